Context: an optimization exercise on an open-source flow, tuned for small area. The choices shown serve that exercise and are no tape-out recipe.
Where RTL was checked, it was by simulation tests only, not by an equivalence proof against the original.
The runs stand in the order in which they began. Some may have run side by side, so a run need not build on the results above it, and the first need not be the original design.
Some runs may be left out. An edit can pass the tests and still lose a function that they never use.
For runs 1, 2 and 6, only the layout was checked, not whether the RTL still works.

==> design.v <==
module DW02_mult #(
    parameter A_width = 32,
    parameter B_width = 32
) (
    input  [A_width-1:0]         A,
    input  [B_width-1:0]         B,
    input                        TC,
    output [A_width+B_width-1:0] PRODUCT
);
    wire [A_width+B_width-1:0] prod_s = $signed(A) * $signed(B);
    wire [A_width+B_width-1:0] prod_u = A * B;
    assign PRODUCT = TC ? prod_s : prod_u;
endmodule
module DW_div #(
    parameter a_width  = 32,
    parameter b_width  = 32,
    parameter tc_mode  = 0,
    parameter rem_mode = 1
) (
    input  [a_width-1:0]     a,
    input  [b_width-1:0]     b,
    output [a_width-1:0]     quotient,
    output [b_width-1:0]     remainder,
    output                   divide_by_0
);
    wire a_neg = (tc_mode != 0) && a[a_width-1];
    wire b_neg = (tc_mode != 0) && b[b_width-1];
    wire [a_width-1:0] a_mag = a_neg ? (~a + 1'b1) : a;
    wire [b_width-1:0] b_mag = b_neg ? (~b + 1'b1) : b;
    reg [b_width:0]   rem;
    reg [a_width-1:0] q;
    integer i;
    always @(*) begin
        rem = '0;
        q   = '0;
        for (i = a_width-1; i >= 0; i = i - 1) begin
            rem = {rem[b_width-1:0], a_mag[i]};
            if (rem >= {1'b0, b_mag}) begin
                rem  = rem - {1'b0, b_mag};
                q[i] = 1'b1;
            end
        end
    end
    assign quotient    = (a_neg ^ b_neg) ? (~q + 1'b1) : q;
    assign remainder   = a_neg ? (~rem[b_width-1:0] + 1'b1) : rem[b_width-1:0];
    assign divide_by_0 = (b == '0);
endmodule
module divv #(
  	parameter a_width  = 32,
  	parameter b_width  = 32
) (
	input  			[a_width-1 : 0] a,
  	input  			[b_width-1 : 0] b,
  	output reg		[a_width-1 : 0] quotient,
  	output reg		[b_width-1 : 0] remainder
);
	wire [a_width-1 : 0] quotient_tmp;
	wire [b_width-1 : 0] remainder_tmp;
    DW_div #(
        .a_width        (a_width),
        .b_width        (b_width),
        .tc_mode        (1'b1),
        .rem_mode       (1'b1)
	) DW_div_signed (
        .a              (a), 
        .b              (b), 
        .quotient       (quotient_tmp), 
        .remainder      (remainder_tmp), 
        .divide_by_0    ()
    );
	always @(*) begin
		quotient = quotient_tmp;
		remainder = remainder_tmp;
		if ((a == 32'h80000000) && (b == {32{1'b1}})) begin		 
			quotient = a;
			remainder = 32'b0;
		end else if (b == 0) begin		 
			quotient = {a_width{1'b1}};
		end
	end
endmodule
module multiplier_unit #(
    parameter XLEN = 32
) (
    input           [XLEN-1:0]  i_mult_in1,
    input           [XLEN-1:0]  i_mult_in2,
    input           [6:0]       i_opcode,
    input           [6:0]       i_funct7,
    input           [2:0]       i_funct3,
    output  logic   [XLEN-1:0]  o_result,
    output  logic               o_muldiv     
);
    localparam OPCODE_R = 7'b0110011;
    localparam FUNCT7_MULDIV = 7'b0000001;
    localparam FUNCT3_MUL = 3'b000;
    localparam FUNCT3_MULH = 3'b001;
    localparam FUNCT3_MULHSU = 3'b010;
    localparam FUNCT3_MULHU = 3'b011;
    localparam FUNCT3_DIV = 3'b100;
    localparam FUNCT3_DIVU= 3'b101;
    localparam FUNCT3_REM = 3'b110;
    localparam FUNCT3_REMU = 3'b111;
    logic [XLEN+XLEN-1:0] mult_result_signed;
    logic [XLEN+XLEN-1:0] mult_result_unsigned;
    logic [XLEN+XLEN-1:0] mult_result_signed_unsigned;
    logic [XLEN+XLEN-1:0] tc_mult_result_signed_unsigned;
    logic [XLEN-1:0] tc_mult_in1;
    assign tc_mult_in1 = ~i_mult_in1 + 1'b1;
    assign tc_mult_result_signed_unsigned = ~mult_result_signed_unsigned + 1'b1;
    DW02_mult #(
        .A_width        (XLEN),
        .B_width        (XLEN)
    ) mult_signed (
        .A              (i_mult_in1),
        .B              (i_mult_in2),
        .TC             (1'b1),
        .PRODUCT        (mult_result_signed)
    );
    DW02_mult #(
        .A_width        (XLEN),
        .B_width        (XLEN)
    ) mult_unsigned (
        .A              (i_mult_in1),
        .B              (i_mult_in2),
        .TC             (1'b0),
        .PRODUCT        (mult_result_unsigned)
    );
    DW02_mult #(
        .A_width        (XLEN),
        .B_width        (XLEN)
    ) mult_signed_unsigned (
        .A              (tc_mult_in1),
        .B              (i_mult_in2),
        .TC             (1'b0),
        .PRODUCT        (mult_result_signed_unsigned)
    );
    logic [XLEN-1:0] div_result_signed;
    logic [XLEN-1:0] div_result_unsigned;
    logic [XLEN-1:0] rem_result_signed;
    logic [XLEN-1:0] rem_result_unsigned;
    divv #(
        .a_width        (XLEN),
        .b_width        (XLEN)
    ) div_signed (
        .a              (i_mult_in1), 
        .b              (i_mult_in2), 
        .quotient       (div_result_signed), 
        .remainder      (rem_result_signed)
    );
    DW_div #(
        .a_width        (XLEN),
        .b_width        (XLEN),
        .tc_mode        (1'b0),
        .rem_mode       (1'b1)
    ) div_unsigned (
        .a              (i_mult_in1), 
        .b              (i_mult_in2), 
        .quotient       (div_result_unsigned), 
        .remainder      (rem_result_unsigned), 
        .divide_by_0    ()
    );
    always @(*) begin
        if ((i_opcode == OPCODE_R) && (i_funct7 == FUNCT7_MULDIV)) begin         
            o_muldiv = 1'b1;
            case (i_funct3) 
                FUNCT3_MUL: begin
                    o_result = mult_result_signed[XLEN-1:0];
                end 
                FUNCT3_MULH: begin
                    o_result = mult_result_signed[XLEN+XLEN-1:XLEN];
                end    
                FUNCT3_MULHSU: begin
                    if (i_mult_in1[XLEN-1]) begin
                        o_result = tc_mult_result_signed_unsigned[XLEN+XLEN-1:XLEN];
                    end else begin 
                        o_result = mult_result_unsigned[XLEN+XLEN-1:XLEN];
                    end
                end        
                FUNCT3_MULHU: begin
                    o_result = mult_result_unsigned[XLEN+XLEN-1:XLEN];
                end
                FUNCT3_DIV: begin
                    o_result = div_result_signed;
                end
                FUNCT3_DIVU: begin
                    o_result = div_result_unsigned;
                end
                FUNCT3_REM: begin
                    o_result = rem_result_signed;
                end
                FUNCT3_REMU: begin
                    o_result = rem_result_unsigned;
                end            
            endcase           
        end else begin
            o_result = 32'b0;
            o_muldiv = 1'b0;
        end
    end
endmodule
module alu #(
    parameter XLEN = 32
) (
    input           [XLEN-1:0]  i_alu_in1,
    input           [XLEN-1:0]  i_alu_in2,
    input           [4:0]       i_alu_control,
    output  logic   [XLEN-1:0]  o_alu_result,
    output  logic               o_alu_zero
);
    localparam ALU_ADD = 5'b0_0000;
    localparam ALU_AND = 5'b0_0001;
    localparam ALU_OR = 5'b0_0010;
    localparam ALU_XOR = 5'b0_0011;
    localparam ALU_SLL = 5'b0_0100;
    localparam ALU_SRL = 5'b0_0101;
    localparam ALU_SRA = 5'b0_0110;
    localparam ALU_SUB = 5'b1_0000;
    localparam ALU_SLTU = 5'b1_1000;
    localparam ALU_SLT = 5'b1_0111;
    always_comb begin
        case (i_alu_control)
            ALU_ADD: begin
                o_alu_result = i_alu_in1 + i_alu_in2;
            end
            ALU_AND: begin
                o_alu_result = i_alu_in1 & i_alu_in2;
            end
            ALU_OR: begin
                o_alu_result = i_alu_in1 | i_alu_in2;
            end
            ALU_XOR: begin
                o_alu_result = i_alu_in1 ^ i_alu_in2;
            end
            ALU_SLL: begin
                o_alu_result = i_alu_in1 << i_alu_in2;
            end
            ALU_SRL: begin
                o_alu_result = i_alu_in1 >> i_alu_in2;
            end
            ALU_SRA: begin
                o_alu_result = $signed(i_alu_in1) >>> i_alu_in2;
            end
            ALU_SUB: begin
                o_alu_result = i_alu_in1 - i_alu_in2;
            end
            ALU_SLTU: begin
                o_alu_result = (i_alu_in1 < i_alu_in2) ? 1 : 0;
            end
            ALU_SLT: begin
                o_alu_result = ($signed(i_alu_in1) < $signed(i_alu_in2)) ? 1 : 0;
            end 
            default: begin
                o_alu_result = i_alu_in1 + i_alu_in2;        
            end
        endcase
    end
    assign o_alu_zero = (o_alu_result == '0) ? 1 : 0;
endmodule
module alu_control_unit (
    input           [6:0]   i_opcode,
    input           [6:0]   i_funct7,
    input           [2:0]   i_funct3,
    output  logic   [4:0]   o_alu_control
);
    localparam OPCODE_R = 7'b0110011;
    localparam OPCODE_I = 7'b0010011;
    localparam OPCODE_B = 7'b1100011;
    localparam BRANCH_BEQ = 3'b000;
    localparam BRANCH_BNE = 3'b001;
    localparam BRANCH_BLT = 3'b100;
    localparam BRANCH_BGE = 3'b101;
    localparam BRANCH_BLTU = 3'b110;
    localparam BRANCH_BGEU = 3'b111;
    localparam FUNCT3_ADD_SUB = 3'b000;
    localparam FUNCT3_SLL = 3'b001;
    localparam FUNCT3_SLT = 3'b010;
    localparam FUNCT3_SLTU = 3'b011;
    localparam FUNCT3_XOR = 3'b100;
    localparam FUNCT3_SRL_SRA = 3'b101;
    localparam FUNCT3_OR = 3'b110;
    localparam FUNCT3_AND = 3'b111;
    localparam ALU_ADD = 5'b0_0000;
    localparam ALU_AND = 5'b0_0001;
    localparam ALU_OR = 5'b0_0010;
    localparam ALU_XOR = 5'b0_0011;
    localparam ALU_SLL = 5'b0_0100;
    localparam ALU_SRL = 5'b0_0101;
    localparam ALU_SRA = 5'b0_0110;
    localparam ALU_SUB = 5'b1_0000;
    localparam ALU_SLTU = 5'b1_1000;
    localparam ALU_SLT = 5'b1_0111;
    always_comb begin
        if (i_opcode == OPCODE_B) begin
            case (i_funct3)
                BRANCH_BEQ: begin
                    o_alu_control = ALU_SUB;
                end
                BRANCH_BNE: begin
                    o_alu_control = ALU_SUB;
                end
                BRANCH_BLT: begin
                    o_alu_control = ALU_SLT;
                end
                BRANCH_BGE: begin
                    o_alu_control = ALU_SLT;
                end
                BRANCH_BLTU: begin
                    o_alu_control = ALU_SLTU;
                end
                BRANCH_BGEU: begin
                    o_alu_control = ALU_SLTU;
                end
                default: begin
                    o_alu_control = ALU_SUB;
                end
            endcase
        end else if ((i_opcode == OPCODE_R) || (i_opcode == OPCODE_I)) begin
            case (i_funct3)
                FUNCT3_ADD_SUB: begin
                    if (i_opcode == OPCODE_R) begin
                        if (i_funct7 == 7'h20) begin             
                            o_alu_control = ALU_SUB;
                        end else if (i_funct7 == 7'h00) begin    
                            o_alu_control = ALU_ADD;
                        end else begin
                            o_alu_control = ALU_ADD;
                        end
                    end else begin
                        o_alu_control = ALU_ADD;                 
                    end
                end
                FUNCT3_SLL: begin
                    o_alu_control = ALU_SLL;
                end
                FUNCT3_SLT: begin
                    o_alu_control = ALU_SLT;
                end
                FUNCT3_SLTU: begin
                    o_alu_control = ALU_SLTU;
                end
                FUNCT3_XOR: begin
                    o_alu_control = ALU_XOR;
                end
                FUNCT3_SRL_SRA: begin
                    if (i_funct7 == 7'h00) begin             
                        o_alu_control = ALU_SRL;
                    end else if (i_funct7 == 7'h20) begin    
                        o_alu_control = ALU_SRA;
                    end else begin
                        o_alu_control = ALU_ADD;
                    end
                end
                FUNCT3_OR: begin
                    o_alu_control = ALU_OR;
                end
                FUNCT3_AND: begin
                    o_alu_control = ALU_AND;
                end 
                default: begin
                    o_alu_control = ALU_ADD;
                end
            endcase
        end else begin
            o_alu_control = ALU_ADD;                     
        end
    end
endmodule
module branch_unit #(
    parameter XLEN = 32
) (
    input           [6:0]       i_opcode,
    input           [2:0]       i_funct3,
    input                       i_alu_zero,
    input           [XLEN-1:0]  i_pc,
    input           [31:0]      i_rs1_dout,
    input           [31:0]      i_imm,
    output  logic               o_branch_taken,
    output  logic   [XLEN-1:0]  o_pc_branch
);
    localparam OPCODE_JALR = 7'b1100111;
    localparam OPCODE_JAL = 7'b1101111;
    localparam OPCODE_BRANCH = 7'b1100011;
    localparam BRANCH_BEQ = 3'b000;
    localparam BRANCH_BNE = 3'b001;
    localparam BRANCH_BLT = 3'b100;
    localparam BRANCH_BGE = 3'b101;
    localparam BRANCH_BLTU = 3'b110;
    localparam BRANCH_BGEU = 3'b111;
    always_comb begin
        o_branch_taken = '0;
        o_pc_branch = '0;
        case (i_opcode)
            OPCODE_JAL: begin
                o_branch_taken = 1'b1;
                o_pc_branch = i_pc + i_imm;
            end
            OPCODE_JALR: begin
                if (i_funct3 == 3'h0) begin
                    o_branch_taken = 1'b1;
                    o_pc_branch = i_rs1_dout + i_imm;
                end else begin
                    o_branch_taken = 1'b0;
                end
            end
            OPCODE_BRANCH: begin
                o_pc_branch = i_pc + i_imm;
                case (i_funct3)
                    BRANCH_BEQ: begin
                        o_branch_taken = (i_alu_zero) ? 1'b1 : 1'b0;
                    end
                    BRANCH_BNE: begin
                        o_branch_taken = (!i_alu_zero) ? 1'b1 : 1'b0;
                    end
                    BRANCH_BLT: begin
                        o_branch_taken = (!i_alu_zero) ? 1'b1 : 1'b0;
                    end
                    BRANCH_BGE: begin
                        o_branch_taken = (i_alu_zero) ? 1'b1 : 1'b0;
                    end
                    BRANCH_BLTU: begin
                        o_branch_taken = (!i_alu_zero) ? 1'b1 : 1'b0;
                    end
                    BRANCH_BGEU: begin
                        o_branch_taken = (i_alu_zero) ? 1'b1 : 1'b0;
                    end 
                    default: begin
                        o_branch_taken = 1'b0;
                    end
                endcase
            end 
            default: begin
                o_branch_taken = 1'b0;
            end
        endcase
    end
endmodule
module forwarding_unit (
    input           [6:0]   i_opcode,
    input           [4:0]   i_rs1,
    input           [4:0]   i_rs2,
    input                   i_wb_reg_write,
    input           [4:0]   i_wb_rd,
    output  logic   [1:0]   o_forward_a,
    output  logic   [1:0]   o_forward_b
);
    localparam OPCODE_R = 7'b0110011;
    localparam OPCODE_STORE = 7'b0100011;
    localparam OPCODE_BRANCH = 7'b1100011;
    localparam OPCODE_JAL = 7'b1101111;
    localparam OPCODE_AUIPC = 7'b0010111;
    localparam OPCODE_LUI = 7'b0110111;
    localparam RF_DATA = 2'b01;
    localparam WB_DATA = 2'b10;
    always_comb begin
        o_forward_a = RF_DATA;
        if ((i_opcode != OPCODE_JAL) && (i_opcode != OPCODE_LUI) && (i_opcode != OPCODE_AUIPC)) begin
            if (i_wb_reg_write && (i_wb_rd != 5'd0) && (i_wb_rd == i_rs1)) begin
                o_forward_a = WB_DATA;
            end else begin
                o_forward_a = RF_DATA;
            end
        end else begin
            o_forward_a = RF_DATA;
        end
    end
    always_comb begin
        o_forward_b = RF_DATA;
        if ((i_opcode == OPCODE_R) || (i_opcode == OPCODE_STORE) || (i_opcode == OPCODE_BRANCH)) begin
            if (i_wb_reg_write && (i_wb_rd != 5'd0) && (i_wb_rd == i_rs2)) begin
                o_forward_b = WB_DATA;
            end else begin
                o_forward_b = RF_DATA;
            end
        end else begin
            o_forward_b = RF_DATA;
        end
    end
endmodule
module cs_registers #(
    parameter XLEN = 32
) (
    input                       i_clk,
    input                       i_rst_n,
    input           [11:0]      i_csr_addr,    
    input           [1:0]       i_csr_op,   
    input                       i_csr_write,
    input           [4:0]       i_fflags,
    input           [XLEN-1:0]  i_wr_data,   
    output  logic   [XLEN-1:0]  o_rd_data,
    output          [2:0]       o_frm
);
    localparam FFLAGS   = 12'h001;
    localparam FRM      = 12'h002;
    localparam FCSR     = 12'h003;
    localparam CSR_RW = 2'b00;
    localparam CSR_RS = 2'b01;
    localparam CSR_RC = 2'b10;
    logic [XLEN-1:0] wr_data;
    logic [7:0] fcsr;
    logic [2:0] frm;     
    struct packed {
        logic nv;    
        logic dz;    
        logic of;    
        logic uf;    
        logic nx;    
    } fflags;
    assign fcsr = {frm, fflags};
    always_comb begin
        case (i_csr_addr)
            FFLAGS: begin
                o_rd_data = {27'b0, fflags};
            end
            FRM: begin
                o_rd_data = {29'b0, frm};
            end 
            FCSR: begin
                o_rd_data = {24'b0, fcsr};
            end
            default: begin
                o_rd_data = '0;
            end
        endcase
    end
    always_comb begin
        case (i_csr_op)
            CSR_RW: begin
                wr_data = i_wr_data;
            end
            CSR_RS: begin    
                wr_data = o_rd_data | i_wr_data;
            end
            CSR_RC: begin    
                wr_data = o_rd_data & (~i_wr_data);
            end 
            default: begin
                wr_data = i_wr_data;
            end
        endcase
    end
    always_ff @(posedge i_clk or negedge i_rst_n) begin
        if (~i_rst_n) begin
            frm <= 3'b000;   
            fflags <= '0;    
        end else begin
            if (i_csr_write) begin
                if (|i_fflags) begin
                    frm <= frm;
                    fflags <= fflags | i_fflags;
                end else begin
                    case (i_csr_addr)
                        FFLAGS: begin
                            fflags <= wr_data[4:0];
                        end
                        FRM: begin
                            frm <= wr_data[2:0];
                        end 
                        FCSR: begin
                            frm <= wr_data[7:5];
                            fflags <= wr_data[4:0];
                        end
                        default: begin
                            frm <= frm;
                            fflags <= fflags;
                        end
                    endcase
                end
            end
        end
    end
    assign o_frm = frm;
    logic [31:0] debug_fcsr;
    logic [31:0] debug_frm;
    logic [31:0] debug_fflags;
    always_comb begin
        debug_fcsr = {24'b0, fcsr};
        debug_frm = {29'b0, frm};
        debug_fflags = {27'b0, fflags};
    end
endmodule
module core_ex_stage #(
    parameter XLEN = 32
) (
    input                       i_clk,
    input                       i_rst_n,
    input           [XLEN-1:0]  i_pc,
    input           [6:0]       i_opcode,
    input           [4:0]       i_rd,
    input           [2:0]       i_funct3,
    input           [4:0]       i_rs1,
    input           [4:0]       i_rs2,
    input           [6:0]       i_funct7,
    input           [XLEN-1:0]  i_rs1_dout,
    input           [XLEN-1:0]  i_rs2_dout,
    input           [XLEN-1:0]  i_imm,
    input           [XLEN-1:0]  i_rd_din,
    input           [1:0]       i_csr_op,
    input                       i_csr_imm,
    input                       i_csr_write,
    input           [4:0]       i_fflags,
    input           [4:0]       i_wb_rd,
    input                       i_wb_reg_write,
    output  logic   [XLEN-1:0]  o_alu_result,
    output  logic   [XLEN-1:0]  o_csr_data,
    output  logic   [XLEN-1:0]  o_mul_result,
    output  logic               o_branch_taken,
    output  logic   [XLEN-1:0]  o_pc_branch,
    output  logic   [XLEN-1:0]  o_forward_in1,
    output  logic   [XLEN-1:0]  o_forward_in2,
    output  logic   [2:0]       o_frm
);
    logic [1:0] forward_a;
    logic [1:0] forward_b;
    logic [4:0] alu_control;
    logic       alu_zero;
    logic [11:0] csr_addr;
    logic [XLEN-1:0] csr_source;
    alu_control_unit alu_ctrl_u (
        .i_opcode       (i_opcode),
        .i_funct7       (i_funct7),
        .i_funct3       (i_funct3),
        .o_alu_control  (alu_control)
    );
    localparam OPCODE_R = 7'b0110011;
    localparam OPCODE_STORE = 7'b0100011;
    localparam OPCODE_BRANCH = 7'b1100011;
    localparam OPCODE_AUIPC = 7'b0010111;
    forwarding_unit f_u (
        .i_opcode           (i_opcode),
        .i_rs1              (i_rs1),
        .i_rs2              (i_rs2),
        .i_wb_reg_write     (i_wb_reg_write),
        .i_wb_rd            (i_wb_rd),
        .o_forward_a        (forward_a),
        .o_forward_b        (forward_b)
    );
    always @(*) begin
        if (forward_a == 2'b10) begin    
            o_forward_in1 = i_rd_din;
        end else begin
            if (i_opcode == OPCODE_AUIPC) begin
                o_forward_in1 = i_pc;
            end else begin
                o_forward_in1 = i_rs1_dout;
            end
        end
    end
    always @(*) begin
        if (forward_b == 2'b10) begin    
            o_forward_in2 = i_rd_din;
        end else begin
            if ((i_opcode == OPCODE_R) || (i_opcode == OPCODE_STORE) || (i_opcode == OPCODE_BRANCH)) begin
                o_forward_in2 = i_rs2_dout;
            end else begin
                o_forward_in2 = i_imm;
            end
        end
    end
    logic [31:0] alu_in2;
    always @(*) begin
        if (i_opcode == OPCODE_STORE) begin
            alu_in2 = i_imm;
        end else if (i_opcode == OPCODE_R) begin
            if ((i_funct3 == 3'h1) || (i_funct3 == 3'h5)) begin
                alu_in2 = {27'b0, o_forward_in2[4:0]};
            end else begin
                alu_in2 = o_forward_in2;
            end
        end else begin
            alu_in2 = o_forward_in2;
        end
    end
    alu #(
        .XLEN           (XLEN)
    ) alu (
        .i_alu_in1      (o_forward_in1),
        .i_alu_in2      (alu_in2),
        .i_alu_control  (alu_control),
        .o_alu_result   (o_alu_result),
        .o_alu_zero     (alu_zero)
    );
    assign csr_addr = {i_funct7, i_rs2};
    assign csr_source = (i_csr_imm) ? {27'b0, i_rs1} : o_forward_in1;
    cs_registers csr (
        .i_clk          (i_clk),
        .i_rst_n        (i_rst_n),
        .i_csr_addr     (csr_addr), 
        .i_csr_op       (i_csr_op),
        .i_csr_write    (i_csr_write),
        .i_fflags       (i_fflags),
        .i_wr_data      (csr_source),  
        .o_rd_data      (o_csr_data),
        .o_frm          (o_frm)
    );
    multiplier_unit #(
        .XLEN(32)
    ) m_u (
        .i_mult_in1 (o_forward_in1),
        .i_mult_in2 (o_forward_in2),
        .i_opcode   (i_opcode),
        .i_funct3   (i_funct3),
        .i_funct7   (i_funct7),
        .o_result   (o_mul_result),
        .o_muldiv   ()
    );
    branch_unit #(
        .XLEN           (XLEN)
    ) b_u (
        .i_opcode       (i_opcode),
        .i_funct3       (i_funct3),
        .i_alu_zero     (alu_zero),
        .i_pc           (i_pc),
        .i_rs1_dout     (o_forward_in1),
        .i_imm          (i_imm),
        .o_branch_taken (o_branch_taken),
        .o_pc_branch    (o_pc_branch)
    );
endmodule
module immediate_generator (
    input           [6:0]   i_opcode,
    input           [4:0]   i_rd,
    input           [2:0]   i_funct3,
    input           [4:0]   i_rs1,
    input           [4:0]   i_rs2,
    input           [6:0]   i_funct7,
    output  logic   [31:0]  o_imm
);
    localparam OPCODE_I = 7'b0010011;
    localparam OPCODE_STORE = 7'b0100011;
    localparam OPCODE_LOAD = 7'b0000011;
    localparam OPCODE_BRANCH = 7'b1100011;
    localparam OPCODE_JALR = 7'b1100111;
    localparam OPCODE_JAL = 7'b1101111;
    localparam OPCODE_AUIPC = 7'b0010111;
    localparam OPCODE_LUI = 7'b0110111;
    localparam OPCODE_FLW = 7'b00_001_11;
    localparam OPCODE_FSW = 7'b01_001_11;
    localparam FUNCT3_SL = 3'b001;
    localparam FUNCT3_SR = 3'b101;
    logic [11:0] imm_i;      
    logic [11:0] imm_s;      
    logic [12:0] imm_b;      
    logic [20:0] imm_j;      
    logic [4:0]  sht_amt;    
    logic [19:0] imm_u;      
    logic [11:0] imm_flw;
    logic [11:0] imm_fsw;
    logic [31:0] imm_i_sext;
    logic [31:0] imm_s_sext;
    logic [31:0] imm_b_sext;
    logic [31:0] sht_amt_sext;
    logic [31:0] imm_j_sext;
    logic [31:0] imm_u_zfill;
    logic [31:0] imm_flw_sext;
    logic [31:0] imm_fsw_sext;
    assign imm_i = {i_funct7, i_rs2};
    assign imm_s = {i_funct7, i_rd};
    assign imm_b = {i_funct7[6], i_rd[0], i_funct7[5:0], i_rd[4:1], 1'b0};
    assign imm_j = {i_funct7[6], i_rs1, i_funct3, i_rs2[0], i_funct7[5:0], i_rs2[4:1], 1'b0};
    assign sht_amt = i_rs2;
    assign imm_u = {i_funct7, i_rs2, i_rs1, i_funct3};
    assign imm_flw = {i_funct7, i_rs2};
    assign imm_fsw = {i_funct7, i_rd};
    assign imm_i_sext = {{20{imm_i[11]}}, imm_i};
    assign imm_s_sext = {{20{imm_s[11]}}, imm_s};
    assign imm_b_sext = {{19{imm_b[12]}}, imm_b};
    assign sht_amt_sext = {{27{1'b0}}, sht_amt};
    assign imm_j_sext = {{11{imm_j[20]}}, imm_j};
    assign imm_u_zfill = {imm_u, 12'b0};
    assign imm_flw_sext = {{20{imm_flw[11]}}, imm_flw};
    assign imm_fsw_sext = {{20{imm_fsw[11]}}, imm_fsw};
    always_comb begin
        o_imm = '0;
        case (i_opcode)
            OPCODE_I: begin
                if ((i_funct3 == FUNCT3_SL) || (i_funct3 == FUNCT3_SR)) begin
                    o_imm = sht_amt_sext;
                end else begin
                    o_imm = imm_i_sext;
                end
            end
            OPCODE_STORE: begin
                o_imm = imm_s_sext;
            end
            OPCODE_LOAD: begin
                o_imm  = imm_i_sext;
            end 
            OPCODE_BRANCH: begin
                o_imm = imm_b_sext;
            end
            OPCODE_JALR: begin
                o_imm = imm_i_sext;          
            end 
            OPCODE_JAL: begin
                o_imm = imm_j_sext;          
            end
            OPCODE_AUIPC: begin
                o_imm = imm_u_zfill;         
            end
            OPCODE_LUI: begin
                o_imm = imm_u_zfill;
            end
            OPCODE_FLW: begin
                o_imm = imm_flw_sext;
            end
            OPCODE_FSW: begin
                o_imm = imm_fsw_sext;
            end
            default: 
                o_imm = '0;
        endcase
    end
endmodule
module main_control_unit (
    input           [6:0]   i_opcode,
    input           [4:0]   i_rd,
    input           [2:0]   i_funct3,
    input           [4:0]   i_rs1,
    input           [6:0]   i_funct7,
    output  logic           o_reg_write,
    output  logic   [1:0]   o_d_size,
    output  logic           o_d_unsigned,
    output  logic   [2:0]   o_mem_to_reg,
    output  logic           o_mem_write,
    output  logic   [1:0]   o_csr_op,
    output  logic           o_csr_imm,
    output  logic           o_csr_write
);
    localparam OPCODE_R = 7'b01_100_11;
    localparam OPCODE_I = 7'b00_100_11;
    localparam OPCODE_STORE = 7'b01_000_11;
    localparam OPCODE_LOAD = 7'b00_000_11;
    localparam OPCODE_JALR = 7'b11_001_11;
    localparam OPCODE_JAL = 7'b11_01111;
    localparam OPCODE_AUIPC = 7'b00_101_11;
    localparam OPCODE_LUI = 7'b01_101_11;
    localparam OPCODE_SYSTEM = 7'b11_100_11;     
    localparam OPCODE_CUSTOM_0 = 7'b00_010_11;
    localparam OPCODE_CUSTON_1 = 7'b01_010_11;
    localparam OPCODE_CUSTON_2 = 7'b10_110_11;   
    localparam OPCODE_CUSTON_3 = 7'b11_110_11;   
    localparam OPCODE_FLW = 7'b00_001_11;
    localparam OPCODE_FSW = 7'b01_001_11;
    localparam OPCODE_FP = 7'b10_100_11; 
    localparam OPCODE_FMADD = 7'b1000011;
    localparam OPCODE_FMSUB = 7'b1000111;
    localparam OPCODE_FNMSUB = 7'b1001011;
    localparam OPCODE_FNMADD = 7'b1001111;
    localparam FUNCT3_BYTE = 3'b000;
    localparam FUNCT3_HALF = 3'b001;
    localparam FUNCT3_WORD = 3'b010;
    localparam FUNCT3_BYTE_U = 3'b100;
    localparam FUNCT3_HALF_U = 3'b101;
    localparam FUNCT3_CSRRW = 3'b001;
    localparam FUNCT3_CSRRS = 3'b010;
    localparam FUNCT3_CSRRC = 3'b011;
    localparam FUNCT3_CSRRWI = 3'b101;
    localparam FUNCT3_CSRRSI = 3'b110;
    localparam FUNCT3_CSRRCI = 3'b111;
    localparam FUNCT7_MUL = 7'h01;
    localparam FUNCT7_FCVT_W_S = 7'b1100000;
    localparam FUNCT7_FMV_FCLASS = 7'b1110000;
    localparam FUNCT7_FCMP = 7'b1010000;
    localparam SIZE_HALF = 2'b01;
    localparam SIZE_WORD = 2'b10;
    localparam SRC_ALU = 3'b000;
    localparam SRC_DMEM = 3'b001;
    localparam SRC_PC_PLUS_4 = 3'b010;
    localparam SRC_IMM = 3'b011;
    localparam SRC_CSR = 3'b100;
    localparam SRC_MUL = 3'b101;      
    localparam SRC_FPU = 3'b110;      
    localparam CSR_RW = 2'b00;
    localparam CSR_RS = 2'b01;
    localparam CSR_RC = 2'b10;
    always_comb begin
        o_mem_write = '0;
        o_reg_write = '0;
        o_d_size = '0;
        o_d_unsigned = '0;
        o_mem_to_reg = '0;
        o_csr_op = '0;
        o_csr_imm = '0;
        o_csr_write = '0;
        case (i_opcode)
            OPCODE_R: begin
                o_reg_write = 1'b1;
                if (i_funct7 == FUNCT7_MUL) begin    
                    o_mem_to_reg = SRC_MUL;
                end else begin
                    o_mem_to_reg = SRC_ALU;          
                end
            end
            OPCODE_I: begin
                o_reg_write = 1'b1;
                o_mem_to_reg = SRC_ALU;
            end
            OPCODE_STORE: begin
                o_mem_write = 1'b1;
                case (i_funct3)
                    FUNCT3_BYTE: begin
                        o_d_size = 2'b00;
                    end
                    FUNCT3_HALF: begin
                        o_d_size = 2'b01;
                    end
                    FUNCT3_WORD: begin
                        o_d_size = 2'b10;
                    end
                    default: begin
                        o_d_size = '0;
                    end
                endcase
            end
            OPCODE_LOAD: begin
                o_reg_write = 1'b1;
                o_mem_to_reg = SRC_DMEM;
                case (i_funct3)
                    FUNCT3_BYTE: begin
                        o_d_size = 2'b00;
                    end
                    FUNCT3_HALF: begin
                        o_d_size = 2'b01;
                    end
                    FUNCT3_WORD: begin
                        o_d_size = 2'b10;
                    end
                    FUNCT3_BYTE_U: begin
                        o_d_size = 2'b00;
                        o_d_unsigned = 1'b1;
                    end
                    FUNCT3_HALF_U: begin
                        o_d_size = 2'b01;
                        o_d_unsigned = 1'b1;
                    end 
                    default: begin
                        o_d_size = '0;
                        o_d_unsigned = '0;
                    end
                endcase
            end
            OPCODE_JALR: begin
                o_reg_write = 1'b1;
                o_mem_to_reg = SRC_PC_PLUS_4;
            end
            OPCODE_JAL: begin
                o_reg_write = 1'b1;
                o_mem_to_reg = SRC_PC_PLUS_4;
            end
            OPCODE_AUIPC: begin
                o_reg_write = 1'b1;
                o_mem_to_reg = SRC_ALU;
            end
            OPCODE_LUI: begin
                o_reg_write = 1'b1;
                o_mem_to_reg = SRC_IMM;
            end
            OPCODE_SYSTEM: begin
                o_mem_to_reg = SRC_CSR;
                case (i_funct3)
                    FUNCT3_CSRRW: begin
                        o_csr_op = CSR_RW;
                        o_csr_write = 1'b1;
                        if (i_rd != '0) begin
                            o_reg_write = 1'b1;
                        end else begin
                            o_reg_write = 1'b0;
                        end
                    end
                    FUNCT3_CSRRS: begin
                        o_csr_op = CSR_RS;
                        o_reg_write = 1'b1;
                        if (i_rs1 != '0) begin
                            o_csr_write = 1'b1;
                        end else begin
                            o_csr_write = 1'b0;
                        end
                    end 
                    FUNCT3_CSRRC: begin
                        o_csr_op = CSR_RC;
                        o_reg_write = 1'b1;
                        if (i_rs1 != '0) begin
                            o_csr_write = 1'b1;
                        end else begin
                            o_csr_write = 1'b0;
                        end
                    end
                    FUNCT3_CSRRWI: begin
                        o_csr_op = CSR_RW;
                        o_csr_imm = 1'b1;
                        o_csr_write = 1'b1;
                        if (i_rd != '0) begin
                            o_reg_write = 1'b1;
                        end else begin
                            o_reg_write = 1'b0;
                        end
                    end
                    FUNCT3_CSRRSI: begin
                        o_csr_op = CSR_RS;
                        o_csr_imm = 1'b1;
                        o_reg_write = 1'b1;
                        if (i_rs1 != '0) begin
                            o_csr_write = 1'b1;
                        end else begin
                            o_csr_write = 1'b0;
                        end
                    end 
                    FUNCT3_CSRRCI: begin
                        o_csr_op = CSR_RC;
                        o_csr_imm = 1'b1;
                        o_reg_write = 1'b1;
                        if (i_rs1 != '0) begin
                            o_csr_write = 1'b1;
                        end else begin
                            o_csr_write = 1'b0;
                        end
                    end 
                    default: begin
                        o_csr_op = CSR_RW;
                        o_csr_imm = '0;
                        o_reg_write = '0;
                        o_csr_write = '0;
                    end
                endcase
            end
            OPCODE_FLW: begin
                o_mem_to_reg = SRC_DMEM;
                o_d_size = 2'b10;
            end
            OPCODE_FSW: begin
                o_mem_write = 1'b1;
                o_d_size = 2'b10;
            end
            OPCODE_FMADD: begin
                o_csr_write = 1'b1;
                o_mem_to_reg = SRC_FPU;
            end
            OPCODE_FMSUB: begin
                o_csr_write = 1'b1;
                o_mem_to_reg = SRC_FPU;
            end
            OPCODE_FNMSUB: begin
                o_csr_write = 1'b1;
                o_mem_to_reg = SRC_FPU;
            end
            OPCODE_FNMADD: begin
                o_csr_write = 1'b1;
                o_mem_to_reg = SRC_FPU;
            end
            OPCODE_FP: begin
                o_csr_write = 1'b1;
                o_reg_write = 1'b0;
                o_mem_to_reg = SRC_FPU;
                case (i_funct7)
                    FUNCT7_FCVT_W_S: begin
                        o_reg_write = 1'b1;
                    end
                    FUNCT7_FMV_FCLASS: begin     
                        o_reg_write = 1'b1;
                    end
                    FUNCT7_FCMP: begin
                        o_reg_write = 1'b1;
                    end
                    default: begin
                        o_reg_write = 1'b0;
                    end
                endcase
            end
            default: begin
                o_mem_write = '0;
                o_reg_write = '0;
                o_d_size = '0;
                o_d_unsigned = '0;
                o_mem_to_reg = '0;
                o_csr_write = '0;
            end
        endcase
    end
endmodule
module register_file #(
    parameter XLEN = 32
) (
    input                       i_clk,
    input                       i_rst_n,
    input           [4:0]       i_rs1,
    input           [4:0]       i_rs2,
    input           [4:0]       i_rd,
    input           [XLEN-1:0]  i_rd_din,
    input                       i_reg_write,
    output          [XLEN-1:0]  o_rs1_dout,
    output          [XLEN-1:0]  o_rs2_dout
);
    logic [XLEN-1:0] rf_data[0:31];
    int i;
    always_ff @(posedge i_clk or negedge i_rst_n) begin
        if (~i_rst_n) begin
            for (i = 0; i < 32; i = i + 1) begin
                rf_data[i] <= '0;
            end
        end else begin
            if (i_reg_write) begin
                if(i_rd == '0) begin
                    rf_data[i_rd] <= '0;             
                end else begin
                    rf_data[i_rd] <= i_rd_din;
                end
            end else begin
                rf_data[i_rd] <= rf_data[i_rd];
            end
        end
    end
    assign o_rs1_dout = (i_reg_write && (i_rd != 5'd0) && (i_rs1 == i_rd)) ? i_rd_din : rf_data[i_rs1];
    assign o_rs2_dout = (i_reg_write && (i_rd != 5'd0) && (i_rs2 == i_rd)) ? i_rd_din : rf_data[i_rs2];
    logic   [XLEN-1:0]  reg_x0;
    logic   [XLEN-1:0]  reg_x1;
    logic   [XLEN-1:0]  reg_x2;
    logic   [XLEN-1:0]  reg_x3;
    logic   [XLEN-1:0]  reg_x4;
    logic   [XLEN-1:0]  reg_x5;
    logic   [XLEN-1:0]  reg_x6;
    logic   [XLEN-1:0]  reg_x7;
    logic   [XLEN-1:0]  reg_x8;
    logic   [XLEN-1:0]  reg_x9;
    logic   [XLEN-1:0]  reg_x10;
    logic   [XLEN-1:0]  reg_x11;
    logic   [XLEN-1:0]  reg_x12;
    logic   [XLEN-1:0]  reg_x13;
    logic   [XLEN-1:0]  reg_x14;
    logic   [XLEN-1:0]  reg_x15;
    logic   [XLEN-1:0]  reg_x16;
    logic   [XLEN-1:0]  reg_x17;
    logic   [XLEN-1:0]  reg_x18;
    logic   [XLEN-1:0]  reg_x19;
    logic   [XLEN-1:0]  reg_x20;
    logic   [XLEN-1:0]  reg_x21;
    logic   [XLEN-1:0]  reg_x22;
    logic   [XLEN-1:0]  reg_x23;
    logic   [XLEN-1:0]  reg_x24;
    logic   [XLEN-1:0]  reg_x25;
    logic   [XLEN-1:0]  reg_x26;
    logic   [XLEN-1:0]  reg_x27;
    logic   [XLEN-1:0]  reg_x28;
    logic   [XLEN-1:0]  reg_x29;
    logic   [XLEN-1:0]  reg_x30;
    logic   [XLEN-1:0]  reg_x31;
    always_comb begin
        reg_x0  = rf_data[0];
        reg_x1  = rf_data[1];
        reg_x2  = rf_data[2];
        reg_x3  = rf_data[3];
        reg_x4  = rf_data[4];
        reg_x5  = rf_data[5];
        reg_x6  = rf_data[6];
        reg_x7  = rf_data[7];
        reg_x8  = rf_data[8];
        reg_x9  = rf_data[9];
        reg_x10 = rf_data[10];
        reg_x11 = rf_data[11];
        reg_x12 = rf_data[12];
        reg_x13 = rf_data[13];
        reg_x14 = rf_data[14];
        reg_x15 = rf_data[15];
        reg_x16 = rf_data[16];
        reg_x17 = rf_data[17];
        reg_x18 = rf_data[18];
        reg_x19 = rf_data[19];
        reg_x20 = rf_data[20];
        reg_x21 = rf_data[21];
        reg_x22 = rf_data[22];
        reg_x23 = rf_data[23];
        reg_x24 = rf_data[24];
        reg_x25 = rf_data[25];
        reg_x26 = rf_data[26];
        reg_x27 = rf_data[27];
        reg_x28 = rf_data[28];
        reg_x29 = rf_data[29];
        reg_x30 = rf_data[30];
        reg_x31 = rf_data[31];
    end
endmodule
module core_id_stage #(
    parameter XLEN = 32
) (
    input                       i_clk,
    input                       i_rst_n,
    input           [XLEN-1:0]  i_instr,
    input           [XLEN-1:0]  i_rd_din,
    input           [4:0]       i_wb_rd,
    input                       i_wb_reg_write,
    output  logic   [6:0]       o_opcode,
    output  logic   [4:0]       o_rd,
    output  logic   [2:0]       o_funct3,
    output  logic   [4:0]       o_rs1,
    output  logic   [4:0]       o_rs2,
    output  logic   [6:0]       o_funct7,
    output  logic               o_mem_write,
    output  logic               o_reg_write,
    output  logic   [2:0]       o_mem_to_reg,
    output  logic   [1:0]       o_d_size,
    output  logic               o_d_unsigned,
    output  logic   [1:0]       o_csr_op,
    output  logic               o_csr_imm,
    output  logic               o_csr_write,
    output  logic   [XLEN-1:0]  o_imm,
    output  logic   [XLEN-1:0]  o_rs1_dout,
    output  logic   [XLEN-1:0]  o_rs2_dout
);
    assign o_opcode = i_instr[6:0];
    assign o_rd = i_instr[11:7];
    assign o_funct3 = i_instr[14:12];
    assign o_rs1 = i_instr[19:15];
    assign o_rs2 = i_instr[24:20];
    assign o_funct7 = i_instr[31:25];
    main_control_unit ctrl_u (
        .i_opcode       (o_opcode),
        .i_rd           (o_rd),
        .i_funct3       (o_funct3),
        .i_rs1          (o_rs1),
        .i_funct7       (o_funct7),
        .o_mem_write    (o_mem_write),
        .o_reg_write    (o_reg_write),
        .o_mem_to_reg   (o_mem_to_reg),
        .o_d_size       (o_d_size),
        .o_d_unsigned   (o_d_unsigned),
        .o_csr_op       (o_csr_op),
        .o_csr_imm      (o_csr_imm),
        .o_csr_write    (o_csr_write)
    );
    immediate_generator imm_gen (
        .i_opcode   (o_opcode),
        .i_rd       (o_rd),
        .i_funct3   (o_funct3),
        .i_rs1      (o_rs1),
        .i_rs2      (o_rs2),
        .i_funct7   (o_funct7),
        .o_imm      (o_imm)
    );
    register_file #(
        .XLEN           (XLEN)
    ) rf (
        .i_clk          (i_clk),
        .i_rst_n        (i_rst_n),
        .i_rs1          (o_rs1),
        .i_rs2          (o_rs2),
        .i_rd           (i_wb_rd),
        .i_rd_din       (i_rd_din),
        .i_reg_write    (i_wb_reg_write),
        .o_rs1_dout     (o_rs1_dout),
        .o_rs2_dout     (o_rs2_dout)
    );
endmodule
module program_counter #(
    parameter XLEN = 32,
    parameter RESET_PC = 32'h4000_0000
) (
    input                       i_clk,
    input                       i_reset_n,
    input                       i_pc_write,
    input           [XLEN-1:0]  i_pc_next,
    output  logic   [XLEN-1:0]  o_pc_curr
);
    always_ff @(posedge i_clk or negedge i_reset_n) begin
        if (~i_reset_n) begin
            o_pc_curr <= RESET_PC;
        end else begin
            if (i_pc_write) begin
                o_pc_curr <= i_pc_next;
            end else begin
                o_pc_curr <= o_pc_curr;
            end
        end
    end
endmodule
module core_if_stage #(
    parameter XLEN = 32,
    parameter RESET_PC = 32'h4000_0000
) (
    input                       i_clk,
    input                       i_rst_n,
    input                       i_pc_write,
    input                       i_branch_taken,
    input   [XLEN-1:0]          i_pc_branch,
    output  logic   [XLEN-1:0]  o_pc_curr,
    output  logic   [XLEN-1:0]  o_pc_instr
);
    logic [XLEN-1:0] pc_next;
    logic [XLEN-1:0] pc_plus_4;
    logic [XLEN-1:0] pc_branch_plus_4;
    assign pc_plus_4 = o_pc_curr + 4;
    assign pc_branch_plus_4 = i_pc_branch + 4;
    assign pc_next = (i_branch_taken) ? pc_branch_plus_4 : pc_plus_4;
    program_counter #(
        .XLEN       (XLEN),
        .RESET_PC   (RESET_PC)
    ) pc (
        .i_clk      (i_clk),
        .i_reset_n  (i_rst_n),
        .i_pc_write (i_pc_write),
        .i_pc_next  (pc_next),
        .o_pc_curr  (o_pc_curr)
    );
    always_ff @(posedge i_clk or negedge i_rst_n) begin
        if (~i_rst_n) begin
            o_pc_instr <= '0;
        end else begin
            if (i_branch_taken) begin
                o_pc_instr <= i_pc_branch;
            end else begin
                o_pc_instr <= o_pc_curr;
            end
        end
    end
endmodule
module core_wb_stage #(
    parameter XLEN = 32,
    parameter FLEN = 32
) (
    input           [1:0]       i_d_size,
    input                       i_d_unsigned,
    input           [2:0]       i_mem_to_reg,
    input           [XLEN-1:0]  i_data_rd_data,
    input           [XLEN-1:0]  i_imm,
    input           [XLEN-1:0]  i_pc_plus_4,
    input           [XLEN-1:0]  i_alu_result,
    input           [XLEN-1:0]  i_csr_data,
    input           [XLEN-1:0]  i_mul_result,
    input           [FLEN-1:0]  i_fpu_result,
    output  logic   [XLEN-1:0]  o_rd_din
);
    localparam SRC_ALU = 3'b000;
    localparam SRC_DMEM = 3'b001;
    localparam SRC_PC_PLUS_4 = 3'b010;
    localparam SRC_IMM = 3'b011;
    localparam SRC_CSR = 3'b100;
    localparam SRC_MUL = 3'b101;     
    localparam SRC_FPU = 3'b110;     
    logic [31:0] dmem_dout;
    logic [31:0] dmem_dout_sized;
    assign dmem_dout = i_data_rd_data;
    always @(*) begin
        case (i_d_size)
            2'b00: begin     
                if (i_d_unsigned) begin
                    dmem_dout_sized = {24'b0, dmem_dout[7:0]};
                end else begin
                    dmem_dout_sized = $signed(dmem_dout << 24) >>> 24;
                end
            end
            2'b01: begin     
                if (i_d_unsigned) begin
                    dmem_dout_sized = {16'b0, dmem_dout[15:0]};
                end else begin
                    dmem_dout_sized = $signed(dmem_dout << 16) >>> 16;
                end
            end
            2'b11: begin     
                dmem_dout_sized = dmem_dout;
            end
            default: begin
                dmem_dout_sized = dmem_dout;
            end
        endcase
    end
    always @(*) begin
        case(i_mem_to_reg)
            SRC_ALU:
                o_rd_din = i_alu_result;     
            SRC_DMEM:
                o_rd_din = dmem_dout_sized;  
            SRC_PC_PLUS_4: 
                o_rd_din = i_pc_plus_4;      
            SRC_IMM:
                o_rd_din = i_imm;            
            SRC_CSR:
                o_rd_din = i_csr_data;
            SRC_MUL:
                o_rd_din = i_mul_result;
            SRC_FPU:
                o_rd_din = i_fpu_result;
            default: 
                o_rd_din = i_alu_result;
        endcase 
    end
endmodule
typedef struct packed {
    logic   [31:0]  pc;
    logic   [31:0]  instr;
} pipe_if_id;
typedef struct packed {
    logic   [31:0]  pc;
    logic   [6:0]   opcode;
    logic   [4:0]   rd;          
    logic   [2:0]   funct3;
    logic   [4:0]   rs1;
    logic   [4:0]   rs2;
    logic   [6:0]   funct7;
    logic   [31:0]  imm;
    logic           mem_write;
    logic           reg_write;
    logic   [2:0]   mem_to_reg;
    logic   [1:0]   d_size;
    logic           d_unsigned;
    logic   [1:0]   csr_op;
    logic           csr_imm;
    logic           csr_write;
    logic   [31:0]  rs1_dout;
    logic   [31:0]  rs2_dout;
} pipe_id_ex;
typedef struct packed {
    logic   [31:0]  pc_plus_4;
    logic   [4:0]   rd;
    logic   [31:0]  imm;
    logic   [31:0]  alu_result;
    logic   [31:0]  csr_data;
    logic   [31:0]  mul_result;
    logic   [31:0]  fpu_result;
    logic           reg_write;
    logic           fp_reg_write;
    logic   [2:0]   mem_to_reg;
    logic   [1:0]   d_size;
    logic           d_unsigned;
    logic   [31:0]  rd_din;
} pipe_ex_wb;
module core #(
    parameter XLEN = 32,
    parameter FLEN = 32,
    parameter RESET_PC = 32'h4000_0000
) (
    input                       i_clk,
    input                       i_rst_n,
    output  logic   [XLEN-1:0]  o_instr_addr,
    input           [XLEN-1:0]  i_instr_data,
    output  logic   [XLEN-1:0]  o_data_addr,
    input           [XLEN-1:0]  i_data_rd_data,
    output  logic   [XLEN-1:0]  o_data_wr_data,
    output  logic   [1:0]       o_data_mask,
    output  logic               o_data_wr_en,
    output  logic               o_data_out_ready,
    output  logic               o_data_in_valid,
    output  logic   [7:0]       o_data_in
);
    localparam OPCODE_FLW = 7'b0000111;
    localparam OPCODE_FSW = 7'b0100111;
    pipe_if_id      id;
    pipe_id_ex      ex;
    pipe_ex_wb      wb;
    logic pc_write;
    logic [XLEN-1:0] pc_curr;
    logic [XLEN-1:0] pc_instr;
    logic branch_taken;
    logic [XLEN-1:0] pc_branch;
    logic [6:0] opcode;
    logic [4:0] rd;
    logic [2:0] funct3;
    logic [4:0] rs1;
    logic [4:0] rs2;
    logic [6:0] funct7;
    logic mem_write;
    logic reg_write;
    logic [2:0] mem_to_reg;
    logic [1:0] d_size;
    logic d_unsigned;
    logic [1:0] csr_op;
    logic csr_imm;
    logic csr_write;
    logic [XLEN-1:0] wr_data;
    logic [XLEN-1:0] forward_in2;
    logic [XLEN-1:0] alu_result;
    logic [XLEN-1:0] csr_data;
    logic [XLEN-1:0] mul_result;
    logic [FLEN-1:0] fpu_result;
    logic ex_mem_write;
    logic [2:0] frm;
    logic [4:0] fflags;
    logic [XLEN-1:0] int_forward_rs1;
    logic [XLEN-1:0] imm;
    logic [XLEN-1:0] rs1_dout;
    logic [XLEN-1:0] rs2_dout;
    logic [XLEN-1:0] rd_din;
    logic [FLEN-1:0] fp_wr_data;
    logic fp_reg_write;
    logic if_flush;    
    logic id_flush;
    core_if_stage #(
        .XLEN           (32),
        .RESET_PC       (32'h4000_0000)
    ) core_IF (
        .i_clk          (i_clk),
        .i_rst_n        (i_rst_n),
        .i_pc_write     (pc_write),
        .i_branch_taken (branch_taken),
        .i_pc_branch    (pc_branch),
        .o_pc_curr      (pc_curr),
        .o_pc_instr     (pc_instr)
    );
    logic [XLEN-1:0] instr;
    assign o_instr_addr = (branch_taken) ? pc_branch : pc_curr;
    assign pc_write = 1'b1;
    assign instr = i_instr_data;
    assign if_flush = (branch_taken) ? 1 : 0;
    always_ff @(posedge i_clk or negedge i_rst_n) begin
        if (~i_rst_n) begin
            id <= '0;
        end else begin
            if (if_flush) begin
                id <= '0;
            end else begin
                id.pc <= pc_instr;
                id.instr <= instr;
            end
        end
    end
    core_id_stage #(
        .XLEN(32)
    ) core_ID (
        .i_clk          (i_clk),
        .i_rst_n        (i_rst_n),
        .i_instr        (id.instr),
        .i_rd_din       (rd_din),
        .i_wb_rd        (wb.rd),
        .i_wb_reg_write (wb.reg_write),
        .o_opcode       (opcode),
        .o_rd           (rd),
        .o_funct3       (funct3),
        .o_rs1          (rs1),
        .o_rs2          (rs2),
        .o_funct7       (funct7),
        .o_imm          (imm),
        .o_mem_write    (mem_write),
        .o_reg_write    (reg_write),
        .o_mem_to_reg   (mem_to_reg),
        .o_d_size       (d_size),
        .o_d_unsigned   (d_unsigned),
        .o_csr_op       (csr_op),
        .o_csr_imm      (csr_imm),
        .o_csr_write    (csr_write),
        .o_rs1_dout     (rs1_dout),
        .o_rs2_dout     (rs2_dout)
    );
    assign id_flush = (branch_taken) ? 1 : 0;
    assign fp_wr_data   = '0;
    assign fflags       = '0;
    assign fpu_result   = '0;
    assign fp_reg_write = 1'b0;
    always_ff @(posedge i_clk or negedge i_rst_n) begin
        if (~i_rst_n) begin
            ex <= '0;
        end else begin
            if (id_flush) begin
                ex <= '0;
            end else begin
                ex.pc <= id.pc;
                ex.opcode <= opcode;
                ex.rd <= rd;
                ex.funct3 <= funct3;
                ex.rs1 <= rs1;
                ex.rs2 <= rs2;
                ex.funct7 <= funct7;
                ex.imm <= imm;
                ex.mem_write <= mem_write;
                ex.reg_write <= reg_write;
                ex.mem_to_reg <= mem_to_reg;
                ex.d_size <= d_size;
                ex.d_unsigned <= d_unsigned;
                ex.csr_op <= csr_op;
                ex.csr_imm <= csr_imm;
                ex.csr_write <= csr_write;
                ex.rs1_dout <= rs1_dout;
                ex.rs2_dout <= rs2_dout;
            end
        end
    end
    core_ex_stage #(
        .XLEN(32)
    ) core_EX (
        .i_clk          (i_clk),
        .i_rst_n        (i_rst_n),
        .i_pc           (ex.pc),
        .i_opcode       (ex.opcode),
        .i_rd           (ex.rd),
        .i_funct3       (ex.funct3),
        .i_rs1          (ex.rs1),
        .i_rs2          (ex.rs2),
        .i_funct7       (ex.funct7),
        .i_rs1_dout     (ex.rs1_dout),
        .i_rs2_dout     (ex.rs2_dout),
        .i_imm          (ex.imm),
        .i_rd_din       (rd_din),
        .i_csr_op       (ex.csr_op),
        .i_csr_imm      (ex.csr_imm),
        .i_csr_write    (ex.csr_write),
        .i_fflags       (fflags),
        .i_wb_rd        (wb.rd),
        .i_wb_reg_write (wb.reg_write),
        .o_alu_result   (alu_result),
        .o_csr_data     (csr_data),
        .o_mul_result   (mul_result),
        .o_branch_taken (branch_taken),
        .o_pc_branch    (pc_branch),
        .o_forward_in1  (int_forward_rs1),
        .o_forward_in2  (forward_in2),
        .o_frm          (frm)
    );
    assign ex_mem_write = ((alu_result == 32'h80000008) && (ex.opcode[6:2] == 5'b01000) && (!branch_taken)) ? 1'b0 : ex.mem_write;
    assign wr_data = (ex.opcode == OPCODE_FSW) ? fp_wr_data : forward_in2;
    logic [7:0] data_in_q;
    logic data_in_valid_q;
    logic data_out_ready_q;
    always_ff @(posedge i_clk) begin
        data_in_q <= ((alu_result == 32'h80000008) && (ex.opcode[6:2] == 5'b01000) && (!branch_taken)) ? wr_data[7:0] : data_in_q;
        data_in_valid_q <= ((alu_result == 32'h80000008) && (ex.opcode[6:2] == 5'b01000) && (!branch_taken));
        data_out_ready_q <= ((alu_result == 32'h80000004) && (ex.opcode[6:2] == 5'b00000) && (!branch_taken));
    end
    assign o_data_in = data_in_q;
    assign o_data_in_valid = data_in_valid_q;
    assign o_data_out_ready = data_out_ready_q;
    assign o_data_addr = alu_result;
    assign o_data_wr_data = wr_data;
    assign o_data_mask = ex.d_size;
    assign o_data_wr_en = ex_mem_write;
    always_ff @(posedge i_clk or negedge i_rst_n) begin
        if (~i_rst_n) begin
            wb <= '0;
        end else begin
            wb.pc_plus_4 <= ex.pc + 4;
            wb.rd <= ex.rd;
            wb.imm <= ex.imm;
            wb.alu_result <= alu_result;
            wb.csr_data <= csr_data;
            wb.mul_result <= mul_result;
            wb.fpu_result <= fpu_result;
            wb.reg_write <= ex.reg_write;
            wb.fp_reg_write <= fp_reg_write;
            wb.mem_to_reg <= ex.mem_to_reg;
            wb.d_size <= ex.d_size;
            wb.d_unsigned <= ex.d_unsigned;
        end
    end
    core_wb_stage #(
        .XLEN(32)
    ) core_WB (
        .i_d_size       (wb.d_size),
        .i_d_unsigned   (wb.d_unsigned),
        .i_mem_to_reg   (wb.mem_to_reg),
        .i_data_rd_data (i_data_rd_data),
        .i_imm          (wb.imm),
        .i_pc_plus_4    (wb.pc_plus_4),
        .i_alu_result   (wb.alu_result),
        .i_csr_data     (wb.csr_data),
        .i_mul_result   (wb.mul_result),
        .i_fpu_result   (wb.fpu_result),
        .o_rd_din       (rd_din)
    );
endmodule
==> run.sh <==
#!/bin/bash
# synth_recipe.tcl (not shown) runs the flow's synth.tcl, then flattens the netlist and writes it again
# the make line also repeats each setting of config.mk as NAME=value (left out here)
make -C /OpenROAD-flow-scripts/flow DESIGN_CONFIG=/design/flow/config.mk WORK_HOME=/design/flow/orfs CLKGATE_MAP_FILE= SYNTH_SCRIPT=/design/flow/synth_recipe.tcl finish
==> config.mk <==
export PLATFORM = sky130hd
export DESIGN_NAME = core
export DESIGN_NICKNAME = core
export VERILOG_FILES = /design/flow/design.v
export SDC_FILE = /design/flow/constraint.sdc
export NUM_CORES = 8
export LEC_CHECK = 0
export CAP_MARGIN = 20
export CORE_MARGIN = 2
export CORE_UTILIZATION = 25
export PLACE_DENSITY = 0.4
export SLEW_MARGIN = 20
==> constraint.sdc <==
create_clock -name core_clock -period 300.0 [get_ports {i_clk}]
set_input_delay 60.0000 -clock core_clock [delete_from_list [all_inputs] [get_ports {i_clk}]]
set_output_delay 60.0000 -clock core_clock [all_outputs]
set_load 0.01 [all_outputs]
==> results of run 1 <==
[per-layer routing]
| layer | vias to the layer above | part of all wire | track usage |
|---|---|---|---|
| met2 | 15700 | 0.43 | 0.460 |
| met4 | 104 | 0.083 | 0.194 |
| met3 | 4709 | 0.090 | 0.0814 |
| met5 | - | 0.0013 | 0.0107 |
| met1 | 146000 | 0.39 | 0.360 |
| li1 | 125000 | - | - |
[final cells by class]
cell class              instances  area, µm²
inverters                    3815      14400
diodes                        184        460
clock inverters                51        591
multi-input cells           29000     231000
flip-flops and latches       1490      37300
fillers                    123000     821000
clock buffers                 239       4930
repair buffers               1275      10300
well taps                   15200      19000
[cells by family after synthesis]
family / after synthesis
and+or+nand+nor: 11000
AOI/OAI and AO/OA: 9627
buffers and inverters: 5509
adders and majority gates: 5269
xor gates and xnor gates: 1639
DFF: 1490
muxes: 1485
[metrics by stage]
| stage | hold WS [ns] | area, µm² | std cells |
|---|---|---|---|
| after CTS | 0.348 | 317000 | 51000 |
| after global placement | 0.333 | 311000 | 50700 |
| after global routing | 0.358 | 317000 | 51100 |
| after detailed placement | 0.335 | 312000 | 50700 |
| after floorplan | 0.331 | 286000 | 36000 |
| final | 0.348 | 318000 | 51200 |
[placed cells by master, fill, tap and decap left out, drive strengths merged, types with 148 or more instances in the layout]
cell type	count
fa	2433
a211oi	180
a22o	541
clkdlybuf4s50	173
o21bai	211
xor2	553
a22oi	405
mux2i	398
ha	2835
xnor2	1086
diode	184
nor2	2862
dfrtp	1479
a21boi	546
a21o	794
nand4	595
o21a	227
nor2b	335
o211ai	148
nor4	173
a31oi	191
a221oi	628
o21ai	2832
and3	182
and2	325
nor3	466
a21oi	1905
nand2	4664
o31ai	162
buf	1102
inv	3809
clkbuf	239
nand2b	343
nand3	508
mux2	1087
[registers in the layout, indices dropped and copies added (netlist names)]
register              cells
core_ID.rf.rf_data     1024
ex                      172
wb                      148
id                       64
core_IF.o_pc_instr       32
core_IF.pc.o_pc_curr     32
data_in_q                 8
core_EX.csr.fflags        5
core_EX.csr.frm           3
data_in_valid_q           1
data_out_ready_q          1
==> summary.md, run 1 <==
| Metric | Value |
|---|---|
| Req. time, crit path | `300.74 ns` |
| # Post-CTS Setup Buffers | `0` |
| Top cells by count, synth | `4662 x nand2_1, 3778 x inv_1, 2858 x nor2_1` |
| Simple-Gate Fraction of Synth Area | `0.172` |
| Total detailed-routing wirelength | `1770000 µm` |
| Final net count | `41100` |
| Critical Path AT | `261.77 ns` |
| Seq/Total Area, Yosys | `0.131` |
| Hold_buf cts | `0` |
| Final Setup Violations | `0` |
| Synthesized area per cell | `7.93 µm²` |
| Io pins | `175` |
| Post-synth EDFFs | `8` |
| Synthesized Nets | `41300` |
| Post-route antenna net violation count | `0` |
| Post-Place Worst Slack | `41.45 ns` |
| Core Box Area | `1140000 µm²` |
| Number of iterations in the first detailed-routing pass | `14` |
| Slowest stage delay, CP | `0.88 ns` |
| Final slew viol count | `0` |
| GRT overflow | `0` |
| Area share of the largest cell type after synthesis | `0.171` |
| Compound-Gate Fraction of Synth Area | `0.221` |
| Largest cells by area after synthesis | `fa_1 17%, dfrtp_1 13%, ha_1 12%` |
| Reg2reg end | `wb[100]$_DFF_PN0_` |
| Final Hold Viols | `0` |
| Critical Path Sink | `wb[100]$_DFF_PN0_` |
| HPWL after DPL | `1350000 µm` |
| Status | `complete, no violations` |
| Total GRT Usage | `0.297` |
| Die area | `1150000 µm²` |
| Mapped Cells | `36000` |
| Setup CP Type | `primary input to flop` |
| Critical Path Slowest Stage Cell | `a211oi_1` |
| CTS root buf | `clkbuf_16` |
| Yosys cell types | `147` |
| RSZ-0062 raised after global routing | `no` |
| Yosys Warn Count | `18` |
| Main synth FF type | `dfrtp_1` |
| Most common cell on crit path | `o21ai_0` |
| Worst-Skew Late Latency | `0.95 ns` |
| Hold Crit Start | `ex[132]$_DFF_PN0_` |
| Worst Skew | `0.106 ns` |
| First DRT Iteration DRCs | `34100` |
| First-pass GRT wire length | `2400000 µm` |
| Util after Layout | `0.279` |
| Final period utilization | `0.870` |
| Initial core utilization | `0.251` |
| Worst Max-Slew Pin Slew | `1.40 ns` |
| Mux cell area share after synthesis | `0.0569` |
| Post-CTS sizing | `0` |
| Setup WS post-layout | `38.97 ns` |
| Vias per inst | `5.70` |
| Fraction of registers with async set/reset | `0.993` |
| Min-Delay Path Class | `flop to flop` |
| Adder-Cell Fraction of Synth Area | `0.295` |
| Min Clock Period, post-route | `261.03 ns` |
| DIE WIDTH | `1070 µm` |
| Fraction of layout cells with a size suffix above 1 | `0.0895` |
| Relative slew margins | `0.0600` |
| Vias in the first global route | `284000` |
| RR Startpoint | `wb[204]$_DFF_PN0_` |
| Num CTS Buffers | `170` |
| Die height | `1070 µm` |
| Cell taking the most area after synthesis | `fa_1` |
| CTS H-tree depth | `4` |
| Cell Area, Synth | `286000 µm²` |
| Deepest clock path buffer count | `4` |
| CP bufs+invs | `47` |
| Hold Crit Endpoint | `wb[204]$_DFF_PN0_` |
| Most frequent cell after synthesis | `nand2_1` |
| Area grow syn2layout | `11.3%` |
| Crit path max fanout | `46` |
| Fmax achieved | `3.83 MHz` |
| Initial antenna violation count | `202` |
| R2R setup slack | `95.78 ns` |
| Crit path max-delay family | `compound AO/OA/AOI/OAI gates` |
| CTS Sinks | `1490` |
| Worst Setup End Kind | `flop` |
| Max cap viols | `0` |
| Largest net degree at the start of global routing | `157` |
| Port buffer count | `174` |
| Number of stages on the worst setup path | `869` |
| RD Place Congestion | `1.02` |
| Main combinational cell family by area after synthesis | `adder cells` |
| Via count | `292000` |
| Row cnt | `392` |
| Critical Path Source Type | `primary input` |
| Clock transition at path regs | `0.06 ns` |
| Setup_tns | `0 ns` |
| Critical path origin | `i_data_rd_data[1]` |
| Hold path depth | `0` |
| Yosys reg bits | `1490` |
| CTS tree | `yes` |
| Remaining DRCs | `0` |
| Xor/xnor share of the synthesized area | `0.0503` |
| Reg2reg path depth | `874` |
| Drt wl/cell | `34.6 µm` |
Power of run 1 is not shown: the default activity estimate is doubtful for this run.
==> run 2: changes to the inputs <==
==> design.v (replaced) <==
module mdu_array (
    input  logic [31:0] b,       
    input  logic [31:0] en,      
    input  logic [31:0] inj,     
    input  logic        divm,
    input  logic [31:0] z,       
    output logic [31:0] lo,      
    output logic [31:0] hi,      
    output logic [31:0] q        
);
    logic [31:0] xn [0:32];
    logic [31:0] h1, h2;
    assign xn[32] = '0;
    genvar i, k;
    generate
        for (i = 31; i >= 0; i = i - 1) begin : row
            logic [31:0] x, y, s;
            logic [32:0] c;
            assign x = {xn[i+1][30:0], inj[i]};
            assign y = b & {32{en[i]}};
            assign c[0] = divm;
            for (k = 0; k < 32; k = k + 1) begin : bitk
                assign s[k] = x[k] ^ y[k] ^ c[k];
                assign c[k+1] = (x[k] & y[k]) | (c[k] & (x[k] ^ y[k]));
            end
            assign q[i] = divm & z[i] & c[32-i];
            for (k = 0; k < 32; k = k + 1) begin : nxt
                if (k <= 31 - i) begin : d
                    assign xn[i][k] = (divm & ~q[i]) ? x[k] : s[k];
                end else begin : m
                    assign xn[i][k] = s[k];
                end
            end
            assign h1[i] = c[32];
            if (i >= 1) begin : hh
                assign h2[i-1] = xn[i][31];
            end
        end
    endgenerate
    assign h2[31] = 1'b0;
    assign lo = xn[0];
    assign hi = h1 + h2;
endmodule
module multiplier_unit (
    input  logic [31:0] i_a,         
    input  logic [31:0] i_b,         
    input  logic [2:0]  i_funct3,
    input  logic        i_shift,     
    input  logic        i_sra,
    input  logic [4:0]  i_shamt,
    output logic [31:0] o_result
);
    logic        divm, sa, sb, sra_s, inva, right;
    logic [31:0] am, bm, onehot, barr, lo, hi, q, z, sel;
    logic [4:0]  sh;
    logic        neg, cin;
    assign divm  = ~i_shift & i_funct3[2];
    assign sa    = ~i_shift & i_a[31] & (i_funct3[2] ? ~i_funct3[0] : (i_funct3[1] ^ i_funct3[0]));
    assign sb    = ~i_shift & i_b[31] & (i_funct3[2] ? ~i_funct3[0] : (~i_funct3[1] & i_funct3[0]));
    assign sra_s = i_shift & i_sra & i_a[31];
    assign right = i_shift & i_funct3[2];
    assign inva  = sa | sra_s;
    assign am = (i_a ^ {32{inva}}) + {31'b0, sa};
    assign bm = (i_b ^ {32{sb}}) + {31'b0, sb};
    assign sh = right ? ~i_shamt : i_shamt;
    assign onehot = 32'b1 << sh;
    assign barr = i_shift ? onehot : (bm ^ {32{divm}});
    assign z[0] = 1'b1;
    genvar i;
    generate
        for (i = 1; i < 32; i = i + 1) begin : zz
            assign z[i] = ~|bm[31:32-i];
        end
    endgenerate
    mdu_array u_arr (
        .b    (barr),
        .en   (am | {32{divm}}),
        .inj  (am & {32{divm}}),
        .divm (divm),
        .z    (z),
        .lo   (lo),
        .hi   (hi),
        .q    (q)
    );
    always_comb begin
        if (i_shift) begin
            sel = right ? {hi[30:0], lo[31]} : lo;
            neg = sra_s;
            cin = 1'b0;
        end else begin
            case (i_funct3)
                3'b000:                 begin sel = lo; neg = 1'b0;            cin = 1'b0; end
                3'b001, 3'b010, 3'b011: begin sel = hi; neg = sa ^ sb;         cin = (sa ^ sb) & ~|lo; end
                3'b100, 3'b101:         begin sel = q;  neg = (sa ^ sb) & |i_b; cin = (sa ^ sb) & |i_b; end
                default:                begin sel = lo; neg = sa;              cin = sa; end
            endcase
        end
    end
    assign o_result = (sel ^ {32{neg}}) + {31'b0, cin};
endmodule
module register_file (
    input  logic        i_clk,
    input  logic        i_rst_n,
    input  logic [4:0]  i_rs1,
    input  logic [4:0]  i_rs2,
    input  logic [4:0]  i_rd,
    input  logic [31:0] i_rd_din,
    input  logic        i_reg_write,
    output logic [31:0] o_rs1_dout,
    output logic [31:0] o_rs2_dout
);
    logic [31:0] rf [1:31];
    logic [31:1] valid;
    logic [31:1] we;
    logic [31:1] sel1, sel2;
    logic        fwd1, fwd2;
    genvar k;
    generate
        for (k = 1; k < 32; k = k + 1) begin : w
            assign we[k] = i_reg_write & (i_rd == k);
            always_ff @(posedge i_clk) begin
                if (we[k]) rf[k] <= i_rd_din;
            end
            always_ff @(posedge i_clk or negedge i_rst_n) begin
                if (~i_rst_n) valid[k] <= 1'b0;
                else if (we[k]) valid[k] <= 1'b1;
            end
        end
    endgenerate
    assign fwd1 = i_reg_write & (i_rd != 5'd0) & (i_rd == i_rs1);
    assign fwd2 = i_reg_write & (i_rd != 5'd0) & (i_rd == i_rs2);
    generate
        for (k = 1; k < 32; k = k + 1) begin : s
            assign sel1[k] = valid[k] & ~fwd1 & (i_rs1 == k);
            assign sel2[k] = valid[k] & ~fwd2 & (i_rs2 == k);
        end
    endgenerate
    always_comb begin
        o_rs1_dout = {32{fwd1}} & i_rd_din;
        o_rs2_dout = {32{fwd2}} & i_rd_din;
        for (int j = 1; j < 32; j = j + 1) begin
            o_rs1_dout = o_rs1_dout | ({32{sel1[j]}} & rf[j]);
            o_rs2_dout = o_rs2_dout | ({32{sel2[j]}} & rf[j]);
        end
    end
endmodule
module core #(
    parameter XLEN = 32,
    parameter FLEN = 32,
    parameter RESET_PC = 32'h4000_0000
) (
    input                       i_clk,
    input                       i_rst_n,
    output  logic   [XLEN-1:0]  o_instr_addr,
    input           [XLEN-1:0]  i_instr_data,
    output  logic   [XLEN-1:0]  o_data_addr,
    input           [XLEN-1:0]  i_data_rd_data,
    output  logic   [XLEN-1:0]  o_data_wr_data,
    output  logic   [1:0]       o_data_mask,
    output  logic               o_data_wr_en,
    output  logic               o_data_out_ready,
    output  logic               o_data_in_valid,
    output  logic   [7:0]       o_data_in
);
    logic [31:0] pc_curr;
    logic [1:0]  rst_cnt;            
    logic [31:2] id_instr, ex_instr;
    logic        id_v, ex_v;
    logic [31:0] wb_result;
    logic [4:0]  wb_rd;
    logic        wb_we, wb_load;
    logic [2:0]  wb_f3;
    logic [2:0]  frm;
    logic [4:0]  fflags;
    logic [7:0]  data_in_q;
    logic        data_in_valid_q, data_out_ready_q;
    logic [31:0] ins;
    assign ins = {ex_instr, 2'b11};
    logic [2:0] f3;
    logic [4:0] rd, rs1, rs2;
    assign f3  = ins[14:12];
    assign rd  = ins[11:7];
    assign rs1 = ins[19:15];
    assign rs2 = ins[24:20];
    logic op_load, op_opimm, op_auipc, op_store, op_op, op_lui, op_branch, op_jalr, op_jal, op_system;
    assign op_load   = ~ins[6] & ~ins[5] & ~ins[4];
    assign op_opimm  = ~ins[6] & ~ins[5] &  ins[4] & ~ins[2];
    assign op_auipc  = ~ins[6] & ~ins[5] &  ins[4] &  ins[2];
    assign op_store  = ~ins[6] &  ins[5] & ~ins[4];
    assign op_op     = ~ins[6] &  ins[5] &  ins[4] & ~ins[2];
    assign op_lui    = ~ins[6] &  ins[5] &  ins[4] &  ins[2];
    assign op_branch =  ins[6] & ~ins[4] & ~ins[2];
    assign op_jalr   =  ins[6] & ~ins[4] &  ins[2] & ~ins[3];
    assign op_jal    =  ins[3];
    assign op_system =  ins[6] &  ins[4];
    logic muldiv, is_shift;
    assign muldiv   = op_op & ins[25];
    assign is_shift = (op_op | op_opimm) & (f3[1:0] == 2'b01);
    logic [31:0] imm;
    always_comb begin
        if (op_store)
            imm = {{20{ins[31]}}, ins[31:25], ins[11:7]};
        else if (op_branch)
            imm = {{20{ins[31]}}, ins[7], ins[30:25], ins[11:8], 1'b0};
        else if (op_lui | op_auipc)
            imm = {ins[31:12], 12'b0};
        else if (op_jal)
            imm = {{12{ins[31]}}, ins[19:12], ins[20], ins[30:21], 1'b0};
        else
            imm = {{20{ins[31]}}, ins[31:20]};
    end
    logic [31:0] rd_din, rs1v, rs2v;
    register_file rf (
        .i_clk       (i_clk),
        .i_rst_n     (i_rst_n),
        .i_rs1       (rs1),
        .i_rs2       (rs2),
        .i_rd        (wb_rd),
        .i_rd_din    (rd_din),
        .i_reg_write (wb_we),
        .o_rs1_dout  (rs1v),
        .o_rs2_dout  (rs2v)
    );
    logic ex_pcz;
    logic [31:0] pc_m8, ex_pc, link;
    assign ex_pcz = (rst_cnt == 2'd2);
    assign pc_m8  = pc_curr - 32'd8;
    assign ex_pc  = ex_pcz ? 32'd0 : pc_m8 - 32'd4;
    assign link   = ex_pcz ? 32'd4 : pc_m8;
    logic [31:0] op2, alu_b, alu_res;
    logic [32:0] sum;
    logic        sub, ltu, lt, eq;
    assign op2   = (op_op | op_branch) ? rs2v : imm;
    assign sub   = op_branch | ((op_op | op_opimm) & f3[1] & ~f3[2]) | (op_op & (f3 == 3'b000) & ins[30]);
    assign alu_b = op2 ^ {32{sub}};
    assign sum   = {1'b0, rs1v} + {1'b0, alu_b} + {32'b0, sub};
    assign ltu   = ~sum[32];
    assign lt    = (rs1v[31] ^ op2[31]) ? rs1v[31] : ltu;
    assign eq    = ~|sum[31:0];
    always_comb begin
        case (f3)
            3'b010:  alu_res = {31'b0, lt};
            3'b011:  alu_res = {31'b0, ltu};
            3'b100:  alu_res = rs1v ^ op2;
            3'b110:  alu_res = rs1v | op2;
            3'b111:  alu_res = rs1v & op2;
            default: alu_res = sum[31:0];
        endcase
    end
    logic [31:0] mdu_res;
    multiplier_unit mdu (
        .i_a      (rs1v),
        .i_b      (rs2v),
        .i_funct3 (f3),
        .i_shift  (~muldiv),
        .i_sra    (ins[30]),
        .i_shamt  (op_op ? rs2v[4:0] : rs2),
        .o_result (mdu_res)
    );
    logic [31:0] tgt;
    logic        cond, taken;
    assign tgt   = ((op_jalr | op_load | op_store) ? rs1v : ex_pc) + imm;
    assign cond  = (f3[2] ? (f3[1] ? ltu : lt) : eq) ^ f3[0];
    assign taken = ex_v & (op_jal | op_jalr | (op_branch & cond));
    assign o_instr_addr = taken ? tgt : pc_curr;
    logic mem_write, uart_w, uart_r;
    assign mem_write = ex_v & op_store;
    assign uart_w    = mem_write & (tgt == 32'h8000_0008);
    assign uart_r    = ex_v & op_load & (tgt == 32'h8000_0004);
    assign o_data_addr    = tgt;
    assign o_data_wr_data = rs2v;
    assign o_data_mask    = f3[1:0];
    assign o_data_wr_en   = mem_write & ~uart_w;
    always_ff @(posedge i_clk) begin
        data_in_q        <= rs2v[7:0];
        data_in_valid_q  <= uart_w;
        data_out_ready_q <= uart_r;
    end
    assign o_data_in        = data_in_q;
    assign o_data_in_valid  = data_in_valid_q;
    assign o_data_out_ready = data_out_ready_q;
    logic [31:0] csr_rdata, csr_src, csr_wdata;
    logic        csr_write;
    logic        a_ff, a_frm, a_fcsr;
    assign a_ff   = (ins[31:20] == 12'h001);
    assign a_frm  = (ins[31:20] == 12'h002);
    assign a_fcsr = (ins[31:20] == 12'h003);
    assign csr_rdata = a_fcsr ? {24'b0, frm, fflags} : a_ff ? {27'b0, fflags} : a_frm ? {29'b0, frm} : 32'b0;
    assign csr_src   = f3[2] ? {27'b0, rs1} : rs1v;
    always_comb begin
        case (f3[1:0])
            2'b10:   csr_wdata = csr_rdata | csr_src;
            2'b11:   csr_wdata = csr_rdata & ~csr_src;
            default: csr_wdata = csr_src;
        endcase
    end
    assign csr_write = ex_v & op_system & (f3[1:0] != 2'b00) & ((f3[1:0] == 2'b01) | (rs1 != 5'd0));
    always_ff @(posedge i_clk or negedge i_rst_n) begin
        if (~i_rst_n) begin
            frm    <= 3'b0;
            fflags <= 5'b0;
        end else if (csr_write) begin
            if (a_ff | a_fcsr) fflags <= csr_wdata[4:0];
            if (a_frm)         frm    <= csr_wdata[2:0];
            else if (a_fcsr)   frm    <= csr_wdata[7:5];
        end
    end
    logic [31:0] ex_result;
    logic        reg_write;
    always_comb begin
        if (op_jal | op_jalr)          ex_result = link;
        else if (op_lui)               ex_result = imm;
        else if (op_auipc)             ex_result = tgt;
        else if (op_system)            ex_result = csr_rdata;
        else if (muldiv | is_shift)    ex_result = mdu_res;
        else                           ex_result = alu_res;
    end
    assign reg_write = ex_v & (rd != 5'd0) &
                       (op_op | op_opimm | op_load | op_jal | op_jalr | op_auipc | op_lui |
                        (op_system & (f3[1:0] != 2'b00)));
    logic [31:0] ld;
    always_comb begin
        case (wb_f3[1:0])
            2'b00:   ld = {{24{~wb_f3[2] & i_data_rd_data[7]}},  i_data_rd_data[7:0]};
            2'b01:   ld = {{16{~wb_f3[2] & i_data_rd_data[15]}}, i_data_rd_data[15:0]};
            default: ld = i_data_rd_data;
        endcase
    end
    assign rd_din = wb_load ? ld : wb_result;
    always_ff @(posedge i_clk or negedge i_rst_n) begin
        if (~i_rst_n) begin
            pc_curr <= RESET_PC;
            rst_cnt <= 2'd0;
            id_v    <= 1'b0;
            ex_v    <= 1'b0;
            wb_we   <= 1'b0;
        end else begin
            pc_curr <= o_instr_addr + 32'd4;
            if (rst_cnt != 2'd3) rst_cnt <= rst_cnt + 2'd1;
            id_v    <= ~taken;
            ex_v    <= id_v & ~taken;
            wb_we   <= reg_write;
        end
    end
    always_ff @(posedge i_clk) begin
        id_instr  <= i_instr_data[31:2];
        ex_instr  <= id_instr;
        wb_result <= ex_result;
        wb_rd     <= rd;
        wb_load   <= op_load;
        wb_f3     <= f3;
    end
endmodule
==> run 2 against run 1 <==
Against the previous run:
- maximum frequency down 11%
- sequential share of layout area up 15 points
- first-iteration DRC count down 49%
- largest cell class unchanged
- setup slack worse by 33 ns
==> summary.md, run 2 <==
| Metric | Value |
|---|---|
| Status | `complete, no violations (unchanged)` |
| Total GRT Usage | `0.328 (was 0.297)` |
| CTS Sinks | `1179 (was 1490)` |
| Reg2reg path depth | `708 (was 874)` |
| Post-synth EDFFs | `992 (was 8)` |
| Row cnt | `239 (was 392)` |
| Synthesized area per cell | `9.54 µm² (was 7.93 µm²)` |
| Area grow syn2layout | `17.8% (was 11.3%)` |
| First DRT Iteration DRCs | `17400 (was 34100)` |
| Worst Max-Slew Pin Slew | `1.39 ns (was 1.40 ns)` |
| CTS H-tree depth | `4 (unchanged)` |
| Deepest clock path buffer count | `4 (unchanged)` |
| Hold Crit Start | `id_instr[6]$_DFF_P_ (was ex[132]$_DFF_PN0_)` |
| Vias in the first global route | `103000 (was 284000)` |
| Max reg flops | `992 (was 1024)` |
| Clock transition at path regs | `0.07 ns (was 0.06 ns)` |
| Critical path origin | `i_data_rd_data[7] (was i_data_rd_data[1])` |
| Setup CP Type | `primary input to flop (unchanged)` |
| Num CTS Buffers | `139 (was 170)` |
| Number of iterations in the first detailed-routing pass | `10 (was 14)` |
| Final Hold Viols | `0 (unchanged)` |
| Yosys Warn Count | `6 (was 18)` |
| Yosys reg bits | `1179 (was 1490)` |
| RSZ-0062 raised after global routing | `no (unchanged)` |
| Drt wl/cell | `41.6 µm (was 34.6 µm)` |
| Worst-Skew Late Latency | `0.90 ns (was 0.95 ns)` |
| Post-route antenna net violation count | `0 (unchanged)` |
| Relative slew margins | `0.0603 (was 0.0600)` |
| Min Clock Period, post-route | `293.70 ns (was 261.03 ns)` |
| Setup_tns | `0 ns (unchanged)` |
| Initial antenna violation count | `126 (was 202)` |
| Largest net degree at the start of global routing | `63 (was 157)` |
| Min-Delay Path Class | `flop to flop (unchanged)` |
| Hold_buf cts | `0 (unchanged)` |
| Total detailed-routing wirelength | `719000 µm (was 1770000 µm)` |
| Critical Path Sink | `wb_result[30]$_DFF_P_ (was wb[100]$_DFF_PN0_)` |
| Seq/Total Area, Yosys | `0.320 (was 0.131)` |
| Placed inst area | `120000 µm² (was 312000 µm²)` |
| Slowest stage delay, CP | `0.75 ns (was 0.88 ns)` |
| Worst Setup End Kind | `flop (unchanged)` |
| Crit path max-delay family | `adder cells (was compound AO/OA/AOI/OAI gates)` |
| Mapped Cells | `11100 (was 36000)` |
| Main synth FF type | `edfxtp_1 (was dfrtp_1)` |
| Synthesized Nets | `12400 (was 41300)` |
| DIE WIDTH | `655 µm (was 1070 µm)` |
| Final net count | `12700 (was 41100)` |
| Final period utilization | `0.979 (was 0.870)` |
| Fmax achieved | `3.40 MHz (was 3.83 MHz)` |
| Hold Crit Endpoint | `ex_instr[6]$_DFF_P_ (was wb[204]$_DFF_PN0_)` |
| Hold path depth | `0 (unchanged)` |
| First-pass GRT wire length | `955000 µm (was 2400000 µm)` |
| Remaining DRCs | `0 (unchanged)` |
| Yosys cell types | `131 (was 147)` |
| Final slew viol count | `0 (unchanged)` |
| Top cells by count, synth | `1508 x nor2_1, 1088 x nand2_1, 996 x fa_1 (was 4662 x nand2_1, 3778 x inv_1, 2858 x nor2_1)` |
| Max cap viols | `0 (unchanged)` |
| Initial core utilization | `0.251 (about the same)` |
| Reg2reg end | `wb_result[30]$_DFF_P_ (was wb[100]$_DFF_PN0_)` |
| CTS root buf | `clkbuf_16 (unchanged)` |
| Final Setup Violations | `0 (unchanged)` |
| Fraction of layout cells with a size suffix above 1 | `0.151 (was 0.0895)` |
| Fraction of registers with async set/reset | `0.0645 (was 0.993)` |
| Io pins | `175 (unchanged)` |
| CP bufs+invs | `76 (was 47)` |
| Core Box Area | `423000 µm² (was 1140000 µm²)` |
| Critical Path Slowest Stage Cell | `or4_1 (was a211oi_1)` |
| R2R setup slack | `63.24 ns (was 95.78 ns)` |
| Most frequent cells in the layout | `1452 x nor2_1, 1085 x nand2_1, 992 x edfxtp_1 (was 4623 x nand2_1, 3746 x inv_1, 2831 x ha_1)` |
| Die height | `655 µm (was 1070 µm)` |
| Port buffer count | `172 (was 174)` |
| CTS tree | `yes (unchanged)` |
| Vias per inst | `6.23 (was 5.70)` |
| HPWL after DPL | `502000 µm (was 1350000 µm)` |
| GRT overflow | `0 (unchanged)` |
| RD Place Congestion | `1.02 (about the same)` |
| RR Startpoint | `ex_instr[24]$_DFF_P_ (was wb[204]$_DFF_PN0_)` |
| Post-route cell area | `125000 µm² (was 318000 µm²)` |
| Largest Register | `rf.rf (was core_ID.rf.rf_data)` |
| Crit path max fanout | `33 (was 46)` |
| Cell taking the most area after synthesis | `edfxtp_1 (was fa_1)` |
| Most common cell after layout, fill and taps aside | `nor2_1 (was nand2_1)` |
| Critical Path Source Type | `primary input (unchanged)` |
| Critical Path AT | `294.38 ns (was 261.77 ns)` |
| Most common cell on crit path | `fa_1 (was o21ai_0)` |
| Cell Area, Synth | `106000 µm² (was 286000 µm²)` |
| Number of stages on the worst setup path | `925 (was 869)` |
| Largest cells by area after synthesis | `edfxtp_1 28%, fa_1 19%, nor2_1 5.3% (was fa_1 17%, dfrtp_1 13%, ha_1 12%)` |
| Via count | `108000 (was 292000)` |
| Req. time, crit path | `300.68 ns (was 300.74 ns)` |
| Most frequent cell after synthesis | `nor2_1 (was nand2_1)` |
| Regs by FF count | `rf.rf: 992 flops, pc_curr: 32 flops, wb_result: 32 flops (was core_ID.rf.rf_data: 1024 flops, ex: 172 flops, wb: 148 flops)` |
| Area share of the largest cell type after synthesis | `0.281 (was 0.171)` |
| Die area | `429000 µm² (was 1150000 µm²)` |
| Worst Skew | `0.104 ns (was 0.106 ns)` |
-- run 2: changes by cell type in the layout (fill, tap and decap cells not counted), moves of 984 or more --
cell	delta
a21oi_1	-1422
dfrtp_1	-1397
edfxtp_1	+984
fa_1	-1440
ha_1	-2627
inv_1	-3271
mux2_2	-1009
nand2_1	-3538
nor2_1	-1290
o21ai_0	-2418
-- run 2: kinds of logic after synthesis --
group / Yosys count / share of synthesized area
AO/OA/AOI/OAI: 2852 / 0.195
AND/OR/NAND/NOR: 4037 / 0.178
multiplexers: 133 / 0.0136
XOR/XNOR: 370 / 0.0306
buffers and inverters: 1345 / 0.0509
adder cells (fa/ha/maj): 1200 / 0.212
flip-flops: 1179 / 0.320
-- run 2: timing repair --
| item | CTS | global route |
|---|---|---|
| buffers inserted | 0 | 17 |
| gates resized for setup | 0 | 40 |
| setup endpoints to repair | 0 | 32 |
-- run 2: final cells by class --
class,instances,area (µm²)
fillers,44200,298000
multi-input cells,8592,68900
flip-flops and latches,1179,33900
repair buffers,1032,8330
well taps,5663,7090
clock buffers,185,3900
inverters,486,1830
clock inverters,55,536
diodes,118,295
-- run 2: metrics by stage --
stage | setup WS, ns | instances | hold slack [ns] | utilization
2_1_floorplan | 26.70 | 11100 | 0.310 | -
3_3_place_gp | 3.56 | 16900 | 0.313 | 0.283
3_5_place_dp | 3.87 | 16900 | 0.315 | 0.283
4_1_cts | 2.95 | 17200 | 0.311 | 0.294
5_1_grt | 0.0191 | 17200 | 0.315 | 0.295
6_report | 6.30 | 17300 | 0.310 | 0.295
-- run 2: layer usage --
| metal | part of all wire | track usage |
|---|---|---|
| met4 | 0.089 | 0.238 |
| met3 | 0.12 | 0.117 |
| met2 | 0.41 | 0.474 |
| met5 | 0.00074 | 0.00362 |
| met1 | 0.38 | 0.400 |
Power of run 2 is not shown: the default activity estimate is doubtful for this run.
==> run 3: changes to the inputs <==
--- a/design.v
+++ b/design.v
@@ -100,2 +100,49 @@
 endmodule
+module rca #(parameter int W = 32) (
+    input  logic [W-1:0] a,
+    input  logic [W-1:0] b,
+    input  logic         ci,
+    output logic [W-1:0] s,
+    output logic         co
+);
+    logic [W:0] c;
+    assign c[0] = ci;
+    genvar k;
+    generate
+        for (k = 0; k < W; k = k + 1) begin : bitk
+            assign s[k]   = a[k] ^ b[k] ^ c[k];
+            assign c[k+1] = (a[k] & b[k]) | (c[k] & (a[k] ^ b[k]));
+        end
+    endgenerate
+    assign co = c[W];
+endmodule
+module inc_rc #(parameter int W = 32) (
+    input  logic [W-1:0] a,
+    input  logic         ci,
+    output logic [W-1:0] s
+);
+    logic [W:0] c;
+    assign c[0] = ci;
+    genvar k;
+    generate
+        for (k = 0; k < W; k = k + 1) begin : bitk
+            assign s[k]   = a[k] ^ c[k];
+            assign c[k+1] = a[k] & c[k];
+        end
+    endgenerate
+endmodule
+module dec_rc #(parameter int W = 32) (
+    input  logic [W-1:0] a,
+    output logic [W-1:0] s
+);
+    logic [W:0] bo;
+    assign bo[0] = 1'b1;
+    genvar k;
+    generate
+        for (k = 0; k < W; k = k + 1) begin : bitk
+            assign s[k]    = a[k] ^ bo[k];
+            assign bo[k+1] = ~a[k] & bo[k];
+        end
+    endgenerate
+endmodule
 module register_file (
@@ -103,8 +150,10 @@
     input  logic        i_rst_n,
-    input  logic [4:0]  i_rs1,
-    input  logic [4:0]  i_rs2,
-    input  logic [4:0]  i_rd,
+    input  logic [4:0]  i_id_rs1,        
+    input  logic [4:0]  i_id_rs2,
+    input  logic [4:0]  i_ex_rd,         
+    input  logic        i_ex_reg_write,  
+    input  logic [4:0]  i_rd,            
     input  logic [31:0] i_rd_din,
     input  logic        i_reg_write,
-    output logic [31:0] o_rs1_dout,
+    output logic [31:0] o_rs1_dout,      
     output logic [31:0] o_rs2_dout
@@ -112,6 +161,6 @@
     logic [31:0] rf [1:31];
-    logic [31:1] valid;
-    logic [31:1] we;
-    logic [31:1] sel1, sel2;
-    logic        fwd1, fwd2;
+    logic [31:1] valid, we, valid_nx;
+    logic [31:1] sel1, sel2;             
+    logic        fwd1, fwd2;             
+    logic        fwd1_nx, fwd2_nx;
     genvar k;
@@ -120,2 +169,3 @@
             assign we[k] = i_reg_write & (i_rd == k);
+            assign valid_nx[k] = valid[k] | we[k];
             always_ff @(posedge i_clk) begin
@@ -125,3 +175,3 @@
                 if (~i_rst_n) valid[k] <= 1'b0;
-                else if (we[k]) valid[k] <= 1'b1;
+                else          valid[k] <= valid_nx[k];
             end
@@ -129,10 +179,12 @@
     endgenerate
-    assign fwd1 = i_reg_write & (i_rd != 5'd0) & (i_rd == i_rs1);
-    assign fwd2 = i_reg_write & (i_rd != 5'd0) & (i_rd == i_rs2);
-    generate
-        for (k = 1; k < 32; k = k + 1) begin : s
-            assign sel1[k] = valid[k] & ~fwd1 & (i_rs1 == k);
-            assign sel2[k] = valid[k] & ~fwd2 & (i_rs2 == k);
+    assign fwd1_nx = i_ex_reg_write & (i_ex_rd == i_id_rs1);
+    assign fwd2_nx = i_ex_reg_write & (i_ex_rd == i_id_rs2);
+    always_ff @(posedge i_clk) begin
+        fwd1 <= fwd1_nx;
+        fwd2 <= fwd2_nx;
+        for (int j = 1; j < 32; j = j + 1) begin
+            sel1[j] <= valid_nx[j] & ~fwd1_nx & (i_id_rs1 == j);
+            sel2[j] <= valid_nx[j] & ~fwd2_nx & (i_id_rs2 == j);
         end
-    endgenerate
+    end
     always_comb begin
@@ -176,2 +228,3 @@
     logic        data_in_valid_q, data_out_ready_q;
+    logic        reg_write;
     logic [31:0] ins;
@@ -215,4 +268,6 @@
         .i_rst_n     (i_rst_n),
-        .i_rs1       (rs1),
-        .i_rs2       (rs2),
+        .i_id_rs1    (id_instr[19:15]),
+        .i_id_rs2    (id_instr[24:20]),
+        .i_ex_rd     (rd),
+        .i_ex_reg_write (reg_write),
         .i_rd        (wb_rd),
@@ -226,4 +281,7 @@
     assign ex_pcz = (rst_cnt == 2'd2);
-    assign pc_m8  = pc_curr - 32'd8;
-    assign ex_pc  = ex_pcz ? 32'd0 : pc_m8 - 32'd4;
+    logic [31:2] pc_m12;
+    assign pc_m8[2:0] = pc_curr[2:0];
+    dec_rc #(29) u_m8  (.a(pc_curr[31:3]), .s(pc_m8[31:3]));
+    dec_rc #(30) u_m12 (.a(pc_m8[31:2]),   .s(pc_m12));
+    assign ex_pc  = ex_pcz ? 32'd0 : {pc_m12, pc_curr[1:0]};
     assign link   = ex_pcz ? 32'd4 : pc_m8;
@@ -235,3 +293,3 @@
     assign alu_b = op2 ^ {32{sub}};
-    assign sum   = {1'b0, rs1v} + {1'b0, alu_b} + {32'b0, sub};
+    rca #(32) u_alu (.a(rs1v), .b(alu_b), .ci(sub), .s(sum[31:0]), .co(sum[32]));
     assign ltu   = ~sum[32];
@@ -261,3 +319,4 @@
     logic        cond, taken;
-    assign tgt   = ((op_jalr | op_load | op_store) ? rs1v : ex_pc) + imm;
+    logic tgt_co;
+    rca #(32) u_tgt (.a((op_jalr | op_load | op_store) ? rs1v : ex_pc), .b(imm), .ci(1'b0), .s(tgt), .co(tgt_co));
     assign cond  = (f3[2] ? (f3[1] ? ltu : lt) : eq) ^ f3[0];
@@ -265,2 +324,5 @@
     assign o_instr_addr = taken ? tgt : pc_curr;
+    logic [31:0] pc_next;
+    assign pc_next[1:0] = o_instr_addr[1:0];
+    inc_rc #(30) u_pc4 (.a(o_instr_addr[31:2]), .ci(1'b1), .s(pc_next[31:2]));
     logic mem_write, uart_w, uart_r;
@@ -308,3 +370,2 @@
     logic [31:0] ex_result;
-    logic        reg_write;
     always_comb begin
@@ -337,3 +398,3 @@
         end else begin
-            pc_curr <= o_instr_addr + 32'd4;
+            pc_curr <= pc_next;
             if (rst_cnt != 2'd3) rst_cnt <= rst_cnt + 2'd1;
==> run 3 against run 2 <==
Against the previous run:
- critical path depth is 5 lower
- sequential share of layout area up 2.1 points
- wire length decreased by 17%
- first-iteration DRC count shrank 14%
- die area shrank 4.1%
- non-clock buffer count up 84
- synthesized cell count shrank 9.0%
- setup slack lost 0.033 ns
- global-route usage fell by 4.5 points
- register-to-register slack better by 1.3 ns
- flip-flop and latch count increased by 64
- via count down 11%
==> summary.md, run 3 <==
| Metric | Value |
|---|---|
| Status | `complete, no violations (unchanged)` |
| Largest net degree at the start of global routing | `82 (was 63)` |
| Post-route antenna net violation count | `0 (unchanged)` |
| Final period utilization | `0.979 (about the same)` |
| Setup_tns | `0 ns (unchanged)` |
| Row cnt | `234 (was 239)` |
| Port buffer count | `172 (unchanged)` |
| Critical Path Slowest Stage Cell | `or4b_2 (was or4_1)` |
| Hold Crit Endpoint | `ex_instr[27]$_DFF_P_ (was ex_instr[6]$_DFF_P_)` |
| Largest cells by area after synthesis | `edfxtp_1 29%, fa_1 21%, nor2_1 5.3% (was edfxtp_1 28%, fa_1 19%, nor2_1 5.3%)` |
| RR Startpoint | `ex_instr[5]$_DFF_P_ (was ex_instr[24]$_DFF_P_)` |
| DR top layer | `met5 (unchanged)` |
| Fraction of layout cells with a size suffix above 1 | `0.161 (was 0.151)` |
| CTS H-tree depth | `4 (unchanged)` |
| GRT overflow | `0 (unchanged)` |
| Top cells by count, synth | `1440 x nor2_1, 1055 x fa_1, 992 x edfxtp_1 (was 1508 x nor2_1, 1088 x nand2_1, 996 x fa_1)` |
| Slowest stage delay, CP | `0.82 ns (was 0.75 ns)` |
| Final net count | `12000 (was 12700)` |
| Post-synth EDFFs | `992 (unchanged)` |
| Critical path origin | `i_data_rd_data[7] (unchanged)` |
| Critical Path AT | `294.43 ns (was 294.38 ns)` |
| Relative slew margins | `0.166 (was 0.0603)` |
| Worst Setup End Kind | `flop (unchanged)` |
| Reg2reg end | `wb_result[30]$_DFF_P_ (unchanged)` |
| Deepest clock path buffer count | `4 (unchanged)` |
| Fmax achieved | `3.40 MHz (about the same)` |
| Mapped Cells | `10100 (was 11100)` |
| Core Box Area | `406000 µm² (was 423000 µm²)` |
| Main synth FF type | `edfxtp_1 (unchanged)` |
| Vias in the first global route | `93000 (was 103000)` |
| Min Clock Period, post-route | `293.74 ns (was 293.70 ns)` |
| Critical Path Sink | `wb_result[30]$_DFF_P_ (unchanged)` |
| HPWL after DPL | `419000 µm (was 502000 µm)` |
| RSZ-0062 raised after global routing | `no (unchanged)` |
| Via count | `96200 (was 108000)` |
| First-pass GRT wire length | `805000 µm (was 955000 µm)` |
| Vias per inst | `5.95 (was 6.23)` |
| R2R setup slack | `64.57 ns (was 63.24 ns)` |
| Final Setup Violations | `0 (unchanged)` |
| Met3 routed WL | `72500 µm (was 86600 µm)` |
| Die height | `641 µm (was 655 µm)` |
| First DRT Iteration DRCs | `14900 (was 17400)` |
| Clock transition at path regs | `0.06 ns (was 0.07 ns)` |
| Area share of the largest cell type after synthesis | `0.293 (was 0.281)` |
| Hold Crit Start | `id_instr[27]$_DFF_P_ (was id_instr[6]$_DFF_P_)` |
| Setup CP Type | `primary input to flop (unchanged)` |
| Crit path max fanout | `33 (unchanged)` |
| Largest Register | `rf.rf (unchanged)` |
| Number of stages on the worst setup path | `920 (was 925)` |
| CTS root buf | `clkbuf_16 (unchanged)` |
| Initial antenna violation count | `42 (was 126)` |
| DIE WIDTH | `641 µm (was 655 µm)` |
| Total detailed-routing wirelength | `598000 µm (was 719000 µm)` |
| Regs by FF count | `rf.rf: 992 flops, pc_curr: 32 flops, wb_result: 32 flops (unchanged)` |
| Reg2reg path depth | `727 (was 708)` |
| Total GRT Usage | `0.283 (was 0.328)` |
| Synthesized area per cell | `10.0 µm² (was 9.54 µm²)` |
| Max cap viols | `0 (unchanged)` |
| Cell Area, Synth | `102000 µm² (was 106000 µm²)` |
| Max reg flops | `992 (unchanged)` |
| CP bufs+invs | `79 (was 76)` |
| Crit path max-delay family | `adder cells (unchanged)` |
| Critical Path Source Type | `primary input (unchanged)` |
| Most common cell on crit path | `fa_1 (unchanged)` |
| Area grow syn2layout | `18.6% (was 17.8%)` |
| Hold_buf cts | `0 (unchanged)` |
| CTS Sinks | `1243 (was 1179)` |
| Final Hold Viols | `0 (unchanged)` |
| Yosys Warn Count | `6 (unchanged)` |
| Yosys reg bits | `1243 (was 1179)` |
| RD Place Congestion | `0.980 (was 1.02)` |
| CTS tree | `yes (unchanged)` |
| Yosys cell types | `123 (was 131)` |
| Final slew viol count | `0 (unchanged)` |
| Req. time, crit path | `300.70 ns (was 300.68 ns)` |
| Die area | `411000 µm² (was 429000 µm²)` |
| Wl on met1 | `247000 µm (was 270000 µm)` |
| Initial core utilization | `0.251 (about the same)` |
| Fraction of registers with async set/reset | `0.0611 (was 0.0645)` |
| Num CTS Buffers | `140 (was 139)` |
| Most frequent cell after synthesis | `nor2_1 (unchanged)` |
| Worst Skew | `0.121 ns (was 0.104 ns)` |
| Seq/Total Area, Yosys | `0.346 (was 0.320)` |
| Number of iterations in the first detailed-routing pass | `10 (unchanged)` |
| Io pins | `175 (unchanged)` |
| Drt wl/cell | `37.0 µm (was 41.6 µm)` |
| Remaining DRCs | `0 (unchanged)` |
| Worst Max-Slew Pin Slew | `1.24 ns (was 1.39 ns)` |
| Min-Delay Path Class | `flop to flop (unchanged)` |
| Worst-Skew Late Latency | `0.90 ns (about the same)` |
| Most frequent cells in the layout | `1384 x nor2_1, 1052 x fa_1, 992 x edfxtp_1 (was 1452 x nor2_1, 1085 x nand2_1, 992 x edfxtp_1)` |
| Met2 routed WL | `243000 µm (was 298000 µm)` |
| Hold path depth | `0 (unchanged)` |
| Most common cell after layout, fill and taps aside | `nor2_1 (unchanged)` |
| Cell taking the most area after synthesis | `edfxtp_1 (unchanged)` |
| Synthesized Nets | `11500 (was 12400)` |
## run 3: kinds of logic (layout without fill, tap and decap cells)
| logic type | Yosys count | count (layout) | synth area share |
|---|---|---|---|
| buf+inv | 1225 | 1841 | 0.0467 |
| mux | 137 | 137 | 0.0143 |
| flops | 1243 | 1243 | 0.346 |
| other cells | 0 | 21 | 0 |
| xor+xnor | 241 | 241 | 0.0209 |
| compound gates | 2544 | 2544 | 0.181 |
| simple gates | 3455 | 3455 | 0.155 |
| fa+ha+maj | 1276 | 1276 | 0.235 |
## run 3: per-stage QoR
step           instances  area, µm²  utilization  hold slack, ns  setup WS (ns)
2_1_floorplan      10100     102000            -           0.310          23.17
3_3_place_gp       15900     116000        0.285           0.311           2.37
3_5_place_dp       15900     116000        0.286           0.312           3.69
4_1_cts            16200     120000        0.296           0.325           2.99
5_1_grt            16200     120000        0.297           0.330          0.130
6_report           16200     121000        0.297           0.324           6.26
## run 3: repair_timing
item / 4_1_cts / 5_1_grt
resized for setup: 0 / 47
setup buffers: 0 / 5
setup endpoints to repair: 0 / 32
## run 3: layout make-up
cell class	instances	area (µm²)
diodes	21	52.6
clock buffers	179	3830
clock inverters	59	562
fillers	42200	285000
inverters	487	1830
multi-input cells	7653	63100
flip-flops and latches	1243	35300
well taps	5428	6790
repair buffers	1116	9060
## run 3: routing by layer
metal	GRT usage	vias to the layer above
met1	0.390	49800
met5	0.00189	-
met3	0.0823	1430
met2	0.403	7214
li1	-	37800
met4	0.132	30
Power of run 3 is not shown: the default activity estimate is doubtful for this run.
==> run 4: changes to the inputs <==
--- a/design.v
+++ b/design.v
@@ -5,3 +5,3 @@
     input  logic        divm,
-    input  logic [31:0] z,       
+    input  logic [31:0] cin,     
     output logic [31:0] lo,      
@@ -20,3 +20,3 @@
             assign y = b & {32{en[i]}};
-            assign c[0] = divm;
+            assign c[0] = cin[i];
             for (k = 0; k < 32; k = k + 1) begin : bitk
@@ -25,3 +25,3 @@
             end
-            assign q[i] = divm & z[i] & c[32-i];
+            assign q[i] = divm & c[32-i];
             for (k = 0; k < 32; k = k + 1) begin : nxt
@@ -43,2 +43,14 @@
 endmodule
+module prefix_or (
+    input  logic [31:0] x,
+    output logic [31:0] po
+);
+    assign po[0] = 1'b0;
+    genvar k;
+    generate
+        for (k = 1; k < 32; k = k + 1) begin : p
+            assign po[k] = po[k-1] | x[k-1];
+        end
+    endgenerate
+endmodule
 module multiplier_unit (
@@ -62,5 +74,8 @@
     assign inva  = sa | sra_s;
-    assign am = (i_a ^ {32{inva}}) + {31'b0, sa};
-    assign bm = (i_b ^ {32{sb}}) + {31'b0, sb};
-    assign sh = right ? ~i_shamt : i_shamt;
+    logic [31:0] poa, pob, pos;
+    prefix_or u_poa (.x(i_a), .po(poa));
+    prefix_or u_pob (.x(i_b), .po(pob));
+    assign am = i_a ^ ({32{inva}} & (poa | {32{~sa}}));
+    assign bm = i_b ^ ({32{sb}} & pob);
+    assign sh = right ? (~i_shamt + 5'd1) : i_shamt;
     assign onehot = 32'b1 << sh;
@@ -76,6 +91,6 @@
         .b    (barr),
-        .en   (am | {32{divm}}),
+        .en   (divm ? z : am),
         .inj  (am & {32{divm}}),
         .divm (divm),
-        .z    (z),
+        .cin  (z & {32{divm}}),
         .lo   (lo),
@@ -86,3 +101,3 @@
         if (i_shift) begin
-            sel = right ? {hi[30:0], lo[31]} : lo;
+            sel = (right & |i_shamt) ? hi : lo;
             neg = sra_s;
@@ -98,3 +113,4 @@
     end
-    assign o_result = (sel ^ {32{neg}}) + {31'b0, cin};
+    prefix_or u_pos (.x(sel), .po(pos));
+    assign o_result = sel ^ ({32{neg}} & (pos | {32{~cin}}));
 endmodule
@@ -370,10 +386,13 @@
     logic [31:0] ex_result;
+    logic [31:0] other_result;
+    logic        use_mdu;
     always_comb begin
-        if (op_jal | op_jalr)          ex_result = link;
-        else if (op_lui)               ex_result = imm;
-        else if (op_auipc)             ex_result = tgt;
-        else if (op_system)            ex_result = csr_rdata;
-        else if (muldiv | is_shift)    ex_result = mdu_res;
-        else                           ex_result = alu_res;
+        if (op_jal | op_jalr)          other_result = link;
+        else if (op_lui)               other_result = imm;
+        else if (op_auipc)             other_result = tgt;
+        else if (op_system)            other_result = csr_rdata;
+        else                           other_result = alu_res;
     end
+    assign use_mdu   = muldiv | is_shift;
+    assign ex_result = use_mdu ? mdu_res : other_result;
     assign reg_write = ex_v & (rd != 5'd0) &
--- a/config.mk
+++ b/config.mk
@@ -9,4 +9,5 @@
 export CORE_MARGIN = 2
-export CORE_UTILIZATION = 25
-export PLACE_DENSITY = 0.4
+export CORE_UTILIZATION = 50
+export CTS_BUF_LIST = sky130_fd_sc_hd__clkbuf_4
+export PLACE_DENSITY = 0.6
 export SLEW_MARGIN = 20
==> run 4 against run 3 <==
Against the previous run:
- register-to-register slack lost 1.7 ns
- non-clock buffer count shrank 533
- setup slack lost 1.5 ns
- die area shrank 50%
- cell count shrank 19%
- worst hold slack lost 0.0024 ns
- synthesized cell count shrank 1.1%
==> summary.md, run 4 <==
| Metric | Value |
|---|---|
| Num CTS Buffers | `305 (was 140)` |
| Reg2reg end | `wb_result[30]$_DFF_P_ (unchanged)` |
| Max cap viols | `0 (unchanged)` |
| Yosys reg bits | `1243 (unchanged)` |
| Final slew viol count | `0 (unchanged)` |
| Most common cell after layout, fill and taps aside | `nand2_1 (was nor2_1)` |
| Worst hold slack | `0.322 ns (was 0.324 ns)` |
| Final Hold Viols | `0 (unchanged)` |
| Total GRT Usage | `0.496 (was 0.283)` |
| Largest cells by area after synthesis | `edfxtp_1 30%, fa_1 21%, nand2_1 4.6% (was edfxtp_1 29%, fa_1 21%, nor2_1 5.3%)` |
| Mapped Cells | `10000 (was 10100)` |
| Fraction of layout cells with a size suffix above 1 | `0.123 (was 0.161)` |
| Sequential Area | `35300 µm² (about the same)` |
| RD Place Congestion | `1.11 (was 0.980)` |
| Fraction of registers with async set/reset | `0.0611 (unchanged)` |
| Post-route antenna net violation count | `0 (unchanged)` |
| Die area | `204000 µm² (was 411000 µm²)` |
| Total detailed-routing wirelength | `515000 µm (was 598000 µm)` |
| Core Box Area | `199000 µm² (was 406000 µm²)` |
| CTS tree | `yes (unchanged)` |
| Final period utilization | `0.984 (was 0.979)` |
| Largest net degree at the start of global routing | `65 (was 82)` |
| Reg2reg path depth | `712 (was 727)` |
| Post-synth EDFFs | `992 (unchanged)` |
| Drt wl/cell | `39.3 µm (was 37.0 µm)` |
| Req. time, crit path | `301.15 ns (was 300.70 ns)` |
| Main synth FF type | `edfxtp_1 (unchanged)` |
| Relative slew margins | `0.0687 (was 0.166)` |
| Critical Path Slowest Stage Cell | `a211o_1 (was or4b_2)` |
| Worst Max-Slew Pin Slew | `1.39 ns (was 1.24 ns)` |
| Synthesized Nets | `11400 (was 11500)` |
| Initial core utilization | `0.502 (was 0.251)` |
| Deepest clock path buffer count | `4 (unchanged)` |
| Critical Path AT | `296.41 ns (was 294.43 ns)` |
| Fmax achieved | `3.39 MHz (was 3.40 MHz)` |
| First DRT Iteration DRCs | `17700 (was 14900)` |
| Cell taking the most area after synthesis | `edfxtp_1 (unchanged)` |
| Yosys cell types | `122 (was 123)` |
| Final Setup Violations | `0 (unchanged)` |
| Number of iterations in the first detailed-routing pass | `13 (was 10)` |
| Largest Register | `rf.rf (unchanged)` |
| Most frequent cells in the layout | `1213 x nand2_1, 1138 x nor2_1, 1052 x fa_1 (was 1384 x nor2_1, 1052 x fa_1, 992 x edfxtp_1)` |
| RSZ-0062 raised after global routing | `no (unchanged)` |
| Crit path max fanout | `34 (was 33)` |
| Critical Path Sink | `wb_result[30]$_DFF_P_ (unchanged)` |
| Status | `complete, no violations (unchanged)` |
| First-pass GRT wire length | `709000 µm (was 805000 µm)` |
| Number of stages on the worst setup path | `926 (was 920)` |
| Vias in the first global route | `92700 (was 93000)` |
| Slowest stage delay, CP | `1.08 ns (was 0.82 ns)` |
| DIE WIDTH | `452 µm (was 641 µm)` |
| Max reg flops | `992 (unchanged)` |
| Setup CP Type | `primary input to flop (unchanged)` |
| Hold Crit Start | `id_instr[29]$_DFF_P_ (was id_instr[27]$_DFF_P_)` |
| Clock transition at path regs | `0.07 ns (was 0.06 ns)` |
| Worst Skew | `0.131 ns (was 0.121 ns)` |
| Most common cell on crit path | `fa_1 (unchanged)` |
| Worst Setup End Kind | `flop (unchanged)` |
| Cell Area, Synth | `100000 µm² (was 102000 µm²)` |
| GRT overflow | `0 (unchanged)` |
| CTS root buf | `clkbuf_4 (was clkbuf_16)` |
| Synthesized area per cell | `10.0 µm² (about the same)` |
| CTS H-tree depth | `5 (was 4)` |
| Crit path max-delay family | `adder cells (unchanged)` |
| Min Clock Period, post-route | `295.26 ns (was 293.74 ns)` |
| Setup_tns | `0 ns (unchanged)` |
| Multi-input gate area | `60700 µm² (was 63100 µm²)` |
| Min-Delay Path Class | `flop to flop (unchanged)` |
| Remaining DRCs | `0 (unchanged)` |
| R2R setup slack | `62.89 ns (was 64.57 ns)` |
| Final net count | `11500 (was 12000)` |
| Area share of the largest cell type after synthesis | `0.297 (was 0.293)` |
| Regs by FF count | `rf.rf: 992 flops, pc_curr: 32 flops, wb_result: 32 flops (unchanged)` |
| Via count | `95800 (was 96200)` |
| Critical Path Source Type | `primary input (unchanged)` |
| HPWL after DPL | `340000 µm (was 419000 µm)` |
| RR Startpoint | `wb_load$_DFF_P_ (was ex_instr[5]$_DFF_P_)` |
| Port buffer count | `172 (unchanged)` |
| Most frequent cell after synthesis | `nand2_1 (was nor2_1)` |
| Seq/Total Area, Yosys | `0.351 (was 0.346)` |
| Vias per inst | `7.32 (was 5.95)` |
| Yosys Warn Count | `6 (unchanged)` |
| Row cnt | `164 (was 234)` |
| Io pins | `175 (unchanged)` |
| Initial antenna violation count | `34 (was 42)` |
| Hold Crit Endpoint | `ex_instr[29]$_DFF_P_ (was ex_instr[27]$_DFF_P_)` |
| CP bufs+invs | `106 (was 79)` |
| Hold path depth | `0 (unchanged)` |
| Area grow syn2layout | `9.90% (was 18.6%)` |
| Top cells by count, synth | `1220 x nand2_1, 1188 x nor2_1, 1055 x fa_1 (was 1440 x nor2_1, 1055 x fa_1, 992 x edfxtp_1)` |
| Worst-Skew Late Latency | `1.32 ns (was 0.90 ns)` |
| Fill cell count | `18000 (was 42200)` |
| Critical path origin | `i_data_rd_data[7] (unchanged)` |
| Die height | `452 µm (was 641 µm)` |
| CTS Sinks | `1243 (unchanged)` |
==> run 4: stage by stage <==
stage	util	cells	area, µm²	setup WS (ns)
3_3_place_gp	0.533	12500	106000	6.57
3_5_place_dp	0.533	12500	106000	5.61
4_1_cts	0.551	13000	110000	5.79
2_1_floorplan	-	10000	100000	24.13
5_1_grt	0.552	13100	110000	0.0695
6_report	0.552	13100	110000	4.74
==> run 4: cells by family after synthesis <==
| kind of cell | synth area share |
|---|---|
| xor+xnor | 0.0173 |
| mux | 0.0135 |
| buf+inv | 0.0515 |
| flops | 0.351 |
| simple gates | 0.147 |
| fa+ha+maj | 0.238 |
| compound gates | 0.180 |
==> run 4: layer usage <==
metal,global-route usage,part of all wire,up-vias
met5,0.0205,0.0014,-
met1,0.583,0.32,46800
met3,0.195,0.15,2955
met4,0.440,0.12,20
met2,0.701,0.41,9417
li1,-,-,36600
==> run 4: repair_timing <==
item,4_1_cts,5_1_grt
hold buffers,0,0
buffers inserted,0,1
hold endpoints to repair,0,0
setup endpoints to repair,0,32
gates resized for setup,0,16
==> run 4: final cells by class <==
class                      count  area share
multi-input combinational   7450       0.551
antenna                       36    0.000818
inverter                     604      0.0206
timing repair buffer         583      0.0437
sequential                  1243       0.320
tap                         2656      0.0302
clock buffer                 423      0.0288
clock inverter                93     0.00407
Power of run 4 is not shown: the default activity estimate is doubtful for this run.
==> run 5: changes to the inputs <==
==> flow/run.sh (new file) <==
#!/bin/bash
export BUFFER_PORTS_ARGS="-buffer_cell sky130_fd_sc_hd__buf_1"
export CTS_ARGS="-sink_clustering_enable -repair_clock_nets -buf_list sky130_fd_sc_hd__clkbuf_4 -sink_clustering_size 8 -sink_clustering_max_diameter 40 -dont_use_dummy_load"
bash standard.sh > standard_flow.log 2>&1
==> standard.sh (new file) <==
#!/bin/bash
# synth_recipe.tcl (not shown) runs the flow's synth.tcl, then flattens the netlist and writes it again
# the make line also repeats each setting of config.mk as NAME=value (left out here)
make -C /OpenROAD-flow-scripts/flow DESIGN_CONFIG=/design/flow/config.mk WORK_HOME=/design/flow/orfs CLKGATE_MAP_FILE= SYNTH_SCRIPT=/design/flow/synth_recipe.tcl "${@:-finish}"
removed: run.sh
==> run 5 against run 4 <==
Against the previous run:
- cell count down 2.3%
- final area down 2.7%
- critical path type unchanged
- clock skew up 0.057 ns
- still clean
- setup slack worse by 0.0063 ns
==> summary.md, run 5 <==
| Metric | Value |
|---|---|
| Initial core utilization | `0.502 (unchanged)` |
| Cell Area, Synth | `100000 µm² (unchanged)` |
| CP bufs+invs | `91 (was 106)` |
| HPWL after DPL | `347000 µm (was 340000 µm)` |
| Global routing usage on met2 | `0.711 (was 0.701)` |
| First DRT Iteration DRCs | `16900 (was 17700)` |
| DIE WIDTH | `452 µm (unchanged)` |
| Die height | `452 µm (unchanged)` |
| Most frequent cell after synthesis | `nand2_1 (unchanged)` |
| Top cells by count, synth | `1220 x nand2_1, 1188 x nor2_1, 1055 x fa_1 (unchanged)` |
| Port buffer count | `172 (unchanged)` |
| Max reg flops | `992 (unchanged)` |
| Relative slew margins | `0.0733 (was 0.0687)` |
| Most common cell after layout, fill and taps aside | `nand2_1 (unchanged)` |
| Status | `complete, no violations (unchanged)` |
| Setup CP Type | `primary input to flop (unchanged)` |
| RR Startpoint | `wb_load$_DFF_P_ (unchanged)` |
| Most frequent cells in the layout | `1213 x nand2_1, 1137 x nor2_1, 1051 x fa_1 (was 1213 x nand2_1, 1138 x nor2_1, 1052 x fa_1)` |
| Post-route antenna net violation count | `0 (unchanged)` |
| Hold Crit Endpoint | `ex_instr[9]$_DFF_P_ (was ex_instr[29]$_DFF_P_)` |
| Die area | `204000 µm² (unchanged)` |
| Min-Delay Path Class | `flop to flop (unchanged)` |
| Mapped Cells | `10000 (unchanged)` |
| Critical Path AT | `296.34 ns (was 296.41 ns)` |
| Hold Crit Start | `id_instr[9]$_DFF_P_ (was id_instr[29]$_DFF_P_)` |
| Regs by FF count | `rf.rf: 992 flops, pc_curr: 32 flops, wb_result: 32 flops (unchanged)` |
| Number of iterations in the first detailed-routing pass | `13 (unchanged)` |
| CTS tree | `yes (unchanged)` |
| RD Place Congestion | `1.07 (was 1.11)` |
| Worst Max-Slew Pin Slew | `1.39 ns (about the same)` |
| RSZ-0062 raised after global routing | `no (unchanged)` |
| Slowest stage delay, CP | `0.97 ns (was 1.08 ns)` |
| GRT overflow | `0 (unchanged)` |
| Remaining DRCs | `0 (unchanged)` |
| First-pass GRT wire length | `710000 µm (was 709000 µm)` |
| Critical Path Sink | `wb_result[30]$_DFF_P_ (unchanged)` |
| Via count | `94000 (was 95800)` |
| Num CTS Buffers | `183 (was 305)` |
| Crit path max fanout | `33 (was 34)` |
| Vias in the first global route | `91000 (was 92700)` |
| Critical path origin | `i_data_rd_data[7] (unchanged)` |
| Core Box Area | `199000 µm² (unchanged)` |
| Largest Register | `rf.rf (unchanged)` |
| Drt wl/cell | `40.4 µm (was 39.3 µm)` |
| Largest cells by area after synthesis | `edfxtp_1 30%, fa_1 21%, nand2_1 4.6% (unchanged)` |
| Worst Setup End Kind | `flop (unchanged)` |
| Main synth FF type | `edfxtp_1 (unchanged)` |
| Min Clock Period, post-route | `295.26 ns (about the same)` |
| Number of stages on the worst setup path | `710 (was 926)` |
| Fraction of layout cells with a size suffix above 1 | `0.104 (was 0.123)` |
| Reg2reg path depth | `715 (was 712)` |
| Worst-Skew Late Latency | `1.25 ns (was 1.32 ns)` |
| Total GRT Usage | `0.500 (was 0.496)` |
| Seq/Total Area, Yosys | `0.351 (unchanged)` |
| Final Hold Viols | `0 (unchanged)` |
| Hold path depth | `0 (unchanged)` |
| Fmax achieved | `3.39 MHz (about the same)` |
| Reg2reg end | `wb_result[30]$_DFF_P_ (unchanged)` |
| Final period utilization | `0.984 (about the same)` |
| Area grow syn2layout | `6.88% (was 9.90%)` |
| Placed inst area | `105000 µm² (was 106000 µm²)` |
| Met3 Resource Use GR | `0.191 (was 0.195)` |
| CTS Sinks | `1243 (unchanged)` |
| CTS root buf | `clkbuf_4 (unchanged)` |
| Clock transition at path regs | `0.08 ns (was 0.07 ns)` |
| Post-route cell area | `107000 µm² (was 110000 µm²)` |
| Synthesized Nets | `11400 (unchanged)` |
| M1 GR Usage | `0.588 (was 0.583)` |
| Vias per inst | `7.35 (was 7.32)` |
| CTS H-tree depth | `4 (was 5)` |
| Post-synth EDFFs | `992 (unchanged)` |
| Top Usage Layer GRT | `met2 (unchanged)` |
| Critical Path Source Type | `primary input (unchanged)` |
| Critical Path Slowest Stage Cell | `a211o_1 (unchanged)` |
| Total detailed-routing wirelength | `517000 µm (was 515000 µm)` |
| Io pins | `175 (unchanged)` |
| Area share of the largest cell type after synthesis | `0.297 (unchanged)` |
| Fraction of registers with async set/reset | `0.0611 (unchanged)` |
| Most common cell on crit path | `fa_1 (unchanged)` |
| Final net count | `11400 (was 11500)` |
| Yosys Warn Count | `6 (unchanged)` |
| Final Setup Violations | `0 (unchanged)` |
| Yosys reg bits | `1243 (unchanged)` |
| Largest net degree at the start of global routing | `65 (unchanged)` |
| Hold_buf cts | `0 (unchanged)` |
| R2R setup slack | `62.74 ns (was 62.89 ns)` |
| Cell taking the most area after synthesis | `edfxtp_1 (unchanged)` |
| Max cap viols | `0 (unchanged)` |
| Deepest clock path buffer count | `3 (was 4)` |
| Worst Skew | `0.188 ns (was 0.131 ns)` |
| Crit path max-delay family | `adder cells (unchanged)` |
| Initial antenna violation count | `37 (was 34)` |
| Final slew viol count | `0 (unchanged)` |
| Req. time, crit path | `301.08 ns (was 301.15 ns)` |
| Row cnt | `164 (unchanged)` |
| Yosys cell types | `122 (unchanged)` |
| Synthesized area per cell | `10.0 µm² (unchanged)` |
| Setup_tns | `0 ns (unchanged)` |
run 5: stage by stage:
step	util	cells	setup WS [ns]	hold WS, ns
after floorplan	-	10000	24.13	0.310
after global placement	0.529	12600	6.58	0.311
after detailed placement	0.529	12600	5.96	0.314
after CTS	0.536	12800	6.03	0.241
after global routing	0.536	12800	0.178	0.268
final	0.537	12800	4.74	0.269
run 5: kinds of logic after synthesis:
logic type | after synthesis | share of synthesized area
XOR/XNOR | 198 | 0.0173
adder cells (fa/ha/maj) | 1276 | 0.238
multiplexers | 127 | 0.0135
AND/OR/NAND/NOR | 3331 | 0.147
buffers and inverters | 1315 | 0.0515
AO/OA/AOI/OAI | 2518 | 0.180
flip-flops | 1243 | 0.351
run 5: what timing repair did:
item                                    CTS  global route
resized for setup                         0            13
buffers inserted                          0             1
endpoints found under the setup margin    0            32
run 5: layout make-up:
| class | instances | area (µm²) |
|---|---|---|
| diodes | 34 | 85.1 |
| fillers | 18300 | 92400 |
| flip-flops and latches | 1243 | 35300 |
| clock buffers | 183 | 1370 |
| inverters | 604 | 2270 |
| well taps | 2656 | 3320 |
| multi-input cells | 7450 | 60700 |
| repair buffers | 622 | 4050 |
run 5: metal layers:
metal  vias up  part of all wire
li1      36100                 -
met1     46400              0.33
met2      8669              0.41
met3      2783              0.15
met4        34              0.12
met5         -            0.0011
Power of run 5 is not shown: the default activity estimate is doubtful for this run.
==> run 6: changes to the inputs <==
--- a/design.v
+++ b/design.v
@@ -2,6 +2,6 @@
     input  logic [31:0] b,       
-    input  logic [31:0] en,      
+    input  logic [31:0] a,       
     input  logic [31:0] inj,     
     input  logic        divm,
-    input  logic [31:0] cin,     
+    input  logic [31:0] z,       
     output logic [31:0] lo,      
@@ -16,15 +16,30 @@
         for (i = 31; i >= 0; i = i - 1) begin : row
+            localparam int L = 32 - i;
             logic [31:0] x, y, s;
             logic [32:0] c;
+            logic keep, cm;
             assign x = {xn[i+1][30:0], inj[i]};
-            assign y = b & {32{en[i]}};
-            assign c[0] = cin[i];
-            for (k = 0; k < 32; k = k + 1) begin : bitk
-                assign s[k] = x[k] ^ y[k] ^ c[k];
-                assign c[k+1] = (x[k] & y[k]) | (c[k] & (x[k] ^ y[k]));
+            assign c[0] = divm;
+            for (k = 0; k < L; k = k + 1) begin : dbit
+                assign s[k] = x[k] ^ b[k] ^ c[k];
+                assign c[k+1] = (x[k] & b[k]) | (c[k] & (x[k] ^ b[k]));
+            end
+            assign q[i] = divm & z[i] & c[L];
+            assign keep = divm ? ~(z[i] & c[L]) : ~a[i];
+            if (L < 32) begin : mreg
+                assign cm = c[L] & a[i];
+                for (k = L; k < 32; k = k + 1) begin : mbit
+                    logic ck;
+                    assign ck = (k == L) ? cm : c[k];
+                    assign y[k] = b[k] & a[i];
+                    assign s[k] = x[k] ^ y[k] ^ ck;
+                    assign c[k+1] = (x[k] & y[k]) | (ck & (x[k] ^ y[k]));
+                end
+                assign h1[i] = c[32];
+            end else begin : nomreg
+                assign h1[i] = c[32] & a[i] & ~divm;
             end
-            assign q[i] = divm & c[32-i];
             for (k = 0; k < 32; k = k + 1) begin : nxt
-                if (k <= 31 - i) begin : d
-                    assign xn[i][k] = (divm & ~q[i]) ? x[k] : s[k];
+                if (k < L) begin : d
+                    assign xn[i][k] = keep ? x[k] : s[k];
                 end else begin : m
@@ -33,3 +48,2 @@
             end
-            assign h1[i] = c[32];
             if (i >= 1) begin : hh
@@ -91,6 +105,6 @@
         .b    (barr),
-        .en   (divm ? z : am),
+        .a    (am),
         .inj  (am & {32{divm}}),
         .divm (divm),
-        .cin  (z & {32{divm}}),
+        .z    (z),
         .lo   (lo),
==> run 6 against run 5 <==
Against the previous run:
- synthesized cell count fell by 7.4%
- critical endpoint is now wb_result[31]$_DFF_P_
- cell count fell by 5.8%
- sequential share of layout area rose by 0.77 points
- critical path type unchanged
- final area fell by 2.3%
- flip-flop and latch count did not move
- clock skew fell by 0.015 ns
- wire length fell by 7.6%
- worst hold slack improved by 0.029 ns
- non-clock buffer count fell by 80
- die area fell by 2.1%
==> summary.md, run 6 <==
| Metric | Value |
|---|---|
| Area grow syn2layout | `6.67% (was 6.88%)` |
| Most common cell on crit path | `fa_1 (unchanged)` |
| Yosys reg bits | `1243 (unchanged)` |
| Status | `complete, no violations (unchanged)` |
| Number of iterations in the first detailed-routing pass | `14 (was 13)` |
| Die area | `200000 µm² (was 204000 µm²)` |
| Main synth FF type | `edfxtp_1 (unchanged)` |
| Core Box Area | `195000 µm² (was 199000 µm²)` |
| Die height | `447 µm (was 452 µm)` |
| CTS Sinks | `1243 (unchanged)` |
| Post-route cell area | `105000 µm² (was 107000 µm²)` |
| Req. time, crit path | `301.07 ns (was 301.08 ns)` |
| Placed inst area | `103000 µm² (was 105000 µm²)` |
| Critical Path Slowest Stage Cell | `a31oi_4 (was a211o_1)` |
| Setup CP Type | `primary input to flop (unchanged)` |
| Total GRT Usage | `0.474 (was 0.500)` |
| Cell taking the most area after synthesis | `edfxtp_1 (unchanged)` |
| Max reg flops | `992 (unchanged)` |
| Total detailed-routing wirelength | `478000 µm (was 517000 µm)` |
| Worst Skew | `0.173 ns (was 0.188 ns)` |
| Worst hold slack | `0.298 ns (was 0.269 ns)` |
| Port buffer count | `172 (unchanged)` |
| Vias per inst | `7.41 (was 7.35)` |
| Final Hold Viols | `0 (unchanged)` |
| Critical path origin | `i_data_rd_data[7] (unchanged)` |
| Worst Setup End Kind | `flop (unchanged)` |
| Hold Crit Endpoint | `ex_instr[4]$_DFF_P_ (was ex_instr[9]$_DFF_P_)` |
| Max cap viols | `0 (unchanged)` |
| Most common cell after layout, fill and taps aside | `nor2_1 (was nand2_1)` |
| Remaining DRCs | `0 (unchanged)` |
| Cell Area, Synth | `98100 µm² (was 100000 µm²)` |
| Min-Delay Path Class | `flop to flop (unchanged)` |
| Reg2reg end | `wb_result[31]$_DFF_P_ (was wb_result[30]$_DFF_P_)` |
| CP bufs+invs | `47 (was 91)` |
| CTS root buf | `clkbuf_4 (unchanged)` |
| Post-synth EDFFs | `992 (unchanged)` |
| Worst Max-Slew Pin Slew | `1.33 ns (was 1.39 ns)` |
| Final net count | `10700 (was 11400)` |
| Largest net degree at the start of global routing | `55 (was 65)` |
| Setup WS post-layout | `5.89 ns (was 4.74 ns)` |
| Post-route antenna net violation count | `0 (unchanged)` |
| Largest Register | `rf.rf (unchanged)` |
| Synthesized Nets | `10600 (was 11400)` |
| Post-Place Worst Slack | `7.01 ns (was 5.96 ns)` |
| RD Place Congestion | `1.04 (was 1.07)` |
| Io pins | `175 (unchanged)` |
| Yosys Warn Count | `6 (unchanged)` |
| RR Startpoint | `rf.sel1[23]$_DFF_P_ (was wb_load$_DFF_P_)` |
| Initial core utilization | `0.503 (was 0.502)` |
| Worst-Skew Late Latency | `1.41 ns (was 1.25 ns)` |
| Crit path max fanout | `41 (was 33)` |
| R2R setup slack | `63.63 ns (was 62.74 ns)` |
| Final Setup Violations | `0 (unchanged)` |
| Crit path max-delay family | `adder cells (unchanged)` |
| Largest cells by area after synthesis | `edfxtp_1 30%, fa_1 22%, a22oi_1 4.9% (was edfxtp_1 30%, fa_1 21%, nand2_1 4.6%)` |
| Slowest stage delay, CP | `0.94 ns (was 0.97 ns)` |
| Most frequent cells in the layout | `1099 x nor2_1, 1054 x fa_1, 992 x edfxtp_1 (was 1213 x nand2_1, 1137 x nor2_1, 1051 x fa_1)` |
| RSZ-0062 raised after global routing | `no (unchanged)` |
| Fraction of registers with async set/reset | `0.0611 (unchanged)` |
| Hold Crit Start | `id_instr[4]$_DFF_P_ (was id_instr[9]$_DFF_P_)` |
| Deepest clock path buffer count | `3 (unchanged)` |
| Fmax achieved | `3.40 MHz (was 3.39 MHz)` |
| Synthesized area per cell | `10.6 µm² (was 10.0 µm²)` |
| Area share of the largest cell type after synthesis | `0.304 (was 0.297)` |
| Reg2reg path depth | `703 (was 715)` |
| Final period utilization | `0.980 (was 0.984)` |
| Number of stages on the worst setup path | `703 (was 710)` |
| Critical Path AT | `295.19 ns (was 296.34 ns)` |
| Row cnt | `162 (was 164)` |
| Initial antenna violation count | `29 (was 37)` |
| GRT overflow | `0 (unchanged)` |
| Fraction of layout cells with a size suffix above 1 | `0.111 (was 0.104)` |
| Most frequent cell after synthesis | `nor2_1 (was nand2_1)` |
| Vias in the first global route | `84700 (was 91000)` |
| CTS H-tree depth | `4 (unchanged)` |
| Critical Path Source Type | `primary input (unchanged)` |
| Critical Path Sink | `wb_result[31]$_DFF_P_ (was wb_result[30]$_DFF_P_)` |
| DIE WIDTH | `447 µm (was 452 µm)` |
| Min Clock Period, post-route | `294.11 ns (was 295.26 ns)` |
| HPWL after DPL | `322000 µm (was 347000 µm)` |
| CTS tree | `yes (unchanged)` |
| Final slew viol count | `0 (unchanged)` |
| Via count | `89300 (was 94000)` |
| Hold path depth | `0 (unchanged)` |
| First-pass GRT wire length | `659000 µm (was 710000 µm)` |
| Yosys cell types | `147 (was 122)` |
| First DRT Iteration DRCs | `18200 (was 16900)` |
| Setup_tns | `0 ns (unchanged)` |
| Regs by FF count | `rf.rf: 992 flops, pc_curr: 32 flops, wb_result: 32 flops (unchanged)` |
| Clock transition at path regs | `0.08 ns (about the same)` |
| Relative slew margins | `0.103 (was 0.0733)` |
| Seq/Total Area, Yosys | `0.359 (was 0.351)` |
| Top cells by count, synth | `1132 x nor2_1, 1055 x fa_1, 992 x edfxtp_1 (was 1220 x nand2_1, 1188 x nor2_1, 1055 x fa_1)` |
| Drt wl/cell | `39.7 µm (was 40.4 µm)` |
| Mapped Cells | `9264 (was 10000)` |
| Num CTS Buffers | `195 (was 183)` |
-- run 6: cell families (layout without fill, tap and decap cells) --
kind of cell,after synthesis,in the layout,share of synthesized area
AO/OA/AOI/OAI,2501,2501,0.189
flip-flops,1243,1243,0.359
other,0,29,0
adder cells (fa/ha/maj),1274,1274,0.243
buffers and inverters,1110,1240,0.0470
AND/OR/NAND/NOR,2851,2851,0.134
XOR/XNOR,165,165,0.0148
multiplexers,120,120,0.0131
-- run 6: metal layers --
layer  GRT usage  part of all wire  up-vias
met5     0.00806           0.00072        -
met4       0.278             0.078       26
met3       0.215              0.18     2087
met2       0.625              0.39     8616
met1       0.636              0.36    44300
li1            -                 -    34300
-- run 6: per-stage QoR --
step,cells,utilization
after floorplan,9264,-
after global placement,11800,0.528
after detailed placement,11800,0.528
after CTS,12000,0.536
after global routing,12000,0.536
final,12000,0.537
-- run 6: what timing repair did --
action / CTS / global route
setup buffers: 0 / 5
resized for setup: 0 / 18
endpoints found under the hold margin: 0 / 0
endpoints found under the setup margin: 0 / 29
hold buffers: 0 / 0
-- run 6: cell type report --
class	count	area, µm²
Fill cell	17700	90400
Antenna cell	29	72.6
Timing Repair Buffer	542	3420
Clock buffer	195	1460
Tap cell	2624	3280
Sequential cell	1243	35300
Multi-Input combinational cell	6911	59200
Timing Repair inverter	1	5.00
Inverter	502	1900
Power of run 6 is not shown: the default activity estimate is doubtful for this run.
==> run 7: changes to the inputs <==
--- a/design.v
+++ b/design.v
@@ -55,3 +55,10 @@
     assign lo = xn[0];
-    assign hi = h1 + h2;
+    logic [31:0] hs, hc;
+    logic        hs_co;
+    rca #(32) u_hs (.a({h1[31:1], 1'b0}), .b(h2), .ci(1'b0), .s(hs), .co(hs_co));
+    assign hc[0] = h1[0];
+    for (k = 1; k < 32; k = k + 1) begin : inc
+        assign hc[k] = hc[k-1] & hs[k-1];
+    end
+    assign hi = hs ^ hc;
 endmodule
==> run 7 against run 6 <==
Against the previous run:
- via count is 0.13% higher
- register-to-register slack worse by 0.98 ns
- worst hold slack better by 0.021 ns
- core utilization is 0.37 points higher
- critical path depth is 6 higher
- critical endpoint unchanged
==> summary.md, run 7 <==
| Metric | Value |
|---|---|
| Die height | `446 µm (was 447 µm)` |
| Cell taking the most area after synthesis | `edfxtp_1 (unchanged)` |
| Crit path max-delay family | `adder cells (unchanged)` |
| First-pass GRT wire length | `680000 µm (was 659000 µm)` |
| Min Clock Period, post-route | `295.06 ns (was 294.11 ns)` |
| CTS tree | `yes (unchanged)` |
| Setup_tns | `0 ns (unchanged)` |
| Max reg flops | `992 (unchanged)` |
| Reg2reg end | `wb_result[31]$_DFF_P_ (unchanged)` |
| Slowest stage delay, CP | `0.90 ns (was 0.94 ns)` |
| Placed inst area | `103000 µm² (about the same)` |
| Number of iterations in the first detailed-routing pass | `13 (was 14)` |
| Fraction of registers with async set/reset | `0.0611 (unchanged)` |
| Critical Path Slowest Stage Cell | `or4_1 (was a31oi_4)` |
| Yosys reg bits | `1243 (unchanged)` |
| Critical path origin | `i_data_rd_data[7] (unchanged)` |
| Total GRT Usage | `0.493 (was 0.474)` |
| Clock transition at path regs | `0.09 ns (was 0.08 ns)` |
| Initial antenna violation count | `40 (was 29)` |
| Total detailed-routing wirelength | `496000 µm (was 478000 µm)` |
| Largest Register | `rf.rf (unchanged)` |
| Most common cell after layout, fill and taps aside | `fa_1 (was nor2_1)` |
| Critical Path Source Type | `primary input (unchanged)` |
| RR Startpoint | `rf.sel1[3]$_DFF_P_ (was rf.sel1[23]$_DFF_P_)` |
| Yosys Warn Count | `6 (unchanged)` |
| Most frequent cells in the layout | `1073 x fa_1, 1065 x nor2_1, 992 x edfxtp_1 (was 1099 x nor2_1, 1054 x fa_1, 992 x edfxtp_1)` |
| Final Setup Violations | `0 (unchanged)` |
| CP bufs+invs | `53 (was 47)` |
| Cell Area, Synth | `97600 µm² (was 98100 µm²)` |
| Reg2reg path depth | `714 (was 703)` |
| Fmax achieved | `3.39 MHz (was 3.40 MHz)` |
| Synthesized area per cell | `10.6 µm² (about the same)` |
| Final Hold Viols | `0 (unchanged)` |
| Final slew viol count | `0 (unchanged)` |
| Req. time, crit path | `301.18 ns (was 301.07 ns)` |
| Mapped Cells | `9180 (was 9264)` |
| Final period utilization | `0.984 (was 0.980)` |
| Worst Max-Slew Pin Slew | `1.34 ns (was 1.33 ns)` |
| Largest cells by area after synthesis | `edfxtp_1 31%, fa_1 22%, a22oi_1 4.7% (was edfxtp_1 30%, fa_1 22%, a22oi_1 4.9%)` |
| Hold_buf cts | `0 (unchanged)` |
| Post-route cell area | `105000 µm² (about the same)` |
| Row cnt | `162 (unchanged)` |
| HPWL after DPL | `337000 µm (was 322000 µm)` |
| Vias in the first global route | `86700 (was 84700)` |
| RD Place Congestion | `1.04 (about the same)` |
| Hold Crit Endpoint | `ex_instr[13]$_DFF_P_ (was ex_instr[4]$_DFF_P_)` |
| Regs by FF count | `rf.rf: 992 flops, pc_curr: 32 flops, wb_result: 32 flops (unchanged)` |
| Top cells by count, synth | `1105 x nor2_1, 1083 x fa_1, 992 x edfxtp_1 (was 1132 x nor2_1, 1055 x fa_1, 992 x edfxtp_1)` |
| R2R setup slack | `62.65 ns (was 63.63 ns)` |
| Crit path max fanout | `38 (was 41)` |
| Min-Delay Path Class | `flop to flop (unchanged)` |
| Drt wl/cell | `41.5 µm (was 39.7 µm)` |
| CTS Sinks | `1243 (unchanged)` |
| Initial core utilization | `0.502 (was 0.503)` |
| Max cap viols | `0 (unchanged)` |
| Core Box Area | `194000 µm² (was 195000 µm²)` |
| RSZ-0062 raised after global routing | `no (unchanged)` |
| Final net count | `10700 (about the same)` |
| Main synth FF type | `edfxtp_1 (unchanged)` |
| Worst-Skew Late Latency | `1.29 ns (was 1.41 ns)` |
| Fraction of layout cells with a size suffix above 1 | `0.115 (was 0.111)` |
| Deepest clock path buffer count | `3 (unchanged)` |
| Number of stages on the worst setup path | `709 (was 703)` |
| Most common cell on crit path | `fa_1 (unchanged)` |
| Setup CP Type | `primary input to flop (unchanged)` |
| DIE WIDTH | `446 µm (was 447 µm)` |
| Worst Setup End Kind | `flop (unchanged)` |
| Io pins | `175 (unchanged)` |
| Area grow syn2layout | `7.63% (was 6.67%)` |
| Port buffer count | `172 (unchanged)` |
| Area share of the largest cell type after synthesis | `0.305 (was 0.304)` |
| GRT overflow | `0 (unchanged)` |
| Most frequent cell after synthesis | `nor2_1 (unchanged)` |
| Post-route antenna net violation count | `0 (unchanged)` |
| Hold path depth | `0 (unchanged)` |
| Status | `complete, no violations (unchanged)` |
| Num CTS Buffers | `180 (was 195)` |
| CTS root buf | `clkbuf_4 (unchanged)` |
| First DRT Iteration DRCs | `16900 (was 18200)` |
| Largest net degree at the start of global routing | `65 (was 55)` |
| Critical Path Sink | `wb_result[31]$_DFF_P_ (unchanged)` |
| Synthesized Nets | `10500 (was 10600)` |
| Critical Path AT | `296.24 ns (was 295.19 ns)` |
| Seq/Total Area, Yosys | `0.361 (was 0.359)` |
| Vias per inst | `7.48 (was 7.41)` |
| Relative slew margins | `0.104 (was 0.103)` |
| Via count | `89400 (was 89300)` |
| Post-synth EDFFs | `992 (unchanged)` |
| Worst Skew | `0.138 ns (was 0.173 ns)` |
| Remaining DRCs | `0 (unchanged)` |
| CTS H-tree depth | `4 (unchanged)` |
| Die area | `199000 µm² (was 200000 µm²)` |
| Hold Crit Start | `id_instr[13]$_DFF_P_ (was id_instr[4]$_DFF_P_)` |
| Yosys cell types | `121 (was 147)` |
==> run 7: metrics by stage <==
stage / hold WS, ns / util / worst slack, ns / cells
2_1_floorplan: 0.310 / - / 31.30 / 9180
3_3_place_gp: 0.311 / 0.532 / 4.10 / 11700
6_report: 0.319 / 0.540 / 4.94 / 12000
3_5_place_dp: 0.312 / 0.532 / 3.92 / 11700
4_1_cts: 0.324 / 0.539 / 3.89 / 11900
5_1_grt: 0.327 / 0.540 / 0.0899 / 11900
==> run 7: timing repair <==
action / CTS / global route
setup buffers: 0 / 4
endpoints found under the setup margin: 0 / 32
resized for setup: 0 / 38
endpoints found under the hold margin: 0 / 0
==> run 7: cell type report <==
class / instances / area [µm²]
diodes: 34 / 85.1
clock buffers: 180 / 1350
inverters: 380 / 1430
fillers: 17200 / 89400
repair buffers: 647 / 4240
well taps: 2542 / 3180
multi-input cells: 6925 / 59400
flip-flops and latches: 1243 / 35300
==> run 7: logic make-up (layout without fill, tap and decap cells) <==
| logic type | Yosys count | after routing | share of synthesized area |
|---|---|---|---|
| and+or+nand+nor | 2821 | 2821 | 0.131 |
| AOI/OAI and AO/OA | 2537 | 2537 | 0.190 |
| adders and majority gates | 1303 | 1303 | 0.250 |
| DFF | 1243 | 1243 | 0.361 |
| buffers and inverters | 1012 | 1207 | 0.0415 |
| xor gates and xnor gates | 152 | 152 | 0.0136 |
| muxes | 112 | 112 | 0.0122 |
| other | 0 | 34 | 0 |
==> run 7: layer usage <==
metal / track usage / wire (µm) / vias up
met2: 0.716 / 206000 / 8156
met5: 0.0147 / 800 / -
li1: - / - / 34400
met3: 0.173 / 69800 / 2628
met4: 0.407 / 55200 / 40
met1: 0.589 / 164000 / 44200
Power of run 7 is not shown: the default activity estimate is doubtful for this run.
==> run 8: changes to the inputs <==
==> run.sh (new file) <==
#!/bin/bash
# synth_recipe.tcl (not shown) runs the flow's synth.tcl, then flattens the netlist and writes it again
# the make line also repeats each setting of config.mk as NAME=value (left out here)
make -C /OpenROAD-flow-scripts/flow DESIGN_CONFIG=/design/flow/config.mk WORK_HOME=/design/flow/orfs CLKGATE_MAP_FILE= SYNTH_SCRIPT=/design/flow/synth_recipe.tcl finish
--- a/config.mk
+++ b/config.mk
@@ -11,2 +11,4 @@
 export CTS_BUF_LIST = sky130_fd_sc_hd__clkbuf_4
+export CTS_CLUSTER_DIAMETER = 40
+export CTS_CLUSTER_SIZE = 8
 export PLACE_DENSITY = 0.6
removed: flow/run.sh
removed: standard.sh
==> run 8 against run 7 <==
Against the previous run:
- wire length down 1.1%
- first-iteration DRC count down 3.3%
- synthesized cell count unchanged
- die area unchanged
- critical endpoint unchanged
- flip-flop and latch count unchanged
- cell count up 0.69%
- still clean
- setup slack worse by 0.094 ns
==> summary.md, run 8 <==
| Metric | Value |
|---|---|
| Crit path max fanout | `38 (unchanged)` |
| Critical Path AT | `296.30 ns (was 296.24 ns)` |
| Worst-Skew Late Latency | `1.34 ns (was 1.29 ns)` |
| CTS tree | `yes (unchanged)` |
| Largest Register | `rf.rf (unchanged)` |
| Seq/Total Area, Yosys | `0.361 (unchanged)` |
| Post-synth EDFFs | `992 (unchanged)` |
| Crit path max-delay family | `adder cells (unchanged)` |
| Most frequent cell after synthesis | `nor2_1 (unchanged)` |
| Critical Path Source Type | `primary input (unchanged)` |
| Row cnt | `162 (unchanged)` |
| Most common cell on crit path | `fa_1 (unchanged)` |
| Setup CP Type | `primary input to flop (unchanged)` |
| Die area | `199000 µm² (unchanged)` |
| Area share of the largest cell type after synthesis | `0.305 (unchanged)` |
| Main synth FF type | `edfxtp_1 (unchanged)` |
| Initial core utilization | `0.502 (unchanged)` |
| Reg2reg path depth | `705 (was 714)` |
| Critical path origin | `i_data_rd_data[7] (unchanged)` |
| Deepest clock path buffer count | `3 (unchanged)` |
| Worst Max-Slew Pin Slew | `1.28 ns (was 1.34 ns)` |
| DIE WIDTH | `446 µm (unchanged)` |
| CTS root buf | `clkbuf_4 (unchanged)` |
| Post-route antenna net violation count | `0 (unchanged)` |
| HPWL after DPL | `329000 µm (was 337000 µm)` |
| Vias in the first global route | `86700 (about the same)` |
| Hold_buf cts | `0 (unchanged)` |
| Via count | `89500 (was 89400)` |
| CP bufs+invs | `51 (was 53)` |
| Yosys reg bits | `1243 (unchanged)` |
| Min-Delay Path Class | `flop to flop (unchanged)` |
| Req. time, crit path | `301.15 ns (was 301.18 ns)` |
| Area grow syn2layout | `9.48% (was 7.63%)` |
| Setup_tns | `0 ns (unchanged)` |
| Critical Path Sink | `wb_result[31]$_DFF_P_ (unchanged)` |
| Slowest stage delay, CP | `0.94 ns (was 0.90 ns)` |
| Initial antenna violation count | `32 (was 40)` |
| Vias per inst | `7.43 (was 7.48)` |
| Core Box Area | `194000 µm² (unchanged)` |
| Die height | `446 µm (unchanged)` |
| Worst Setup End Kind | `flop (unchanged)` |
| Most frequent cells in the layout | `1073 x fa_1, 1065 x nor2_1, 992 x edfxtp_1 (unchanged)` |
| Cell Area, Synth | `97600 µm² (unchanged)` |
| Largest net degree at the start of global routing | `77 (was 65)` |
| Yosys Warn Count | `6 (unchanged)` |
| Drt wl/cell | `40.8 µm (was 41.5 µm)` |
| RD Place Congestion | `1.05 (was 1.04)` |
| Fill cell count | `17200 (about the same)` |
| Max reg flops | `992 (unchanged)` |
| Remaining DRCs | `0 (unchanged)` |
| CTS H-tree depth | `4 (unchanged)` |
| Hold Crit Endpoint | `ex_instr[9]$_DFF_P_ (was ex_instr[13]$_DFF_P_)` |
| Status | `complete, no violations (unchanged)` |
| Critical Path Slowest Stage Cell | `or4_1 (unchanged)` |
| Top cells by count, synth | `1105 x nor2_1, 1083 x fa_1, 992 x edfxtp_1 (unchanged)` |
| Num CTS Buffers | `183 (was 180)` |
| Min Clock Period, post-route | `295.15 ns (was 295.06 ns)` |
| First DRT Iteration DRCs | `16300 (was 16900)` |
| Hold Crit Start | `id_instr[9]$_DFF_P_ (was id_instr[13]$_DFF_P_)` |
| Cell taking the most area after synthesis | `edfxtp_1 (unchanged)` |
| CTS Sinks | `1243 (unchanged)` |
| Relative slew margins | `0.142 (was 0.104)` |
| First-pass GRT wire length | `674000 µm (was 680000 µm)` |
| Port buffer count | `172 (unchanged)` |
| Synthesized area per cell | `10.6 µm² (unchanged)` |
| Final net count | `10800 (was 10700)` |
| Most common cell after layout, fill and taps aside | `fa_1 (unchanged)` |
| R2R setup slack | `62.73 ns (was 62.65 ns)` |
| Yosys cell types | `121 (unchanged)` |
| Regs by FF count | `rf.rf: 992 flops, pc_curr: 32 flops, wb_result: 32 flops (unchanged)` |
| Worst Skew | `0.129 ns (was 0.138 ns)` |
| Number of iterations in the first detailed-routing pass | `13 (unchanged)` |
| Hold path depth | `0 (unchanged)` |
| Fraction of registers with async set/reset | `0.0611 (unchanged)` |
| Clock transition at path regs | `0.09 ns (about the same)` |
| Number of stages on the worst setup path | `706 (was 709)` |
| Final Hold Viols | `0 (unchanged)` |
| Max cap viols | `0 (unchanged)` |
| Total detailed-routing wirelength | `491000 µm (was 496000 µm)` |
| Largest cells by area after synthesis | `edfxtp_1 31%, fa_1 22%, a22oi_1 4.7% (unchanged)` |
| Total GRT Usage | `0.487 (was 0.493)` |
| GRT overflow | `0 (unchanged)` |
| RR Startpoint | `wb_load$_DFF_P_ (was rf.sel1[3]$_DFF_P_)` |
| Fraction of layout cells with a size suffix above 1 | `0.122 (was 0.115)` |
| Fmax achieved | `3.39 MHz (about the same)` |
| Final Setup Violations | `0 (unchanged)` |
| Reg2reg end | `wb_result[31]$_DFF_P_ (unchanged)` |
| RSZ-0062 raised after global routing | `no (unchanged)` |
| Synthesized Nets | `10500 (unchanged)` |
| Final period utilization | `0.984 (about the same)` |
| Final slew viol count | `0 (unchanged)` |
| Mapped Cells | `9180 (unchanged)` |
| Io pins | `175 (unchanged)` |
## run 8: cell count changes in the layout (fill, tap and decap cells not counted), sizes merged
| cell | change |
|---|---|
| clkbuf | +32 |
| a31oi | +1 |
| clkinv | +16 |
| clkdlybuf4s50 | +171 |
| clkinvlp | +9 |
| diode | +11 |
| buf | -168 |
| inv | +3 |
| bufinv | +8 |
## run 8: cell type report
cell class | instances | area (µm²) | area share
antenna | 45 | 113 | 0.00105
clock buffer | 213 | 1600 | 0.0150
clock inverter | 36 | 442 | 0.00414
inverter | 380 | 1430 | 0.0134
multi-input combinational | 6926 | 59400 | 0.557
sequential | 1243 | 35300 | 0.330
tap | 2542 | 3180 | 0.0298
timing repair buffer | 649 | 5320 | 0.0498
## run 8: cell families after synthesis
logic type               synth area share
AO/OA/AOI/OAI                       0.190
XOR/XNOR                           0.0136
adder cells (fa/ha/maj)             0.250
buffers and inverters              0.0415
flip-flops                          0.361
multiplexers                       0.0122
AND/OR/NAND/NOR                     0.131
## run 8: per-stage QoR
stage	util	area, µm²	hold slack [ns]	instances	setup WS [ns]
floorplan	-	97600	0.310	9180	31.30
global placement	0.537	104000	0.310	11700	4.61
detailed placement	0.537	104000	0.312	11700	4.19
CTS	0.548	106000	0.318	12000	4.26
global route	0.549	107000	0.332	12000	0.00426
finish	0.549	107000	0.315	12000	4.85
## run 8: what timing repair did
action | CTS | global route
endpoints found under the setup margin | 0 | 32
setup buffers | 0 | 11
gates resized for setup | 0 | 32
hold endpoints to repair | 0 | 0
## run 8: layer usage
layer / vias up / global-route usage / wire length [µm]
li1: 34500 / - / -
met1: 44400 / 0.582 / 164000
met2: 8032 / 0.711 / 206000
met3: 2569 / 0.174 / 69100
met4: 22 / 0.390 / 51500
met5: - / 0.00440 / 144
Power of run 8 is not shown: the default activity estimate is doubtful for this run.
==> run 9: changes to the inputs <==
--- a/design.v
+++ b/design.v
@@ -83,3 +83,5 @@
     input  logic [4:0]  i_shamt,
-    output logic [31:0] o_result
+    output logic [31:0] o_result,    
+    output logic        o_neg,       
+    output logic        o_cin
 );
@@ -95,3 +97,3 @@
     assign inva  = sa | sra_s;
-    logic [31:0] poa, pob, pos;
+    logic [31:0] poa, pob;
     prefix_or u_poa (.x(i_a), .po(poa));
@@ -134,4 +136,5 @@
     end
-    prefix_or u_pos (.x(sel), .po(pos));
-    assign o_result = sel ^ ({32{neg}} & (pos | {32{~cin}}));
+    assign o_result = sel;
+    assign o_neg    = neg;
+    assign o_cin    = neg & cin;
 endmodule
@@ -259,3 +262,3 @@
     logic [4:0]  wb_rd;
-    logic        wb_we, wb_load;
+    logic        wb_we, wb_load, wb_neg, wb_cin;
     logic [2:0]  wb_f3;
@@ -345,2 +348,3 @@
     logic [31:0] mdu_res;
+    logic        mdu_neg, mdu_cin;
     multiplier_unit mdu (
@@ -352,3 +356,5 @@
         .i_shamt  (op_op ? rs2v[4:0] : rs2),
-        .o_result (mdu_res)
+        .o_result (mdu_res),
+        .o_neg    (mdu_neg),
+        .o_cin    (mdu_cin)
     );
@@ -429,3 +435,5 @@
     end
-    assign rd_din = wb_load ? ld : wb_result;
+    logic [31:0] wb_val;
+    inc_rc #(32) u_wbneg (.a(wb_result ^ {32{wb_neg}}), .ci(wb_cin), .s(wb_val));
+    assign rd_din = wb_load ? ld : wb_val;
     always_ff @(posedge i_clk or negedge i_rst_n) begin
@@ -451,2 +459,4 @@
         wb_load   <= op_load;
+        wb_neg    <= use_mdu & mdu_neg;
+        wb_cin    <= use_mdu & mdu_cin;
         wb_f3     <= f3;
==> flow/run.sh (new file) <==
#!/bin/bash
export BUFFER_PORTS_ARGS="-buffer_cell sky130_fd_sc_hd__buf_1"
export CTS_ARGS="-sink_clustering_enable -repair_clock_nets -buf_list sky130_fd_sc_hd__clkbuf_4 -sink_clustering_size 8 -sink_clustering_max_diameter 40 -dont_use_dummy_load"
bash standard.sh > standard_flow.log 2>&1
==> standard.sh (new file) <==
#!/bin/bash
# synth_recipe.tcl (not shown) runs the flow's synth.tcl, then flattens the netlist and writes it again
# the make line also repeats each setting of config.mk as NAME=value (left out here)
make -C /OpenROAD-flow-scripts/flow DESIGN_CONFIG=/design/flow/config.mk WORK_HOME=/design/flow/orfs CLKGATE_MAP_FILE= SYNTH_SCRIPT=/design/flow/synth_recipe.tcl "${@:-finish}"
--- a/config.mk
+++ b/config.mk
@@ -11,4 +11,2 @@
 export CTS_BUF_LIST = sky130_fd_sc_hd__clkbuf_4
-export CTS_CLUSTER_DIAMETER = 40
-export CTS_CLUSTER_SIZE = 8
 export PLACE_DENSITY = 0.6
removed: run.sh
==> run 9 against run 8 <==
Against the previous run:
- area after synthesis shrank 1.7%
- synthesized cell count shrank 3.8%
- worst hold slack lost 0.012 ns
- register-to-register slack lost 1.9 ns
- sequential share of layout area grew 1.3 points
- still clean
- global-route usage shrank 2.2 points
- flip-flop and latch count grew 2
- highest routed layer unchanged
- clock skew grew 0.023 ns
- first-iteration DRC count shrank 11%
- cell count shrank 4.1%
- wire length shrank 5.8%
==> summary.md, run 9 <==
| Metric | Value |
|---|---|
| Status | `complete, no violations (unchanged)` |
| CTS Sinks | `1245 (was 1243)` |
| Hold Crit Start | `id_instr[13]$_DFF_P_ (was id_instr[9]$_DFF_P_)` |
| GRT overflow | `0 (unchanged)` |
| Top cells by count, synth | `1100 x nor2_1, 1083 x fa_1, 992 x edfxtp_1 (was 1105 x nor2_1, 1083 x fa_1, 992 x edfxtp_1)` |
| Total GRT Usage | `0.465 (was 0.487)` |
| Row cnt | `160 (was 162)` |
| Initial antenna violation count | `26 (was 32)` |
| Most frequent cell after synthesis | `nor2_1 (unchanged)` |
| Crit path max fanout | `34 (was 38)` |
| Largest net degree at the start of global routing | `68 (was 77)` |
| Number of stages on the worst setup path | `693 (was 706)` |
| Critical Path Slowest Stage Cell | `nor4b_2 (was or4_1)` |
| CTS H-tree depth | `4 (unchanged)` |
| Number of iterations in the first detailed-routing pass | `11 (was 13)` |
| CTS tree | `yes (unchanged)` |
| Core Box Area | `190000 µm² (was 194000 µm²)` |
| Critical Path Source Type | `primary input (unchanged)` |
| Cell taking the most area after synthesis | `edfxtp_1 (unchanged)` |
| Area grow syn2layout | `7.19% (was 9.48%)` |
| Yosys reg bits | `1245 (was 1243)` |
| Final net count | `10400 (was 10800)` |
| Drt wl/cell | `40.0 µm (was 40.8 µm)` |
| R2R setup slack | `60.87 ns (was 62.73 ns)` |
| Total detailed-routing wirelength | `462000 µm (was 491000 µm)` |
| Post-CTS sizing | `0 (unchanged)` |
| HPWL after DPL | `319000 µm (was 329000 µm)` |
| Synthesized area per cell | `10.9 µm² (was 10.6 µm²)` |
| Post-route antenna net violation count | `0 (unchanged)` |
| Die height | `442 µm (was 446 µm)` |
| Reg2reg end | `wb_result[31]$_DFF_P_ (unchanged)` |
| Regs by FF count | `rf.rf: 992 flops, pc_curr: 32 flops, wb_result: 32 flops (unchanged)` |
| Critical Path AT | `294.72 ns (was 296.30 ns)` |
| Most common cell on crit path | `fa_1 (unchanged)` |
| Fmax achieved | `3.40 MHz (was 3.39 MHz)` |
| Hold path depth | `0 (unchanged)` |
| Post-synth EDFFs | `992 (unchanged)` |
| First-pass GRT wire length | `638000 µm (was 674000 µm)` |
| Clock transition at path regs | `0.09 ns (about the same)` |
| Fraction of registers with async set/reset | `0.0610 (was 0.0611)` |
| Setup CP Type | `primary input to flop (unchanged)` |
| Mapped Cells | `8833 (was 9180)` |
| Slowest stage delay, CP | `0.93 ns (was 0.94 ns)` |
| RD Place Congestion | `1.06 (was 1.05)` |
| Cell Area, Synth | `95900 µm² (was 97600 µm²)` |
| Io pins | `175 (unchanged)` |
| Req. time, crit path | `301.01 ns (was 301.15 ns)` |
| Max reg flops | `992 (unchanged)` |
| Setup_tns | `0 ns (unchanged)` |
| Via count | `85000 (was 89500)` |
| Critical path origin | `i_data_rd_data[2] (was i_data_rd_data[7])` |
| Yosys Warn Count | `6 (unchanged)` |
| Vias per inst | `7.36 (was 7.43)` |
| Reg2reg path depth | `720 (was 705)` |
| Deepest clock path buffer count | `3 (unchanged)` |
| Initial core utilization | `0.504 (was 0.502)` |
| Yosys cell types | `135 (was 121)` |
| Fill cell count | `16900 (was 17200)` |
| Hold_buf cts | `0 (unchanged)` |
| Most frequent cells in the layout | `1083 x fa_1, 1067 x nor2_1, 992 x edfxtp_1 (was 1073 x fa_1, 1065 x nor2_1, 992 x edfxtp_1)` |
| Min Clock Period, post-route | `293.70 ns (was 295.15 ns)` |
| Fraction of layout cells with a size suffix above 1 | `0.116 (was 0.122)` |
| Min-Delay Path Class | `flop to flop (unchanged)` |
| Area share of the largest cell type after synthesis | `0.310 (was 0.305)` |
| Largest Register | `rf.rf (unchanged)` |
| Worst Max-Slew Pin Slew | `1.38 ns (was 1.28 ns)` |
| Most common cell after layout, fill and taps aside | `fa_1 (unchanged)` |
| Main synth FF type | `edfxtp_1 (unchanged)` |
| Critical Path Sink | `wb_result[31]$_DFF_P_ (unchanged)` |
| Final period utilization | `0.979 (was 0.984)` |
| RR Startpoint | `wb_neg$_DFF_P_ (was wb_load$_DFF_P_)` |
| Crit path max-delay family | `adder cells (unchanged)` |
| Synthesized Nets | `10200 (was 10500)` |
| Seq/Total Area, Yosys | `0.367 (was 0.361)` |
| Largest cells by area after synthesis | `edfxtp_1 31%, fa_1 23%, a22oi_1 5.4% (was edfxtp_1 31%, fa_1 22%, a22oi_1 4.7%)` |
| # Post-CTS Setup Buffers | `0 (unchanged)` |
| Relative slew margins | `0.0746 (was 0.142)` |
| CP bufs+invs | `46 (was 51)` |
| Vias in the first global route | `82700 (was 86700)` |
| Final Hold Viols | `0 (unchanged)` |
| Max cap viols | `0 (unchanged)` |
| Worst Setup End Kind | `flop (unchanged)` |
| Worst Skew | `0.152 ns (was 0.129 ns)` |
| Remaining DRCs | `0 (unchanged)` |
| First DRT Iteration DRCs | `14600 (was 16300)` |
| RSZ-0062 raised after global routing | `no (unchanged)` |
| Final slew viol count | `0 (unchanged)` |
| Final Setup Violations | `0 (unchanged)` |
| Worst-Skew Late Latency | `1.34 ns (about the same)` |
| Die area | `195000 µm² (was 199000 µm²)` |
| CTS root buf | `clkbuf_4 (unchanged)` |
| Port buffer count | `172 (unchanged)` |
| DIE WIDTH | `442 µm (was 446 µm)` |
| Num CTS Buffers | `204 (was 183)` |
| Hold Crit Endpoint | `ex_instr[13]$_DFF_P_ (was ex_instr[9]$_DFF_P_)` |
[run 9: cell types whose count changed after synthesis, sizes merged, moves of 17 or more]
cell    previous run  this run
a21oi            334       285
clkbuf           409       359
ha               220       251
o22ai             58        19
a211o             40        20
a31oi            131       114
nor3             169       139
inv              378       351
a22oi            616       694
a221oi           210       174
xor2              26        66
buf              223       246
xnor2            126       100
a22o             179       135
[run 9: area by class of cell]
class	instances	area, µm²	area share
diodes	21	52.6	0.000511
clock buffers	204	1530	0.0149
inverters	354	1330	0.0129
multi-input cells	6629	57700	0.561
flip-flops and latches	1245	35300	0.343
well taps	2511	3140	0.0305
repair buffers	581	3800	0.0370
[run 9: cell families (layout without fill, tap and decap cells)]
family / count (synthesis) / count (layout) / share of synthesized area
simple gates: 2701 / 2701 / 0.127
buf+inv: 959 / 1139 / 0.0412
mux: 128 / 128 / 0.0143
fa+ha+maj: 1334 / 1334 / 0.259
xor+xnor: 167 / 167 / 0.0155
other cells: 0 / 21 / 0
compound gates: 2299 / 2299 / 0.175
flops: 1245 / 1245 / 0.367
[run 9: routing by layer]
| layer | GRT usage | wire (µm) | up-vias |
|---|---|---|---|
| met2 | 0.683 | 195000 | 7390 |
| met4 | 0.380 | 49200 | 20 |
| met5 | 0.00635 | 318 | - |
| met3 | 0.176 | 66600 | 2363 |
| li1 | - | - | 32800 |
| met1 | 0.542 | 151000 | 42400 |
[run 9: stage by stage]
stage	hold slack, ns	setup slack [ns]	cell area (µm²)	instances	util
floorplan	0.310	33.46	95900	8833	-
global placement	0.313	8.08	101000	11300	0.531
detailed placement	0.312	7.15	101000	11300	0.531
CTS	0.308	7.94	103000	11500	0.540
global route	0.314	0.671	103000	11500	0.540
finish	0.303	6.30	103000	11500	0.540
Power of run 9 is not shown: the default activity estimate is doubtful for this run.
==> run 10: changes to the inputs <==
==> run.sh (new file) <==
#!/bin/bash
# synth_recipe.tcl (not shown) runs the flow's synth.tcl, then flattens the netlist and writes it again
# the make line also repeats each setting of config.mk as NAME=value (left out here)
make -C /OpenROAD-flow-scripts/flow DESIGN_CONFIG=/design/flow/config.mk WORK_HOME=/design/flow/orfs CLKGATE_MAP_FILE= SYNTH_SCRIPT=/design/flow/synth_recipe.tcl finish
--- a/config.mk
+++ b/config.mk
@@ -11,2 +11,4 @@
 export CTS_BUF_LIST = sky130_fd_sc_hd__clkbuf_4
+export CTS_CLUSTER_DIAMETER = 40
+export CTS_CLUSTER_SIZE = 8
 export PLACE_DENSITY = 0.6
removed: flow/run.sh
removed: standard.sh
==> run 10 against run 9 <==
Against the previous run:
- via count is essentially flat
- wire length is 1.1% lower
- setup slack worse by 0.58 ns
- die area stayed put
- worst hold slack worse by 0.016 ns
- sequential share of layout area decreased by 0.76 points
- register-to-register slack lost 1.0 ns
- critical endpoint unchanged
==> summary.md, run 10 <==
| Metric | Value |
|---|---|
| Critical Path Slowest Stage Cell | `nor4b_2 (unchanged)` |
| Vias per inst | `7.28 (was 7.36)` |
| Worst Skew | `0.113 ns (was 0.152 ns)` |
| Core Box Area | `190000 µm² (unchanged)` |
| Remaining DRCs | `0 (unchanged)` |
| Area share of the largest cell type after synthesis | `0.310 (unchanged)` |
| RD Place Congestion | `1.04 (was 1.06)` |
| Most common cell after layout, fill and taps aside | `fa_1 (unchanged)` |
| # Post-CTS Setup Buffers | `0 (unchanged)` |
| Cell taking the most area after synthesis | `edfxtp_1 (unchanged)` |
| Min Clock Period, post-route | `294.29 ns (was 293.70 ns)` |
| Row cnt | `160 (unchanged)` |
| Placed inst area | `102000 µm² (was 101000 µm²)` |
| Number of stages on the worst setup path | `687 (was 693)` |
| Final Setup Violations | `0 (unchanged)` |
| Post-route antenna net violation count | `0 (unchanged)` |
| Fraction of layout cells with a size suffix above 1 | `0.125 (was 0.116)` |
| Max cap viols | `0 (unchanged)` |
| Hold_buf cts | `0 (unchanged)` |
| Synthesized Nets | `10200 (unchanged)` |
| Final net count | `10400 (about the same)` |
| Clock transition at path regs | `0.09 ns (about the same)` |
| Critical Path Source Type | `primary input (unchanged)` |
| DIE WIDTH | `442 µm (unchanged)` |
| Initial antenna violation count | `30 (was 26)` |
| Die height | `442 µm (unchanged)` |
| Hold Crit Start | `id_instr[27]$_DFF_P_ (was id_instr[13]$_DFF_P_)` |
| Max reg flops | `992 (unchanged)` |
| Mapped Cells | `8833 (unchanged)` |
| Post-synth EDFFs | `992 (unchanged)` |
| RSZ-0062 raised after global routing | `no (unchanged)` |
| RR Startpoint | `wb_neg$_DFF_P_ (unchanged)` |
| Worst Setup End Kind | `flop (unchanged)` |
| Final Hold Viols | `0 (unchanged)` |
| Setup_tns | `0 ns (unchanged)` |
| Total detailed-routing wirelength | `457000 µm (was 462000 µm)` |
| Cell Area, Synth | `95900 µm² (unchanged)` |
| First-pass GRT wire length | `634000 µm (was 638000 µm)` |
| Critical path origin | `i_data_rd_data[15] (was i_data_rd_data[2])` |
| Critical Path AT | `295.37 ns (was 294.72 ns)` |
| Hold path depth | `0 (unchanged)` |
| Min-Delay Path Class | `flop to flop (unchanged)` |
| Critical Path Sink | `wb_result[31]$_DFF_P_ (unchanged)` |
| Largest cells by area after synthesis | `edfxtp_1 31%, fa_1 23%, a22oi_1 5.4% (unchanged)` |
| Main synth FF type | `edfxtp_1 (unchanged)` |
| Synthesized area per cell | `10.9 µm² (unchanged)` |
| CTS root buf | `clkbuf_4 (unchanged)` |
| Initial core utilization | `0.504 (unchanged)` |
| R2R setup slack | `59.86 ns (was 60.87 ns)` |
| Most common cell on crit path | `fa_1 (unchanged)` |
| Largest Register | `rf.rf (unchanged)` |
| Drt wl/cell | `39.2 µm (was 40.0 µm)` |
| CTS tree | `yes (unchanged)` |
| Total GRT Usage | `0.460 (was 0.465)` |
| Area grow syn2layout | `9.63% (was 7.19%)` |
| Seq/Total Area, Yosys | `0.367 (unchanged)` |
| Regs by FF count | `rf.rf: 992 flops, pc_curr: 32 flops, wb_result: 32 flops (unchanged)` |
| Setup CP Type | `primary input to flop (unchanged)` |
| Post-route cell area | `105000 µm² (was 103000 µm²)` |
| Slowest stage delay, CP | `0.92 ns (was 0.93 ns)` |
| Num CTS Buffers | `207 (was 204)` |
| Final slew viol count | `0 (unchanged)` |
| Final period utilization | `0.981 (was 0.979)` |
| First DRT Iteration DRCs | `14300 (was 14600)` |
| Fmax achieved | `3.40 MHz (about the same)` |
| Crit path max fanout | `40 (was 34)` |
| Via count | `85000 (about the same)` |
| Most frequent cells in the layout | `1083 x fa_1, 1067 x nor2_1, 992 x edfxtp_1 (unchanged)` |
| Fraction of registers with async set/reset | `0.0610 (unchanged)` |
| Number of iterations in the first detailed-routing pass | `11 (unchanged)` |
| HPWL after DPL | `314000 µm (was 319000 µm)` |
| Relative slew margins | `0.105 (was 0.0746)` |
| Worst Max-Slew Pin Slew | `1.34 ns (was 1.38 ns)` |
| Crit path max-delay family | `adder cells (unchanged)` |
| Post-CTS sizing | `0 (unchanged)` |
| GRT overflow | `0 (unchanged)` |
| Top cells by count, synth | `1100 x nor2_1, 1083 x fa_1, 992 x edfxtp_1 (unchanged)` |
| Most frequent cell after synthesis | `nor2_1 (unchanged)` |
| Hold Crit Endpoint | `ex_instr[27]$_DFF_P_ (was ex_instr[13]$_DFF_P_)` |
| CP bufs+invs | `44 (was 46)` |
| CTS Sinks | `1245 (unchanged)` |
| Req. time, crit path | `301.08 ns (was 301.01 ns)` |
| CTS H-tree depth | `4 (unchanged)` |
| Reg2reg end | `wb_result[31]$_DFF_P_ (unchanged)` |
| Yosys reg bits | `1245 (unchanged)` |
| Die area | `195000 µm² (unchanged)` |
| Port buffer count | `172 (unchanged)` |
| Io pins | `175 (unchanged)` |
| Largest net degree at the start of global routing | `62 (was 68)` |
| Yosys Warn Count | `6 (unchanged)` |
| Status | `complete, no violations (unchanged)` |
| Reg2reg path depth | `709 (was 720)` |
| Vias in the first global route | `83200 (was 82700)` |
| Worst-Skew Late Latency | `1.38 ns (was 1.34 ns)` |
| Yosys cell types | `135 (unchanged)` |
| Deepest clock path buffer count | `3 (unchanged)` |
[run 10: cell counts after synthesis]
Identical to the previous run, type by type.
[run 10: cell type report]
cell class	instances	area (µm²)
multi-input cells	6629	57700
repair buffers	559	4680
well taps	2511	3140
clock inverters	87	1060
diodes	30	75.1
flip-flops and latches	1245	35300
inverters	354	1330
clock buffers	254	1910
fillers	16600	85200
[run 10: cell families after synthesis]
| group | after synthesis | share of synthesized area |
|---|---|---|
| adder cells (fa/ha/maj) | 1334 | 0.259 |
| XOR/XNOR | 167 | 0.0155 |
| flip-flops | 1245 | 0.367 |
| AND/OR/NAND/NOR | 2701 | 0.127 |
| buffers and inverters | 959 | 0.0412 |
| AO/OA/AOI/OAI | 2299 | 0.175 |
| multiplexers | 128 | 0.0143 |
[run 10: metrics by stage]
step	hold slack (ns)	worst slack, ns	utilization	std cells
2_1_floorplan	0.310	33.46	-	8833
3_3_place_gp	0.314	7.39	0.536	11300
3_5_place_dp	0.313	6.89	0.536	11300
4_1_cts	0.278	7.49	0.552	11600
5_1_grt	0.263	0.492	0.552	11700
6_report	0.287	5.71	0.552	11700
[run 10: routing by layer]
metal | wire, µm | global-route usage | up-vias
li1 | - | - | 33000
met1 | 151000 | 0.542 | 42500
met2 | 196000 | 0.688 | 7298
met3 | 66400 | 0.174 | 2218
met4 | 44100 | 0.338 | 18
met5 | 148 | 0.00366 | -
Power of run 10 is not shown: the default activity estimate is doubtful for this run.
==> run 11: changes to the inputs <==
==> flow/run.sh (new file) <==
#!/bin/bash
export BUFFER_PORTS_ARGS="-buffer_cell sky130_fd_sc_hd__buf_1"
export CTS_ARGS="-sink_clustering_enable -repair_clock_nets -buf_list sky130_fd_sc_hd__clkbuf_4 -sink_clustering_size 8 -sink_clustering_max_diameter 40 -dont_use_dummy_load"
bash standard.sh > standard_flow.log 2>&1
==> standard.sh (new file) <==
#!/bin/bash
# synth_recipe.tcl (not shown) runs the flow's synth.tcl, then flattens the netlist and writes it again
# the make line also repeats each setting of config.mk as NAME=value (left out here)
make -C /OpenROAD-flow-scripts/flow DESIGN_CONFIG=/design/flow/config.mk WORK_HOME=/design/flow/orfs CLKGATE_MAP_FILE= SYNTH_SCRIPT=/design/flow/synth_recipe.tcl "${@:-finish}"
--- a/config.mk
+++ b/config.mk
@@ -11,5 +11,3 @@
 export CTS_BUF_LIST = sky130_fd_sc_hd__clkbuf_4
-export CTS_CLUSTER_DIAMETER = 40
-export CTS_CLUSTER_SIZE = 8
-export PLACE_DENSITY = 0.6
+export PLACE_DENSITY = 0.8
 export SLEW_MARGIN = 20
removed: run.sh
==> run 11 against run 10 <==
Against the previous run:
- critical endpoint unchanged
- critical path depth up 5
- largest cell class unchanged
- setup slack worse by 0.048 ns
- non-clock buffer count down 57
- first-iteration DRC count up 23%
==> summary.md, run 11 <==
| Metric | Value |
|---|---|
| Util after Layout | `0.536 (was 0.552)` |
| Fill cell count | `16300 (was 16600)` |
| Seq/Total Area, Yosys | `0.367 (unchanged)` |
| Vias per inst | `7.57 (was 7.28)` |
| Total GRT Usage | `0.446 (was 0.460)` |
| Vias in the first global route | `84000 (was 83200)` |
| Synthesized Nets | `10200 (unchanged)` |
| GRT overflow | `0 (unchanged)` |
| Critical path origin | `i_data_rd_data[7] (was i_data_rd_data[15])` |
| Number of stages on the worst setup path | `692 (was 687)` |
| Most frequent cells in the layout | `1083 x fa_1, 1067 x nor2_1, 992 x edfxtp_1 (unchanged)` |
| Relative slew margins | `0.0960 (was 0.105)` |
| Worst Max-Slew Pin Slew | `1.36 ns (was 1.34 ns)` |
| Num CTS Buffers | `183 (was 207)` |
| Status | `complete, no violations (unchanged)` |
| Min Clock Period, post-route | `294.33 ns (was 294.29 ns)` |
| Critical Path Sink | `wb_result[31]$_DFF_P_ (unchanged)` |
| R2R setup slack | `59.34 ns (was 59.86 ns)` |
| Crit path max-delay family | `adder cells (unchanged)` |
| CTS H-tree depth | `4 (unchanged)` |
| # Post-CTS Setup Buffers | `0 (unchanged)` |
| Non-Filler Instances | `11400 (was 11700)` |
| Final Hold Viols | `0 (unchanged)` |
| Yosys cell types | `135 (unchanged)` |
| Total detailed-routing wirelength | `445000 µm (was 457000 µm)` |
| Top cells by count, synth | `1100 x nor2_1, 1083 x fa_1, 992 x edfxtp_1 (unchanged)` |
| Fraction of registers with async set/reset | `0.0610 (unchanged)` |
| Min-Delay Path Class | `flop to flop (unchanged)` |
| Largest net degree at the start of global routing | `63 (was 62)` |
| Die area | `195000 µm² (unchanged)` |
| Io pins | `175 (unchanged)` |
| Hold path depth | `0 (unchanged)` |
| CP bufs+invs | `48 (was 44)` |
| Fraction of layout cells with a size suffix above 1 | `0.106 (was 0.125)` |
| Post-route antenna net violation count | `0 (unchanged)` |
| Final net count | `10300 (was 10400)` |
| Initial antenna violation count | `20 (was 30)` |
| Worst Skew | `0.211 ns (was 0.113 ns)` |
| Reg2reg path depth | `718 (was 709)` |
| Final Setup Violations | `0 (unchanged)` |
| First-pass GRT wire length | `620000 µm (was 634000 µm)` |
| Yosys reg bits | `1245 (unchanged)` |
| Cell Area, Synth | `95900 µm² (unchanged)` |
| Post-CTS sizing | `0 (unchanged)` |
| Placed inst area | `101000 µm² (was 102000 µm²)` |
| Area share of the largest cell type after synthesis | `0.310 (unchanged)` |
| RD Place Congestion | `1.08 (was 1.04)` |
| Number of iterations in the first detailed-routing pass | `13 (was 11)` |
| Deepest clock path buffer count | `3 (unchanged)` |
| Main synth FF type | `edfxtp_1 (unchanged)` |
| Yosys Warn Count | `6 (unchanged)` |
| Hold Crit Endpoint | `ex_instr[14]$_DFF_P_ (was ex_instr[27]$_DFF_P_)` |
| Final period utilization | `0.981 (about the same)` |
| Largest cells by area after synthesis | `edfxtp_1 31%, fa_1 23%, a22oi_1 5.4% (unchanged)` |
| Most frequent cell after synthesis | `nor2_1 (unchanged)` |
| Via count | `86700 (was 85000)` |
| Sequential Area | `35300 µm² (about the same)` |
| Multi-input gate area | `57700 µm² (about the same)` |
| Crit path max fanout | `34 (was 40)` |
| RSZ-0062 raised after global routing | `no (unchanged)` |
| Critical Path AT | `295.39 ns (was 295.37 ns)` |
| Critical Path Slowest Stage Cell | `o32ai_2 (was nor4b_2)` |
| Clock transition at path regs | `0.09 ns (about the same)` |
| Max reg flops | `992 (unchanged)` |
| Hold_buf cts | `0 (unchanged)` |
| Fmax achieved | `3.40 MHz (about the same)` |
| Port buffer count | `172 (unchanged)` |
| Cell taking the most area after synthesis | `edfxtp_1 (unchanged)` |
| Row cnt | `160 (unchanged)` |
| Critical Path Source Type | `primary input (unchanged)` |
| Regs by FF count | `rf.rf: 992 flops, pc_curr: 32 flops, wb_result: 32 flops (unchanged)` |
| Final slew viol count | `0 (unchanged)` |
| Core Box Area | `190000 µm² (unchanged)` |
| DP Cell Count | `11200 (was 11300)` |
| Hold Crit Start | `id_instr[14]$_DFF_P_ (was id_instr[27]$_DFF_P_)` |
| Post-route cell area | `102000 µm² (was 105000 µm²)` |
| Worst-Skew Late Latency | `1.26 ns (was 1.38 ns)` |
| CTS tree | `yes (unchanged)` |
| First DRT Iteration DRCs | `17600 (was 14300)` |
| Setup_tns | `0 ns (unchanged)` |
| Initial core utilization | `0.504 (unchanged)` |
| Mapped Cells | `8833 (unchanged)` |
| Drt wl/cell | `38.8 µm (was 39.2 µm)` |
| Largest Register | `rf.rf (unchanged)` |
| Remaining DRCs | `0 (unchanged)` |
| Worst Setup End Kind | `flop (unchanged)` |
| Reg2reg end | `wb_result[31]$_DFF_P_ (unchanged)` |
| CTS root buf | `clkbuf_4 (unchanged)` |
| RR Startpoint | `wb_neg$_DFF_P_ (unchanged)` |
| Max cap viols | `0 (unchanged)` |
| Synthesized area per cell | `10.9 µm² (unchanged)` |
| CTS Sinks | `1245 (unchanged)` |
| Setup CP Type | `primary input to flop (unchanged)` |
| Most common cell on crit path | `fa_1 (unchanged)` |
| DIE WIDTH | `442 µm (unchanged)` |
| Post-synth EDFFs | `992 (unchanged)` |
| Req. time, crit path | `301.05 ns (was 301.08 ns)` |
| Slowest stage delay, CP | `0.91 ns (was 0.92 ns)` |
| Most common cell after layout, fill and taps aside | `fa_1 (unchanged)` |
| Area grow syn2layout | `6.35% (was 9.63%)` |
| Die height | `442 µm (unchanged)` |
| HPWL after DPL | `302000 µm (was 314000 µm)` |
==> run 11: per-layer routing <==
layer | wire [µm] | track usage | vias to the layer above
met5 | 385 | 0.00928 | -
met4 | 49800 | 0.355 | 28
met3 | 76400 | 0.205 | 3003
met2 | 180000 | 0.633 | 8951
met1 | 138000 | 0.518 | 42000
li1 | - | - | 32600
==> run 11: cells by family after synthesis <==
logic type | Yosys count | share of synthesized area
adders and majority gates | 1334 | 0.259
muxes | 128 | 0.0143
buffers and inverters | 959 | 0.0412
DFF | 1245 | 0.367
xor gates and xnor gates | 167 | 0.0155
AOI/OAI and AO/OA | 2299 | 0.175
and+or+nand+nor | 2701 | 0.127
==> run 11: per-stage QoR <==
stage | setup slack (ns) | hold WS (ns)
final | 5.67 | 0.329
after global placement | 10.22 | 0.311
after detailed placement | 8.67 | 0.312
after floorplan | 33.46 | 0.310
after global routing | 0.867 | 0.334
after CTS | 8.94 | 0.327
==> run 11: final cells by class <==
| type | instances | area share |
|---|---|---|
| Timing Repair Buffer | 502 | 0.0306 |
| Sequential cell | 1245 | 0.346 |
| Clock buffer | 183 | 0.0135 |
| Tap cell | 2511 | 0.0308 |
| Multi-Input combinational cell | 6629 | 0.565 |
| Inverter | 354 | 0.0130 |
| Antenna cell | 25 | 0.000613 |
Power of run 11 is not shown: the default activity estimate is doubtful for this run.
==> run 12: changes to the inputs <==
==> run.sh (new file) <==
#!/bin/bash
# synth_recipe.tcl (not shown) runs the flow's synth.tcl, then flattens the netlist and writes it again
# the make line also repeats each setting of config.mk as NAME=value (left out here)
make -C /OpenROAD-flow-scripts/flow DESIGN_CONFIG=/design/flow/config.mk WORK_HOME=/design/flow/orfs CLKGATE_MAP_FILE= SYNTH_SCRIPT=/design/flow/synth_recipe.tcl finish
--- a/config.mk
+++ b/config.mk
@@ -11,2 +11,4 @@
 export CTS_BUF_LIST = sky130_fd_sc_hd__clkbuf_4
+export CTS_CLUSTER_DIAMETER = 40
+export CTS_CLUSTER_SIZE = 8
 export PLACE_DENSITY = 0.8
removed: flow/run.sh
removed: standard.sh
==> run 12 against run 11 <==
Against the previous run:
- core utilization up 1.1 points
- die area unchanged
- critical path depth down 2
- wire length up 0.98%
- setup slack worse by 1.1 ns
- still clean
- sequential share of layout area down 0.71 points
==> summary.md, run 12 <==
| Metric | Value |
|---|---|
| Worst Skew | `0.199 ns (was 0.211 ns)` |
| Fill cell count | `16100 (was 16300)` |
| Met3 Resource Use GR | `0.206 (was 0.205)` |
| Total detailed-routing wirelength | `449000 µm (was 445000 µm)` |
| Seq/Total Area, Yosys | `0.367 (unchanged)` |
| Min Clock Period, post-route | `295.40 ns (was 294.33 ns)` |
| Post-route antenna net violation count | `0 (unchanged)` |
| Slowest stage delay, CP | `0.86 ns (was 0.91 ns)` |
| Die height | `442 µm (unchanged)` |
| Most common cell on crit path | `fa_1 (unchanged)` |
| Largest cells by area after synthesis | `edfxtp_1 31%, fa_1 23%, a22oi_1 5.4% (unchanged)` |
| Most frequent cell after synthesis | `nor2_1 (unchanged)` |
| Via count | `86700 (about the same)` |
| Mapped Cells | `8833 (unchanged)` |
| Main synth FF type | `edfxtp_1 (unchanged)` |
| Core Box Area | `190000 µm² (unchanged)` |
| Io pins | `175 (unchanged)` |
| CTS root buf | `clkbuf_4 (unchanged)` |
| CTS tree | `yes (unchanged)` |
| Port buffer count | `172 (unchanged)` |
| First-pass GRT wire length | `624000 µm (was 620000 µm)` |
| Setup CP Type | `primary input to flop (unchanged)` |
| Cell Area, Synth | `95900 µm² (unchanged)` |
| Initial core utilization | `0.504 (unchanged)` |
| Vias in the first global route | `83700 (was 84000)` |
| Final net count | `10300 (about the same)` |
| HPWL after DPL | `303000 µm (was 302000 µm)` |
| Area share of the largest cell type after synthesis | `0.310 (unchanged)` |
| Crit path max fanout | `32 (was 34)` |
| Total GRT Usage | `0.449 (was 0.446)` |
| Fraction of registers with async set/reset | `0.0610 (unchanged)` |
| Worst Setup End Kind | `flop (unchanged)` |
| Fmax achieved | `3.39 MHz (was 3.40 MHz)` |
| Deepest clock path buffer count | `3 (unchanged)` |
| Clock transition at path regs | `0.09 ns (about the same)` |
| Most frequent cells in the layout | `1083 x fa_1, 1066 x nor2_1, 992 x edfxtp_1 (was 1083 x fa_1, 1067 x nor2_1, 992 x edfxtp_1)` |
| Yosys reg bits | `1245 (unchanged)` |
| First DRT Iteration DRCs | `17900 (was 17600)` |
| Critical Path Slowest Stage Cell | `or4_1 (was o32ai_2)` |
| Number of stages on the worst setup path | `690 (was 692)` |
| Req. time, crit path | `301.07 ns (was 301.05 ns)` |
| DP Cell Count | `11300 (was 11200)` |
| CTS H-tree depth | `4 (unchanged)` |
| CTS Sinks | `1245 (unchanged)` |
| R2R setup slack | `59.07 ns (was 59.34 ns)` |
| RSZ-0062 raised after global routing | `no (unchanged)` |
| Crit path max-delay family | `adder cells (unchanged)` |
| Status | `complete, no violations (unchanged)` |
| Util after Layout | `0.547 (was 0.536)` |
| Initial antenna violation count | `33 (was 20)` |
| Max reg flops | `992 (unchanged)` |
| Worst Max-Slew Pin Slew | `1.34 ns (was 1.36 ns)` |
| Min-Delay Path Class | `flop to flop (unchanged)` |
| Critical Path AT | `296.47 ns (was 295.39 ns)` |
| M1 GR Usage | `0.520 (was 0.518)` |
| Final slew viol count | `0 (unchanged)` |
| Top cells by count, synth | `1100 x nor2_1, 1083 x fa_1, 992 x edfxtp_1 (unchanged)` |
| Vias per inst | `7.50 (was 7.57)` |
| Number of iterations in the first detailed-routing pass | `15 (was 13)` |
| Reg2reg end | `wb_result[31]$_DFF_P_ (unchanged)` |
| Hold Crit Endpoint | `ex_instr[13]$_DFF_P_ (was ex_instr[14]$_DFF_P_)` |
| Synthesized Nets | `10200 (unchanged)` |
| Drt wl/cell | `38.8 µm (about the same)` |
| Remaining DRCs | `0 (unchanged)` |
| Largest Register | `rf.rf (unchanged)` |
| Cell taking the most area after synthesis | `edfxtp_1 (unchanged)` |
| Row cnt | `160 (unchanged)` |
| DIE WIDTH | `442 µm (unchanged)` |
| Reg2reg path depth | `718 (unchanged)` |
| Hold path depth | `0 (unchanged)` |
| Critical Path Source Type | `primary input (unchanged)` |
| Non-Filler Instances | `11600 (was 11400)` |
| Max cap viols | `0 (unchanged)` |
| CP bufs+invs | `44 (was 48)` |
| Most common cell after layout, fill and taps aside | `fa_1 (unchanged)` |
| Global routing usage on met2 | `0.639 (was 0.633)` |
| Final period utilization | `0.985 (was 0.981)` |
| RR Startpoint | `wb_neg$_DFF_P_ (unchanged)` |
| Yosys Warn Count | `6 (unchanged)` |
| Die area | `195000 µm² (unchanged)` |
| Num CTS Buffers | `193 (was 183)` |
| Relative slew margins | `0.105 (was 0.0960)` |
| Post-synth EDFFs | `992 (unchanged)` |
| Hold Crit Start | `id_instr[13]$_DFF_P_ (was id_instr[14]$_DFF_P_)` |
| Regs by FF count | `rf.rf: 992 flops, pc_curr: 32 flops, wb_result: 32 flops (unchanged)` |
| Fraction of layout cells with a size suffix above 1 | `0.116 (was 0.106)` |
| Area grow syn2layout | `8.54% (was 6.35%)` |
| Critical Path Sink | `wb_result[31]$_DFF_P_ (unchanged)` |
| Worst-Skew Late Latency | `1.38 ns (was 1.26 ns)` |
| Critical path origin | `i_data_rd_data[0] (was i_data_rd_data[7])` |
| RD Place Congestion | `1.08 (about the same)` |
| Setup_tns | `0 ns (unchanged)` |
| # Post-CTS Setup Buffers | `0 (unchanged)` |
| Largest net degree at the start of global routing | `62 (was 63)` |
| Final Setup Violations | `0 (unchanged)` |
| GRT overflow | `0 (unchanged)` |
| Synthesized area per cell | `10.9 µm² (unchanged)` |
| Final Hold Viols | `0 (unchanged)` |
| Yosys cell types | `135 (unchanged)` |
| Top Usage Layer GRT | `met2 (unchanged)` |
run 12: cell count changes in the layout (fill, tap and decap cells not counted), sizes merged:
cell	delta
diode	-2
buf	-159
bufinv	+8
clkdlybuf4s50	+171
clkbuf	+44
clkinvlp	+5
inv	+6
clkinv	+36
run 12: kinds of logic after synthesis:
family,share of synthesized area
muxes,0.0143
DFF,0.367
adders and majority gates,0.259
xor gates and xnor gates,0.0155
AOI/OAI and AO/OA,0.175
and+or+nand+nor,0.127
buffers and inverters,0.0412
run 12: layout make-up:
class	count	area, µm²	share of cell area
sequential	1245	35300	0.339
clock buffer	227	1700	0.0164
timing repair buffer	514	4290	0.0412
tap	2511	3140	0.0302
multi-input combinational	6629	57700	0.554
antenna	23	57.6	0.000553
inverter	354	1330	0.0128
clock inverter	55	587	0.00563
run 12: per-layer routing:
metal	wire length, µm	vias to the layer above	share of wire
met2	183000	8877	0.41
met3	74700	3012	0.17
li1	-	32800	-
met5	813	-	0.0018
met1	140000	42000	0.31
met4	49600	48	0.11
run 12: repair_timing:
item,CTS,global route
setup endpoints to repair,0,9
hold endpoints to repair,0,0
resized for setup,0,10
hold buffers,0,0
run 12: metrics by stage:
stage / area, µm² / hold WS, ns / setup slack [ns]
after detailed placement: 102000 / 0.312 / 5.93
after global placement: 102000 / 0.311 / 7.13
after floorplan: 95900 / 0.310 / 33.46
after CTS: 104000 / 0.324 / 6.25
final: 104000 / 0.323 / 4.60
after global routing: 104000 / 0.330 / 0.166
Power of run 12 is not shown: the default activity estimate is doubtful for this run.
==> run 13: changes to the inputs <==
--- a/design.v
+++ b/design.v
@@ -28,3 +28,10 @@
             assign keep = divm ? ~(z[i] & c[L]) : ~a[i];
-            if (L < 32) begin : mreg
+            if (i == 31) begin : mreg31
+                for (k = L; k < 32; k = k + 1) begin : mbit
+                    assign s[k] = b[k] & a[i];
+                    assign c[k+1] = 1'b0;
+                end
+                assign cm = 1'b0;
+                assign h1[i] = 1'b0;
+            end else if (L < 32) begin : mreg
                 assign cm = c[L] & a[i];
==> flow/run.sh (new file) <==
#!/bin/bash
export BUFFER_PORTS_ARGS="-buffer_cell sky130_fd_sc_hd__buf_1"
export CTS_ARGS="-sink_clustering_enable -repair_clock_nets -buf_list sky130_fd_sc_hd__clkbuf_4 -sink_clustering_size 8 -sink_clustering_max_diameter 40 -dont_use_dummy_load"
bash standard.sh > standard_flow.log 2>&1
==> standard.sh (new file) <==
#!/bin/bash
# synth_recipe.tcl (not shown) runs the flow's synth.tcl, then flattens the netlist and writes it again
# the make line also repeats each setting of config.mk as NAME=value (left out here)
make -C /OpenROAD-flow-scripts/flow DESIGN_CONFIG=/design/flow/config.mk WORK_HOME=/design/flow/orfs CLKGATE_MAP_FILE= SYNTH_SCRIPT=/design/flow/synth_recipe.tcl "${@:-finish}"
--- a/config.mk
+++ b/config.mk
@@ -11,4 +11,2 @@
 export CTS_BUF_LIST = sky130_fd_sc_hd__clkbuf_4
-export CTS_CLUSTER_DIAMETER = 40
-export CTS_CLUSTER_SIZE = 8
 export PLACE_DENSITY = 0.8
removed: run.sh
==> run 13 against run 12 <==
Against the previous run:
- clock-buffer cell count fell by 46
- clock skew is 0.0019 ns lower
- worst hold slack got worse by 0.0013 ns
- synthesized cell count increased by 0.61%
- wire length is 0.14% lower
- critical path type unchanged
- via count up 0.84%
- sequential share of layout area rose by 0.70 points
==> summary.md, run 13 <==
| Metric | Value |
|---|---|
| Via count | `87400 (was 86700)` |
| Mapped Cells | `8887 (was 8833)` |
| Util after Layout | `0.537 (was 0.547)` |
| # Post-CTS Setup Buffers | `0 (unchanged)` |
| Largest cells by area after synthesis | `edfxtp_1 31%, fa_1 23%, a22oi_1 5.2% (was edfxtp_1 31%, fa_1 23%, a22oi_1 5.4%)` |
| Crit path max fanout | `38 (was 32)` |
| Mux cell area share after synthesis | `0.0125 (was 0.0143)` |
| R2R setup slack | `58.72 ns (was 59.07 ns)` |
| Final slew viol count | `0 (unchanged)` |
| Num CTS Buffers | `181 (was 193)` |
| Final net count | `10400 (was 10300)` |
| Worst-Skew Late Latency | `1.33 ns (was 1.38 ns)` |
| DIE WIDTH | `441 µm (was 442 µm)` |
| Yosys cell types | `119 (was 135)` |
| Max reg flops | `992 (unchanged)` |
| Min-Delay Path Class | `flop to flop (unchanged)` |
| Xor/xnor share of the synthesized area | `0.0157 (was 0.0155)` |
| Drt wl/cell | `38.8 µm (about the same)` |
| Number of stages on the worst setup path | `691 (was 690)` |
| Initial antenna violation count | `30 (was 33)` |
| Final period utilization | `0.983 (was 0.985)` |
| CTS root buf | `clkbuf_4 (unchanged)` |
| Port buffer count | `172 (unchanged)` |
| Fmax achieved | `3.39 MHz (about the same)` |
| RR Startpoint | `wb_neg$_DFF_P_ (unchanged)` |
| Final Setup Violations | `0 (unchanged)` |
| Synthesized Nets | `10300 (was 10200)` |
| Most common cell after layout, fill and taps aside | `fa_1 (unchanged)` |
| HPWL after DPL | `292000 µm (was 303000 µm)` |
| Simple-Gate Fraction of Synth Area | `0.130 (was 0.127)` |
| Adder-Cell Fraction of Synth Area | `0.256 (was 0.259)` |
| CTS H-tree depth | `4 (unchanged)` |
| Most frequent cell after synthesis | `fa_1 (was nor2_1)` |
| Io pins | `175 (unchanged)` |
| Core Box Area | `190000 µm² (about the same)` |
| Main combinational cell family by area after synthesis | `adder cells (unchanged)` |
| Main synth FF type | `edfxtp_1 (unchanged)` |
| Yosys reg bits | `1245 (unchanged)` |
| CTS Sinks | `1245 (unchanged)` |
| Worst Setup End Kind | `flop (unchanged)` |
| Setup_tns | `0 ns (unchanged)` |
| Largest Register | `rf.rf (unchanged)` |
| Number of iterations in the first detailed-routing pass | `13 (was 15)` |
| Critical Path Slowest Stage Cell | `a2111o_1 (was or4_1)` |
| Hold Crit Start | `id_instr[25]$_DFF_P_ (was id_instr[13]$_DFF_P_)` |
| Die area | `195000 µm² (about the same)` |
| Min Clock Period, post-route | `294.78 ns (was 295.40 ns)` |
| Top cells by count, synth | `1083 x fa_1, 1059 x nor2_1, 992 x edfxtp_1 (was 1100 x nor2_1, 1083 x fa_1, 992 x edfxtp_1)` |
| Crit path max-delay family | `adder cells (unchanged)` |
| Remaining DRCs | `0 (unchanged)` |
| Clock transition at path regs | `0.08 ns (was 0.09 ns)` |
| Critical Path Sink | `wb_result[30]$_DFF_P_ (was wb_result[31]$_DFF_P_)` |
| Area grow syn2layout | `6.75% (was 8.54%)` |
| Cell taking the most area after synthesis | `edfxtp_1 (unchanged)` |
| Seq/Total Area, Yosys | `0.369 (was 0.367)` |
| Area share of the largest cell type after synthesis | `0.312 (was 0.310)` |
| Die height | `441 µm (was 442 µm)` |
| CP bufs+invs | `51 (was 44)` |
| Vias per inst | `7.57 (was 7.50)` |
| Cell Area, Synth | `95600 µm² (was 95900 µm²)` |
| Worst Max-Slew Pin Slew | `1.41 ns (was 1.34 ns)` |
| Largest net degree at the start of global routing | `77 (was 62)` |
| Most common cell on crit path | `fa_1 (unchanged)` |
| Fraction of layout cells with a size suffix above 1 | `0.103 (was 0.116)` |
| Critical Path AT | `295.84 ns (was 296.47 ns)` |
| Req. time, crit path | `301.06 ns (was 301.07 ns)` |
| Worst hold slack | `0.322 ns (was 0.323 ns)` |
| Synthesized area per cell | `10.8 µm² (was 10.9 µm²)` |
| Yosys Warn Count | `6 (unchanged)` |
| Initial core utilization | `0.503 (was 0.504)` |
| Vias in the first global route | `84700 (was 83700)` |
| Compound-Gate Fraction of Synth Area | `0.177 (was 0.175)` |
| Fill cell count | `16300 (was 16100)` |
| Setup CP Type | `primary input to flop (unchanged)` |
| RD Place Congestion | `1.05 (was 1.08)` |
| Fraction of registers with async set/reset | `0.0610 (unchanged)` |
| Deepest clock path buffer count | `3 (unchanged)` |
| Critical path origin | `i_data_rd_data[15] (was i_data_rd_data[0])` |
| Reg2reg end | `wb_result[30]$_DFF_P_ (was wb_result[31]$_DFF_P_)` |
| Regs by FF count | `rf.rf: 992 flops, pc_curr: 32 flops, wb_result: 32 flops (unchanged)` |
| CTS tree | `yes (unchanged)` |
| Status | `complete, no violations (unchanged)` |
| Critical Path Source Type | `primary input (unchanged)` |
| Final Hold Viols | `0 (unchanged)` |
| First DRT Iteration DRCs | `17700 (was 17900)` |
| Post-synth EDFFs | `992 (unchanged)` |
| First-pass GRT wire length | `622000 µm (was 624000 µm)` |
| RSZ-0062 raised after global routing | `no (unchanged)` |
| Hold path depth | `0 (unchanged)` |
| GRT overflow | `0 (unchanged)` |
| Total GRT Usage | `0.455 (was 0.449)` |
| Hold Crit Endpoint | `ex_instr[25]$_DFF_P_ (was ex_instr[13]$_DFF_P_)` |
| Relative slew margins | `0.0564 (was 0.105)` |
| Total detailed-routing wirelength | `448000 µm (was 449000 µm)` |
| Max cap viols | `0 (unchanged)` |
| Worst Skew | `0.198 ns (was 0.199 ns)` |
| Post-route antenna net violation count | `0 (unchanged)` |
| Slowest stage delay, CP | `0.80 ns (was 0.86 ns)` |
| Most frequent cells in the layout | `1083 x fa_1, 1023 x nor2_1, 992 x edfxtp_1 (was 1083 x fa_1, 1066 x nor2_1, 992 x edfxtp_1)` |
| Row cnt | `160 (unchanged)` |
| Reg2reg path depth | `718 (unchanged)` |
[run 13: cell types whose count changed after synthesis, moves of 41 or more]
cell      change
a21oi_1      +63
nand2_1      +54
clkbuf_1     +49
nor3_1       +45
o21ai_0      -44
nor2_1       -41
[run 13: per-stage QoR]
step / worst slack [ns] / cells / area, µm²
3_3_place_gp: 10.23 / 11300 / 100000
5_1_grt: 0.258 / 11500 / 102000
2_1_floorplan: 34.61 / 8887 / 95600
3_5_place_dp: 8.33 / 11300 / 100000
6_report: 5.22 / 11500 / 102000
4_1_cts: 8.54 / 11500 / 102000
[run 13: cells by family after synthesis]
kind of cell               after synthesis
muxes                                  112
and+or+nand+nor                       2760
AOI/OAI and AO/OA                     2315
adders and majority gates             1303
xor gates and xnor gates               170
buffers and inverters                  982
DFF                                   1245
[run 13: repair_timing]
item | in CTS | in global routing
endpoints found under the setup margin | 0 | 4
hold buffers | 0 | 0
endpoints found under the hold margin | 0 | 0
resized for setup | 0 | 6
[run 13: final cells by class]
type                    instances  area (µm²)  area share
clock buffers                 181        1360      0.0133
repair buffers                514        3240      0.0318
inverters                     395        1490      0.0146
well taps                    2511        3140      0.0308
diodes                         41         103     0.00101
flip-flops and latches       1245       35300       0.346
multi-input cells            6660       57400       0.562
[run 13: per-layer routing]
metal  track usage  share of wire
met3         0.220           0.18
met5       0.00440        0.00086
met4         0.364           0.11
met1         0.545           0.32
met2         0.620           0.39
Power of run 13 is not shown: the default activity estimate is doubtful for this run.
==> run 14: changes to the inputs <==
==> flow/run.sh (replaced) <==
#!/bin/bash
export BUFFER_PORTS_ARGS="-buffer_cell sky130_fd_sc_hd__buf_1"
export CTS_ARGS="-sink_clustering_enable -repair_clock_nets -buf_list sky130_fd_sc_hd__clkbuf_4 -sink_clustering_size 10 -sink_clustering_max_diameter 40 -dont_use_dummy_load"
bash standard.sh > standard_flow.log 2>&1
==> run 14 against run 13 <==
Against the previous run:
- worst hold slack better by 0.0026 ns
- area after synthesis unchanged
- global-route usage down 0.12 points
- sequential share of layout area up 0.084 points
- clock-buffer cell count down 28
- wire length down 0.25%
- clock skew down 0.030 ns
==> summary.md, run 14 <==
| Metric | Value |
|---|---|
| Deepest clock path buffer count | `3 (unchanged)` |
| Worst hold slack | `0.324 ns (was 0.322 ns)` |
| Die height | `441 µm (unchanged)` |
| Yosys reg bits | `1245 (unchanged)` |
| Most frequent cell after synthesis | `fa_1 (unchanged)` |
| Synthesized Nets | `10300 (unchanged)` |
| Yosys Warn Count | `6 (unchanged)` |
| RR Startpoint | `wb_neg$_DFF_P_ (unchanged)` |
| Post-route antenna net violation count | `0 (unchanged)` |
| Worst Skew | `0.167 ns (was 0.198 ns)` |
| Largest cells by area after synthesis | `edfxtp_1 31%, fa_1 23%, a22oi_1 5.2% (unchanged)` |
| CTS Sinks | `1245 (unchanged)` |
| Min Clock Period, post-route | `294.85 ns (was 294.78 ns)` |
| Total detailed-routing wirelength | `447000 µm (was 448000 µm)` |
| Fraction of registers with async set/reset | `0.0610 (unchanged)` |
| Num CTS Buffers | `153 (was 181)` |
| DIE WIDTH | `441 µm (unchanged)` |
| Most frequent cells in the layout | `1083 x fa_1, 1022 x nor2_1, 992 x edfxtp_1 (was 1083 x fa_1, 1023 x nor2_1, 992 x edfxtp_1)` |
| Final net count | `10300 (was 10400)` |
| Initial antenna violation count | `29 (was 30)` |
| Final period utilization | `0.983 (about the same)` |
| Max cap viols | `0 (unchanged)` |
| DP Cell Count | `11300 (unchanged)` |
| R2R setup slack | `58.73 ns (was 58.72 ns)` |
| Largest Register | `rf.rf (unchanged)` |
| Core Box Area | `190000 µm² (unchanged)` |
| Seq/Total Area, Yosys | `0.369 (unchanged)` |
| Main synth FF type | `edfxtp_1 (unchanged)` |
| Area grow syn2layout | `6.49% (was 6.75%)` |
| Setup CP Type | `primary input to flop (unchanged)` |
| Port buffer count | `172 (unchanged)` |
| Io pins | `175 (unchanged)` |
| CTS tree | `yes (unchanged)` |
| Vias in the first global route | `84300 (was 84700)` |
| Fmax achieved | `3.39 MHz (about the same)` |
| Util after Layout | `0.536 (was 0.537)` |
| GRT overflow | `0 (unchanged)` |
| Req. time, crit path | `300.98 ns (was 301.06 ns)` |
| HPWL after DPL | `292000 µm (unchanged)` |
| Status | `complete, no violations (unchanged)` |
| Critical Path Source Type | `primary input (unchanged)` |
| Most common cell on crit path | `fa_1 (unchanged)` |
| Hold Crit Endpoint | `ex_instr[10]$_DFF_P_ (was ex_instr[25]$_DFF_P_)` |
| Worst-Skew Late Latency | `1.28 ns (was 1.33 ns)` |
| Crit path max-delay family | `adder cells (unchanged)` |
| Critical path origin | `i_data_rd_data[15] (unchanged)` |
| Cell Area, Synth | `95600 µm² (unchanged)` |
| Min-Delay Path Class | `flop to flop (unchanged)` |
| First-pass GRT wire length | `620000 µm (was 622000 µm)` |
| First DRT Iteration DRCs | `18000 (was 17700)` |
| Largest net degree at the start of global routing | `77 (unchanged)` |
| Top cells by count, synth | `1083 x fa_1, 1059 x nor2_1, 992 x edfxtp_1 (unchanged)` |
| CP bufs+invs | `51 (unchanged)` |
| Remaining DRCs | `0 (unchanged)` |
| Final Setup Violations | `0 (unchanged)` |
| Hold path depth | `0 (unchanged)` |
| Final slew viol count | `0 (unchanged)` |
| Initial core utilization | `0.503 (unchanged)` |
| Mapped Cells | `8887 (unchanged)` |
| Hold Crit Start | `id_instr[10]$_DFF_P_ (was id_instr[25]$_DFF_P_)` |
| Fraction of layout cells with a size suffix above 1 | `0.100 (was 0.103)` |
| Yosys cell types | `119 (unchanged)` |
| RSZ-0062 raised after global routing | `no (unchanged)` |
| Clock transition at path regs | `0.10 ns (was 0.08 ns)` |
| CTS root buf | `clkbuf_4 (unchanged)` |
| Setup_tns | `0 ns (unchanged)` |
| Area share of the largest cell type after synthesis | `0.312 (unchanged)` |
| Die area | `195000 µm² (unchanged)` |
| Final Hold Viols | `0 (unchanged)` |
| Regs by FF count | `rf.rf: 992 flops, pc_curr: 32 flops, wb_result: 32 flops (unchanged)` |
| Critical Path Slowest Stage Cell | `nor4_2 (was a2111o_1)` |
| Hold_buf cts | `0 (unchanged)` |
| Row cnt | `160 (unchanged)` |
| Relative slew margins | `0.0829 (was 0.0564)` |
| Reg2reg end | `wb_result[30]$_DFF_P_ (unchanged)` |
| Worst Setup End Kind | `flop (unchanged)` |
| Non-Filler Instances | `11500 (about the same)` |
| Most common cell after layout, fill and taps aside | `fa_1 (unchanged)` |
| Slowest stage delay, CP | `0.96 ns (was 0.80 ns)` |
| Number of stages on the worst setup path | `688 (was 691)` |
| Synthesized area per cell | `10.8 µm² (unchanged)` |
| Number of iterations in the first detailed-routing pass | `14 (was 13)` |
| Drt wl/cell | `38.9 µm (was 38.8 µm)` |
| Reg2reg path depth | `718 (unchanged)` |
| # Post-CTS Setup Buffers | `0 (unchanged)` |
| Cell taking the most area after synthesis | `edfxtp_1 (unchanged)` |
| Vias per inst | `7.59 (was 7.57)` |
| CTS H-tree depth | `4 (unchanged)` |
| RD Place Congestion | `1.05 (unchanged)` |
| Post-synth EDFFs | `992 (unchanged)` |
| Total GRT Usage | `0.454 (was 0.455)` |
| Crit path max fanout | `38 (unchanged)` |
| Critical Path AT | `295.84 ns (about the same)` |
| Critical Path Sink | `wb_result[30]$_DFF_P_ (unchanged)` |
| Worst Max-Slew Pin Slew | `1.38 ns (was 1.41 ns)` |
| Via count | `87400 (about the same)` |
| Max reg flops | `992 (unchanged)` |
==> run 14: cell count changes in the layout (fill, tap and decap cells not counted), sizes merged <==
| cell | previous run | this run |
|---|---|---|
| diode | 41 | 34 |
| clkbuf | 182 | 154 |
| buf | 513 | 512 |
==> run 14: timing repair <==
item | CTS | global route
setup endpoints to repair | 0 | 4
resized for setup | 0 | 6
endpoints found under the hold margin | 0 | 0
==> run 14: through the flow <==
stage / instance area [µm²] / setup WS (ns)
floorplan: 95600 / 34.61
global placement: 100000 / 10.23
detailed placement: 100000 / 8.33
CTS: 102000 / 8.51
global route: 102000 / 0.188
finish: 102000 / 5.15
==> run 14: metal layers <==
metal	global-route usage	up-vias	wire, µm	part of all wire
li1	-	32800	-	-
met5	0.00220	-	358	0.00080
met1	0.544	42100	143000	0.32
met3	0.219	2943	80000	0.18
met2	0.620	9551	175000	0.39
met4	0.357	28	49000	0.11
==> run 14: cell type report <==
type                       count  area, µm²
antenna                       34       85.1
clock buffer                 153       1150
fill                       16300      88200
inverter                     395       1490
multi-input combinational   6660      57400
sequential                  1245      35300
tap                         2511       3140
timing repair buffer         513       3230
==> run 14: logic make-up after synthesis <==
| logic type | count (synthesis) | share of synthesized area |
|---|---|---|
| and+or+nand+nor | 2760 | 0.130 |
| AOI/OAI and AO/OA | 2315 | 0.177 |
| adders and majority gates | 1303 | 0.256 |
| DFF | 1245 | 0.369 |
| buffers and inverters | 982 | 0.0408 |
| xor gates and xnor gates | 170 | 0.0157 |
| muxes | 112 | 0.0125 |
Power of run 14 is not shown: the default activity estimate is doubtful for this run.

[afterwards: timing with drivers on the ports]
Ports are ideal in the flow. The routed layouts listed here were re-timed in OpenROAD. Step 1 sets driving cells, clkbuf_16 on the clock port and buf_2 on the other inputs (assumed; they add their load-dependent delay and slew). Step 2 adds t to the input delays and takes it off the output delays; t is the mean of the earliest and latest rising clock arrival at the registers after step 1. Input paths then give back, and output paths get back, about the clock's delay inside the block. Slacks: ideal ports / drivers / drivers and shift; pairs: ideal ports / drivers.
run | t, ns | setup slack, ns | clock arrival spread, ns
run 1 | 1.002 | 38.970 / 39.056 / 38.054 | 0.110 / 0.110
run 2 | 0.942 | 6.297 / 6.313 / 5.371 | 0.106 / 0.105
run 3 | 0.906 | 6.264 / 6.312 / 5.406 | 0.129 / 0.130
run 4 | 1.325 | 4.744 / 4.796 / 3.470 | 0.140 / 0.141
run 5 | 1.239 | 4.738 / 4.788 / 3.549 | 0.188 / 0.188
run 6 | 1.383 | 5.887 / 5.942 / 4.559 | 0.226 / 0.225
run 7 | 1.297 | 4.944 / 4.995 / 3.698 | 0.138 / 0.138
run 8 | 1.351 | 4.851 / 4.902 / 3.551 | 0.129 / 0.129
run 9 | 1.311 | 6.297 / 6.374 / 5.063 | 0.254 / 0.254
run 10 | 1.388 | 5.714 / 5.769 / 4.381 | 0.152 / 0.152
run 11 | 1.241 | 5.666 / 5.727 / 4.486 | 0.211 / 0.210
run 12 | 1.358 | 4.596 / 4.655 / 3.297 | 0.201 / 0.202
run 13 | 1.303 | 5.217 / 5.269 / 3.966 | 0.209 / 0.210
run 14 | 1.271 | 5.146 / 5.200 / 3.929 | 0.167 / 0.168
After both steps setup and hold are still met in every run listed. For run 10, which loses most, drivers alone change the setup slack by +0.055 ns; drivers and shift together by -1.333 ns.
